What follows belongs to an exercise in optimizing a design on an open flow for small area, a short achievable clock period and few clock cycles per item; a production flow would make more cautious choices.
RTL that was checked went through simulation tests only; none was proved equivalent to the original.
The runs stand in the order in which they began. Some may have run side by side, so a run need not build on the results above it, and the first need not be the original design.
Some runs may be left out. An edit can pass the tests and still lose a function that they never use.
The RTL of runs 3 to 5 and 15 to 19 was laid out without a check of its function.

**constraint.sdc**
```tcl
create_clock -name core_clock -period 6.0 [get_ports {clk_i}]
set_input_delay 1.2000 -clock core_clock [delete_from_list [all_inputs] [get_ports {clk_i}]]
set_output_delay 1.2000 -clock core_clock [all_outputs]
set_load 0.01 [all_outputs]
```
**design.v**
```verilog
   module ctrl_regs(	clk_i,
						rstn_i,
						cmd_i,
						cmd_addr_i,
						cmd_data_i,
						cmd_data_o,
			      slv0_pkglen_o,
						slv1_pkglen_o,
						slv2_pkglen_o,
			      slv0_prio_o,
						slv1_prio_o,
						slv2_prio_o,		
						slv0_margin_i,
						slv1_margin_i,
						slv2_margin_i,
					 	slv0_en_o,
						slv1_en_o,
						slv2_en_o);
input clk_i;
input rstn_i;
input [1:0] cmd_i;
input [8-1:0]  cmd_addr_i; 
input [32-1:0]  cmd_data_i;
input [8-1:0] slv0_margin_i;
input [8-1:0] slv1_margin_i;
input [8-1:0] slv2_margin_i;
reg [32-1:0] mem [5:0];
reg [32-1:0] cmd_data_reg;
output  [32-1:0] cmd_data_o;
output  [3-1:0]  slv0_pkglen_o;
output  [3-1:0]  slv1_pkglen_o;
output  [3-1:0]  slv2_pkglen_o;
output  [2-1:0]  slv0_prio_o;
output  [2-1:0]  slv1_prio_o;
output  [2-1:0]  slv2_prio_o;
output   slv0_en_o;
output   slv1_en_o;
output   slv2_en_o;
always @ (posedge clk_i or negedge rstn_i)  
begin 
  if (!rstn_i)
    begin
      mem [3] <= 32'h00000020;    
      mem [4] <= 32'h00000020;
      mem [5] <= 32'h00000020;
    end
    else 
    begin
      mem [3] <= {24'b0,slv0_margin_i};
      mem [4] <= {24'b0,slv1_margin_i};
      mem [5] <= {24'b0,slv2_margin_i};
    end
end
always @ (posedge clk_i or negedge rstn_i)  
begin
	if (!rstn_i)
  begin 
    mem [0] <= 32'h00000007;
    mem [1] <= 32'h00000007;
    mem [2] <= 32'h00000007;
  end
 else if (cmd_i== 2'b10) begin
				case(cmd_addr_i)
				8'h00: mem[0]<= {26'b0,cmd_data_i[5:0]};				
				8'h04: mem[1]<= {26'b0,cmd_data_i[5:0]};			
				8'h08: mem[2]<= {26'b0,cmd_data_i[5:0]};   
				endcase 
			end	
end 
always@ (posedge clk_i or negedge rstn_i)  
  if(!rstn_i)
  	  cmd_data_reg <= 32'b0;
		else if(cmd_i == 2'b01)
      begin       
				case(cmd_addr_i)
				8'h00:		cmd_data_reg  <= mem[0];
				8'h04:		cmd_data_reg  <= mem[1];
				8'h08:	  cmd_data_reg  <= mem[2];					
				8'h10: 		cmd_data_reg  <= mem[3];
				8'h14: 		cmd_data_reg  <= mem[4];
				8'h18: 		cmd_data_reg  <= mem[5];
				endcase
     end
assign  cmd_data_o  = cmd_data_reg;
assign  slv0_pkglen_o  = mem[0][5:3];
assign  slv1_pkglen_o  = mem[1][5:3];
assign  slv2_pkglen_o  = mem[2][5:3];
assign  slv0_prio_o  = mem[0][2:1];
assign  slv1_prio_o  = mem[1][2:1];
assign  slv2_prio_o  = mem[2][2:1];
assign  slv0_en_o = mem[0][0];
assign  slv1_en_o = mem[1][0];
assign  slv2_en_o = mem[2][0];
endmodule
module slave_fifo (
input                       clk_i,                   
input                       rstn_i,                  
input                       chx_valid_i,             
input [31:0]                chx_data_i,              
input                       a2sx_ack_i,              
input                       slvx_en_i,               
output reg                  chx_ready_o,             
output reg [31:0]           slvx_data_o,             
output [5:0]                margin_o,                
output reg                  slvx_val_o,              
output reg                  slvx_req_o 
);
reg [5:0] w_pointer_r;   
reg [5:0] r_pointer_r;   
reg [31:0] mem [0:31];   
wire full_s, empty_s, r_en_s;
wire [5:0] data_cnt_s;
assign full_s = ({~w_pointer_r[5],w_pointer_r[4:0]} == r_pointer_r);
assign empty_s = (w_pointer_r == r_pointer_r);
assign data_cnt_s = (6'd32 - (w_pointer_r - r_pointer_r));
assign margin_o = data_cnt_s;
assign r_en_s = a2sx_ack_i;
always @ (*)  
begin
  if (!full_s && slvx_en_i) chx_ready_o = 1'b1; 
  else chx_ready_o = 1'b0;
end
always @ (*)  
begin
  if (!rstn_i) slvx_req_o = 1'b0;
  else if (!empty_s) slvx_req_o = 1'b1;
  else slvx_req_o = 1'b0;
end
always @ (posedge clk_i or negedge rstn_i)
begin : WRITE_POINTER
  if (!rstn_i) begin
    w_pointer_r <= 6'b0000;
  end else
  if (chx_valid_i && chx_ready_o) begin
    w_pointer_r <= w_pointer_r + 6'b0001;
  end
end
always @ (posedge clk_i or negedge rstn_i)
begin : READ_POINTER
  if (!rstn_i) begin
    r_pointer_r <= 6'b0000;
  end else 
  if (r_en_s && (!empty_s)) begin
    r_pointer_r <= r_pointer_r + 6'b0001;
  end
end
always @ (posedge clk_i or negedge rstn_i)
begin
  if (!rstn_i) slvx_val_o <= 1'b0;
  else if (r_en_s && (!empty_s))
    slvx_val_o <= 1'b1;
  else slvx_val_o <= 1'b0;
end
always  @ (posedge clk_i )
begin : READ_DATA 
  if (rstn_i && r_en_s && (!empty_s)) begin
    slvx_data_o <= mem[r_pointer_r[4:0]];
  end
end
always @ (posedge clk_i)
begin : MEM_WRITE
	if (rstn_i && chx_valid_i && chx_ready_o && slvx_en_i) 
  begin
	  mem[w_pointer_r[4:0]] <= chx_data_i;
	end
end
endmodule 
module arbiter(
input                    clk_i,
input                    rstn_i,
input  [1:0]             slv0_prio_i,
input  [1:0]             slv1_prio_i,
input  [1:0]             slv2_prio_i,
input [2:0] 				 slv0_pkglen_i,
input [2:0]					 slv1_pkglen_i,
input [2:0]					 slv2_pkglen_i,
input  [31:0]            slv0_data_i,
input  [31:0]            slv1_data_i,
input  [31:0]            slv2_data_i,
input                    slv0_req_i,
input                    slv1_req_i,
input                    slv2_req_i,
input                    slv0_val_i,
input                    slv1_val_i,
input                    slv2_val_i,
output                   a2s0_ack_o,
output                   a2s1_ack_o,
output                   a2s2_ack_o,
input                    f2a_id_req_i,
input                    f2a_ack_i,
output                   a2f_val_o,
output [1:0]             a2f_id_o,
output [31:0]            a2f_data_o,
output [2:0] 				 a2f_pkglen_sel_o
);
reg                   a2f_val_r;
reg [1:0]             a2f_id_r;
reg [31:0]            a2f_data_r;
reg [1:0]             id_sel_r;
reg [2:0] 				 a2f_pkglen_sel_r;
always @ (posedge clk_i or negedge rstn_i)
begin : CHANEL_SELECT
  if (!rstn_i) begin
    id_sel_r  <= 2'b11;
    a2f_pkglen_sel_r <= 3'b111;
  end
  else if (f2a_id_req_i)
         case ({slv2_req_i,slv1_req_i,slv0_req_i})  
				3'b001: 	begin 
							id_sel_r <= 2'b00;
							a2f_pkglen_sel_r <= slv0_pkglen_i;
							end 
				3'b010: 	begin
							id_sel_r <= 2'b01;
							a2f_pkglen_sel_r <= slv1_pkglen_i;
							end 
				3'b011: 	begin
							if(slv1_prio_i >= slv0_prio_i) 
								begin
									id_sel_r <= 2'b00;
									a2f_pkglen_sel_r <= slv0_pkglen_i;
								end 
							else 
								begin
									id_sel_r <= 2'b01;
									a2f_pkglen_sel_r <= slv1_pkglen_i;
								end 
							end 
				3'b100: 	begin
								id_sel_r <= 2'b10;
								a2f_pkglen_sel_r <= slv2_pkglen_i;
							end 
				3'b101: 	begin
							if(slv2_prio_i >= slv0_prio_i) 
								begin
									id_sel_r <= 2'b00;
									a2f_pkglen_sel_r <= slv0_pkglen_i;
								end 
							else 
								begin
									id_sel_r <= 2'b10;
									a2f_pkglen_sel_r <= slv2_pkglen_i;
								end 
							end
		     3'b110: 	begin
							if(slv2_prio_i >= slv1_prio_i) 
								begin
									id_sel_r <= 2'b01;
									a2f_pkglen_sel_r <= slv1_pkglen_i;
								end 
							else 
								begin
									id_sel_r <= 2'b10;
									a2f_pkglen_sel_r <= slv2_pkglen_i;
								end 
							end
		     3'b111: 	begin
							      if(slv2_prio_i >= slv0_prio_i && slv1_prio_i >= slv0_prio_i)  
										begin 
											id_sel_r <= 2'b00;
											a2f_pkglen_sel_r <= slv0_pkglen_i;
										end  																														 
							      if(slv2_prio_i >= slv0_prio_i && slv1_prio_i < slv0_prio_i)   
										begin
											id_sel_r <= 2'b01;              																				 
											a2f_pkglen_sel_r <= slv1_pkglen_i;
										end 
							      if(slv2_prio_i < slv0_prio_i && slv2_prio_i >= slv1_prio_i)   
										begin
											id_sel_r <= 2'b01; 																								 
											a2f_pkglen_sel_r <= slv1_pkglen_i;
										end 	
							      if(slv2_prio_i < slv0_prio_i && slv2_prio_i < slv1_prio_i)    
										begin 
											id_sel_r <= 2'b10; 																								 
											a2f_pkglen_sel_r <= slv2_pkglen_i;
										end 
							    end
		     default: 	begin 
								id_sel_r <= 2'b11;
								a2f_pkglen_sel_r <= 3'b111;
							end 
		     endcase 
       else 
			begin
				id_sel_r <= id_sel_r;
				a2f_pkglen_sel_r <= a2f_pkglen_sel_r;
			end 
end 
always@( id_sel_r or slv0_data_i or slv1_data_i or slv2_data_i or
        slv0_val_i or slv1_val_i or slv2_val_i) begin
  case ( id_sel_r)
    2'b00: begin
      a2f_id_r = 2'b00;
      a2f_data_r = slv0_data_i;
      a2f_val_r = slv0_val_i;
    end
    2'b01: begin
      a2f_id_r = 2'b01;
      a2f_data_r = slv1_data_i;
      a2f_val_r = slv1_val_i;
    end
    2'b10: begin
      a2f_id_r = 2'b10;
      a2f_data_r = slv2_data_i;
      a2f_val_r = slv2_val_i;
    end
    default :begin
      a2f_id_r = 2'b11;               
      a2f_data_r = 32'hffff_ffff; 
      a2f_val_r = 1'b0;
    end
  endcase
end
assign a2s0_ack_o = ( id_sel_r == 2'b00)?f2a_ack_i:1'b0;
assign a2s1_ack_o = ( id_sel_r == 2'b01)?f2a_ack_i:1'b0;
assign a2s2_ack_o = ( id_sel_r == 2'b10)?f2a_ack_i:1'b0;
assign  a2f_val_o = a2f_val_r;
assign  a2f_id_o = a2f_id_r;
assign  a2f_data_o = a2f_data_r;
assign  a2f_pkglen_sel_o = a2f_pkglen_sel_r;
endmodule
module formater(
                 input                      clk_i,
                 input                      rstn_i,
				         output                     f2a_ack_o,
                 output                     fmt_id_req_o,
                 input                      a2f_val_i,
                 input    [1:0]             a2f_id_i,
                 input    [31:0]            a2f_data_i,
					       input 	  [2:0] 				  pkglen_sel_i,
				        input                      fmt_grant_i,
                output   [1:0]             fmt_chid_o,                  
                output   [5:0]             fmt_length_o,                  
                output                     fmt_req_o,
                output   [31:0]            fmt_data_o,
                output                     fmt_start_o,
                output                     fmt_end_o
               );
reg [5:0]     length_r;
reg [31:0]    fmt_fifo [0:31];
reg [5:0]     cnt_rec_r;
reg [5:0]     cnt_sen_r;
reg [31:0]    slv0_buffer_r;
reg [31:0]    slv1_buffer_r;
reg [31:0]    slv2_buffer_r;
reg [31:0]    fmt_data_r;
reg [2:0]     c_state, n_state;
reg buffer0_val_r;
reg buffer1_val_r;
reg buffer2_val_r;
reg fmt_end_r;
reg fmt_start_r;
reg fmt_req_r;
reg fmt_ack_r;
reg fmt_send_r;
reg fmt_id_req_r;
always @ (*)   						
begin
  if (!rstn_i) length_r = 6'd32;
  else 
  case (pkglen_sel_i) 
    3'd0 : length_r = 6'd4;
    3'd1 : length_r = 6'd8;
    3'd2 : length_r = 6'd16;
    3'd3 : length_r = 6'd32;
    default : length_r = 6'd32;
  endcase
end 
always @ (posedge clk_i or negedge rstn_i)
begin
  if (!rstn_i) cnt_rec_r <= 1'b0;
  else if (fmt_id_req_r) cnt_rec_r <= 1'b0;
  else 
  case (a2f_id_i)
    2'b00 : if ((a2f_val_i | buffer0_val_r) && fmt_ack_r) cnt_rec_r <= cnt_rec_r + 1'b1;
    2'b01 : if ((a2f_val_i | buffer1_val_r) && fmt_ack_r) cnt_rec_r <= cnt_rec_r + 1'b1;
    2'b10 : if ((a2f_val_i | buffer2_val_r) && fmt_ack_r) cnt_rec_r <= cnt_rec_r + 1'b1;
    default : cnt_rec_r <= cnt_rec_r;
  endcase 
end 
always @ (posedge clk_i or negedge rstn_i)
begin
  if (!rstn_i) begin
                      slv0_buffer_r <= 32'hffff_ffff; 
					            buffer0_val_r <= 1'b0;
                      slv1_buffer_r <= 32'hffff_ffff;
					            buffer1_val_r <= 1'b0;
                      slv2_buffer_r <= 32'hffff_ffff;
					            buffer2_val_r <= 1'b0;
                end 
  else if (fmt_ack_r) 
        case (a2f_id_i)
              2'b00 : if (buffer0_val_r && fmt_ack_r) buffer0_val_r <= 1'b0;
              2'b01 : if (buffer1_val_r && fmt_ack_r) buffer1_val_r <= 1'b0;
              2'b10 : if (buffer2_val_r && fmt_ack_r) buffer2_val_r <= 1'b0;
        endcase
    else 
      case (a2f_id_i)
            2'b00 : if (a2f_val_i && !fmt_ack_r) begin slv0_buffer_r <= a2f_data_i; buffer0_val_r <= 1'b1; end
            2'b01 : if (a2f_val_i && !fmt_ack_r) begin slv1_buffer_r <= a2f_data_i; buffer1_val_r <= 1'b1; end
            2'b10 : if (a2f_val_i && !fmt_ack_r) begin slv2_buffer_r <= a2f_data_i; buffer2_val_r <= 1'b1; end 
      endcase 
end 
always @ (posedge clk_i)
begin
  if (rstn_i && fmt_ack_r)
        case (a2f_id_i)
              2'b00 : if (buffer0_val_r) fmt_fifo[cnt_rec_r[4:0]] <= slv0_buffer_r;
              else if (a2f_val_i) fmt_fifo[cnt_rec_r[4:0]] <= a2f_data_i;
              2'b01 : if (buffer1_val_r) fmt_fifo[cnt_rec_r[4:0]] <= slv1_buffer_r;
              else if (a2f_val_i) fmt_fifo[cnt_rec_r[4:0]] <= a2f_data_i;
              2'b10 : if (buffer2_val_r) fmt_fifo[cnt_rec_r[4:0]] <= slv2_buffer_r;
              else if (a2f_val_i) fmt_fifo[cnt_rec_r[4:0]] <= a2f_data_i;
        endcase
end
always @ (posedge clk_i or negedge rstn_i)
begin 
  if (!rstn_i) cnt_sen_r <= 1'b0;
  else if (fmt_id_req_r) cnt_sen_r <= 1'b0;
  else if (fmt_send_r) cnt_sen_r <= cnt_sen_r + 1'b1;
end 
always @ (*)
begin
	if (!rstn_i) fmt_data_r <= 32'hffff_ffff;
	else if (fmt_send_r) fmt_data_r <= fmt_fifo[cnt_sen_r[4:0]];
	else fmt_data_r <= 32'hffff_ffff;
end 
parameter FMT_REQ = 3'b000;
parameter FMT_WAIT_GRANT = 3'b001;
parameter FMT_START = 3'b011;
parameter FMT_SEND = 3'b010;
parameter FMT_END = 3'b110;
parameter FMT_IDLE = 3'b111;
always @ (posedge clk_i or negedge rstn_i)
if (!rstn_i) c_state <= FMT_IDLE;
else c_state <= n_state;
always @ (*)                       
begin
	if (!rstn_i) 
	n_state = FMT_IDLE;
	else case (c_state)
	FMT_IDLE : 	begin
						if (cnt_rec_r == length_r - 2'd1)  
							n_state = FMT_REQ;       
						else 
							n_state = FMT_IDLE;
					end 
	FMT_REQ : if(cnt_rec_r >= length_r)	n_state = FMT_WAIT_GRANT;
            else n_state = FMT_REQ;
	FMT_WAIT_GRANT : 	begin
								if(fmt_grant_i) n_state = FMT_START;
								else n_state = FMT_WAIT_GRANT;
							end 
	FMT_START :  n_state = FMT_SEND ;
	FMT_SEND  : 	begin
							if (cnt_sen_r == length_r - 2'd2) n_state = FMT_END;
							else n_state = FMT_SEND;
						end 
	FMT_END : n_state = FMT_IDLE;	
	default : n_state = FMT_IDLE;
	endcase 
end 
always @ (*)
begin
  if (!rstn_i)begin
                fmt_end_r = 1'b0;
                fmt_start_r = 1'b0;
                fmt_req_r = 1'b0;
                fmt_ack_r = 1'b0;
                fmt_send_r = 1'b0;
                fmt_id_req_r = 1'b1;
              end
  else case (c_state)
    FMT_IDLE : begin
      if (a2f_id_i != 2'b11) fmt_ack_r = 1'b1;
      else fmt_ack_r = 1'b0;
      if (a2f_id_i == 2'b11) fmt_id_req_r = 1'b1;
      else fmt_id_req_r = 1'b0;
      fmt_end_r = 1'b0;
      fmt_start_r = 1'b0;
      fmt_req_r = 1'b0;
      fmt_send_r = 1'b0;
    end 
    FMT_REQ : begin
      if (cnt_rec_r >= length_r)  fmt_ack_r = 1'b0;
      else fmt_ack_r = 1'b1;
      fmt_req_r = 1'b1;
      fmt_end_r = 1'b0;
      fmt_start_r = 1'b0;
      fmt_send_r = 1'b0;
      fmt_id_req_r = 1'b0;
    end
    FMT_WAIT_GRANT : begin
      fmt_req_r = 1'b1;
      fmt_ack_r = 1'b0;
      fmt_start_r = 1'b0;
      fmt_end_r = 1'b0;
      fmt_send_r = 1'b0;
      fmt_id_req_r = 1'b0;
    end
    FMT_START : begin
      fmt_req_r = 1'b0;
      fmt_ack_r = 1'b0;
      fmt_start_r = 1'b1;
      fmt_end_r = 1'b0;
      fmt_send_r = 1'b1;
      fmt_id_req_r = 1'b0;
    end
    FMT_SEND : begin
      fmt_req_r = 1'b0;
      fmt_ack_r = 1'b0;
      fmt_start_r = 1'b0;
      fmt_end_r = 1'b0;
      fmt_send_r = 1'b1;
      fmt_id_req_r = 1'b0;
    end
    FMT_END : begin 
      fmt_req_r = 1'b0;
      fmt_ack_r = 1'b0;
      fmt_start_r = 1'b0;
      fmt_end_r = 1'b1;
      fmt_send_r = 1'b1;
      fmt_id_req_r = 1'b1;
    end
    default : begin
      fmt_req_r = 1'b0;
      fmt_ack_r = 1'b0;
      fmt_start_r = 1'b0;
      fmt_end_r = 1'b0;
      fmt_send_r = 1'b0;
      fmt_id_req_r = 1'b0;
    end
  endcase 
end  
assign fmt_id_req_o = fmt_id_req_r;
assign fmt_chid_o = a2f_id_i;
assign fmt_length_o = length_r;
assign fmt_req_o = fmt_req_r;
assign fmt_start_o = fmt_start_r;
assign fmt_end_o = fmt_end_r; 
assign f2a_ack_o = fmt_ack_r;
assign fmt_data_o = fmt_data_r;
endmodule 
module mcdf(
  input clk_i,
  input rstn_i,
  input [1:0]  cmd_i,
  input [8-1:0] cmd_addr_i,
  input [32-1:0] cmd_data_i,
  output[32-1:0] cmd_data_o,
  input [31:0] ch0_data_i,
  input  ch0_vld_i,
  input [31:0] ch1_data_i,
  input  ch1_vld_i,
  input [31:0] ch2_data_i,
  input  ch2_vld_i,
  output  ch0_ready_o,
  output  ch1_ready_o,
  output  ch2_ready_o,
  input  fmt_grant_i,
  output [1:0] fmt_chid_o,
  output fmt_req_o,
  output [5:0]  fmt_length_o,
  output [31:0] fmt_data_o,
  output fmt_start_o,
  output fmt_end_o );
wire  slv0_en_s;
wire  slv1_en_s;
wire  slv2_en_s;
wire [5:0] slv0_margin_s;
wire [5:0] slv1_margin_s;
wire [5:0] slv2_margin_s;
wire [2-1:0] slv0_prio_s;
wire [2-1:0] slv1_prio_s;
wire [2-1:0] slv2_prio_s;
wire  [3-1:0]  slv0_pkglen_s;
wire  [3-1:0]  slv1_pkglen_s;
wire  [3-1:0]  slv2_pkglen_s;
wire [31:0]  slv0_data_s;
wire [31:0]  slv1_data_s;
wire [31:0]  slv2_data_s;
wire slv0_req_s;
wire slv1_req_s;
wire slv2_req_s;
wire slv0_val_s;
wire slv1_val_s;
wire slv2_val_s;
wire a2s0_ack_s;
wire a2s1_ack_s;
wire a2s2_ack_s;
wire   			f2a_ack_s;
wire    			a2f_val_s;
wire    			f2a_id_req_s;
wire[31:0] 		a2f_data_s;
wire[1:0]   	a2f_id_s;
wire[2:0] 		pkglen_sel_s;
ctrl_regs ctrl_regs_inst(
	.clk_i(clk_i),   
	.rstn_i(rstn_i),
	.cmd_i(cmd_i),
	.cmd_addr_i(cmd_addr_i),
	.cmd_data_i(cmd_data_i),
	.cmd_data_o(cmd_data_o),
	.slv0_pkglen_o(slv0_pkglen_s),
	.slv1_pkglen_o(slv1_pkglen_s),
	.slv2_pkglen_o(slv2_pkglen_s),
	.slv0_prio_o(slv0_prio_s),
	.slv1_prio_o(slv1_prio_s),
	.slv2_prio_o(slv2_prio_s),		
	.slv0_margin_i({2'b0, slv0_margin_s}),
	.slv1_margin_i({2'b0, slv1_margin_s}),
	.slv2_margin_i({2'b0, slv2_margin_s}),
	.slv0_en_o(slv0_en_s),
	.slv1_en_o(slv1_en_s),
	.slv2_en_o(slv2_en_s));
 slave_fifo slv0_inst(
         .clk_i(clk_i),
         .rstn_i(rstn_i),
         .chx_data_i(ch0_data_i),
         .chx_valid_i(ch0_vld_i),
         .chx_ready_o(ch0_ready_o),
         .slvx_en_i(slv0_en_s),
         .margin_o(slv0_margin_s),
         .a2sx_ack_i(a2s0_ack_s),
         .slvx_req_o(slv0_req_s),
         .slvx_val_o(slv0_val_s),
         .slvx_data_o(slv0_data_s)
          );
 slave_fifo slv1_inst(
         .clk_i(clk_i),
         .rstn_i(rstn_i),
         .chx_data_i(ch1_data_i),
         .chx_valid_i(ch1_vld_i),
         .chx_ready_o(ch1_ready_o),
         .slvx_en_i(slv1_en_s),
         .margin_o(slv1_margin_s),
         .slvx_req_o(slv1_req_s),
         .a2sx_ack_i(a2s1_ack_s),
         .slvx_val_o(slv1_val_s),
         .slvx_data_o(slv1_data_s)
          );
 slave_fifo slv2_inst(
         .clk_i(clk_i),
         .rstn_i(rstn_i),
         .chx_data_i(ch2_data_i),
         .chx_valid_i(ch2_vld_i),
         .chx_ready_o(ch2_ready_o),
         .slvx_en_i(slv2_en_s),
         .margin_o(slv2_margin_s),
         .slvx_req_o(slv2_req_s),
         .a2sx_ack_i(a2s2_ack_s),
         .slvx_val_o(slv2_val_s),
         .slvx_data_o(slv2_data_s)
          );
arbiter arbiter_inst(
  .clk_i(clk_i),
  .rstn_i(rstn_i),
  .slv0_prio_i(slv0_prio_s),
  .slv1_prio_i(slv1_prio_s),
  .slv2_prio_i(slv2_prio_s),
  .slv0_data_i(slv0_data_s),
  .slv1_data_i(slv1_data_s),
  .slv2_data_i(slv2_data_s),
  .slv0_req_i(slv0_req_s),
  .slv1_req_i(slv1_req_s),
  .slv2_req_i(slv2_req_s),
  .slv0_val_i(slv0_val_s),
  .slv1_val_i(slv1_val_s),
  .slv2_val_i(slv2_val_s),
  .slv0_pkglen_i(slv0_pkglen_s),
  .slv1_pkglen_i(slv1_pkglen_s),
  .slv2_pkglen_i(slv2_pkglen_s),  
  .a2s0_ack_o(a2s0_ack_s),
  .a2s1_ack_o(a2s1_ack_s),
  .a2s2_ack_o(a2s2_ack_s),
  .a2f_pkglen_sel_o(pkglen_sel_s),
  .f2a_ack_i(f2a_ack_s),
  .f2a_id_req_i(f2a_id_req_s),
  .a2f_val_o(a2f_val_s),
  .a2f_id_o(a2f_id_s),
  .a2f_data_o(a2f_data_s)
);
formater formater_inst(
                 .clk_i(clk_i),
                 .rstn_i(rstn_i),
                 .a2f_val_i(a2f_val_s),
					       .pkglen_sel_i(pkglen_sel_s),
                 .a2f_id_i(a2f_id_s),
                 .a2f_data_i(a2f_data_s),                          
                 .f2a_ack_o(f2a_ack_s),
                 .fmt_id_req_o(f2a_id_req_s),
                 .fmt_chid_o(fmt_chid_o),                  
                 .fmt_length_o(fmt_length_o),                  
                 .fmt_req_o(fmt_req_o),
                 .fmt_grant_i(fmt_grant_i),
                 .fmt_data_o(fmt_data_o),
                 .fmt_start_o(fmt_start_o),
                 .fmt_end_o(fmt_end_o)
                  );
endmodule
```
**config.mk**
```make
export PLATFORM = sky130hd
export DESIGN_NAME = mcdf
export DESIGN_NICKNAME = mcdf
export VERILOG_FILES = /design/flow/design.v
export SDC_FILE = /design/flow/constraint.sdc
export NUM_CORES = 4
export LEC_CHECK = 0
export CAP_MARGIN = 20
export CORE_MARGIN = 2
export CORE_UTILIZATION = 45
export PLACE_DENSITY = 0.6
export SLEW_MARGIN = 20
```
**run.sh**
```bash
#!/bin/bash
# synth_recipe.tcl (not shown) runs the flow's synth.tcl, then flattens the netlist and writes it again
# the make line also repeats each setting of config.mk as NAME=value (left out here)
make -C /OpenROAD-flow-scripts/flow DESIGN_CONFIG=/design/flow/config.mk WORK_HOME=/design/flow/orfs CLKGATE_MAP_FILE= SYNTH_SCRIPT=/design/flow/synth_recipe.tcl finish
```
==> results of run 1 <==
==> critical path: stages (launching register included) <==
cell	delay [ps]
dfrtp_4	720
buf_4	590
mux4_2	570
mux4_2	520
mux2i_1	490
nand2_1	120
clkdlybuf4s50_1	530
==> metrics by stage <==
| stage | worst slack (ps) | std cells | util | area [sq um] | hold WS (ps) |
|---|---|---|---|---|---|
| 2_1_floorplan | 803 | 7317 | - | 170000 | 458 |
| 3_3_place_gp | 624 | 12300 | 0.479 | 180000 | 465 |
| 3_5_place_dp | 504 | 12300 | 0.479 | 180000 | 474 |
| 4_1_cts | 142 | 13100 | 0.517 | 194000 | 483 |
| 5_1_grt | 19.0 | 13200 | 0.517 | 194000 | 489 |
| 6_report | 251 | 13200 | 0.517 | 194000 | 480 |
==> synthesized netlist by cell type, types with 42 or more instances <==
master | count | area (sq um)
a211oi_1 | 42 | 315
dfstp_2 | 116 | 3050
dfrtp_1 | 84 | 2100
o21ai_0 | 136 | 681
xnor2_1 | 49 | 429
nand2_1 | 204 | 766
clkbuf_1 | 227 | 852
edfxtp_1 | 4192 | 126000
buf_4 | 55 | 413
nor2_1 | 135 | 507
buf_2 | 89 | 445
ha_1 | 65 | 813
and3_1 | 49 | 307
mux2_2 | 117 | 1320
mux4_2 | 1280 | 28800
inv_1 | 50 | 188
==> cells by family after synthesis <==
logic type      count (synthesis)
flops                        4392
fa+ha+maj                      68
simple gates                  514
buf+inv                       469
xor+xnor                       60
other cells                     1
mux                          1431
compound gates                355
==> cell usage in the layout, fill, tap and decap left out, types with 35 or more instances in the layout <==
cell type        instances
edfxtp_1              4192
mux4_2                1280
clkbuf_16              453
nand2_1                204
buf_4                  173
o21ai_0                136
clkdlybuf4s50_1        127
mux2_2                 117
dfstp_2                116
clkinv_1               111
clkbuf_1               108
nor2_4                  96
buf_12                  91
clkinv_2                64
dfrtp_1                 64
ha_1                    62
inv_1                   50
xnor2_1                 49
nor2_1                  39
buf_2                   39
a211oi_1                36
bufinv_16               35
==> area by class of cell <==
type                    instances  area, sq um  share of cell area
flip-flops and latches       4392       131000               0.675
multi-input cells            2456        37800               0.195
clock buffers                 568        11800              0.0610
well taps                    4994         6250              0.0322
repair buffers                441         4800              0.0247
clock inverters               246         2140              0.0110
inverters                      50          188            0.000967
diodes                         13         32.5            0.000168
==> repair_timing <==
item	in CTS	in global routing
setup buffers	0	0
hold buffers	1	0
endpoints found under the hold margin	10	0
setup endpoints to repair	0	0
resized for setup	0	0
==> path summary, 6_finish.rpt <==
path	from	end	slack [ps]	cells past startpoint
hold / removal	formater_inst.slv1_buffer_r[31]	formater_inst.slv1_buffer_r[31]	480	2
setup reg to reg	arbiter_inst.a2f_pkglen_sel_r[2]	formater_inst.fmt_fifo[13][30]	1640	12
max in group asynchronous	rstn_i	ctrl_regs_inst.mem[5][4]	2990	5
min in group asynchronous	rstn_i	formater_inst.cnt_sen_r[2]	730	2
setup / recovery	formater_inst.cnt_sen_r[0]	fmt_data_o[27]	250	6
hold reg to reg	formater_inst.slv1_buffer_r[31]	formater_inst.slv1_buffer_r[31]	480	2
==> layer usage <==
metal  global-route usage  vias to the layer above  share of wire
met5                    0                        -        0.00025
met2                0.356                     2666           0.50
met1                0.300                    42800           0.41
met3               0.0335                      608          0.063
met4               0.0624                       18          0.032
li1                     -                    32000              -
==> qor.yml, run 1 <==
place:
  gp_congestion: 0.842
  place.detailed.hpwl_mm: 236
  port_buffers: 167
die:
  fp-row-count: 225
  die-height_um: 618
  initial_core_util: 0.452
  dieArea_sq_um: 382000
  ios: 222
  placeableCoreArea_sq_um: 376000
  die_width_um: 618
timing:
  max_freq_ghz: 0.174
  slew_violations: 0
  rsz0062_at_grt: "no"
  fin_skew_ps: 72.9
  fin_tns_setup_ps: 0
  maxSlewHeadroom: 0.239
  min_period_ps: 5750
  worst-slew-pin-transition_ps: 1140
  finalHoldViolCount: 0
  period_share: 0.958
  setup_viol: 0
logic_synthesis:
  synth_mux_area_frac: 0.180
  yosysSeqAreaShare: 0.772
  yosys_warnings: 5
  synth-simple-area-share: 0.0138
  synth_edf_count: 4192
  synth.distinct_cells: 64
  synth_xor_area_frac: 0.00309
  synthArstFlopShare: 0.0455
  synth_compound_area_frac: 0.0137
  syn_area_sq_um: 170000
  synth_top_flop_cell: "edfxtp_1"
  synth_adder_area_share: 0.00514
  avgSynthCellArea_sq_um: 23.3
  synthCells: 7290
  synth_top_family_by_area: "multiplexers"
  ys_ff_latch: 4392
critical_path:
  critPathArrivalTime_ps: 4550
  critPathKind: "register to primary output"
  cp_max_fo: 31
  worstSetupStartpointType: "register"
  worstSetupEndpointType: "primary output"
  crit_required_ps: 4800
route:
  firstDrtPassIters: 5
  via_count: 78100
  wl_per_cell_um: 31.4
  ant_nets: 0
  drc: 0
  drt_iter0_drc: 8270
  wl_mm: 414
  via_per_inst: 5.93
global_routing:
  grt_overflow: 0
  track_usage: 0.216
  grt_pass1_vias: 80000
  grt_pass1_wl_mm: 591
  grt_start_max_net_pins: 154
  antenna_found_initial: 51
status:
  status: "timing/DRC/antenna clean"
final_layout:
  areaGrowthSynthToFinish_pct: 14.3
  nets: 7993
  n_fill_cell: 29000
  drive_gt1_frac: 0.321
job:
  max_cap_viol_count: 0
clock_tree:
  clk-insertion-delay-late_ps: 1010
  cts_tree: "built"
  cts_htree_levels: 5
  clk_pin_slew_worst_paths_ps: 60
  clockBufferDepth: 4
  cts_buffers: 440
  cts-root-buf: "clkbuf_16"
  clock-sinks: 4392
worst_hold_path:
  min_path_type: "register to register"
Testbench counts, summed over its fixed seeds: cycles 6,876, items 3,072.
Power of run 1 is not shown: the default activity estimate is doubtful for this run.
==> run 2: changes to the inputs <==
==> design.v (replaced) <==
module mcdf(
  input clk_i,
  input rstn_i,
  input [1:0]  cmd_i,
  input [8-1:0] cmd_addr_i,
  input [32-1:0] cmd_data_i,
  output[32-1:0] cmd_data_o,
  input [31:0] ch0_data_i,
  input  ch0_vld_i,
  input [31:0] ch1_data_i,
  input  ch1_vld_i,
  input [31:0] ch2_data_i,
  input  ch2_vld_i,
  output  ch0_ready_o,
  output  ch1_ready_o,
  output  ch2_ready_o,
  input  fmt_grant_i,
  output [1:0] fmt_chid_o,
  output fmt_req_o,
  output [5:0]  fmt_length_o,
  output [31:0] fmt_data_o,
  output fmt_start_o,
  output fmt_end_o );
reg [5:0] creg0, creg1, creg2;           
wire cmd_wr = (cmd_i == 2'b10);
wire cmd_rd = (cmd_i == 2'b01);
wire wr0 = cmd_wr & (cmd_addr_i == 8'h00);
wire wr1 = cmd_wr & (cmd_addr_i == 8'h04);
wire wr2 = cmd_wr & (cmd_addr_i == 8'h08);
always @(posedge clk_i or negedge rstn_i)
  if (!rstn_i) begin
    creg0 <= 6'h07; creg1 <= 6'h07; creg2 <= 6'h07;
  end else begin
    if (wr0) creg0 <= cmd_data_i[5:0];
    if (wr1) creg1 <= cmd_data_i[5:0];
    if (wr2) creg2 <= cmd_data_i[5:0];
  end
wire [2:0] en = {creg2[0], creg1[0], creg0[0]};
wire [2:0] en_n = {wr2 ? cmd_data_i[0] : creg2[0],
                   wr1 ? cmd_data_i[0] : creg1[0],
                   wr0 ? cmd_data_i[0] : creg0[0]};
function [4:0] lmask;
  input [2:0] code;
  case (code)
    3'd0: lmask = 5'd3;
    3'd1: lmask = 5'd7;
    3'd2: lmask = 5'd15;
    default: lmask = 5'd31;
  endcase
endfunction
function [2:0] code_of;
  input [1:0] ch;
  case (ch)
    2'd0: code_of = creg0[5:3];
    2'd1: code_of = creg1[5:3];
    default: code_of = creg2[5:3];
  endcase
endfunction
reg  [1023:0] ring;           
reg  [2:0]    sel_r;          
reg  [1:0]    ich;            
reg           in_busy;        
reg  [4:0]    in_cnt;         
reg  [4:0]    nw;             
reg           aligned;        
reg  [5:0]    free;           
reg           f0, f31, f32;   
reg  [4:0]    k;              
reg  [3:0]    count;          
reg  [1:0]    pq [0:7];       
reg           gnt_ok;
reg           req_r;
reg           start_r, end_r, sending;
reg  [4:0]    out_idx;
reg  [1:0]    chid_r;
reg  [5:0]    len_r;
reg  [5:0]    cmd_data_r;
wire emp   = f32 | (f31 & sending);                  
wire wr_ok = (aligned & (~f0 | sending)) | emp;      
wire [2:0] rdy = sel_r & {3{wr_ok}};
wire [2:0] vld = {ch2_vld_i, ch1_vld_i, ch0_vld_i};
wire [2:0] acc_v = rdy & vld;
wire acc = |acc_v;
wire [1:0] acc_ch = {acc_v[2], acc_v[1]};
assign ch0_ready_o = rdy[0];
assign ch1_ready_o = rdy[1];
assign ch2_ready_o = rdy[2];
wire [4:0] in_mask = lmask(code_of(ich));
wire in_last = (in_cnt == in_mask);
wire push = acc & ~in_busy;
wire [31:0] r31 = ring[1023:992];
wire [31:0] r0_n = ({32{rdy[0]}} & ch0_data_i) |
                   ({32{rdy[1]}} & ch1_data_i) |
                   ({32{rdy[2]}} & ch2_data_i) |
                   ({32{~(|rdy)}} & r31);
always @(posedge clk_i)
  ring <= {ring[991:0], r0_n};
assign fmt_data_o = r31;
wire has_head = (count != 4'd0);
wire head_inprog = (count == 4'd1) & in_busy;
wire at_tap = (~sending & (k == 5'd30)) | end_r;
wire start_d = has_head & gnt_ok & at_tap & (~head_inprog | (acc & in_last));
wire [3:0] cnt_a = count - {3'd0, start_r};       
wire busy_n = in_busy ? ~(acc & in_last) : acc;
wire [2:0] cand = vld & en_n & ~rdy;
reg  [2:0] pick;
always @(*) begin
  pick = 3'b000;
  case (ich)
    2'd0: if (cand[1]) pick = 3'b010; else if (cand[2]) pick = 3'b100; else if (cand[0]) pick = 3'b001;
          else if (en_n[0]) pick = 3'b001; else if (en_n[1]) pick = 3'b010; else if (en_n[2]) pick = 3'b100;
    2'd1: if (cand[2]) pick = 3'b100; else if (cand[0]) pick = 3'b001; else if (cand[1]) pick = 3'b010;
          else if (en_n[1]) pick = 3'b010; else if (en_n[2]) pick = 3'b100; else if (en_n[0]) pick = 3'b001;
    default:
          if (cand[0]) pick = 3'b001; else if (cand[1]) pick = 3'b010; else if (cand[2]) pick = 3'b100;
          else if (en_n[2]) pick = 3'b100; else if (en_n[0]) pick = 3'b001; else if (en_n[1]) pick = 3'b010;
  endcase
end
wire [2:0] ich_oh = {ich == 2'd2, ich == 2'd1, ich == 2'd0};
wire [2:0] sel_n = busy_n ? ((in_busy ? ich_oh : acc_v) & en_n) : pick;
integer i;
reg [2:0] busy;
always @(*) begin
  busy = 3'b000;
  if (in_busy) busy = busy | ich_oh;
  if (sending) busy = busy | {chid_r == 2'd2, chid_r == 2'd1, chid_r == 2'd0};
  for (i = 0; i < 8; i = i + 1)
    if (i < count)
      busy = busy | {pq[i] == 2'd2, pq[i] == 2'd1, pq[i] == 2'd0};
end
always @(posedge clk_i or negedge rstn_i)
  if (!rstn_i) begin
    sel_r <= 3'b000;
    ich <= 2'd0;
    in_busy <= 1'b0;
    in_cnt <= 5'd0;
    nw <= 5'd0;
    aligned <= 1'b0;
    free <= 6'd32;
    f0 <= 1'b0; f31 <= 1'b0; f32 <= 1'b1;
    k <= 5'd0;
    count <= 4'd0;
    gnt_ok <= 1'b0;
    req_r <= 1'b0;
    start_r <= 1'b0;
    end_r <= 1'b0;
    sending <= 1'b0;
    out_idx <= 5'd0;
    chid_r <= 2'd0;
    len_r <= 6'd32;
    cmd_data_r <= 6'd0;
  end else begin
    sel_r <= sel_n;
    if (push) ich <= acc_ch;
    in_busy <= busy_n;
    if (acc) in_cnt <= in_busy ? in_cnt + 5'd1 : 5'd1;
    nw <= acc ? 5'd0 : nw + 5'd1;
    aligned <= acc | (nw == 5'd31);
    free <= acc ? (free + {5'd0, sending} - 6'd1) : (free + {5'd0, sending});
    f0  <= acc ? ((free == 6'd1 & ~sending) | (f0 & sending))
               : (f0 & ~sending);
    f32 <= acc ? (f32 & sending)
               : (f32 | (f31 & sending));
    f31 <= acc ? ((f32 & ~sending) | (f31 & sending))
               : ((f31 & ~sending) | ((free == 6'd30) & sending));
    k <= (acc & emp) ? 5'd0 : (sending ? 5'd31 : k + 5'd1);
    count <= push ? cnt_a + 4'd1 : cnt_a;
    gnt_ok <= ~start_r & (gnt_ok | (req_r & fmt_grant_i));
    req_r <= (cnt_a > 4'd1) | ((cnt_a == 4'd1) & (push | ~start_d)) | ((cnt_a == 4'd0) & push);
    start_r <= start_d;
    sending <= start_d | (sending & ~end_r);
    end_r <= sending & ~end_r & ({1'b0, out_idx} == len_r - 6'd2);
    out_idx <= (sending & ~end_r) ? out_idx + 5'd1 : 5'd0;
    if (~(sending & ~end_r)) begin
      chid_r <= pq[0];
      len_r <= {1'b0, lmask(code_of(pq[0]))} + 6'd1;
    end
    if (cmd_rd)
      case (cmd_addr_i)
        8'h00: cmd_data_r <= creg0;
        8'h04: cmd_data_r <= creg1;
        8'h08: cmd_data_r <= creg2;
        8'h10:  cmd_data_r <= busy[0] ? free : 6'd32;
        8'h14:  cmd_data_r <= busy[1] ? free : 6'd32;
        8'h18:  cmd_data_r <= busy[2] ? free : 6'd32;
        default: ;
      endcase
  end
always @(posedge clk_i)
  for (i = 0; i < 8; i = i + 1)
    if (push && cnt_a == i)
      pq[i] <= acc_ch;
    else if (start_r)
      pq[i] <= (i < 7) ? pq[(i + 1) % 8] : pq[7];
assign fmt_req_o = req_r;
assign fmt_start_o = start_r;
assign fmt_end_o = end_r;
assign fmt_chid_o = chid_r;
assign fmt_length_o = len_r;
assign cmd_data_o = {26'd0, cmd_data_r};
endmodule
==> run 2 against run 1 <==
Still clean on timing, DRC and antenna. Clock skew fell by 54 ps. Register-to-register slack improved by 1200 ps. Routed wire length fell by 90%. Via count is 84% lower.
==> qor.yml, run 2 <==
timing:
  fin_skew_ps: 18.9  # -54.0 ps
  slew_violations: 0  # unchanged
  fin_tns_setup_ps: 0  # unchanged
  finalHoldViolCount: 0  # unchanged
  max_freq_ghz: 0.249  # +43%
  worst-slew-pin-transition_ps: 1030  # -111 ps
  rsz0062_at_grt: "no"
  maxSlewHeadroom: 0.305  # +0.0663
  min_period_ps: 4010  # -1740 ps
  setup_viol: 0  # unchanged
  period_share: 0.668  # -0.290
clock_tree:
  cts_htree_levels: 3  # -2
  cts_resized: 0  # unchanged
  clock-sinks: 1115  # -75%
  cts_tree: "built"
  cts-root-buf: "clkbuf_16"
  clk_pin_slew_worst_paths_ps: 60  # about the same
  clk-insertion-delay-late_ps: 630  # -380 ps
  cts_buffers: 99  # -78%
  clockBufferDepth: 3  # -1
  hold_buffers: 0  # -1
  cts_setup_buffers: 0  # unchanged
die:
  ios: 222  # unchanged
  dieArea_sq_um: 62200  # -84%
  initial_core_util: 0.458  # +0.00559
  fp-row-count: 89  # -60%
  placeableCoreArea_sq_um: 59200  # -84%
  die-height_um: 249  # -60%
  die_width_um: 249  # -60%
global_routing:
  grt_start_max_net_pins: 70  # -55%
  antenna_found_initial: 0  # -100%
  grt_overflow: 0  # unchanged
  track_usage: 0.128  # -0.0876
  grt_pass1_wl_mm: 64.2  # -89%
  grt_pass1_vias: 12300  # -85%
logic_synthesis:
  synth.distinct_cells: 77  # +20%
  synth.most_common_cell: "dfxtp_1"
  synth_top_flop_cell: "dfxtp_1"
  synth_area_leaders: "dfxtp_1 (76%), dfrtp_1 (5.8%), edfxtp_1 (1.8%), buf_4 (1.7%), nand2_1 (1.5%)"
  avgSynthCellArea_sq_um: 15.6  # -33%
  synth.largest_area_cell: "dfxtp_1"
  yosys_warnings: 2  # -3
  synth_common_cells: "dfxtp_1 (1,024), nand2_1 (109), dfrtp_1 (63)"
  syn_area_sq_um: 27100  # -84%
  synthArstFlopShare: 0.0673  # +0.0217
  ys_ff_latch: 1115  # -75%
  synth_edf_count: 16  # -99.6%
  synth_top_area_share: 0.756  # +0.0146
  synthCells: 1743  # -76%
  yosysSeqAreaShare: 0.843  # +0.0718
route:
  via_per_inst: 4.42  # -25%
  drc: 0  # unchanged
  wl_per_cell_um: 14.1  # -55%
  drt_iter0_drc: 814  # -90%
  via_count: 12400  # -84%
  firstDrtPassIters: 5  # unchanged
  ant_nets: 0  # unchanged
  wl_mm: 39.7  # -90%
critical_path:
  cp_cell_sequence: "nor2_1 -> a211oi_4 -> buf_4 -> clkdlybuf4s50_1"
  crit_family: "buffers and inverters"
  crit_required_ps: 4800  # about the same
  critPathArrivalTime_ps: 2810  # -1740 ps
  worstSetupEndpointType: "primary output"
  cpPeakStageDelay_ps: 620  # -100 ps
  critPathKind: "register to primary output"
  slowest_stage: "clkdlybuf4s50_1"
  reg2reg_to: "ring[3]"
  rrSetupSlack_ps: 2810  # +1170 ps
  cp_max_fo: 22  # -29%
  worstSetupStartpointType: "register"
  reg2reg_depth: 7  # -5
  crit_buf_inv: 2  # unchanged
worst_hold_path:
  hold_end: "ring[939]"
  hold_depth: 0  # -2
  worstHoldStart: "ring[907]"
  min_path_type: "register to register"
final_layout:
  largest_reg_flops: 1024
  largest-register: "ring"
  final_cell_mix: "dfxtp_1 (1,024), clkdlybuf4s50_1 (166), nand2_1 (109), clkbuf_16 (101), dfrtp_1 (63)"
  top_regs: "ring x1024, pq x16"
  multi_input_area_sq_um: 3620  # -90%
  nets: 2113  # -74%
  layout_commonest_cell: "dfxtp_1"
  finish.utilization: 0.550  # +0.0335
  instances_no_fill: 2806  # -79%
  n_fill_cell: 4735  # -84%
  areaGrowthSynthToFinish_pct: 20.3
  seq_area_sq_um: 22900  # -83%
  drive_gt1_frac: 0.116  # -0.206
status:
  status: "timing/DRC/antenna clean"
place:
  gp_congestion: 0.809  # -4.0%
  port_buffers: 167  # unchanged
  place.detailed.hpwl_mm: 24.5  # -90%
  place_inst: 2621  # -79%
job:
  max_cap_viol_count: 0  # unchanged
## run 2: cell types whose count changed in the layout (fill, tap and decap cells not counted), sizes merged, moves of 44 or more
cell    before   now
o21ai      139    18
edfxtp    4192    16
and3        49     5
ha          65    20
clkinv     185    21
nor2       135    42
mux4      1280     0
buf        313     9
dfxtp        0  1024
mux2       117    30
nand2      204   109
dfstp      116    12
clkbuf     568   142
## run 2: final cells by class
type | count | share of cell area
Sequential cell | 1115 | 0.701
Multi-Input combinational cell | 529 | 0.111
Clock buffer | 142 | 0.0877
Timing Repair Buffer | 175 | 0.0529
Tap cell | 773 | 0.0297
Clock inverter | 41 | 0.0138
Inverter | 29 | 0.00334
Antenna cell | 2 | 0.000153
## run 2: stage by stage
| step | setup WS, ps | hold WS (ps) | instance area, sq um |
|---|---|---|---|
| finish | 1990 | 316 | 32600 |
| global route | 1820 | 324 | 32600 |
| global placement | 1950 | 310 | 29300 |
| floorplan | 2980 | 310 | 27200 |
| CTS | 1940 | 308 | 32600 |
| detailed placement | 1890 | 312 | 29300 |
## run 2: layer usage
metal / wire (um) / part of all wire / track usage
met1: 20300 / 0.51 / 0.187
met2: 16400 / 0.41 / 0.181
met3: 2040 / 0.051 / 0.0351
met4: 1040 / 0.026 / 0.0515
met5: 0 / 0 / 0
## run 2: cell families (layout without fill, tap and decap cells)
family                     count (synthesis)  count (layout)  synth area share
DFF                                     1115            1115             0.843
and+or+nand+nor                          262             262            0.0497
AOI/OAI and AO/OA                        154             154            0.0454
buffers and inverters                    126             387            0.0277
muxes                                     38              38            0.0155
xor gates and xnor gates                  27              27           0.00872
adders and majority gates                 20              20           0.00923
other                                      1              30          0.000138
## run 2: worst max path at each step
stage / startpoint / end / slack [ps] / depth (start not counted)
6_report: sending / ch2_ready_o / 1990 / 4
2_1_floorplan: ch1_vld_i / register / 2980 / 10
4_1_cts: sending / ch2_ready_o / 1940 / 4
5_1_grt: register / ch2_ready_o / 1820 / 4
3_5_place_dp: cmd_addr_i[3] / sel_r[0] / 1890 / 8
3_3_place_gp: cmd_addr_i[3] / sel_r[0] / 1950 / 8
Testbench counts for the RTL of run 2, summed over its fixed seeds: cycles 3,336, items 3,072.
Power of run 2 is not shown: the default activity estimate is doubtful for this run.
==> run 3: changes to the inputs <==
--- a/design.v
+++ b/design.v
@@ -59,3 +59,3 @@
 reg  [1023:0] ring;           
-reg  [2:0]    sel_r;          
+reg  [2:0]    rdy_r;          
 reg  [1:0]    ich;            
@@ -63,4 +63,4 @@
 reg  [4:0]    in_cnt;         
+reg           in_last;        
 reg  [4:0]    nw;             
-reg           aligned;        
 reg  [5:0]    free;           
@@ -68,2 +68,3 @@
 reg  [4:0]    k;              
+reg           k30;            
 reg  [3:0]    count;          
@@ -77,20 +78,15 @@
 reg  [5:0]    cmd_data_r;
-wire emp   = f32 | (f31 & sending);                  
-wire wr_ok = (aligned & (~f0 | sending)) | emp;      
-wire [2:0] rdy = sel_r & {3{wr_ok}};
 wire [2:0] vld = {ch2_vld_i, ch1_vld_i, ch0_vld_i};
-wire [2:0] acc_v = rdy & vld;
-wire acc = |acc_v;
-wire [1:0] acc_ch = {acc_v[2], acc_v[1]};
-assign ch0_ready_o = rdy[0];
-assign ch1_ready_o = rdy[1];
-assign ch2_ready_o = rdy[2];
+wire acc = |(rdy_r & vld);                   
+wire [1:0] rdy_ch = {rdy_r[2], rdy_r[1]};
+assign ch0_ready_o = rdy_r[0];
+assign ch1_ready_o = rdy_r[1];
+assign ch2_ready_o = rdy_r[2];
+wire [2:0] ich_oh = {ich == 2'd2, ich == 2'd1, ich == 2'd0};
 wire [4:0] in_mask = lmask(code_of(ich));
-wire in_last = (in_cnt == in_mask);
-wire push = acc & ~in_busy;
 wire [31:0] r31 = ring[1023:992];
-wire [31:0] r0_n = ({32{rdy[0]}} & ch0_data_i) |
-                   ({32{rdy[1]}} & ch1_data_i) |
-                   ({32{rdy[2]}} & ch2_data_i) |
-                   ({32{~(|rdy)}} & r31);
+wire [31:0] r0_n = ({32{rdy_r[0]}} & ch0_data_i) |
+                   ({32{rdy_r[1]}} & ch1_data_i) |
+                   ({32{rdy_r[2]}} & ch2_data_i) |
+                   ({32{~(|rdy_r)}} & r31);
 always @(posedge clk_i)
@@ -100,7 +96,7 @@
 wire head_inprog = (count == 4'd1) & in_busy;
-wire at_tap = (~sending & (k == 5'd30)) | end_r;
-wire start_d = has_head & gnt_ok & at_tap & (~head_inprog | (acc & in_last));
-wire [3:0] cnt_a = count - {3'd0, start_r};       
-wire busy_n = in_busy ? ~(acc & in_last) : acc;
-wire [2:0] cand = vld & en_n & ~rdy;
+wire at_tap = (~sending & k30) | end_r;
+wire st_base = has_head & gnt_ok & at_tap;
+wire emp = f32 | (f31 & sending);            
+wire [3:0] cnt_a = count - {3'd0, start_r};  
+wire [2:0] cand = vld & en_n & ~rdy_r;
 reg  [2:0] pick;
@@ -118,4 +114,20 @@
 end
-wire [2:0] ich_oh = {ich == 2'd2, ich == 2'd1, ich == 2'd0};
-wire [2:0] sel_n = busy_n ? ((in_busy ? ich_oh : acc_v) & en_n) : pick;
+wire start0 = st_base & ~head_inprog;
+wire start1 = st_base & (~head_inprog | in_last);
+wire snd_keep = sending & ~end_r;
+wire snd0 = start0 | snd_keep;
+wire snd1 = start1 | snd_keep;
+wire al0 = (nw == 5'd31);
+wire f0_0  = f0 & ~sending;
+wire f0_1  = ((free == 6'd1) & ~sending) | (f0 & sending);
+wire f32_0 = f32 | (f31 & sending);
+wire f32_1 = f32 & sending;
+wire f31_0 = (f31 & ~sending) | ((free == 6'd30) & sending);
+wire f31_1 = (f32 & ~sending) | (f31 & sending);
+wire wok0 = (al0 & (~f0_0 | snd0)) | f32_0 | (f31_0 & snd0);
+wire wok1 = (~f0_1 | snd1) | f32_1 | (f31_1 & snd1);
+wire [2:0] sel0 = in_busy ? (ich_oh & en_n) : pick;
+wire [2:0] sel1 = in_busy ? (in_last ? pick : (ich_oh & en_n)) : (rdy_r & en_n);
+wire busy1 = ~in_busy | ~in_last;
+wire start_d = acc ? start1 : start0;
 integer i;
@@ -130,5 +142,6 @@
 end
+wire push = acc & ~in_busy;
 always @(posedge clk_i or negedge rstn_i)
   if (!rstn_i) begin
-    sel_r <= 3'b000;
+    rdy_r <= 3'b000;
     ich <= 2'd0;
@@ -136,4 +149,4 @@
     in_cnt <= 5'd0;
+    in_last <= 1'b0;
     nw <= 5'd0;
-    aligned <= 1'b0;
     free <= 6'd32;
@@ -141,2 +154,3 @@
     k <= 5'd0;
+    k30 <= 1'b0;
     count <= 4'd0;
@@ -152,16 +166,14 @@
   end else begin
-    sel_r <= sel_n;
-    if (push) ich <= acc_ch;
-    in_busy <= busy_n;
+    rdy_r <= acc ? (sel1 & {3{wok1}}) : (sel0 & {3{wok0}});
+    if (push) ich <= rdy_ch;
+    in_busy <= acc ? busy1 : in_busy;
     if (acc) in_cnt <= in_busy ? in_cnt + 5'd1 : 5'd1;
+    if (acc) in_last <= in_busy & ((in_cnt + 5'd1) == in_mask);
     nw <= acc ? 5'd0 : nw + 5'd1;
-    aligned <= acc | (nw == 5'd31);
     free <= acc ? (free + {5'd0, sending} - 6'd1) : (free + {5'd0, sending});
-    f0  <= acc ? ((free == 6'd1 & ~sending) | (f0 & sending))
-               : (f0 & ~sending);
-    f32 <= acc ? (f32 & sending)
-               : (f32 | (f31 & sending));
-    f31 <= acc ? ((f32 & ~sending) | (f31 & sending))
-               : ((f31 & ~sending) | ((free == 6'd30) & sending));
+    f0  <= acc ? f0_1  : f0_0;
+    f32 <= acc ? f32_1 : f32_0;
+    f31 <= acc ? f31_1 : f31_0;
     k <= (acc & emp) ? 5'd0 : (sending ? 5'd31 : k + 5'd1);
+    k30 <= ~(acc & emp) & ~sending & (k == 5'd29);
     count <= push ? cnt_a + 4'd1 : cnt_a;
@@ -170,6 +182,6 @@
     start_r <= start_d;
-    sending <= start_d | (sending & ~end_r);
-    end_r <= sending & ~end_r & ({1'b0, out_idx} == len_r - 6'd2);
-    out_idx <= (sending & ~end_r) ? out_idx + 5'd1 : 5'd0;
-    if (~(sending & ~end_r)) begin
+    sending <= acc ? snd1 : snd0;
+    end_r <= snd_keep & ({1'b0, out_idx} == len_r - 6'd2);
+    out_idx <= snd_keep ? out_idx + 5'd1 : 5'd0;
+    if (~snd_keep) begin
       chid_r <= pq[0];
@@ -191,3 +203,3 @@
     if (push && cnt_a == i)
-      pq[i] <= acc_ch;
+      pq[i] <= rdy_ch;
     else if (start_r)
==> run 3 against run 2 <==
Still clean. Setup slack better by 700 ps. Non-clock buffer count shrank 1. Hold slack worse by 15 ps. Critical path type is now input pin to register.
==> qor.yml, run 3 <==
route:
  via_count: 12600  # +1.9%
  wl_per_cell_um: 14.6  # +3.5%
  ant_nets: 0  # unchanged
  wl_mm: 41.2  # +3.8%
  firstDrtPassIters: 6  # +1
  drc: 0  # unchanged
  via_per_inst: 4.49  # +1.6%
  drt_iter0_drc: 922  # +13%
die:
  die-height_um: 249  # -0.20%
  placeableCoreArea_sq_um: 59100  # -0.19%
  ios: 222  # unchanged
  initial_core_util: 0.457  # -0.00104
  die_width_um: 249  # -0.20%
  fp-row-count: 89  # unchanged
  dieArea_sq_um: 62000  # -0.41%
clock_tree:
  cts-root-buf: "clkbuf_16"
  clk_pin_slew_worst_paths_ps: 60  # about the same
  cts_tree: "built"
  cts_setup_buffers: 0  # unchanged
  cts_buffers: 102  # +3.0%
  hold_buffers: 0  # unchanged
  clock-sinks: 1116  # +0.090%
  cts_htree_levels: 3  # unchanged
  clk-insertion-delay-late_ps: 640  # about the same
  clockBufferDepth: 3  # unchanged
  cts_resized: 0  # unchanged
final_layout:
  layout_commonest_cell: "dfxtp_1"
  diodes: 0  # -2
  finish.utilization: 0.553  # +0.00220
  top_regs: "ring x1024, pq x16"
  final_cell_mix: "dfxtp_1 (1,024), clkdlybuf4s50_1 (166), nand2_1 (112), clkbuf_16 (108), dfrtp_1 (61)"
  nets: 2120  # +0.33%
  n_fill_cell: 4715  # -0.42%
  areaGrowthSynthToFinish_pct: 21.0
  largest_reg_flops: 1024  # unchanged
  largest-register: "ring"
  drive_gt1_frac: 0.114  # -0.00149
logic_synthesis:
  syn_area_sq_um: 27000  # -0.42%
  synth_mux_area_frac: 0.0155  # -0.0000278
  synth_top_area_share: 0.759  # +0.00315
  synth.largest_area_cell: "dfxtp_1"
  yosys_warnings: 2  # unchanged
  synth_common_cells: "dfxtp_1 (1,024), nand2_1 (112), dfrtp_1 (64)"
  synth-simple-area-share: 0.0483  # -0.00141
  synth_adder_area_share: 0.00880  # -0.000425
  synth_area_leaders: "dfxtp_1 (76%), dfrtp_1 (5.9%), edfxtp_1 (1.8%), buf_4 (1.7%), nand2_1 (1.6%)"
  synthCells: 1751  # +0.46%
  synth_edf_count: 16  # unchanged
  synth_xor_area_frac: 0.00876  # +0.0000364
  avgSynthCellArea_sq_um: 15.4  # -0.87%
  ys_ff_latch: 1116  # +0.090%
  synth_top_family_by_area: "simple AND/OR/NAND/NOR gates"
  yosysSeqAreaShare: 0.848  # +0.00444
  synth_compound_area_frac: 0.0445  # -0.000923
  synth.distinct_cells: 72  # -6.5%
  synth_top_flop_cell: "dfxtp_1"
  synth.most_common_cell: "dfxtp_1"
  synthArstFlopShare: 0.0681  # +0.000836
place:
  place.detailed.hpwl_mm: 24.4  # about the same
  port_buffers: 167  # unchanged
  gp_congestion: 0.841  # +3.9%
global_routing:
  antenna_found_initial: 2  # +2
  grt_pass1_vias: 12600  # +2.9%
  grt_start_max_net_pins: 77  # +10%
  grt_overflow: 0  # unchanged
  grt_pass1_wl_mm: 67.0  # +4.2%
  track_usage: 0.135  # +0.00664
critical_path:
  worstSetupStartpointType: "input pin"
  reg2reg_depth: 6  # -1
  cp_max_fo: 7  # -68%
  critPathArrivalTime_ps: 3840  # +1030 ps
  critPathKind: "input pin to register"
  worstSetupEndpointType: "register"
  rrSetupSlack_ps: 3240  # +430 ps
  crit_required_ps: 6520  # +1720 ps
job:
  max_cap_viol_count: 0  # unchanged
timing:
  min_period_ps: 3310  # -695 ps
  max_freq_ghz: 0.302  # +21%
  finalHoldViolCount: 0  # unchanged
  period_share: 0.552  # -0.116
  setup_viol: 0  # unchanged
  slew_violations: 0  # unchanged
  worst-slew-pin-transition_ps: 966  # -62.4 ps
  fin_tns_setup_ps: 0  # unchanged
  fin_skew_ps: 29.9  # +11.0 ps
  rsz0062_at_grt: "no"
  maxSlewHeadroom: 0.356  # +0.0512
worst_hold_path:
  min_path_type: "register to register"
  hold_depth: 0  # unchanged
status:
  status: "timing/DRC/antenna clean"
==> run 3: cell count changes after synthesis, sizes merged, moves of 6 or more <==
cell / previous run / this run
nor2b: 4 / 10
buf: 75 / 67
clkbuf: 22 / 32
a22oi: 9 / 3
nand2b: 13 / 20
nor2: 42 / 31
nand3: 15 / 24
==> run 3: cell families (layout without fill, tap and decap cells) <==
group | count (synthesis) | after routing
buf+inv | 123 | 385
xor+xnor | 27 | 27
fa+ha+maj | 19 | 19
simple gates | 267 | 267
mux | 38 | 38
other cells | 1 | 28
flops | 1116 | 1116
compound gates | 160 | 160
==> run 3: cell type report <==
cell class | instances | area (sq um) | area share
multi-input cells | 539 | 3510 | 0.107
flip-flops and latches | 1116 | 22900 | 0.701
repair buffers | 174 | 1720 | 0.0526
inverters | 24 | 90.1 | 0.00276
clock inverters | 45 | 502 | 0.0154
clock buffers | 142 | 2990 | 0.0915
well taps | 773 | 967 | 0.0296
==> run 3: layer usage <==
layer	vias to the layer above	global-route usage	share of wire
met5	-	0	0
met4	0	0.0513	0.024
met3	70	0.0346	0.051
met2	322	0.195	0.42
met1	6054	0.195	0.50
li1	6195	-	-
==> run 3: worst max-delay path, stage by stage <==
cell	delay [ps]
clkdlybuf4s50_1	600
or4b_2	640
nor3_1	690
nand2_1	340
mux2_2	360
==> run 3: per-stage QoR <==
step	hold WS, ps	instance area (sq um)	cells	worst slack, ps
after floorplan	310	27100	1778	2890
after global placement	310	29200	2626	2180
after detailed placement	312	29200	2626	2080
after CTS	300	32700	2813	2750
after global routing	311	32700	2813	2620
final	302	32700	2813	2690
==> run 3: final timing paths <==
| path | startpoint | to |
|---|---|---|
| setup / recovery | cmd_addr_i[2] | creg1[4] |
| hold / removal | ring[654] | ring[686] |
| setup reg to reg | sending | rdy_r[1] |
| hold reg to reg | ring[654] | ring[686] |
| max in group asynchronous | rstn_i | rdy_r[0] |
| min in group asynchronous | rstn_i | nw[2] |
Power of run 3 is not shown: the default activity estimate is doubtful for this run.
==> run 4: changes to the inputs <==
--- a/config.mk
+++ b/config.mk
@@ -7,2 +7,3 @@
 export LEC_CHECK = 0
+export ABC_CLOCK_PERIOD_IN_PS = 2400
 export CAP_MARGIN = 20
@@ -11,2 +12,3 @@
 export PLACE_DENSITY = 0.6
+export SETUP_SLACK_MARGIN = 3.6
 export SLEW_MARGIN = 20
==> run 4 against run 3 <==
Setup slack gained 670 ps. Die area is the same. First-iteration DRC count shrank 26%. Register-to-register slack gained 220 ps. Synthesized area is the same. Synthesized cell count is the same. Count of clock-buffer cells in the layout is the same. Routed wire length grew 5.4%. Largest cell class unchanged.
==> qor.yml, run 4 <==
final_layout:
  drive_gt1_frac: 0.212  # +0.0979
  n_fill_cell: 4644  # -1.5%
  multi_input_area_sq_um: 4110  # +17%
  areaGrowthSynthToFinish_pct: 24.8
  diodes: 0  # unchanged
  final_cell_mix: "dfxtp_1 (1,006), nand2_1 (108), clkbuf_16 (105), clkdlybuf4s50_1 (102), buf_4 (64)"
  layout_commonest_cell: "dfxtp_1"
  nets: 2190  # +3.3%
  largest_reg_flops: 1024  # unchanged
  top_regs: "ring x1024, pq x16"
  seq_area_sq_um: 23000  # +0.30%
  largest-register: "ring"
critical_path:
  reg2reg_to: "rdy_r[1]"
  reg2reg_depth: 6  # unchanged
  worstSetupStartpointType: "input pin"
  worstSetupEndpointType: "register"
  cp_cell_sequence: "buf_8 -> or4_4 -> o31a_1 -> or2_4 -> a2111o_1 -> a32o_1 -> o311ai_1"
  rrSetupSlack_ps: 3460  # +220 ps
  crit_required_ps: 6520  # about the same
  critPathKind: "input pin to register"
  worstReg2RegStart: "sending"
  crit_family: "compound AO/OA/AOI/OAI gates"
  cpPeakStageDelay_ps: 540  # -150 ps
  cp_max_fo: 4  # -3
  slowest_stage: "or4_4"
  crit_buf_inv: 1  # unchanged
  critPathArrivalTime_ps: 3160  # -680 ps
status:
  status: "timing/DRC/antenna clean"
clock_tree:
  cts-root-buf: "clkbuf_16"
  clock-sinks: 1116  # unchanged
  clockBufferDepth: 3  # unchanged
  clk-insertion-delay-late_ps: 640  # about the same
  cts_buffers: 99  # -2.9%
  clk_pin_slew_worst_paths_ps: 60  # about the same
  cts_htree_levels: 3  # unchanged
  cts_tree: "built"
die:
  die-height_um: 249  # unchanged
  initial_core_util: 0.457  # unchanged
  dieArea_sq_um: 62000  # unchanged
  fp-row-count: 89  # unchanged
  die_width_um: 249  # unchanged
  ios: 222  # unchanged
  placeableCoreArea_sq_um: 59100  # unchanged
logic_synthesis:
  synth_adder_area_share: 0.00880  # unchanged
  synth-simple-area-share: 0.0483  # unchanged
  synth_top_area_share: 0.759  # unchanged
  ys_ff_latch: 1116  # unchanged
  synth.distinct_cells: 72  # unchanged
  synth_edf_count: 16  # unchanged
  synth_top_family_by_area: "simple AND/OR/NAND/NOR gates"
  synthCells: 1751  # unchanged
  yosys_warnings: 2  # unchanged
  synth_area_leaders: "dfxtp_1 (76%), dfrtp_1 (5.9%), edfxtp_1 (1.8%), buf_4 (1.7%), nand2_1 (1.6%)"
  yosysSeqAreaShare: 0.848  # unchanged
  synth_common_cells: "dfxtp_1 (1,024), nand2_1 (112), dfrtp_1 (64)"
  synth.largest_area_cell: "dfxtp_1"
  synth_mux_area_frac: 0.0155  # unchanged
  avgSynthCellArea_sq_um: 15.4  # unchanged
  synth.most_common_cell: "dfxtp_1"
  syn_area_sq_um: 27000  # unchanged
  synth_top_flop_cell: "dfxtp_1"
  synth_compound_area_frac: 0.0445  # unchanged
  synth_xor_area_frac: 0.00876  # unchanged
  synthArstFlopShare: 0.0681  # unchanged
timing:
  worst-slew-pin-transition_ps: 1010  # +40.9 ps
  max_freq_ghz: 0.379  # +25%
  period_share: 0.440  # -0.112
  setup_viol: 0  # unchanged
  slew_violations: 0  # unchanged
  rsz0062_at_grt: "yes"
  min_period_ps: 2640  # -673 ps
  fin_skew_ps: 31.2  # +1.31 ps
  maxSlewHeadroom: 0.329  # -0.0273
  fin_tns_setup_ps: 0  # unchanged
  finalHoldViolCount: 0  # unchanged
place:
  port_buffers: 167  # unchanged
  gp_congestion: 0.833  # -0.86%
  place.detailed.hpwl_mm: 25.4  # +4.0%
global_routing:
  track_usage: 0.141  # +0.00599
  grt_pass1_vias: 13000  # +2.9%
  grt_start_max_net_pins: 77  # unchanged
  grt_overflow: 0  # unchanged
  grt_pass1_wl_mm: 69.3  # +3.4%
  antenna_found_initial: 0  # -2
job:
  max_cap_viol_count: 0  # unchanged
route:
  drt_iter0_drc: 680  # -26%
  wl_mm: 43.4  # +5.4%
  drc: 0  # unchanged
  via_count: 13000  # +2.5%
  via_per_inst: 4.51  # +0.27%
  ant_nets: 0  # unchanged
  firstDrtPassIters: 6  # unchanged
  wl_per_cell_um: 15.1  # +3.1%
worst_hold_path:
  worstHoldStart: "ring[770]"
  hold_depth: 0  # unchanged
  hold_end: "ring[802]"
  min_path_type: "register to register"
## run 4: cell count changes in the layout (fill, tap and decap cells not counted), moves of 8 or more
cell | previous run | this run
mux2_4 | 0 | 14
buf_4 | 7 | 64
dfxtp_1 | 1024 | 1006
clkdlybuf4s50_1 | 166 | 102
dfrtp_2 | 3 | 11
dfxtp_4 | 0 | 11
mux2_2 | 31 | 17
buf_6 | 0 | 30
buf_2 | 1 | 39
dfrtp_1 | 61 | 51
## run 4: worst max-delay path by stage
stage / endpoint / startpoint / cells past startpoint / slack [ps]
after floorplan: rdy_r[1] / cmd_addr_i[1] / 7 / 2910
after global placement: rdy_r[2] / cmd_addr_i[1] / 8 / 2090
after detailed placement: rdy_r[2] / cmd_addr_i[4] / 7 / 2130
after CTS: ch0_ready_o / rdy_r[0] / 2 / 3350
after global routing: ch0_ready_o / rdy_r[0] / 2 / 3350
final: rdy_r[1] / cmd_addr_i[2] / 7 / 3360
## run 4: logic make-up (layout without fill, tap and decap cells)
family / after synthesis / after routing
DFF: 1116 / 1116
adders and majority gates: 19 / 19
buffers and inverters: 123 / 447
AOI/OAI and AO/OA: 160 / 160
and+or+nand+nor: 267 / 268
xor gates and xnor gates: 27 / 27
muxes: 38 / 38
other: 1 / 28
## run 4: layer usage
metal	vias up	wire length (um)	part of all wire	GRT usage
li1	6316	-	-	-
met1	6243	21100	0.48	0.195
met2	301	18600	0.43	0.206
met3	99	2290	0.053	0.0395
met4	0	1480	0.034	0.0648
met5	-	0	0	0
## run 4: area by class of cell
class                   count  area share
repair buffers            246      0.0654
flip-flops and latches   1116       0.682
inverters                  24     0.00275
clock inverters            35      0.0125
well taps                 773      0.0287
clock buffers             142      0.0869
multi-input cells         540       0.122
## run 4: timing repair
action | 4_1_cts | 5_1_grt
cloned | 1 | 0
pin swaps | 29 | 22
hold buffers | 0 | 0
setup buffers | 53 | 19
resized for setup | 367 | 51
endpoints found under the setup margin | 117 | 56
## run 4: through the flow
stage / area (sq um) / hold slack [ps] / setup WS (ps) / instances / util
finish: 33700 / 297 / 3360 / 2876 / 0.570
floorplan: 27300 / 310 / 2910 / 1778 / -
global route: 33700 / 301 / 3350 / 2876 / 0.570
CTS: 33300 / 303 / 3350 / 2857 / 0.563
global placement: 29300 / 311 / 2090 / 2626 / 0.496
detailed placement: 29300 / 312 / 2130 / 2626 / 0.496
Power of run 4 is not shown: the default activity estimate is doubtful for this run.
==> run 5: changes to the inputs <==
--- a/config.mk
+++ b/config.mk
@@ -11,2 +11,4 @@
 export CORE_UTILIZATION = 45
+export CTS_BUF_LIST = sky130_fd_sc_hd__clkbuf_8
+export CTS_CLUSTER_SIZE = 30
 export PLACE_DENSITY = 0.6
==> run 5 against run 4 <==
Cell area is 0.22% higher. Routed wire length is 1.9% higher. Still clean. Critical path depth is 5 lower. Synthesized cell count stayed put. Global-route usage is 0.44 points higher. Hold slack worse by 2.0 ps. Critical endpoint is now ch0_ready_o. Largest cell class unchanged. Count of clock-buffer cells in the layout is 61 higher. Synthesized area stayed put.
==> qor.yml, run 5 <==
clock_tree:
  clock-sinks: 1116  # unchanged
  cts-root-buf: "clkbuf_8"
  clk-insertion-delay-late_ps: 780  # +140 ps
  clockBufferDepth: 3  # unchanged
  cts_htree_levels: 4  # +1
  cts_buffers: 162  # +64%
  cts_tree: "built"
  clk_pin_slew_worst_paths_ps: 60  # about the same
critical_path:
  worstSetupStartpointType: "register"
  worstSetupEndpointType: "primary output"
  reg2reg_depth: 7  # +1
  cp_max_fo: 2  # -2
  crit_required_ps: 4800  # -1720 ps
  critPathKind: "register to primary output"
  slowest_stage: "dfrtp_4"
  critPathArrivalTime_ps: 1540  # -1620 ps
  rrSetupSlack_ps: 3550  # +90 ps
  worstReg2RegStart: "count[0]"
  reg2reg_to: "pq[4][0]"
  crit_buf_inv: 2  # +1
  crit_family: "flip-flops"
  cpPeakStageDelay_ps: 510  # -30 ps
  worst-path-stages: 2  # -5
  cp_cell_sequence: "buf_12 -> buf_6"
logic_synthesis:
  synth_common_cells: "dfxtp_1 (1,024), nand2_1 (112), dfrtp_1 (64)"
  synth_top_flop_cell: "dfxtp_1"
  synth.most_common_cell: "dfxtp_1"
  synthArstFlopShare: 0.0681  # unchanged
  synth.largest_area_cell: "dfxtp_1"
  synthCells: 1751  # unchanged
  avgSynthCellArea_sq_um: 15.4  # unchanged
  synth_area_leaders: "dfxtp_1 (76%), dfrtp_1 (5.9%), edfxtp_1 (1.8%), buf_4 (1.7%), nand2_1 (1.6%)"
  yosys_warnings: 2  # unchanged
  synth_edf_count: 16  # unchanged
  synth.distinct_cells: 72  # unchanged
  syn_area_sq_um: 27000  # unchanged
  synth_top_area_share: 0.759  # unchanged
  yosysSeqAreaShare: 0.848  # unchanged
  ys_ff_latch: 1116  # unchanged
timing:
  finalHoldViolCount: 0  # unchanged
  maxSlewHeadroom: 0.338  # +0.00901
  fin_tns_setup_ps: 0  # unchanged
  slew_violations: 0  # unchanged
  period_share: 0.457  # +0.0175
  fin_skew_ps: 38.9  # +7.64 ps
  worst-slew-pin-transition_ps: 993  # -13.5 ps
  rsz0062_at_grt: "yes"
  setup_viol: 0  # unchanged
  hold_slack_ps: 295  # -2.00 ps
  max_freq_ghz: 0.364  # -3.8%
  min_period_ps: 2740  # +105 ps
final_layout:
  layout_commonest_cell: "dfxtp_1"
  seq_area_sq_um: 23000  # about the same
  areaGrowthSynthToFinish_pct: 25.0
  final_cell_mix: "dfxtp_1 (992), clkbuf_8 (203), nand2_1 (109), clkdlybuf4s50_1 (103), inv_1 (77)"
  design_area_sq_um: 33800  # +0.22%
  nets: 2250  # +2.7%
  multi_input_area_sq_um: 4080  # -0.91%
  n_fill_cell: 4652  # +0.17%
  largest_reg_flops: 1024  # unchanged
  drive_gt1_frac: 0.240  # +0.0277
  largest-register: "ring"
  finish.utilization: 0.571  # +0.00127
  top_regs: "ring x1024, pq x16"
route:
  drt_iter0_drc: 699  # +2.8%
  met1_length_mm: 21.3  # +1.0%
  via_per_inst: 4.45  # -1.3%
  drc: 0  # unchanged
  ant_nets: 0  # unchanged
  firstDrtPassIters: 7  # +1
  wl_met3_mm: 2.54  # +11%
  wl_per_cell_um: 14.8  # -2.0%
  wl_mm: 44.2  # +1.9%
  via_count: 13300  # +2.6%
  dr_wl_met2_mm: 19.1  # +2.9%
  routed.top_layer: "met4"
place:
  postPlaceCellArea_sq_um: 29300  # unchanged
  gp_congestion: 0.833  # unchanged
  port_buffers: 167  # unchanged
  place.detailed.hpwl_mm: 25.4  # unchanged
die:
  fp-row-count: 89  # unchanged
  initial_core_util: 0.457  # unchanged
  die_width_um: 249  # unchanged
  placeableCoreArea_sq_um: 59100  # unchanged
  dieArea_sq_um: 62000  # unchanged
  ios: 222  # unchanged
  die-height_um: 249  # unchanged
job:
  max_cap_viol_count: 0  # unchanged
global_routing:
  track_usage: 0.146  # +0.00440
  grt_overflow: 0  # unchanged
  grt_pass1_wl_mm: 70.7  # +2.0%
  antenna_found_initial: 1  # +1
  grt_pass1_vias: 13700  # +4.9%
  grt_start_max_net_pins: 77  # unchanged
worst_hold_path:
  min_path_type: "register to register"
  hold_depth: 0  # unchanged
  worstHoldStart: "ring[871]"
  hold_end: "ring[903]"
status:
  status: "timing/DRC/antenna clean"
==> run 5: cell counts after synthesis <==
No cell type changed its count.
==> run 5: cell type report <==
type | instances | share of cell area
well taps | 773 | 0.0286
clock inverters | 89 | 0.0165
inverters | 24 | 0.00267
clock buffers | 203 | 0.0827
diodes | 2 | 0.000148
flip-flops and latches | 1116 | 0.681
multi-input cells | 540 | 0.121
repair buffers | 243 | 0.0678
==> run 5: cells by family after synthesis <==
| logic type | synth area share |
|---|---|
| simple gates | 0.0483 |
| other cells | 0.000139 |
| flops | 0.848 |
| fa+ha+maj | 0.00880 |
| xor+xnor | 0.00876 |
| compound gates | 0.0445 |
| buf+inv | 0.0260 |
| mux | 0.0155 |
==> run 5: worst max-delay path by stage <==
| stage | start | to |
|---|---|---|
| final | rdy_r[0] | ch0_ready_o |
| after global routing | rdy_r[0] | ch0_ready_o |
| after CTS | rdy_r[0] | ch0_ready_o |
| after detailed placement | cmd_addr_i[4] | rdy_r[2] |
| after global placement | cmd_addr_i[1] | rdy_r[2] |
| after floorplan | cmd_addr_i[1] | rdy_r[1] |
==> run 5: what timing repair did <==
item                       4_1_cts  5_1_grt
gates cloned                     1        0
pin swaps                       19       27
hold buffers                     0        0
gates resized for setup        382       51
setup buffers                   46       23
setup endpoints to repair      113       87
==> run 5: worst register-to-register path, delay by kind of cell (launching register included) <==
| family | cells | cell delay (ps) |
|---|---|---|
| fa+ha+maj | 2 | 410 |
| simple gates | 2 | 610 |
| buf+inv | 1 | 80 |
| xor+xnor | 1 | 190 |
| mux | 1 | 330 |
| flops | 1 | 540 |
==> run 5: layer usage <==
layer  track usage  up-vias
li1              -     6471
met1         0.196     6370
met2         0.209      363
met3        0.0445       97
met4        0.0805        0
met5             0        -
==> run 5: stage by stage <==
step | setup WS, ps | cells
after floorplan | 2910 | 1778
after global placement | 2090 | 2626
after detailed placement | 2130 | 2626
after CTS | 3160 | 2965
after global routing | 3180 | 2990
final | 3260 | 2990
Power of run 5 is not shown: the default activity estimate is doubtful for this run.
==> run 6: changes to the inputs <==
--- a/design.v
+++ b/design.v
@@ -60,2 +60,3 @@
 reg  [2:0]    rdy_r;          
+reg  [2:0]    wsel_r;         
 reg  [1:0]    ich;            
@@ -87,6 +88,6 @@
 wire [31:0] r31 = ring[1023:992];
-wire [31:0] r0_n = ({32{rdy_r[0]}} & ch0_data_i) |
-                   ({32{rdy_r[1]}} & ch1_data_i) |
-                   ({32{rdy_r[2]}} & ch2_data_i) |
-                   ({32{~(|rdy_r)}} & r31);
+wire [31:0] r0_n = ({32{wsel_r[0]}} & ch0_data_i) |
+                   ({32{wsel_r[1]}} & ch1_data_i) |
+                   ({32{wsel_r[2]}} & ch2_data_i) |
+                   ({32{~(|wsel_r)}} & r31);
 always @(posedge clk_i)
@@ -100,3 +101,3 @@
 wire [3:0] cnt_a = count - {3'd0, start_r};  
-wire [2:0] cand = vld & en_n & ~rdy_r;
+wire [2:0] cand = vld & en & ~rdy_r;
 reg  [2:0] pick;
@@ -106,8 +107,8 @@
     2'd0: if (cand[1]) pick = 3'b010; else if (cand[2]) pick = 3'b100; else if (cand[0]) pick = 3'b001;
-          else if (en_n[0]) pick = 3'b001; else if (en_n[1]) pick = 3'b010; else if (en_n[2]) pick = 3'b100;
+          else if (en[0]) pick = 3'b001; else if (en[1]) pick = 3'b010; else if (en[2]) pick = 3'b100;
     2'd1: if (cand[2]) pick = 3'b100; else if (cand[0]) pick = 3'b001; else if (cand[1]) pick = 3'b010;
-          else if (en_n[1]) pick = 3'b010; else if (en_n[2]) pick = 3'b100; else if (en_n[0]) pick = 3'b001;
+          else if (en[1]) pick = 3'b010; else if (en[2]) pick = 3'b100; else if (en[0]) pick = 3'b001;
     default:
           if (cand[0]) pick = 3'b001; else if (cand[1]) pick = 3'b010; else if (cand[2]) pick = 3'b100;
-          else if (en_n[2]) pick = 3'b100; else if (en_n[0]) pick = 3'b001; else if (en_n[1]) pick = 3'b010;
+          else if (en[2]) pick = 3'b100; else if (en[0]) pick = 3'b001; else if (en[1]) pick = 3'b010;
   endcase
@@ -128,4 +129,6 @@
 wire wok1 = (~f0_1 | snd1) | f32_1 | (f31_1 & snd1);
-wire [2:0] sel0 = in_busy ? (ich_oh & en_n) : pick;
-wire [2:0] sel1 = in_busy ? (in_last ? pick : (ich_oh & en_n)) : (rdy_r & en_n);
+wire [2:0] sel0 = in_busy ? (ich_oh & en) : pick;
+wire [2:0] sel1 = in_busy ? (in_last ? pick : (ich_oh & en)) : (rdy_r & en);
+wire [2:0] kill = {wr2 & ~cmd_data_i[0], wr1 & ~cmd_data_i[0], wr0 & ~cmd_data_i[0]};
+wire [2:0] wsel_n = acc ? (sel1 & {3{wok1}}) : (sel0 & {3{wok0}});
 wire busy1 = ~in_busy | ~in_last;
@@ -146,2 +149,3 @@
     rdy_r <= 3'b000;
+    wsel_r <= 3'b000;
     ich <= 2'd0;
@@ -166,3 +170,4 @@
   end else begin
-    rdy_r <= acc ? (sel1 & {3{wok1}}) : (sel0 & {3{wok0}});
+    wsel_r <= wsel_n;
+    rdy_r <= wsel_n & ~kill;
     if (push) ich <= rdy_ch;
@@ -202,3 +207,3 @@
   for (i = 0; i < 8; i = i + 1)
-    if (push && cnt_a == i)
+    if (~in_busy && cnt_a == i)      
       pq[i] <= rdy_ch;
--- a/config.mk
+++ b/config.mk
@@ -11,4 +11,2 @@
 export CORE_UTILIZATION = 45
-export CTS_BUF_LIST = sky130_fd_sc_hd__clkbuf_8
-export CTS_CLUSTER_SIZE = 30
 export PLACE_DENSITY = 0.6
==> run 6 against run 5 <==
First-iteration DRC count increased by 4.6%. Critical endpoint is now fmt_length_o[5]. Setup slack improved by 260 ps. Flip-flop and latch count increased by 3. Still clean on timing, DRC and antenna.
==> qor.yml, run 6 <==
final_layout:
  nets: 2152  # -4.4%
  top_regs: "ring x1024, pq x16"
  drive_gt1_frac: 0.182  # -0.0580
  areaGrowthSynthToFinish_pct: 22.6
  final_cell_mix: "dfxtp_1 (1,003), clkdlybuf4s50_1 (107), nand2_1 (104), clkbuf_16 (103), dfrtp_1 (54)"
  design_area_sq_um: 33300  # -1.3%
  largest-register: "ring"
  seq_area_sq_um: 23000  # +0.15%
  largest_reg_flops: 1024  # unchanged
  n_fill_cell: 4756  # +2.2%
  multi_input_area_sq_um: 3730  # -8.4%
  layout_commonest_cell: "dfxtp_1"
place:
  postPlaceCellArea_sq_um: 29400  # +0.18%
  place.detailed.hpwl_mm: 24.6  # -3.3%
  gp_congestion: 0.811  # -2.7%
  port_buffers: 167  # unchanged
global_routing:
  antenna_found_initial: 1  # unchanged
  grt_overflow: 0  # unchanged
  met2_usage: 0.193  # -0.0163
  top_usage_layer: "met2"
  grt_util_met3: 0.0356  # -0.00895
  grt_pass1_wl_mm: 67.7  # -4.2%
  track_usage: 0.136  # -0.00952
  grt_pass1_vias: 12900  # -5.3%
  use_met1: 0.192  # -0.00382
  grt_start_max_net_pins: 80  # +3.9%
critical_path:
  reg2reg_depth: 6  # -1
  reg2reg_to: "cmd_data_r[0]"
  crit_required_ps: 4800  # about the same
  crit_family: "flip-flops"
  rrSetupSlack_ps: 3720  # +170 ps
  critPathKind: "register to primary output"
  crit_start: "len_r[5]"
  slowest_stage: "dfstp_2"
  worstSetupStartpointType: "register"
  worst-path-stages: 1  # -1
  cp-endpoint: "fmt_length_o[5]"
  cp_max_fo: 2  # unchanged
  cp_cell_sequence: "buf_6"
  crit_buf_inv: 1  # -1
  cpPeakStageDelay_ps: 540  # +30 ps
  worstReg2RegStart: "count[1]"
  critPathArrivalTime_ps: 1280  # -260 ps
  worstSetupEndpointType: "primary output"
logic_synthesis:
  synth_edf_count: 16  # unchanged
  synth.most_common_cell: "dfxtp_1"
  avgSynthCellArea_sq_um: 15.4  # about the same
  synth.distinct_cells: 71  # -1.4%
  yosys_warnings: 2  # unchanged
  synthCells: 1763  # +0.69%
  ys_ff_latch: 1119  # +0.27%
  synth_top_area_share: 0.754  # -0.00475
  synth_common_cells: "dfxtp_1 (1,024), nand2_1 (106), dfrtp_1 (67)"
  synth_top_flop_cell: "dfxtp_1"
  synthArstFlopShare: 0.0706  # +0.00250
  synth.largest_area_cell: "dfxtp_1"
  syn_area_sq_um: 27200  # +0.63%
  yosysSeqAreaShare: 0.845  # -0.00255
  synth_area_leaders: "dfxtp_1 (75%), dfrtp_1 (6.2%), edfxtp_1 (1.8%), buf_4 (1.7%), nand2_1 (1.5%)"
timing:
  period_share: 0.414  # -0.0436
  maxSlewHeadroom: 0.385  # +0.0469
  rsz0062_at_grt: "yes"
  setup_viol: 0  # unchanged
  fin_tns_setup_ps: 0  # unchanged
  slew_violations: 0  # unchanged
  worst-slew-pin-transition_ps: 923  # -70.3 ps
  max_freq_ghz: 0.403  # +11%
  fin_skew_ps: 39.6  # +0.768 ps
  finalHoldViolCount: 0  # unchanged
  min_period_ps: 2480  # -262 ps
die:
  die-height_um: 250  # +0.31%
  ios: 222  # unchanged
  placeableCoreArea_sq_um: 60000  # +1.5%
  die_width_um: 250  # +0.31%
  initial_core_util: 0.453  # -0.00393
  dieArea_sq_um: 62400  # +0.62%
  fp-row-count: 90  # +1.1%
route:
  drt_iter0_drc: 731  # +4.6%
  via_per_inst: 4.45  # about the same
  drc: 0  # unchanged
  firstDrtPassIters: 6  # -1
  wl_mm: 42.4  # -4.3%
  wl_per_cell_um: 14.8  # +0.15%
  ant_nets: 0  # unchanged
  via_count: 12700  # -4.4%
clock_tree:
  clockBufferDepth: 3  # unchanged
  hold_buffers: 0  # unchanged
  cts-root-buf: "clkbuf_16"
  cts_tree: "built"
  clk-insertion-delay-late_ps: 640  # -140 ps
  cts_buffers: 100  # -38%
  clock-sinks: 1119  # +0.27%
  clk_pin_slew_worst_paths_ps: 60  # about the same
  cts_htree_levels: 3  # -1
job:
  max_cap_viol_count: 0  # unchanged
worst_hold_path:
  min_path_type: "register to register"
  hold_depth: 0  # unchanged
status:
  status: "timing/DRC/antenna clean"
[run 6: cell types whose count changed after synthesis, sizes merged, moves of 5 or more]
cell | before | now
nand3 | 24 | 17
o221ai | 1 | 6
nor2 | 31 | 41
nand2 | 112 | 106
o21ai | 21 | 28
o31ai | 8 | 3
a21boi | 1 | 8
o21bai | 1 | 6
nand2b | 20 | 27
[run 6: cells by family (layout without fill, tap and decap cells)]
kind of cell | count (synthesis) | count (layout) | synth area share
muxes | 42 | 42 | 0.0169
and+or+nand+nor | 266 | 266 | 0.0482
adders and majority gates | 19 | 19 | 0.00875
other | 1 | 29 | 0.000138
AOI/OAI and AO/OA | 155 | 155 | 0.0437
buffers and inverters | 132 | 417 | 0.0275
DFF | 1119 | 1119 | 0.845
xor gates and xnor gates | 29 | 29 | 0.00935
[run 6: worst min path at each step]
| stage | to | slack [ps] | startpoint |
|---|---|---|---|
| 2_1_floorplan | ring[1000] | 310 | ring[968] |
| 3_3_place_gp | ring[607] | 310 | ring[575] |
| 3_5_place_dp | ring[1022] | 310 | ring[990] |
| 4_1_cts | ring[594] | 300 | ring[562] |
| 5_1_grt | ring[594] | 300 | ring[562] |
| 6_report | ring[594] | 300 | ring[562] |
[run 6: through the flow]
step	instances	hold WS, ps	util	worst slack, ps
finish	2858	296	0.555	3520
detailed placement	2640	312	0.490	2530
CTS	2851	304	0.552	3460
global placement	2640	311	0.490	2580
global route	2857	303	0.555	3460
floorplan	1790	310	-	3370
[run 6: what timing repair did]
| item | 4_1_cts | 5_1_grt |
|---|---|---|
| pin swaps | 6 | 7 |
| endpoints found under the setup margin | 85 | 83 |
| resized for setup | 250 | 36 |
| cloned | 1 | 0 |
| buffers inserted | 22 | 6 |
| hold endpoints to repair | 0 | 0 |
[run 6: cell type report]
| class | instances | share of cell area |
|---|---|---|
| inverter | 29 | 0.00345 |
| sequential | 1119 | 0.691 |
| multi-input combinational | 539 | 0.112 |
| clock inverter | 61 | 0.0270 |
| antenna | 1 | 0.0000751 |
| clock buffer | 127 | 0.0845 |
| tap | 782 | 0.0294 |
| timing repair buffer | 200 | 0.0527 |
[run 6: per-layer routing]
| metal | part of all wire | routed length [um] |
|---|---|---|
| met2 | 0.42 | 17700 |
| met1 | 0.49 | 20900 |
| met3 | 0.048 | 2050 |
| met4 | 0.040 | 1700 |
| met5 | 0 | 0 |
Testbench counts for the RTL of run 6, summed over its fixed seeds: cycles 3,336, items 3,072.
Power of run 6 is not shown: the default activity estimate is doubtful for this run.
==> run 7: changes to the inputs <==
--- a/config.mk
+++ b/config.mk
@@ -11,2 +11,5 @@
 export CORE_UTILIZATION = 45
+export CTS_BUF_LIST = sky130_fd_sc_hd__clkbuf_16
+export CTS_CLUSTER_DIAMETER = 50
+export CTS_CLUSTER_SIZE = 40
 export PLACE_DENSITY = 0.6
==> run 7 against run 6 <==
Utilization decreased by 1.4 points. Setup slack gained 45 ps. Register-to-register slack about the same. Clock skew about the same. Maximum frequency is 1.9% higher. Non-clock buffer count is 2 higher. Synthesized cell count stayed put. Synthesized area stayed put.
==> qor.yml, run 7 <==
die:
  die-height_um: 250  # unchanged
  die_width_um: 250  # unchanged
  initial_core_util: 0.453  # unchanged
  fp-row-count: 90  # unchanged
  placeableCoreArea_sq_um: 60000  # unchanged
  ios: 222  # unchanged
  dieArea_sq_um: 62400  # unchanged
critical_path:
  crit_buf_inv: 1  # unchanged
  cpPeakStageDelay_ps: 500  # -40 ps
  crit_family: "flip-flops"
  worstSetupEndpointType: "primary output"
  crit_required_ps: 4800  # about the same
  cp_max_fo: 2  # unchanged
  worstSetupStartpointType: "register"
  critPathArrivalTime_ps: 1240  # -40 ps
  critPathKind: "register to primary output"
  cp_cell_sequence: "buf_6"
  slowest_stage: "dfrtp_4"
logic_synthesis:
  synth.most_common_cell: "dfxtp_1"
  synth_common_cells: "dfxtp_1 (1,024), nand2_1 (106), dfrtp_1 (67)"
  avgSynthCellArea_sq_um: 15.4  # unchanged
  synth_area_leaders: "dfxtp_1 (75%), dfrtp_1 (6.2%), edfxtp_1 (1.8%), buf_4 (1.7%), nand2_1 (1.5%)"
  synth.distinct_cells: 71  # unchanged
  synth_top_area_share: 0.754  # unchanged
  synthArstFlopShare: 0.0706  # unchanged
  yosys_warnings: 2  # unchanged
  synth.largest_area_cell: "dfxtp_1"
  syn_area_sq_um: 27200  # unchanged
  synth_edf_count: 16  # unchanged
  yosysSeqAreaShare: 0.845  # unchanged
  synthCells: 1763  # unchanged
  ys_ff_latch: 1119  # unchanged
  synth_top_flop_cell: "dfxtp_1"
final_layout:
  top_regs: "ring x1024, pq x16"
  layout_commonest_cell: "dfxtp_1"
  drive_gt1_frac: 0.171  # -0.0110
  final_cell_mix: "dfxtp_1 (998), clkdlybuf4s50_1 (106), nand2_1 (104), clkbuf_16 (83), dfrtp_1 (54)"
  nets: 2135  # -0.79%
  areaGrowthSynthToFinish_pct: 19.6
  diodes: 0  # -1
  largest_reg_flops: 1024  # unchanged
  largest-register: "ring"
timing:
  slew_violations: 0  # unchanged
  min_period_ps: 2440  # -45.4 ps
  fin_tns_setup_ps: 0  # unchanged
  rsz0062_at_grt: "yes"
  period_share: 0.406  # -0.00756
  fin_skew_ps: 39.2  # -0.443 ps
  max_freq_ghz: 0.410  # +1.9%
  finalHoldViolCount: 0  # unchanged
  worst-slew-pin-transition_ps: 901  # -22.0 ps
  maxSlewHeadroom: 0.400  # +0.0147
  setup_viol: 0  # unchanged
global_routing:
  grt_start_max_net_pins: 80  # unchanged
  antenna_found_initial: 1  # unchanged
  grt_pass1_vias: 12600  # -2.2%
  track_usage: 0.134  # -0.00240
  grt_pass1_wl_mm: 66.6  # -1.6%
  grt_overflow: 0  # unchanged
status:
  status: "timing/DRC/antenna clean"
clock_tree:
  clockBufferDepth: 3  # unchanged
  clk_pin_slew_worst_paths_ps: 100  # +40 ps
  cts_htree_levels: 3  # unchanged
  cts-root-buf: "clkbuf_16"
  cts_buffers: 81  # -19%
  hold_buffers: 0  # unchanged
  clk-insertion-delay-late_ps: 620  # -20 ps
  cts_tree: "built"
  clock-sinks: 1119  # unchanged
route:
  wl_per_cell_um: 14.7  # -0.78%
  wl_mm: 41.5  # -2.1%
  ant_nets: 0  # unchanged
  via_count: 12500  # -1.4%
  drc: 0  # unchanged
  firstDrtPassIters: 7  # +1
  drt_iter0_drc: 703  # -3.8%
  via_per_inst: 4.45  # -0.11%
place:
  place.detailed.hpwl_mm: 24.6  # unchanged
  port_buffers: 167  # unchanged
  gp_congestion: 0.811  # unchanged
worst_hold_path:
  min_path_type: "register to register"
job:
  max_cap_viol_count: 0  # unchanged
## run 7: cell counts after synthesis
Identical to the previous run, type by type.
## run 7: final cells by class
type	instances	area [sq um]
clock buffer	83	2080
clock inverter	67	827
fill	4865	27500
inverter	29	114
multi-input combinational	539	3740
sequential	1119	23000
tap	782	978
timing repair buffer	202	1740
## run 7: timing repair
action,4_1_cts,5_1_grt
resized for setup,261,29
endpoints found under the setup margin,87,72
gates cloned,1,0
hold endpoints to repair,0,0
pin swaps,6,8
setup buffers,25,5
## run 7: final timing paths
path	end	cells past startpoint	slack (ps)	startpoint
worst max-delay path	ch1_ready_o	1	3560	rdy_r[1]
worst min-delay path	ring[813]	0	290	ring[781]
worst max register to register	pq[1][0]	7	3720	start_r
worst min register to register	ring[813]	0	290	ring[781]
max in group asynchronous	ich[1]	1	4800	rstn_i
min in group asynchronous	out_idx[4]	1	620	rstn_i
## run 7: logic make-up after synthesis
family	after synthesis	share of synthesized area
DFF	1119	0.845
AOI/OAI and AO/OA	155	0.0437
xor gates and xnor gates	29	0.00935
other	1	0.000138
and+or+nand+nor	266	0.0482
adders and majority gates	19	0.00875
muxes	42	0.0169
buffers and inverters	132	0.0275
## run 7: per-layer routing
layer | routed length [um] | GRT usage | vias up
met3 | 1920 | 0.0330 | 105
met1 | 20700 | 0.190 | 5999
met5 | 0 | 0 | -
met2 | 17400 | 0.193 | 278
li1 | - | - | 6160
met4 | 1420 | 0.0592 | 0
## run 7: per-stage QoR
| step | util | area (sq um) | hold WS, ps | std cells | setup slack [ps] |
|---|---|---|---|---|---|
| after CTS | 0.539 | 32400 | 289 | 2816 | 3510 |
| after global routing | 0.542 | 32500 | 293 | 2821 | 3520 |
| final | 0.542 | 32500 | 290 | 2821 | 3560 |
| after global placement | 0.490 | 29400 | 311 | 2640 | 2580 |
| after floorplan | - | 27400 | 310 | 1790 | 3370 |
| after detailed placement | 0.490 | 29400 | 312 | 2640 | 2530 |
Power of run 7 is not shown: the default activity estimate is doubtful for this run.
==> run 8: changes to the inputs <==
--- a/config.mk
+++ b/config.mk
@@ -7,3 +7,3 @@
 export LEC_CHECK = 0
-export ABC_CLOCK_PERIOD_IN_PS = 2400
+export ABC_CLOCK_PERIOD_IN_PS = 2000
 export CAP_MARGIN = 20
@@ -15,3 +15,3 @@
 export PLACE_DENSITY = 0.6
-export SETUP_SLACK_MARGIN = 3.6
+export SETUP_SLACK_MARGIN = 4.0
 export SLEW_MARGIN = 20
==> run 8 against run 7 <==
Critical path depth stayed put. Setup slack worse by 6.1 ps. Critical path type unchanged. Utilization is 2.7 points higher. Maximum frequency is 0.25% lower. Register-to-register slack worse by 20 ps. Routed wire length is 5.0% higher. Non-clock buffer count is 64 higher. Synthesized area stayed put. Synthesized cell count stayed put. Hold slack worse by 6.7 ps. Die area stayed put.
==> qor.yml, run 8 <==
status:
  status: "timing/DRC/antenna clean"
critical_path:
  crit_required_ps: 4800  # about the same
  cpPeakStageDelay_ps: 540  # +40 ps
  worstReg2RegStart: "rdy_r[2]"
  worstSetupStartpointType: "register"
  worstSetupEndpointType: "primary output"
  critPathArrivalTime_ps: 1240  # about the same
  crit_family: "flip-flops"
  critPathKind: "register to primary output"
  reg2reg_depth: 15  # +8
  crit_buf_inv: 1  # unchanged
  rrSetupSlack_ps: 3700  # -20 ps
  cp_cell_sequence: "buf_6"
  slowest_stage: "dfstp_2"
  reg2reg_to: "in_cnt[1]"
  cp_max_fo: 2  # unchanged
clock_tree:
  hold_buffers: 0  # unchanged
  clockBufferDepth: 3  # unchanged
  cts-root-buf: "clkbuf_16"
  clk_pin_slew_worst_paths_ps: 100  # about the same
  cts_buffers: 82  # +1.2%
  clock-sinks: 1119  # unchanged
  clk-insertion-delay-late_ps: 640  # +20 ps
  cts_htree_levels: 3  # unchanged
  cts_tree: "built"
route:
  drc: 0  # unchanged
  via_per_inst: 4.47  # +0.61%
  wl_per_cell_um: 15.1  # +2.5%
  firstDrtPassIters: 5  # -2
  wl_mm: 43.6  # +5.0%
  drt_iter0_drc: 624  # -11%
  via_count: 12900  # +3.0%
  ant_nets: 0  # unchanged
logic_synthesis:
  synthCells: 1763  # unchanged
  synth_top_flop_cell: "dfxtp_1"
  yosysSeqAreaShare: 0.845  # unchanged
  synth_area_leaders: "dfxtp_1 (75%), dfrtp_1 (6.2%), edfxtp_1 (1.8%), buf_4 (1.7%), nand2_1 (1.5%)"
  synth_top_area_share: 0.754  # unchanged
  synth_common_cells: "dfxtp_1 (1,024), nand2_1 (106), dfrtp_1 (67)"
  syn_area_sq_um: 27200  # unchanged
  synth_edf_count: 16  # unchanged
  synthArstFlopShare: 0.0706  # unchanged
  ys_ff_latch: 1119  # unchanged
  synth.distinct_cells: 71  # unchanged
  synth.most_common_cell: "dfxtp_1"
  yosys_warnings: 2  # unchanged
  synth.largest_area_cell: "dfxtp_1"
  avgSynthCellArea_sq_um: 15.4  # unchanged
final_layout:
  finish.utilization: 0.568  # +0.0267
  layout_commonest_cell: "dfxtp_1"
  final_cell_mix: "dfxtp_1 (992), clkdlybuf4s50_1 (103), nand2_1 (92), clkbuf_16 (84), buf_4 (67)"
  nets: 2201  # +3.1%
  drive_gt1_frac: 0.238  # +0.0676
  largest_reg_flops: 1024  # unchanged
  diodes: 0  # unchanged
  top_regs: "ring x1024, pq x16"
  instances_no_fill: 2889  # +2.4%
  areaGrowthSynthToFinish_pct: 25.5
  n_fill_cell: 4706  # -3.3%
  largest-register: "ring"
place:
  place.detailed.hpwl_mm: 24.6  # about the same
  port_buffers: 167  # unchanged
  place_inst: 2641  # +0.038%
  gp_congestion: 0.836  # +3.0%
timing:
  setup_viol: 0  # unchanged
  slew_violations: 0  # unchanged
  maxSlewHeadroom: 0.511  # +0.112
  fin_skew_ps: 49.2  # +10.0 ps
  finalHoldViolCount: 0  # unchanged
  hold_slack_ps: 283  # -6.67 ps
  rsz0062_at_grt: "yes"
  min_period_ps: 2440  # +6.09 ps
  fin_tns_setup_ps: 0  # unchanged
  worst-slew-pin-transition_ps: 733  # -167 ps
  max_freq_ghz: 0.409  # -0.25%
  period_share: 0.407  # +0.00101
worst_hold_path:
  min_path_type: "register to register"
  worstHoldStart: "ring[252]"
  hold_end: "ring[284]"
  hold_depth: 0  # unchanged
global_routing:
  grt_overflow: 0  # unchanged
  grt_pass1_vias: 12900  # +2.4%
  grt_start_max_net_pins: 80  # unchanged
  grt_pass1_wl_mm: 69.3  # +3.9%
  track_usage: 0.139  # +0.00572
  antenna_found_initial: 2  # +1
die:
  placeableCoreArea_sq_um: 60000  # unchanged
  dieArea_sq_um: 62400  # unchanged
  ios: 222  # unchanged
  initial_core_util: 0.453  # unchanged
  die-height_um: 250  # unchanged
  fp-row-count: 90  # unchanged
  die_width_um: 250  # unchanged
job:
  max_cap_viol_count: 0  # unchanged
==> run 8: what timing repair did <==
action	4_1_cts	5_1_grt
setup endpoints to repair	141	125
pin swaps	28	29
resized for setup	417	76
setup buffers	60	32
cloned	3	0
==> run 8: metrics by stage <==
| stage | cell area (sq um) | setup slack [ps] |
|---|---|---|
| after floorplan | 27500 | 3370 |
| after global placement | 29500 | 2560 |
| after detailed placement | 29500 | 2520 |
| after CTS | 33500 | 3500 |
| after global routing | 34100 | 3490 |
| final | 34100 | 3560 |
==> run 8: routing by layer <==
layer	vias to the layer above	global-route usage	routed length (um)
met5	-	0	0
met4	0	0.0535	1340
met3	116	0.0336	1980
met2	296	0.208	18900
met1	6207	0.197	21400
li1	6304	-	-
==> run 8: kinds of logic (layout without fill, tap and decap cells) <==
logic type,Yosys count,in the layout,share of synthesized area
AO/OA/AOI/OAI,155,155,0.0437
XOR/XNOR,29,29,0.00935
adder cells (fa/ha/maj),19,19,0.00875
buffers and inverters,132,448,0.0275
flip-flops,1119,1119,0.845
multiplexers,42,42,0.0169
other,1,28,0.000138
AND/OR/NAND/NOR,266,267,0.0482
==> run 8: how the worst max path moves through the flow <==
| stage | startpoint | end | slack (ps) | cells past startpoint |
|---|---|---|---|---|
| global placement | cmd_addr_i[0] | creg0[3] | 2560 | 6 |
| CTS | len_r[5] | fmt_length_o[5] | 3500 | 1 |
| floorplan | cmd_addr_i[0] | creg1[3] | 3370 | 6 |
| global route | len_r[5] | fmt_length_o[5] | 3490 | 1 |
| detailed placement | cmd_addr_i[0] | creg2[2] | 2520 | 6 |
| finish | len_r[5] | fmt_length_o[5] | 3560 | 1 |
==> run 8: final cells by class <==
cell class / instances / area [sq um] / area share
Clock buffer: 84 / 2100 / 0.0616
Clock inverter: 69 / 968 / 0.0284
Inverter: 29 / 120 / 0.00352
Multi-Input combinational cell: 540 / 4300 / 0.126
Sequential cell: 1119 / 23000 / 0.676
Tap cell: 782 / 978 / 0.0287
Timing Repair Buffer: 266 / 2590 / 0.0759
Power of run 8 is not shown: the default activity estimate is doubtful for this run.
==> run 9: changes to the inputs <==
--- a/config.mk
+++ b/config.mk
@@ -7,3 +7,3 @@
 export LEC_CHECK = 0
-export ABC_CLOCK_PERIOD_IN_PS = 2000
+export ABC_CLOCK_PERIOD_IN_PS = 2400
 export CAP_MARGIN = 20
@@ -13,5 +13,5 @@
 export CTS_CLUSTER_DIAMETER = 50
-export CTS_CLUSTER_SIZE = 40
+export CTS_CLUSTER_SIZE = 50
 export PLACE_DENSITY = 0.6
-export SETUP_SLACK_MARGIN = 4.0
+export SETUP_SLACK_MARGIN = 3.6
 export SLEW_MARGIN = 20
==> run 9 against run 8 <==
Critical path depth unchanged. Via count decreased by 2.9%. Clock skew decreased by 10 ps. Utilization decreased by 2.7 points.
==> qor.yml, run 9 <==
route:
  firstDrtPassIters: 7  # +2
  drt_iter0_drc: 703  # +13%
  drc: 0  # unchanged
  ant_nets: 0  # unchanged
  wl_mm: 41.5  # -4.8%
  wl_per_cell_um: 14.7  # -2.5%
  via_count: 12500  # -2.9%
  via_per_inst: 4.45  # -0.61%
critical_path:
  critPathArrivalTime_ps: 1240  # about the same
  crit_required_ps: 4800  # about the same
  critPathKind: "register to primary output"
  cp_cell_sequence: "buf_6"
  cpPeakStageDelay_ps: 500  # -40 ps
  worstSetupStartpointType: "register"
  rrSetupSlack_ps: 3720  # +20 ps
  crit_family: "flip-flops"
  crit_buf_inv: 1  # unchanged
  worstSetupEndpointType: "primary output"
  cp_max_fo: 2  # unchanged
  slowest_stage: "dfrtp_4"
clock_tree:
  clk-insertion-delay-late_ps: 620  # -20 ps
  cts_tree: "built"
  cts_htree_levels: 3  # unchanged
  cts-root-buf: "clkbuf_16"
  cts_buffers: 81  # -1.2%
  clock-sinks: 1119  # unchanged
  clockBufferDepth: 3  # unchanged
  clk_pin_slew_worst_paths_ps: 100  # about the same
final_layout:
  instances_no_fill: 2821  # -2.4%
  largest_reg_flops: 1024  # unchanged
  areaGrowthSynthToFinish_pct: 19.6
  diodes: 0  # unchanged
  n_fill_cell: 4865  # +3.4%
  nets: 2135  # -3.0%
  drive_gt1_frac: 0.171  # -0.0676
  design_area_sq_um: 32500  # -4.7%
  largest-register: "ring"
  top_regs: "ring x1024, pq x16"
  final_cell_mix: "dfxtp_1 (998), clkdlybuf4s50_1 (106), nand2_1 (104), clkbuf_16 (83), dfrtp_1 (54)"
  layout_commonest_cell: "dfxtp_1"
place:
  place_inst: 2640  # -0.038%
  postPlaceCellArea_sq_um: 29400  # -0.31%
  place.detailed.hpwl_mm: 24.6  # about the same
  gp_congestion: 0.811  # -2.9%
  port_buffers: 167  # unchanged
global_routing:
  track_usage: 0.134  # -0.00572
  grt_overflow: 0  # unchanged
  grt_pass1_vias: 12600  # -2.3%
  grt_pass1_wl_mm: 66.6  # -3.8%
  grt_start_max_net_pins: 80  # unchanged
  antenna_found_initial: 1  # -1
job:
  max_cap_viol_count: 0  # unchanged
timing:
  fin_tns_setup_ps: 0  # unchanged
  max_freq_ghz: 0.410  # +0.25%
  fin_skew_ps: 39.2  # -10.0 ps
  rsz0062_at_grt: "yes"
  min_period_ps: 2440  # -6.09 ps
  finalHoldViolCount: 0  # unchanged
  maxSlewHeadroom: 0.400  # -0.112
  worst-slew-pin-transition_ps: 901  # +167 ps
  slew_violations: 0  # unchanged
  period_share: 0.406  # -0.00101
  setup_viol: 0  # unchanged
logic_synthesis:
  yosysSeqAreaShare: 0.845  # unchanged
  yosys_warnings: 2  # unchanged
  synthArstFlopShare: 0.0706  # unchanged
  ys_ff_latch: 1119  # unchanged
  synth_area_leaders: "dfxtp_1 (75%), dfrtp_1 (6.2%), edfxtp_1 (1.8%), buf_4 (1.7%), nand2_1 (1.5%)"
  synth_top_flop_cell: "dfxtp_1"
  synth.largest_area_cell: "dfxtp_1"
  syn_area_sq_um: 27200  # unchanged
  synth.distinct_cells: 71  # unchanged
  synthCells: 1763  # unchanged
  synth_edf_count: 16  # unchanged
  synth_top_area_share: 0.754  # unchanged
  synth.most_common_cell: "dfxtp_1"
  avgSynthCellArea_sq_um: 15.4  # unchanged
  synth_common_cells: "dfxtp_1 (1,024), nand2_1 (106), dfrtp_1 (67)"
die:
  die-height_um: 250  # unchanged
  die_width_um: 250  # unchanged
  placeableCoreArea_sq_um: 60000  # unchanged
  ios: 222  # unchanged
  dieArea_sq_um: 62400  # unchanged
  initial_core_util: 0.453  # unchanged
  fp-row-count: 90  # unchanged
worst_hold_path:
  min_path_type: "register to register"
status:
  status: "timing/DRC/antenna clean"
## run 9: kinds of logic after synthesis
family	synth area share
and+or+nand+nor	0.0482
adders and majority gates	0.00875
other	0.000138
buffers and inverters	0.0275
muxes	0.0169
AOI/OAI and AO/OA	0.0437
xor gates and xnor gates	0.00935
DFF	0.845
## run 9: final timing paths
kind,start,to,cells past startpoint
min reg2reg,ring[781],ring[813],0
max,rdy_r[1],ch1_ready_o,1
min,ring[781],ring[813],0
max reg2reg,start_r,pq[1][0],7
min in group asynchronous,rstn_i,out_idx[4],1
max in group asynchronous,rstn_i,ich[1],1
## run 9: what timing repair did
action / in CTS / in global routing
endpoints found under the setup margin: 87 / 72
hold buffers: 0 / 0
gates resized for setup: 261 / 29
setup buffers: 25 / 5
pin swaps: 6 / 8
cloned: 1 / 0
## run 9: final cells by class
type                            instances  area (sq um)  share of cell area
Tap cell                              782           978              0.0301
Clock inverter                         67           827              0.0254
Inverter                               29           114             0.00350
Timing Repair Buffer                  202          1740              0.0535
Clock buffer                           83          2080              0.0639
Multi-Input combinational cell        539          3740               0.115
Sequential cell                      1119         23000               0.709
## run 9: routing by layer
metal / up-vias / routed length [um] / GRT usage
li1: 6160 / - / -
met1: 5999 / 20700 / 0.190
met2: 278 / 17400 / 0.193
met3: 105 / 1920 / 0.0330
met4: 0 / 1420 / 0.0592
met5: - / 0 / 0
## run 9: per-stage QoR
step / hold WS, ps / utilization / setup slack (ps)
final: 290 / 0.542 / 3560
after global routing: 293 / 0.542 / 3520
after CTS: 289 / 0.539 / 3510
after detailed placement: 312 / 0.490 / 2530
after global placement: 311 / 0.490 / 2580
after floorplan: 310 / - / 3370
Power of run 9 is not shown: the default activity estimate is doubtful for this run.
==> run 10: changes to the inputs <==
--- a/config.mk
+++ b/config.mk
@@ -12,4 +12,4 @@
 export CTS_BUF_LIST = sky130_fd_sc_hd__clkbuf_16
-export CTS_CLUSTER_DIAMETER = 50
-export CTS_CLUSTER_SIZE = 50
+export CTS_CLUSTER_DIAMETER = 55
+export CTS_CLUSTER_SIZE = 45
 export PLACE_DENSITY = 0.6
==> run 10 against run 9 <==
Highest routed layer unchanged. Hold slack gained 17 ps. Non-clock buffer count is the same. Critical path type unchanged. Synthesized cell count is the same.
==> qor.yml, run 10 <==
status:
  status: "timing/DRC/antenna clean"
final_layout:
  n_fill_cell: 4928  # +1.3%
  seq_area_sq_um: 23000  # about the same
  final_cell_mix: "dfxtp_1 (996), clkdlybuf4s50_1 (106), nand2_1 (104), clkbuf_16 (70), dfrtp_1 (54)"
  top_regs: "ring x1024, pq x16"
  diodes: 0  # unchanged
  largest-register: "ring"
  drive_gt1_frac: 0.161  # -0.00924
  multi_input_area_sq_um: 3740  # unchanged
  nets: 2120  # -0.70%
  areaGrowthSynthToFinish_pct: 17.5
  largest_reg_flops: 1024  # unchanged
  layout_commonest_cell: "dfxtp_1"
timing:
  fin_tns_setup_ps: 0  # unchanged
  maxSlewHeadroom: 0.396  # -0.00366
  rsz0062_at_grt: "yes"
  period_share: 0.403  # -0.00281
  finalHoldViolCount: 0  # unchanged
  setup_viol: 0  # unchanged
  fin_skew_ps: 39.3  # +0.121 ps
  min_period_ps: 2420  # -16.8 ps
  max_freq_ghz: 0.413  # +0.70%
  worst-slew-pin-transition_ps: 906  # +5.50 ps
  slew_violations: 0  # unchanged
global_routing:
  antenna_found_initial: 1  # unchanged
  grt_pass1_wl_mm: 66.1  # -0.78%
  track_usage: 0.133  # -0.000524
  grt_start_max_net_pins: 80  # unchanged
  grt_pass1_vias: 12500  # -1.2%
  grt_overflow: 0  # unchanged
clock_tree:
  cts_htree_levels: 3  # unchanged
  hold_buffers: 0  # unchanged
  cts-root-buf: "clkbuf_16"
  cts_buffers: 66  # -19%
  clock-sinks: 1119  # unchanged
  clockBufferDepth: 3  # unchanged
  clk_pin_slew_worst_paths_ps: 90  # about the same
  clk-insertion-delay-late_ps: 610  # about the same
  cts_tree: "built"
route:
  wl_mm: 41.2  # -0.68%
  wl_per_cell_um: 14.8  # +0.46%
  ant_nets: 0  # unchanged
  firstDrtPassIters: 6  # -1
  drc: 0  # unchanged
  via_count: 12500  # -0.33%
  drt_iter0_drc: 710  # +1.0%
  via_per_inst: 4.48  # +0.82%
critical_path:
  slowest_stage: "dfstp_2"
  crit_start: "len_r[5]"
  crit_required_ps: 4800  # about the same
  worst-path-stages: 1  # unchanged
  cp-endpoint: "fmt_length_o[5]"
  worstReg2RegStart: "count[1]"
  worstSetupEndpointType: "primary output"
  worstSetupStartpointType: "register"
  critPathKind: "register to primary output"
  crit_family: "flip-flops"
  critPathArrivalTime_ps: 1220  # -20 ps
  reg2reg_to: "cmd_data_r[4]"
  cp_cell_sequence: "buf_6"
  cpPeakStageDelay_ps: 540  # +40 ps
  cp_max_fo: 2  # unchanged
  reg2reg_depth: 6  # -1
  rrSetupSlack_ps: 3700  # -20 ps
  crit_buf_inv: 1  # unchanged
logic_synthesis:
  synth-simple-area-share: 0.0482  # unchanged
  synth_adder_area_share: 0.00875  # unchanged
  synth_area_leaders: "dfxtp_1 (75%), dfrtp_1 (6.2%), edfxtp_1 (1.8%), buf_4 (1.7%), nand2_1 (1.5%)"
  ys_ff_latch: 1119  # unchanged
  synth_common_cells: "dfxtp_1 (1,024), nand2_1 (106), dfrtp_1 (67)"
  synthArstFlopShare: 0.0706  # unchanged
  synth_top_family_by_area: "simple AND/OR/NAND/NOR gates"
  yosys_warnings: 2  # unchanged
  synth.distinct_cells: 71  # unchanged
  synth.largest_area_cell: "dfxtp_1"
  synth_top_area_share: 0.754  # unchanged
  synthCells: 1763  # unchanged
  synth_top_flop_cell: "dfxtp_1"
  synth_mux_area_frac: 0.0169  # unchanged
  syn_area_sq_um: 27200  # unchanged
  synth.most_common_cell: "dfxtp_1"
  synth_edf_count: 16  # unchanged
  synth_xor_area_frac: 0.00935  # unchanged
  synth_compound_area_frac: 0.0437  # unchanged
  yosysSeqAreaShare: 0.845  # unchanged
  avgSynthCellArea_sq_um: 15.4  # unchanged
job:
  max_cap_viol_count: 0  # unchanged
die:
  ios: 222  # unchanged
  fp-row-count: 90  # unchanged
  placeableCoreArea_sq_um: 60000  # unchanged
  dieArea_sq_um: 62400  # unchanged
  die_width_um: 250  # unchanged
  die-height_um: 250  # unchanged
  initial_core_util: 0.453  # unchanged
place:
  port_buffers: 167  # unchanged
  place.detailed.hpwl_mm: 24.6  # unchanged
  gp_congestion: 0.811  # unchanged
worst_hold_path:
  min_path_type: "register to register"
  hold_depth: 0  # unchanged
## run 10: cell counts after synthesis
Identical to the previous run, type by type.
## run 10: final cells by class
cell class                 count  share of cell area
sequential                  1119               0.721
multi-input combinational    539               0.117
clock buffer                  70              0.0549
timing repair buffer         202              0.0541
tap                          782              0.0307
clock inverter                48              0.0183
inverter                      29             0.00357
## run 10: stage by stage
step	area (sq um)	instances	setup WS [ps]	hold WS (ps)	util
finish	31900	2789	3580	307	0.532
floorplan	27400	1790	3370	310	-
global placement	29400	2640	2580	311	0.490
CTS	31800	2785	3520	305	0.530
detailed placement	29400	2640	2530	312	0.490
global route	31900	2789	3520	303	0.532
## run 10: how the worst min path moves through the flow
| stage | from | end | slack [ps] |
|---|---|---|---|
| finish | ring[429] | ring[461] | 310 |
| global route | ring[429] | ring[461] | 300 |
| CTS | ring[433] | ring[465] | 310 |
| detailed placement | ring[990] | ring[1022] | 310 |
| global placement | ring[575] | ring[607] | 310 |
| floorplan | ring[968] | ring[1000] | 310 |
## run 10: routing by layer
layer,routed length [um],global-route usage
met1,20400,0.189
met4,1560,0.0608
met3,2100,0.0323
met5,0,0
met2,17200,0.192
## run 10: cell families (layout without fill, tap and decap cells)
logic type | count (synthesis) | count (layout)
flip-flops | 1119 | 1119
AND/OR/NAND/NOR | 266 | 266
AO/OA/AOI/OAI | 155 | 155
buffers and inverters | 132 | 349
multiplexers | 42 | 42
XOR/XNOR | 29 | 29
adder cells (fa/ha/maj) | 19 | 19
other | 1 | 28
## run 10: timing repair
item / 4_1_cts / 5_1_grt
buffers inserted: 26 / 4
setup endpoints to repair: 85 / 71
resized for setup: 261 / 32
gates cloned: 1 / 0
pin swaps: 6 / 7
Power of run 10 is not shown: the default activity estimate is doubtful for this run.
==> run 11: changes to the inputs <==
--- a/config.mk
+++ b/config.mk
@@ -10,3 +10,3 @@
 export CORE_MARGIN = 2
-export CORE_UTILIZATION = 45
+export CORE_UTILIZATION = 80
 export CTS_BUF_LIST = sky130_fd_sc_hd__clkbuf_16
@@ -14,3 +14,3 @@
 export CTS_CLUSTER_SIZE = 45
-export PLACE_DENSITY = 0.6
+export PLACE_DENSITY = 0.88
 export SETUP_SLACK_MARGIN = 3.6
==> run 11 against run 10 <==
The run now fails in clock tree synthesis. Synthesized cell count unchanged. Synthesized area unchanged.
==> qor.yml, run 11 <==
logic_synthesis:
  synth_top_area_share: 0.754  # unchanged
  synth.largest_area_cell: "dfxtp_1"
  ys_ff_latch: 1119  # unchanged
  synth_top_flop_cell: "dfxtp_1"
  synthCells: 1763  # unchanged
  yosysSeqAreaShare: 0.845  # unchanged
  yosys_warnings: 2  # unchanged
  syn_area_sq_um: 27200  # unchanged
  synth.distinct_cells: 71  # unchanged
  synth.most_common_cell: "dfxtp_1"
  synth_common_cells: "dfxtp_1 (1,024), nand2_1 (106), dfrtp_1 (67)"
  synth_area_leaders: "dfxtp_1 (75%), dfrtp_1 (6.2%), edfxtp_1 (1.8%), buf_4 (1.7%), nand2_1 (1.5%)"
  synthArstFlopShare: 0.0706  # unchanged
  avgSynthCellArea_sq_um: 15.4  # unchanged
  synth_edf_count: 16  # unchanged
clock_tree:
  cts_resized: 302  # +16%
  cts_buffers: 40  # -39%
  hold_buffers: 0  # unchanged
  cts_setup_buffers: 43  # +65%
  cts-root-buf: "clkbuf_16"
  clockBufferDepth: 3  # unchanged
  clock-sinks: 1119  # unchanged
  cts_htree_levels: 2  # -1
die:
  initial_core_util: 0.810  # +0.358
  ios: 222  # unchanged
  fp-row-count: 67  # -26%
  die_width_um: 188  # -25%
  die-height_um: 188  # -25%
place:
  gp_congestion: 0.839  # +3.4%
  place.detailed.hpwl_mm: 37.7  # +53%
  port_buffers: 167  # unchanged
status:
  error: "[ERROR DPL-0033] detailed placement checks failed during check placement."
  lastStage: "clock tree synthesis"
  status: "stopped before the end"
==> run 11: cell counts after synthesis <==
No cell type changed its count.
==> run 11: how the worst max path moves through the flow <==
| stage | startpoint | endpoint | cells after the start |
|---|---|---|---|
| detailed placement | cmd_addr_i[0] | creg2[2] | 6 |
| global placement | cmd_addr_i[0] | cmd_data_r[5] | 7 |
| floorplan | cmd_addr_i[0] | creg1[3] | 6 |
==> run 11: kinds of logic after synthesis <==
kind of cell | count (synthesis) | synth area share
flops | 1119 | 0.845
simple gates | 266 | 0.0482
compound gates | 155 | 0.0437
buf+inv | 132 | 0.0275
mux | 42 | 0.0169
xor+xnor | 29 | 0.00935
fa+ha+maj | 19 | 0.00875
other cells | 1 | 0.000138
==> run 11: through the flow <==
step	area (sq um)	setup slack, ps	instances	hold WS (ps)
detailed placement	29000	2420	2306	312
global placement	29000	2590	2306	310
floorplan	27400	3370	1790	310
==> run 12: changes to the inputs <==
==> flow/run.sh (new file) <==
#!/bin/bash
set -e
export BUFFER_PORTS_ARGS="-buffer_cell sky130_fd_sc_hd__buf_1"
export CTS_ARGS="-sink_clustering_enable -repair_clock_nets -sink_clustering_size 45 -sink_clustering_max_diameter 55 -buf_list sky130_fd_sc_hd__clkbuf_16 -dont_use_dummy_load"
bash standard.sh > standard.log 2>&1
==> standard.sh (new file) <==
#!/bin/bash
# synth_recipe.tcl (not shown) runs the flow's synth.tcl, then flattens the netlist and writes it again
# the make line also repeats each setting of config.mk as NAME=value (left out here)
make -C /OpenROAD-flow-scripts/flow DESIGN_CONFIG=/design/flow/config.mk WORK_HOME=/design/flow/orfs CLKGATE_MAP_FILE= SYNTH_SCRIPT=/design/flow/synth_recipe.tcl "${@:-finish}"
--- a/config.mk
+++ b/config.mk
@@ -10,3 +10,3 @@
 export CORE_MARGIN = 2
-export CORE_UTILIZATION = 80
+export CORE_UTILIZATION = 45
 export CTS_BUF_LIST = sky130_fd_sc_hd__clkbuf_16
@@ -14,3 +14,3 @@
 export CTS_CLUSTER_SIZE = 45
-export PLACE_DENSITY = 0.88
+export PLACE_DENSITY = 0.6
 export SETUP_SLACK_MARGIN = 3.6
removed: run.sh
==> run 12 against run 11 <==
Now clean on timing, DRC and antenna. Synthesized cell count unchanged. Synthesized area unchanged.
==> qor.yml, run 12 <==
status:
  status: "timing/DRC/antenna clean"
timing:
  fin_skew_ps: 75.8
  setup_viol: 0
  min_period_ps: 2430
  maxSlewHeadroom: 0.387
  hold_slack_ps: 248
  fin_tns_setup_ps: 0
  slew_violations: 0
  period_share: 0.406
  worst-slew-pin-transition_ps: 920
  max_freq_ghz: 0.411
  rsz0062_at_grt: "yes"
  finalHoldViolCount: 0
critical_path:
  worstSetupStartpointType: "register"
  critPathArrivalTime_ps: 1230
  cp_max_fo: 2
  slowest_stage: "dfrtp_4"
  crit_family: "flip-flops"
  cpPeakStageDelay_ps: 520
  cp_cell_sequence: "buf_6"
  critPathKind: "register to primary output"
  crit_required_ps: 4800
  crit_buf_inv: 1
  worstSetupEndpointType: "primary output"
logic_synthesis:
  syn_area_sq_um: 27200  # unchanged
  synth.largest_area_cell: "dfxtp_1"
  ys_ff_latch: 1119  # unchanged
  synthArstFlopShare: 0.0706  # unchanged
  synth_common_cells: "dfxtp_1 (1,024), nand2_1 (106), dfrtp_1 (67)"
  synth.distinct_cells: 71  # unchanged
  synth_area_leaders: "dfxtp_1 (75%), dfrtp_1 (6.2%), edfxtp_1 (1.8%), buf_4 (1.7%), nand2_1 (1.5%)"
  yosysSeqAreaShare: 0.845  # unchanged
  yosys_warnings: 2  # unchanged
  synth_top_area_share: 0.754  # unchanged
  synth_edf_count: 16  # unchanged
  synth_top_flop_cell: "dfxtp_1"
  avgSynthCellArea_sq_um: 15.4  # unchanged
  synthCells: 1763  # unchanged
  synth.most_common_cell: "dfxtp_1"
final_layout:
  nets: 2092
  drive_gt1_frac: 0.103
  top_regs: "ring x1024, pq x16"
  areaGrowthSynthToFinish_pct: 10.5
  layout_commonest_cell: "dfxtp_1"
  final_cell_mix: "dfxtp_1 (1,011), buf_1 (143), nand2_1 (105), clkbuf_16 (57), dfrtp_1 (53)"
  diodes: 0
  largest_reg_flops: 1024
  largest-register: "ring"
clock_tree:
  clk_pin_slew_worst_paths_ps: 120
  clk-insertion-delay-late_ps: 650
  cts_tree: "built"
  cts_buffers: 57  # +43%
  cts_htree_levels: 2  # unchanged
  clockBufferDepth: 3  # unchanged
  clock-sinks: 1119  # unchanged
  cts-root-buf: "clkbuf_16"
job:
  max_cap_viol_count: 0
die:
  fp-row-count: 90  # +34%
  die-height_um: 250  # +33%
  initial_core_util: 0.453  # -0.358
  dieArea_sq_um: 62400
  ios: 222  # unchanged
  die_width_um: 250  # +33%
  placeableCoreArea_sq_um: 60000
worst_hold_path:
  min_path_type: "register to register"
route:
  wl_per_cell_um: 14.6
  firstDrtPassIters: 7
  drc: 0
  via_count: 12200
  wl_mm: 39.5
  ant_nets: 0
  drt_iter0_drc: 637
  via_per_inst: 4.51
global_routing:
  grt_start_max_net_pins: 80
  grt_pass1_vias: 11800
  track_usage: 0.126
  grt_pass1_wl_mm: 63.0
  antenna_found_initial: 0
  grt_overflow: 0
place:
  gp_congestion: 0.799  # -4.7%
  port_buffers: 167  # unchanged
  place.detailed.hpwl_mm: 23.9  # -37%
## run 12: cell counts after synthesis
No cell type changed its count.
## run 12: path summary, 6_finish.rpt
kind	from	end	slack, ps	cells after the start
worst max register to register	ich[0]	cmd_data_r[4]	3690	6
worst min register to register	ring[125]	ring[157]	250	0
max in group asynchronous	rstn_i	in_busy	4770	1
min in group asynchronous	rstn_i	rdy_r[2]	670	1
worst min-delay path	ring[125]	ring[157]	250	0
worst max-delay path	rdy_r[1]	ch1_ready_o	3570	1
## run 12: cell families (layout without fill, tap and decap cells)
logic type | after synthesis | count (layout) | synth area share
adders and majority gates | 19 | 19 | 0.00875
muxes | 42 | 42 | 0.0169
and+or+nand+nor | 266 | 266 | 0.0482
DFF | 1119 | 1119 | 0.845
AOI/OAI and AO/OA | 155 | 155 | 0.0437
buffers and inverters | 132 | 269 | 0.0275
other | 1 | 28 | 0.000138
xor gates and xnor gates | 29 | 29 | 0.00935
## run 12: metal layers
metal	track usage	wire length (um)	up-vias	part of all wire
li1	-	-	5994	-
met1	0.188	20000	5880	0.51
met2	0.180	16300	265	0.41
met3	0.0246	2040	83	0.052
met4	0.0475	1190	0	0.030
met5	0	0	-	0
## run 12: stage by stage
step                      utilization  instances  setup slack (ps)  area [sq um]
after floorplan                     -       1790              3370         27400
after global placement          0.472       2640              2910         28400
after detailed placement        0.472       2640              2880         28400
after CTS                       0.498       2705              3530         29900
after global routing            0.500       2709              3530         30000
final                           0.500       2709              3570         30000
## run 12: timing repair
action / CTS / global route
setup buffers: 8 / 3
hold buffers: 0 / 0
setup endpoints to repair: 53 / 54
gates cloned: 0 / 1
pin swaps: 0 / 3
resized for setup: 42 / 30
## run 12: final cells by class
| cell class | instances | area (sq um) |
|---|---|---|
| fillers | 5063 | 30000 |
| flip-flops and latches | 1119 | 23000 |
| multi-input cells | 539 | 3680 |
| clock buffers | 57 | 1430 |
| well taps | 782 | 978 |
| repair buffers | 183 | 821 |
| inverters | 29 | 113 |
Power of run 12 is not shown: the default activity estimate is doubtful for this run.
==> run 13: changes to the inputs <==
==> flow/run.sh (replaced) <==
#!/bin/bash
set -e
export BUFFER_PORTS_ARGS="-buffer_cell sky130_fd_sc_hd__buf_2"
export CTS_ARGS="-sink_clustering_enable -repair_clock_nets -sink_clustering_size 45 -sink_clustering_max_diameter 55 -buf_list sky130_fd_sc_hd__clkbuf_16 -dont_use_dummy_load"
bash standard.sh > standard.log 2>&1
==> run 13 against run 12 <==
Critical path depth stayed put. Highest routed layer unchanged. Cell area is 0.79% higher. Sequential share of layout area is 0.58 points lower. Global-route usage hardly changed. Register-to-register slack better by 50 ps. Setup slack better by 19 ps. Flip-flop and latch count stayed put. Critical endpoint unchanged. Hold slack better by 23 ps. Clock skew is 1.1 ps higher. Die area stayed put.
==> qor.yml, run 13 <==
critical_path:
  worstSetupStartpointType: "register"
  worstSetupEndpointType: "primary output"
  cp_cell_sequence: "buf_6"
  cp_max_fo: 2  # unchanged
  crit_family: "flip-flops"
  critPathKind: "register to primary output"
  cpPeakStageDelay_ps: 510  # about the same
  crit_required_ps: 4800  # about the same
  critPathArrivalTime_ps: 1220  # about the same
  crit_buf_inv: 1  # unchanged
  slowest_stage: "dfrtp_4"
place:
  place.detailed.hpwl_mm: 24.2  # +1.3%
  port_buffers: 167  # unchanged
  preCtsSetupSlack_ps: 2900  # +19.5 ps
  gp_congestion: 0.800  # +0.10%
final_layout:
  areaGrowthSynthToFinish_pct: 11.4
  largest_reg_flops: 1024  # unchanged
  drive_gt1_frac: 0.181  # +0.0780
  nets: 2096  # +0.19%
  final_cell_mix: "dfxtp_1 (1,009), buf_2 (163), nand2_1 (105), clkbuf_16 (58), dfrtp_1 (52)"
  largest-register: "ring"
  finish.utilization: 0.504  # +0.00396
  top_regs: "ring x1024, pq x16"
  layout_commonest_cell: "dfxtp_1"
job:
  max_cap_viol_count: 0  # unchanged
clock_tree:
  clk-insertion-delay-late_ps: 640  # about the same
  cts_htree_levels: 2  # unchanged
  clockBufferDepth: 3  # unchanged
  cts-root-buf: "clkbuf_16"
  cts_tree: "built"
  cts_buffers: 58  # +1.8%
  clock-sinks: 1119  # unchanged
  clk_pin_slew_worst_paths_ps: 120  # about the same
route:
  wl_per_cell_um: 14.6  # about the same
  via_per_inst: 4.44  # -1.6%
  routed.top_layer: "met4"
  ant_nets: 0  # unchanged
  via_count: 12100  # -1.4%
  firstDrtPassIters: 6  # -1
  dr_wl_met2_mm: 16.6  # +2.0%
  drt_iter0_drc: 778  # +22%
  met1_length_mm: 20.4  # +1.8%
  drc: 0  # unchanged
  wl_met3_mm: 1.62  # -20%
  wl_mm: 39.6  # +0.20%
die:
  initial_core_util: 0.453  # unchanged
  placeableCoreArea_sq_um: 60000  # unchanged
  fp-row-count: 90  # unchanged
  ios: 222  # unchanged
  die_width_um: 250  # unchanged
  dieArea_sq_um: 62400  # unchanged
  die-height_um: 250  # unchanged
timing:
  maxSlewHeadroom: 0.381  # -0.00611
  min_period_ps: 2420  # -18.9 ps
  slew_violations: 0  # unchanged
  fin_skew_ps: 76.9  # +1.08 ps
  setup_viol: 0  # unchanged
  period_share: 0.403  # -0.00315
  rsz0062_at_grt: "yes"
  hold_slack_ps: 271  # +23.0 ps
  worst-slew-pin-transition_ps: 929  # +9.17 ps
  setup_ws_ps: 3580  # +18.9 ps
  fin_tns_setup_ps: 0  # unchanged
  max_freq_ghz: 0.414  # +0.78%
  finalHoldViolCount: 0  # unchanged
logic_synthesis:
  synth_mux_area_frac: 0.0169  # unchanged
  synth.largest_area_cell: "dfxtp_1"
  yosys_warnings: 2  # unchanged
  synthArstFlopShare: 0.0706  # unchanged
  syn_area_sq_um: 27200  # unchanged
  synth.most_common_cell: "dfxtp_1"
  ys_ff_latch: 1119  # unchanged
  synth_area_leaders: "dfxtp_1 (75%), dfrtp_1 (6.2%), edfxtp_1 (1.8%), buf_4 (1.7%), nand2_1 (1.5%)"
  synth_top_area_share: 0.754  # unchanged
  synth_top_flop_cell: "dfxtp_1"
  synth.distinct_cells: 71  # unchanged
  synth_xor_area_frac: 0.00935  # unchanged
  avgSynthCellArea_sq_um: 15.4  # unchanged
  synth-simple-area-share: 0.0482  # unchanged
  synth_compound_area_frac: 0.0437  # unchanged
  yosysSeqAreaShare: 0.845  # unchanged
  synth_edf_count: 16  # unchanged
  synth_common_cells: "dfxtp_1 (1,024), nand2_1 (106), dfrtp_1 (67)"
  synth_top_family_by_area: "simple AND/OR/NAND/NOR gates"
  synthCells: 1763  # unchanged
  synth_adder_area_share: 0.00875  # unchanged
status:
  status: "timing/DRC/antenna clean"
global_routing:
  grt_pass1_vias: 12100  # +2.0%
  track_usage: 0.126  # +0.000425
  grt_pass1_wl_mm: 63.4  # +0.68%
  antenna_found_initial: 2  # +2
  grt_start_max_net_pins: 80  # unchanged
  grt_overflow: 0  # unchanged
worst_hold_path:
  min_path_type: "register to register"
## run 13: what timing repair did
action | CTS | global route
gates cloned | 0 | 1
buffers inserted | 9 | 4
setup endpoints to repair | 50 | 50
hold buffers | 0 | 0
pin swaps | 0 | 5
resized for setup | 31 | 20
## run 13: routing by layer
metal	global-route usage	vias to the layer above
li1	-	6021
met1	0.186	5736
met2	0.184	228
met3	0.0253	71
met4	0.0466	0
met5	0	-
## run 13: cell type report
cell class,count,area (sq um)
fill,5005,29700
sequential,1119,23000
multi-input combinational,539,3690
clock buffer,58,1450
timing repair buffer,186,1010
tap,782,978
inverter,29,113
antenna,4,10.0
## run 13: metrics by stage
step | std cells | instance area (sq um)
floorplan | 1790 | 27400
global placement | 2641 | 28600
CTS | 2708 | 30100
finish | 2717 | 30300
detailed placement | 2641 | 28600
global route | 2713 | 30300
## run 13: logic make-up (layout without fill, tap and decap cells)
group,Yosys count,count (layout)
AOI/OAI and AO/OA,155,155
xor gates and xnor gates,29,29
adders and majority gates,19,19
buffers and inverters,132,273
DFF,1119,1119
muxes,42,42
other,1,32
and+or+nand+nor,266,266
## run 13: final timing paths
check	start	end	slack (ps)	depth (start not counted)
min in group asynchronous	rstn_i	cmd_data_r[1]	740	2
worst min register to register	ring[537]	ring[569]	270	0
worst min-delay path	ring[537]	ring[569]	270	0
max in group asynchronous	rstn_i	in_busy	4660	2
worst max-delay path	rdy_r[1]	ch1_ready_o	3580	1
worst max register to register	count[1]	cmd_data_r[3]	3740	6
Power of run 13 is not shown: the default activity estimate is doubtful for this run.
==> run 14: changes to the inputs <==
==> flow/run.sh (replaced) <==
#!/bin/bash
set -e
export BUFFER_PORTS_ARGS="-buffer_cell sky130_fd_sc_hd__buf_2"
export CTS_ARGS="-sink_clustering_enable -repair_clock_nets -sink_clustering_size 40 -sink_clustering_max_diameter 50 -buf_list sky130_fd_sc_hd__clkbuf_16 -dont_use_dummy_load"
bash standard.sh > standard.log 2>&1
--- a/config.mk
+++ b/config.mk
@@ -10,3 +10,3 @@
 export CORE_MARGIN = 2
-export CORE_UTILIZATION = 45
+export CORE_UTILIZATION = 55
 export CTS_BUF_LIST = sky130_fd_sc_hd__clkbuf_16
@@ -14,3 +14,3 @@
 export CTS_CLUSTER_SIZE = 45
-export PLACE_DENSITY = 0.6
+export PLACE_DENSITY = 0.68
 export SETUP_SLACK_MARGIN = 3.6
==> run 14 against run 13 <==
Register-to-register slack worse by 40 ps. Still clean. Critical path type unchanged. Utilization up 11 points. Via count up 0.97%. Flip-flop and latch count unchanged. Sequential share of layout area up 0.11 points. Hold slack worse by 3.4 ps.
==> qor.yml, run 14 <==
status:
  status: "timing/DRC/antenna clean"
critical_path:
  critPathKind: "register to primary output"
  crit_buf_inv: 1  # unchanged
  cp_max_fo: 2  # unchanged
  cpPeakStageDelay_ps: 510  # about the same
  slowest_stage: "dfrtp_4"
  worstSetupEndpointType: "primary output"
  worstSetupStartpointType: "register"
  crit_required_ps: 4800  # about the same
  critPathArrivalTime_ps: 1220  # about the same
  cp_cell_sequence: "buf_6"
  crit_family: "flip-flops"
global_routing:
  grt_pass1_vias: 12000  # -0.74%
  grt_pass1_wl_mm: 62.4  # -1.6%
  antenna_found_initial: 0  # -2
  grt_start_max_net_pins: 55  # -31%
  grt_overflow: 0  # unchanged
  track_usage: 0.156  # +0.0296
clock_tree:
  cts-root-buf: "clkbuf_16"
  cts_tree: "built"
  clock-sinks: 1119  # unchanged
  cts_buffers: 61  # +5.2%
  clk-insertion-delay-late_ps: 640  # about the same
  hold_buffers: 0  # unchanged
  clk_pin_slew_worst_paths_ps: 70  # -50 ps
  clockBufferDepth: 3  # unchanged
  cts_htree_levels: 2  # unchanged
logic_synthesis:
  synth.distinct_cells: 71  # unchanged
  ys_ff_latch: 1119  # unchanged
  yosys_warnings: 2  # unchanged
  synthCells: 1763  # unchanged
  avgSynthCellArea_sq_um: 15.4  # unchanged
  synthArstFlopShare: 0.0706  # unchanged
  synth.largest_area_cell: "dfxtp_1"
  synth_common_cells: "dfxtp_1 (1,024), nand2_1 (106), dfrtp_1 (67)"
  syn_area_sq_um: 27200  # unchanged
  synth_top_flop_cell: "dfxtp_1"
  yosysSeqAreaShare: 0.845  # unchanged
  synth_edf_count: 16  # unchanged
  synth.most_common_cell: "dfxtp_1"
  synth_top_area_share: 0.754  # unchanged
  synth_area_leaders: "dfxtp_1 (75%), dfrtp_1 (6.2%), edfxtp_1 (1.8%), buf_4 (1.7%), nand2_1 (1.5%)"
route:
  ant_nets: 0  # unchanged
  wl_per_cell_um: 15.3  # +5.2%
  firstDrtPassIters: 6  # unchanged
  drc: 0  # unchanged
  wl_mm: 39.8  # +0.65%
  via_count: 12200  # +0.97%
  drt_iter0_drc: 828  # +6.4%
  via_per_inst: 4.68  # +5.5%
job:
  max_cap_viol_count: 0  # unchanged
timing:
  period_share: 0.404  # +0.00144
  fin_tns_setup_ps: 0  # unchanged
  fin_skew_ps: 58.6  # -18.2 ps
  worst-slew-pin-transition_ps: 698  # -231 ps
  hold_slack_ps: 267  # -3.41 ps
  maxSlewHeadroom: 0.535  # +0.154
  max_freq_ghz: 0.412  # -0.36%
  min_period_ps: 2420  # +8.62 ps
  slew_violations: 0  # unchanged
  finalHoldViolCount: 0  # unchanged
  setup_viol: 0  # unchanged
  rsz0062_at_grt: "yes"
final_layout:
  largest_reg_flops: 1024  # unchanged
  top_regs: "ring x1024, pq x16"
  final_cell_mix: "dfxtp_1 (1,008), buf_2 (160), nand2_1 (104), clkbuf_16 (61), dfrtp_1 (53)"
  n_fill_cell: 3705  # -26%
  largest-register: "ring"
  areaGrowthSynthToFinish_pct: 11.2
  design_area_sq_um: 30200  # -0.15%
  layout_commonest_cell: "dfxtp_1"
  nets: 2100  # +0.19%
  drive_gt1_frac: 0.183  # +0.00273
die:
  die_width_um: 226  # -9.4%
  dieArea_sq_um: 51200  # -18%
  ios: 222  # unchanged
  placeableCoreArea_sq_um: 48800  # -19%
  fp-row-count: 81  # -10%
  die-height_um: 226  # -9.4%
  initial_core_util: 0.556  # +0.104
place:
  port_buffers: 167  # unchanged
  postPlaceCellArea_sq_um: 28400  # -0.49%
  place.detailed.hpwl_mm: 24.4  # +1.1%
  gp_congestion: 0.844  # +5.5%
worst_hold_path:
  min_path_type: "register to register"
run 14: cell types whose count changed in the layout (fill, tap and decap cells not counted), moves of 2 or more:
cell | before | now
buf_2 | 163 | 160
buf_4 | 18 | 21
buf_6 | 4 | 6
clkbuf_16 | 58 | 61
diode_2 | 4 | 1
run 14: routing by layer:
layer	share of wire	wire length, um	GRT usage
met5	0	0	0
met4	0.026	1030	0.0539
met3	0.049	1940	0.0320
met2	0.43	17200	0.234
met1	0.49	19600	0.225
run 14: timing repair:
action | CTS | global route
cloned | 0 | 0
buffers inserted | 11 | 3
pin swaps | 0 | 3
resized for setup | 34 | 22
endpoints found under the setup margin | 52 | 45
run 14: cells by family after synthesis:
| logic type | count (synthesis) | share of synthesized area |
|---|---|---|
| flip-flops | 1119 | 0.845 |
| AO/OA/AOI/OAI | 155 | 0.0437 |
| other | 1 | 0.000138 |
| AND/OR/NAND/NOR | 266 | 0.0482 |
| adder cells (fa/ha/maj) | 19 | 0.00875 |
| buffers and inverters | 132 | 0.0275 |
| XOR/XNOR | 29 | 0.00935 |
| multiplexers | 42 | 0.0169 |
run 14: layout make-up:
class                      instances  area [sq um]  area share
clock buffer                      61          1530      0.0505
tap                              664           831      0.0275
inverter                          29           113     0.00373
antenna                            1          2.50   0.0000828
sequential                      1119         23000       0.761
timing repair buffer             187          1030      0.0339
multi-input combinational        539          3710       0.123
run 14: worst paths after layout:
| kind | startpoint | end | slack (ps) | depth (start not counted) |
|---|---|---|---|---|
| max reg2reg | start_r | pq[6][1] | 3700 | 8 |
| min reg2reg | ring[6] | ring[38] | 270 | 0 |
| min in group asynchronous | rstn_i | out_idx[0] | 620 | 1 |
| max in group asynchronous | rstn_i | cmd_data_r[5] | 4190 | 2 |
| max | rdy_r[1] | ch1_ready_o | 3580 | 1 |
| min | ring[6] | ring[38] | 270 | 0 |
run 14: metrics by stage:
| stage | worst slack, ps | util | cells |
|---|---|---|---|
| finish | 3580 | 0.619 | 2600 |
| global route | 3530 | 0.619 | 2599 |
| CTS | 3510 | 0.617 | 2596 |
| detailed placement | 2940 | 0.582 | 2524 |
| global placement | 2970 | 0.582 | 2524 |
| floorplan | 3370 | - | 1790 |
Power of run 14 is not shown: the default activity estimate is doubtful for this run.
==> run 15: changes to the inputs <==
--- a/design.v
+++ b/design.v
@@ -60,2 +60,3 @@
 reg  [2:0]    rdy_r;          
+reg  [2:0]    kill_q;         
 reg  [2:0]    wsel_r;         
@@ -77,7 +78,9 @@
 reg  [1:0]    chid_r;
-reg  [5:0]    len_r;
+reg  [5:0]    len_r;          
+reg  [4:0]    lm_r;           
 reg  [5:0]    cmd_data_r;
 wire [2:0] vld = {ch2_vld_i, ch1_vld_i, ch0_vld_i};
-wire acc = |(rdy_r & vld);                   
-wire [1:0] rdy_ch = {rdy_r[2], rdy_r[1]};
+wire [2:0] rdy_i = wsel_r & ~kill_q;         
+wire acc = |(rdy_i & vld);                   
+wire [1:0] rdy_ch = {wsel_r[2], wsel_r[1]};
 assign ch0_ready_o = rdy_r[0];
@@ -101,3 +104,3 @@
 wire [3:0] cnt_a = count - {3'd0, start_r};  
-wire [2:0] cand = vld & en & ~rdy_r;
+wire [2:0] cand = vld & en & ~rdy_i;
 reg  [2:0] pick;
@@ -130,3 +133,3 @@
 wire [2:0] sel0 = in_busy ? (ich_oh & en) : pick;
-wire [2:0] sel1 = in_busy ? (in_last ? pick : (ich_oh & en)) : (rdy_r & en);
+wire [2:0] sel1 = in_busy ? (in_last ? pick : (ich_oh & en)) : (wsel_r & en);
 wire [2:0] kill = {wr2 & ~cmd_data_i[0], wr1 & ~cmd_data_i[0], wr0 & ~cmd_data_i[0]};
@@ -149,2 +152,3 @@
     rdy_r <= 3'b000;
+    kill_q <= 3'b000;
     wsel_r <= 3'b000;
@@ -168,2 +172,3 @@
     len_r <= 6'd32;
+    lm_r <= 5'd31;
     cmd_data_r <= 6'd0;
@@ -172,2 +177,3 @@
     rdy_r <= wsel_n & ~kill;
+    kill_q <= kill;
     if (push) ich <= rdy_ch;
@@ -188,3 +194,3 @@
     sending <= acc ? snd1 : snd0;
-    end_r <= snd_keep & ({1'b0, out_idx} == len_r - 6'd2);
+    end_r <= snd_keep & (out_idx == {lm_r[4:1], 1'b0});
     out_idx <= snd_keep ? out_idx + 5'd1 : 5'd0;
@@ -193,2 +199,3 @@
       len_r <= {1'b0, lmask(code_of(pq[0]))} + 6'd1;
+      lm_r <= lmask(code_of(pq[0]));
     end
==> flow/run.sh (replaced) <==
#!/bin/bash
set -e
export BUFFER_PORTS_ARGS="-buffer_cell sky130_fd_sc_hd__buf_2"
export CTS_ARGS="-sink_clustering_enable -repair_clock_nets -sink_clustering_size 45 -sink_clustering_max_diameter 55 -buf_list sky130_fd_sc_hd__clkbuf_16 -dont_use_dummy_load"
bash standard.sh > standard.log 2>&1
--- a/config.mk
+++ b/config.mk
@@ -10,3 +10,3 @@
 export CORE_MARGIN = 2
-export CORE_UTILIZATION = 55
+export CORE_UTILIZATION = 45
 export CTS_BUF_LIST = sky130_fd_sc_hd__clkbuf_16
@@ -14,3 +14,3 @@
 export CTS_CLUSTER_SIZE = 45
-export PLACE_DENSITY = 0.68
+export PLACE_DENSITY = 0.6
 export SETUP_SLACK_MARGIN = 3.6
==> run 15 against run 14 <==
Still clean. Hold slack got worse by 30 ps. Non-clock buffer count rose by 2. Flip-flop and latch count rose by 5. Global-route usage fell by 2.7 points. Critical path depth did not move. Count of clock-buffer cells in the layout fell by 2. Critical path type unchanged.
==> qor.yml, run 15 <==
route:
  wl_per_cell_um: 14.7  # -3.9%
  via_per_inst: 4.52  # -3.4%
  drc: 0  # unchanged
  via_count: 12500  # +2.4%
  ant_nets: 0  # unchanged
  firstDrtPassIters: 7  # +1
  drt_iter0_drc: 776  # -6.3%
  wl_mm: 40.6  # +1.8%
logic_synthesis:
  yosys_warnings: 2  # unchanged
  synth_area_leaders: "dfxtp_1 (75%), dfrtp_1 (6.4%), edfxtp_1 (1.8%), buf_4 (1.7%), nand2_1 (1.5%)"
  avgSynthCellArea_sq_um: 15.2  # -1.2%
  synth_common_cells: "dfxtp_1 (1,024), nand2_1 (110), dfrtp_1 (70)"
  synth.most_common_cell: "dfxtp_1"
  synth_top_area_share: 0.748  # -0.00665
  syn_area_sq_um: 27400  # +0.89%
  synth.distinct_cells: 72  # +1.4%
  synth.largest_area_cell: "dfxtp_1"
  synth_top_flop_cell: "dfxtp_1"
  synthArstFlopShare: 0.0747  # +0.00413
  ys_ff_latch: 1124  # +0.45%
  synthCells: 1801  # +2.2%
  synth_edf_count: 16  # unchanged
  yosysSeqAreaShare: 0.843  # -0.00279
critical_path:
  crit_buf_inv: 1  # unchanged
  cp_max_fo: 2  # unchanged
  critPathArrivalTime_ps: 1190  # -30 ps
  cpPeakStageDelay_ps: 540  # +30 ps
  critPathKind: "register to primary output"
  slowest_stage: "dfstp_2"
  worstSetupEndpointType: "primary output"
  reg2reg_depth: 7  # -1
  worstSetupStartpointType: "register"
  crit_family: "flip-flops"
  cp_cell_sequence: "buf_6"
  worst-path-stages: 1  # unchanged
  crit_required_ps: 4800  # about the same
clock_tree:
  clk_pin_slew_worst_paths_ps: 100  # +30 ps
  cts_tree: "built"
  cts_htree_levels: 2  # unchanged
  cts-root-buf: "clkbuf_16"
  clock-sinks: 1124  # +0.45%
  clockBufferDepth: 3  # unchanged
  cts_buffers: 59  # -3.3%
  clk-insertion-delay-late_ps: 650  # about the same
final_layout:
  areaGrowthSynthToFinish_pct: 11.5
  finish.utilization: 0.507  # -0.111
  final_cell_mix: "dfxtp_1 (1,013), buf_2 (162), nand2_1 (109), dfrtp_1 (61), clkbuf_16 (59)"
  layout_commonest_cell: "dfxtp_1"
  drive_gt1_frac: 0.177  # -0.00648
  nets: 2136  # +1.7%
  design_area_sq_um: 30600  # +1.1%
  largest-register: "ring"
  largest_reg_flops: 1024  # unchanged
  top_regs: "ring x1024, pq x16"
worst_hold_path:
  hold_depth: 0  # unchanged
  min_path_type: "register to register"
global_routing:
  grt_overflow: 0  # unchanged
  grt_start_max_net_pins: 85  # +55%
  grt_pass1_vias: 12400  # +3.3%
  track_usage: 0.129  # -0.0271
  grt_pass1_wl_mm: 64.4  # +3.2%
  antenna_found_initial: 0  # unchanged
timing:
  fin_skew_ps: 105  # +46.3 ps
  fin_tns_setup_ps: 0  # unchanged
  rsz0062_at_grt: "yes"
  maxSlewHeadroom: 0.473  # -0.0614
  slew_violations: 0  # unchanged
  setup_viol: 0  # unchanged
  max_freq_ghz: 0.418  # +1.4%
  period_share: 0.399  # -0.00555
  finalHoldViolCount: 0  # unchanged
  worst-slew-pin-transition_ps: 790  # +92.1 ps
  min_period_ps: 2390  # -33.3 ps
place:
  gp_congestion: 0.789  # -6.5%
  place.detailed.hpwl_mm: 24.9  # +1.9%
  port_buffers: 167  # unchanged
  postPlaceCellArea_sq_um: 28700  # +1.1%
status:
  status: "timing/DRC/antenna clean"
die:
  ios: 222  # unchanged
  die_width_um: 251  # +11%
  initial_core_util: 0.455  # -0.101
  die-height_um: 251  # +11%
  fp-row-count: 90  # +11%
  dieArea_sq_um: 62900  # +23%
  placeableCoreArea_sq_um: 60200  # +23%
job:
  max_cap_viol_count: 0  # unchanged
==> run 15: per-stage QoR <==
stage	setup slack, ps	hold WS [ps]	cells
after floorplan	3080	310	1828
after global placement	2530	310	2678
after detailed placement	2510	312	2678
after CTS	3510	223	2749
after global routing	3540	233	2754
final	3610	237	2756
==> run 15: logic make-up (layout without fill, tap and decap cells) <==
| logic type | count (synthesis) | after routing | synth area share |
|---|---|---|---|
| other cells | 1 | 30 | 0.000137 |
| fa+ha+maj | 18 | 18 | 0.00822 |
| mux | 42 | 42 | 0.0168 |
| flops | 1124 | 1124 | 0.843 |
| xor+xnor | 28 | 28 | 0.00895 |
| buf+inv | 131 | 275 | 0.0278 |
| compound gates | 172 | 172 | 0.0443 |
| simple gates | 285 | 285 | 0.0512 |
==> run 15: path summary, 6_finish.rpt <==
check | start | slack, ps | end
worst max-delay path | len_r[5] | 3610 | fmt_length_o[5]
worst min-delay path | ring[327] | 240 | ring[359]
worst max register to register | wsel_r[2] | 3690 | rdy_r[1]
worst min register to register | ring[327] | 240 | ring[359]
max in group asynchronous | rstn_i | 4660 | wsel_r[2]
min in group asynchronous | rstn_i | 680 | gnt_ok
==> run 15: cell type report <==
| cell class | count | area (sq um) |
|---|---|---|
| multi-input cells | 573 | 3820 |
| flip-flops and latches | 1124 | 23100 |
| inverters | 27 | 101 |
| clock buffers | 59 | 1480 |
| well taps | 782 | 978 |
| repair buffers | 189 | 1060 |
| diodes | 2 | 5.00 |
| fillers | 4980 | 29700 |
==> run 15: repair_timing <==
item | in CTS | in global routing
resized for setup | 35 | 25
hold buffers | 0 | 0
pin swaps | 0 | 1
setup buffers | 12 | 5
setup endpoints to repair | 62 | 41
==> run 15: per-layer routing <==
| metal | vias to the layer above | wire length (um) | part of all wire | track usage |
|---|---|---|---|---|
| li1 | 6160 | - | - | - |
| met2 | 233 | 17600 | 0.43 | 0.195 |
| met4 | 0 | 1080 | 0.027 | 0.0457 |
| met5 | - | 0 | 0 | 0 |
| met3 | 77 | 1850 | 0.045 | 0.0284 |
| met1 | 5993 | 20000 | 0.49 | 0.182 |
Power of run 15 is not shown: the default activity estimate is doubtful for this run.
==> run 16: changes to the inputs <==
--- a/config.mk
+++ b/config.mk
@@ -15,3 +15,3 @@
 export PLACE_DENSITY = 0.6
-export SETUP_SLACK_MARGIN = 3.6
+export SETUP_SLACK_MARGIN = 3.8
 export SLEW_MARGIN = 20
==> run 16 against run 15 <==
Still clean on timing, DRC and antenna. Setup slack lost 38 ps. First-iteration DRC count grew 2.8%. Cell area grew 3.2%. Count of clock-buffer cells in the layout grew 7. Routed wire length grew 5.1%. Utilization grew 1.6 points. Synthesized area is the same. Die area is the same. Global-route usage grew 0.78 points. Cell count grew 1.7%. Critical path depth is the same. Critical path type unchanged.
==> qor.yml, run 16 <==
logic_synthesis:
  synth.largest_area_cell: "dfxtp_1"
  synth_top_flop_cell: "dfxtp_1"
  yosys_warnings: 2  # unchanged
  synth_top_area_share: 0.748  # unchanged
  synth_edf_count: 16  # unchanged
  synthArstFlopShare: 0.0747  # unchanged
  avgSynthCellArea_sq_um: 15.2  # unchanged
  synth.distinct_cells: 72  # unchanged
  yosysSeqAreaShare: 0.843  # unchanged
  synth_area_leaders: "dfxtp_1 (75%), dfrtp_1 (6.4%), edfxtp_1 (1.8%), buf_4 (1.7%), nand2_1 (1.5%)"
  synth.most_common_cell: "dfxtp_1"
  synthCells: 1801  # unchanged
  ys_ff_latch: 1124  # unchanged
  syn_area_sq_um: 27400  # unchanged
  synth_common_cells: "dfxtp_1 (1,024), nand2_1 (110), dfrtp_1 (70)"
critical_path:
  crit_buf_inv: 1  # unchanged
  cpPeakStageDelay_ps: 550  # about the same
  cp_cell_sequence: "buf_6"
  worstSetupEndpointType: "primary output"
  worstSetupStartpointType: "register"
  critPathArrivalTime_ps: 1230  # +40 ps
  worst-path-stages: 1  # unchanged
  critPathKind: "register to primary output"
  cp_max_fo: 2  # unchanged
  crit_required_ps: 4800  # about the same
  crit_family: "flip-flops"
  slowest_stage: "dfstp_2"
  reg2reg_depth: 6  # -1
clock_tree:
  cts-root-buf: "clkbuf_16"
  cts_htree_levels: 3  # +1
  cts_tree: "built"
  clk_pin_slew_worst_paths_ps: 100  # about the same
  clockBufferDepth: 3  # unchanged
  hold_buffers: 0  # unchanged
  clock-sinks: 1124  # unchanged
  cts_buffers: 66  # +12%
  clk-insertion-delay-late_ps: 630  # -20 ps
timing:
  maxSlewHeadroom: 0.517  # +0.0438
  setup_viol: 0  # unchanged
  setup_ws_ps: 3570  # -37.7 ps
  finalHoldViolCount: 0  # unchanged
  max_freq_ghz: 0.412  # -1.6%
  min_period_ps: 2430  # +37.7 ps
  rsz0062_at_grt: "yes"
  slew_violations: 0  # unchanged
  period_share: 0.405  # +0.00628
  fin_skew_ps: 110  # +5.14 ps
  fin_tns_setup_ps: 0  # unchanged
  worst-slew-pin-transition_ps: 724  # -65.7 ps
final_layout:
  largest_reg_flops: 1024  # unchanged
  layout_commonest_cell: "dfxtp_1"
  drive_gt1_frac: 0.223  # +0.0459
  top_regs: "ring x1024, pq x16"
  largest-register: "ring"
  nets: 2183  # +2.2%
  final_cell_mix: "dfxtp_1 (992), buf_2 (129), nand2_1 (104), clkbuf_16 (66), dfrtp_1 (57)"
  areaGrowthSynthToFinish_pct: 15.1
route:
  via_count: 12700  # +1.5%
  via_per_inst: 4.52  # -0.13%
  wl_mm: 42.6  # +5.1%
  firstDrtPassIters: 7  # unchanged
  drt_iter0_drc: 798  # +2.8%
  drc: 0  # unchanged
  wl_per_cell_um: 15.2  # +3.4%
  ant_nets: 0  # unchanged
place:
  port_buffers: 167  # unchanged
  place.detailed.hpwl_mm: 24.3  # -2.2%
  preCtsSetupSlack_ps: 2520  # +12.1 ps
  gp_congestion: 0.795  # +0.70%
die:
  initial_core_util: 0.455  # unchanged
  ios: 222  # unchanged
  dieArea_sq_um: 62900  # unchanged
  die-height_um: 251  # unchanged
  die_width_um: 251  # unchanged
  fp-row-count: 90  # unchanged
  placeableCoreArea_sq_um: 60200  # unchanged
global_routing:
  grt_pass1_wl_mm: 67.3  # +4.5%
  grt_overflow: 0  # unchanged
  grt_start_max_net_pins: 46  # -46%
  grt_pass1_vias: 12500  # +1.3%
  antenna_found_initial: 1  # +1
  track_usage: 0.136  # +0.00775
status:
  status: "timing/DRC/antenna clean"
worst_hold_path:
  min_path_type: "register to register"
  hold_depth: 0  # unchanged
job:
  max_cap_viol_count: 0  # unchanged
[run 16: cell counts after synthesis]
Identical to the previous run, type by type.
[run 16: layout make-up]
type | instances | area, sq um
Clock buffer | 66 | 1650
Sequential cell | 1124 | 23200
Inverter | 27 | 101
Tap cell | 782 | 978
Antenna cell | 1 | 2.50
Timing Repair Buffer | 229 | 1630
Fill cell | 4927 | 28700
Multi-Input combinational cell | 573 | 4030
[run 16: metrics by stage]
stage | instances | hold slack [ps] | util | instance area [sq um]
global route | 2801 | 271 | 0.524 | 31600
CTS | 2790 | 265 | 0.520 | 31300
floorplan | 1828 | 310 | - | 27600
detailed placement | 2678 | 312 | 0.478 | 28800
global placement | 2678 | 311 | 0.478 | 28800
finish | 2802 | 266 | 0.524 | 31600
[run 16: what timing repair did]
item                       CTS  global route
buffers inserted            46            11
resized for setup          123            30
setup endpoints to repair  137            80
gates cloned                 0             0
pin swaps                    8            11
[run 16: cells by family after synthesis]
kind of cell    Yosys count  synth area share
simple gates            285            0.0512
buf+inv                 131            0.0278
compound gates          172            0.0443
fa+ha+maj                18           0.00822
mux                      42            0.0168
xor+xnor                 28           0.00895
other cells               1          0.000137
flops                  1124             0.843
[run 16: final timing paths]
check	startpoint	end	slack, ps
setup / recovery	len_r[5]	fmt_length_o[5]	3570
hold / removal	ring[67]	ring[99]	270
setup reg to reg	ich[1]	cmd_data_r[2]	3800
hold reg to reg	ring[67]	ring[99]	270
max in group asynchronous	rstn_i	wsel_r[2]	4320
min in group asynchronous	rstn_i	out_idx[0]	620
[run 16: routing by layer]
metal	share of wire	vias to the layer above	track usage	wire (um)
li1	-	6267	-	-
met5	0	-	0	0
met4	0.031	0	0.0541	1340
met3	0.053	94	0.0340	2270
met1	0.49	6031	0.193	20800
met2	0.43	262	0.202	18300
Power of run 16 is not shown: the default activity estimate is doubtful for this run.
==> run 17: changes to the inputs <==
--- a/config.mk
+++ b/config.mk
@@ -15,3 +15,3 @@
 export PLACE_DENSITY = 0.6
-export SETUP_SLACK_MARGIN = 3.8
+export SETUP_SLACK_MARGIN = 3.7
 export SLEW_MARGIN = 20
==> run 17 against run 16 <==
Cell area is 0.79% lower. First-iteration DRC count is 0.88% lower. Register-to-register slack worse by 30 ps. Hold slack worse by 7.5 ps. Sequential share of layout area is 0.56 points higher. Largest cell class unchanged. Critical path type unchanged. Synthesized area stayed put. Still clean. Maximum frequency is 0.21% higher. Non-clock buffer count is 16 lower. Count of clock-buffer cells in the layout stayed put.
==> qor.yml, run 17 <==
timing:
  setup_viol: 0  # unchanged
  fin_tns_setup_ps: 0  # unchanged
  fin_skew_ps: 96.5  # -13.6 ps
  worst-slew-pin-transition_ps: 801  # +77.0 ps
  max_freq_ghz: 0.413  # +0.21%
  period_share: 0.404  # -0.000838
  rsz0062_at_grt: "yes"
  min_period_ps: 2420  # -5.03 ps
  maxSlewHeadroom: 0.466  # -0.0514
  finalHoldViolCount: 0  # unchanged
  slew_violations: 0  # unchanged
critical_path:
  critPathArrivalTime_ps: 1220  # about the same
  slowest_stage: "dfstp_2"
  reg2reg_depth: 6  # unchanged
  worst-path-stages: 1  # unchanged
  worstSetupEndpointType: "primary output"
  crit_buf_inv: 1  # unchanged
  crit_required_ps: 4800  # about the same
  cpPeakStageDelay_ps: 550  # about the same
  worstSetupStartpointType: "register"
  cp_max_fo: 2  # unchanged
  critPathKind: "register to primary output"
  crit_family: "flip-flops"
  worstReg2RegStart: "count[1]"
  reg2reg_to: "rdy_r[0]"
  cp-endpoint: "fmt_length_o[5]"
  crit_start: "len_r[5]"
  rrSetupSlack_ps: 3770  # -30 ps
  cp_cell_sequence: "buf_6"
final_layout:
  diodes: 0  # -1
  nets: 2167  # -0.73%
  drive_gt1_frac: 0.210  # -0.0127
  layout_commonest_cell: "dfxtp_1"
  top_regs: "ring x1024, pq x16"
  areaGrowthSynthToFinish_pct: 14.2
  final_cell_mix: "dfxtp_1 (992), buf_2 (130), nand2_1 (106), clkbuf_16 (66), dfrtp_1 (57)"
  largest-register: "ring"
  largest_reg_flops: 1024  # unchanged
  n_fill_cell: 4947  # +0.41%
route:
  ant_nets: 0  # unchanged
  wl_mm: 42.1  # -1.3%
  via_count: 12600  # -0.055%
  firstDrtPassIters: 8  # +1
  via_per_inst: 4.54  # +0.55%
  wl_per_cell_um: 15.1  # -0.66%
  drt_iter0_drc: 791  # -0.88%
  drc: 0  # unchanged
logic_synthesis:
  synthCells: 1801  # unchanged
  synth.distinct_cells: 72  # unchanged
  synth.largest_area_cell: "dfxtp_1"
  synth_top_area_share: 0.748  # unchanged
  syn_area_sq_um: 27400  # unchanged
  synth_area_leaders: "dfxtp_1 (75%), dfrtp_1 (6.4%), edfxtp_1 (1.8%), buf_4 (1.7%), nand2_1 (1.5%)"
  synth_top_flop_cell: "dfxtp_1"
  synth.most_common_cell: "dfxtp_1"
  synth_common_cells: "dfxtp_1 (1,024), nand2_1 (110), dfrtp_1 (70)"
  synth_edf_count: 16  # unchanged
  avgSynthCellArea_sq_um: 15.2  # unchanged
  ys_ff_latch: 1124  # unchanged
  yosys_warnings: 2  # unchanged
  yosysSeqAreaShare: 0.843  # unchanged
  synthArstFlopShare: 0.0747  # unchanged
clock_tree:
  hold_buffers: 0  # unchanged
  cts-root-buf: "clkbuf_16"
  clockBufferDepth: 3  # unchanged
  cts_buffers: 66  # unchanged
  cts_htree_levels: 3  # unchanged
  clk_pin_slew_worst_paths_ps: 90  # about the same
  cts_tree: "built"
  clk-insertion-delay-late_ps: 620  # about the same
  clock-sinks: 1124  # unchanged
global_routing:
  grt_overflow: 0  # unchanged
  grt_start_max_net_pins: 85  # +85%
  track_usage: 0.133  # -0.00352
  grt_pass1_wl_mm: 65.9  # -2.1%
  top_usage_layer: "met2"
  grt_util_met3: 0.0298  # -0.00414
  grt_pass1_vias: 12500  # -0.27%
  antenna_found_initial: 3  # +2
  use_met1: 0.184  # -0.00850
  met2_usage: 0.203  # +0.00159
job:
  max_cap_viol_count: 0  # unchanged
worst_hold_path:
  min_path_type: "register to register"
place:
  place.detailed.hpwl_mm: 25.0  # +2.6%
  gp_congestion: 0.788  # -0.89%
  port_buffers: 167  # unchanged
status:
  status: "timing/DRC/antenna clean"
die:
  fp-row-count: 90  # unchanged
  ios: 222  # unchanged
  die_width_um: 251  # unchanged
  initial_core_util: 0.455  # unchanged
  dieArea_sq_um: 62900  # unchanged
  placeableCoreArea_sq_um: 60200  # unchanged
  die-height_um: 251  # unchanged
[run 17: cell counts after synthesis]
Identical to the previous run, type by type.
[run 17: worst min-delay path by stage]
| stage | start | endpoint | cells past startpoint |
|---|---|---|---|
| after global placement | ring[991] | ring[1023] | 0 |
| final | ring[134] | ring[166] | 0 |
| after CTS | ring[134] | ring[166] | 0 |
| after detailed placement | ring[978] | ring[1010] | 0 |
| after global routing | ring[326] | ring[358] | 0 |
| after floorplan | ring[968] | ring[1000] | 0 |
[run 17: timing repair]
| action | in CTS | in global routing |
|---|---|---|
| endpoints found under the setup margin | 120 | 85 |
| gates resized for setup | 101 | 41 |
| buffers inserted | 26 | 14 |
| pin swaps | 3 | 10 |
| cloned | 1 | 0 |
[run 17: area by class of cell]
type | count | area (sq um) | share of cell area
inverters | 27 | 101 | 0.00324
repair buffers | 213 | 1470 | 0.0471
multi-input cells | 573 | 3950 | 0.126
well taps | 782 | 978 | 0.0312
clock buffers | 66 | 1650 | 0.0527
flip-flops and latches | 1124 | 23200 | 0.740
[run 17: logic make-up (layout without fill, tap and decap cells)]
group,after synthesis,count (layout),share of synthesized area
AO/OA/AOI/OAI,172,172,0.0443
XOR/XNOR,28,28,0.00895
adder cells (fa/ha/maj),18,18,0.00822
buffers and inverters,131,306,0.0278
flip-flops,1124,1124,0.843
multiplexers,42,42,0.0168
other,1,28,0.000137
AND/OR/NAND/NOR,285,285,0.0512
[run 17: per-layer routing]
metal | wire, um | vias to the layer above | share of wire
li1 | - | 6235 | -
met1 | 20600 | 6039 | 0.49
met4 | 1260 | 0 | 0.030
met5 | 0 | - | 0
met3 | 1850 | 91 | 0.044
met2 | 18300 | 282 | 0.44
[run 17: per-stage QoR]
stage | cells | hold slack [ps] | worst slack [ps] | cell area, sq um | util
2_1_floorplan | 1828 | 310 | 3080 | 27600 | -
3_3_place_gp | 2678 | 311 | 2580 | 28700 | 0.477
3_5_place_dp | 2678 | 312 | 2480 | 28700 | 0.477
4_1_cts | 2771 | 247 | 3540 | 31000 | 0.515
5_1_grt | 2785 | 245 | 3520 | 31300 | 0.520
6_report | 2785 | 258 | 3580 | 31300 | 0.520
Power of run 17 is not shown: the default activity estimate is doubtful for this run.
==> run 18: changes to the inputs <==
--- a/design.v
+++ b/design.v
@@ -170,5 +170,2 @@
     out_idx <= 5'd0;
-    chid_r <= 2'd0;
-    len_r <= 6'd32;
-    lm_r <= 5'd31;
     cmd_data_r <= 6'd0;
@@ -196,7 +193,2 @@
     out_idx <= snd_keep ? out_idx + 5'd1 : 5'd0;
-    if (~snd_keep) begin
-      chid_r <= pq[0];
-      len_r <= {1'b0, lmask(code_of(pq[0]))} + 6'd1;
-      lm_r <= lmask(code_of(pq[0]));
-    end
     if (cmd_rd)
@@ -211,2 +203,8 @@
       endcase
+  end
+always @(posedge clk_i)
+  if (~snd_keep) begin
+    chid_r <= pq[0];
+    len_r <= {1'b0, lmask(code_of(pq[0]))} + 6'd1;
+    lm_r <= lmask(code_of(pq[0]));
   end
--- a/config.mk
+++ b/config.mk
@@ -15,3 +15,3 @@
 export PLACE_DENSITY = 0.6
-export SETUP_SLACK_MARGIN = 3.7
+export SETUP_SLACK_MARGIN = 3.8
 export SLEW_MARGIN = 20
==> run 18 against run 17 <==
Critical path depth did not move. Maximum frequency increased by 1.5%. Still clean on timing, DRC and antenna. First-iteration DRC count up 1.5%. Global-route usage barely moved. Critical endpoint is now fmt_chid_o[1]. Synthesized area about the same. Clock skew shrank 47 ps. Routed wire length up 1.3%. Register-to-register slack better by 40 ps.
==> qor.yml, run 18 <==
status:
  status: "timing/DRC/antenna clean"
die:
  ios: 222  # unchanged
  die_width_um: 251  # about the same
  die-height_um: 251  # about the same
  placeableCoreArea_sq_um: 60200  # unchanged
  fp-row-count: 90  # unchanged
  initial_core_util: 0.455  # about the same
  dieArea_sq_um: 62900  # about the same
clock_tree:
  clk-insertion-delay-late_ps: 640  # +20 ps
  cts-root-buf: "clkbuf_16"
  clk_pin_slew_worst_paths_ps: 90  # about the same
  clockBufferDepth: 3  # unchanged
  cts_tree: "built"
  clock-sinks: 1124  # unchanged
  cts_htree_levels: 2  # -1
  hold_buffers: 0  # unchanged
  cts_buffers: 60  # -9.1%
timing:
  period_share: 0.398  # -0.00601
  rsz0062_at_grt: "yes"
  setup_viol: 0  # unchanged
  fin_skew_ps: 49.6  # -46.9 ps
  max_freq_ghz: 0.419  # +1.5%
  slew_violations: 0  # unchanged
  min_period_ps: 2390  # -36.1 ps
  fin_tns_setup_ps: 0  # unchanged
  maxSlewHeadroom: 0.507  # +0.0416
  finalHoldViolCount: 0  # unchanged
  worst-slew-pin-transition_ps: 739  # -62.5 ps
  setup_ws_ps: 3610  # +36.1 ps
logic_synthesis:
  synth_top_area_share: 0.748  # about the same
  synth.largest_area_cell: "dfxtp_1"
  synthCells: 1819  # +1.0%
  synthArstFlopShare: 0.0676  # -0.00712
  syn_area_sq_um: 27400  # about the same
  synth_common_cells: "dfxtp_1 (1,024), nand2_1 (122), dfrtp_1 (65)"
  yosysSeqAreaShare: 0.844  # +0.00136
  synth_edf_count: 24  # +8
  synth_top_flop_cell: "dfxtp_1"
  synth_area_leaders: "dfxtp_1 (75%), dfrtp_1 (5.9%), edfxtp_1 (2.6%), buf_4 (1.7%), nand2_1 (1.7%)"
  synth.most_common_cell: "dfxtp_1"
  synth.distinct_cells: 68  # -5.6%
  ys_ff_latch: 1124  # unchanged
  yosys_warnings: 2  # unchanged
  avgSynthCellArea_sq_um: 15.1  # -0.99%
final_layout:
  diodes: 0  # unchanged
  top_regs: "ring x1024, pq x16"
  areaGrowthSynthToFinish_pct: 14.4
  layout_commonest_cell: "dfxtp_1"
  finish.utilization: 0.520  # +0.000623
  final_cell_mix: "dfxtp_1 (992), buf_2 (129), nand2_1 (120), clkbuf_16 (61), buf_4 (54)"
  nets: 2194  # +1.2%
  design_area_sq_um: 31400  # +0.12%
  drive_gt1_frac: 0.209  # -0.000825
  largest-register: "ring"
  largest_reg_flops: 1024  # unchanged
critical_path:
  worstSetupStartpointType: "register"
  crit_required_ps: 4800  # about the same
  rrSetupSlack_ps: 3810  # +40 ps
  crit_buf_inv: 1  # unchanged
  worst-path-stages: 1  # unchanged
  cp_max_fo: 2  # unchanged
  critPathArrivalTime_ps: 1190  # -30 ps
  worstReg2RegStart: "count[3]"
  critPathKind: "register to primary output"
  reg2reg_depth: 6  # unchanged
  cp_cell_sequence: "buf_6"
  slowest_stage: "edfxtp_1"
  worstSetupEndpointType: "primary output"
  cpPeakStageDelay_ps: 440  # -110 ps
  crit_family: "flip-flops"
  reg2reg_to: "rdy_r[0]"
route:
  wl_mm: 42.6  # +1.3%
  drt_iter0_drc: 803  # +1.5%
  firstDrtPassIters: 6  # -2
  wl_per_cell_um: 15.2  # +0.32%
  met1_length_mm: 20.5  # -0.83%
  ant_nets: 0  # unchanged
  wl_met3_mm: 1.96  # +5.9%
  drc: 0  # unchanged
  routed.top_layer: "met5"
  via_per_inst: 4.58  # +0.89%
  via_count: 12900  # +1.9%
  dr_wl_met2_mm: 18.9  # +2.8%
global_routing:
  grt_overflow: 0  # unchanged
  antenna_found_initial: 1  # -2
  track_usage: 0.133  # -0.000139
  grt_start_max_net_pins: 77  # -9.4%
  grt_pass1_wl_mm: 66.9  # +1.6%
  grt_pass1_vias: 12700  # +1.9%
worst_hold_path:
  worstHoldStart: "ring[625]"
  hold_end: "ring[657]"
  min_path_type: "register to register"
  hold_depth: 0  # unchanged
place:
  preCtsSetupSlack_ps: 2810  # +329 ps
  place.detailed.hpwl_mm: 24.5  # -1.8%
  postPlaceCellArea_sq_um: 28800  # +0.12%
  gp_congestion: 0.854  # +8.4%
  port_buffers: 167  # unchanged
job:
  max_cap_viol_count: 0  # unchanged
## run 18: cell count changes in the layout (fill, tap and decap cells not counted), sizes merged, moves of 9 or more
cell    previous run  this run
buf              212       230
nand2            110       122
nand2b            24        13
mux2              33        23
a21oi             41        50
inv               25        37
## run 18: cell type report
type	count	area (sq um)
repair buffers	232	1670
multi-input cells	576	3850
inverters	38	144
fillers	4993	28900
flip-flops and latches	1124	23200
well taps	782	978
clock buffers	60	1500
## run 18: per-stage QoR
stage	hold WS [ps]	std cells
after floorplan	310	1846
after global placement	311	2689
after detailed placement	312	2689
after CTS	276	2795
after global routing	284	2812
final	286	2812
## run 18: kinds of logic (layout without fill, tap and decap cells)
family | after synthesis | in the layout | synth area share
AO/OA/AOI/OAI | 182 | 182 | 0.0462
XOR/XNOR | 27 | 27 | 0.00863
adder cells (fa/ha/maj) | 18 | 18 | 0.00822
buffers and inverters | 148 | 330 | 0.0294
flip-flops | 1124 | 1124 | 0.844
multiplexers | 31 | 31 | 0.0124
other | 1 | 28 | 0.000137
AND/OR/NAND/NOR | 288 | 290 | 0.0511
## run 18: worst max path at each step
stage                        startpoint             to  slack [ps]
final                         chid_r[1]  fmt_chid_o[1]        3610
after global routing          chid_r[1]  fmt_chid_o[1]        3560
after global placement    cmd_addr_i[0]       creg2[5]        2850
after detailed placement  cmd_addr_i[0]       creg2[5]        2810
after floorplan           cmd_addr_i[0]       creg0[3]        3320
after CTS                     chid_r[1]  fmt_chid_o[1]        3560
## run 18: timing repair
action	4_1_cts	5_1_grt
endpoints found under the setup margin	118	88
cloned	1	1
setup buffers	45	16
gates resized for setup	123	18
hold endpoints to repair	0	0
pin swaps	22	10
## run 18: routing by layer
metal,GRT usage,vias up
met3,0.0262,112
met5,0,-
met4,0.0518,2
li1,-,6274
met2,0.203,316
met1,0.186,6179
Power of run 18 is not shown: the default activity estimate is doubtful for this run.
==> run 19: changes to the inputs <==
--- a/config.mk
+++ b/config.mk
@@ -15,3 +15,3 @@
 export PLACE_DENSITY = 0.6
-export SETUP_SLACK_MARGIN = 3.8
+export SETUP_SLACK_MARGIN = 4.0
 export SLEW_MARGIN = 20
==> run 19 against run 18 <==
Still clean. Clock skew grew 49 ps. Global-route usage grew 0.20 points. Die area is the same. Utilization grew 0.93 points. Cell area grew 1.8%. Via count grew 1.3%. Critical path type unchanged. Largest cell class unchanged.
==> qor.yml, run 19 <==
final_layout:
  diodes: 0  # unchanged
  n_fill_cell: 4897  # -1.9%
  nets: 2221  # +1.2%
  largest-register: "ring"
  areaGrowthSynthToFinish_pct: 16.4
  final_cell_mix: "dfxtp_1 (992), buf_2 (132), nand2_1 (103), buf_4 (71), clkbuf_16 (60)"
  top_regs: "ring x1024, pq x16"
  drive_gt1_frac: 0.245  # +0.0352
  largest_reg_flops: 1024  # unchanged
  layout_commonest_cell: "dfxtp_1"
logic_synthesis:
  syn_area_sq_um: 27400  # unchanged
  synth_mux_area_frac: 0.0124  # unchanged
  synth_common_cells: "dfxtp_1 (1,024), nand2_1 (122), dfrtp_1 (65)"
  synth_compound_area_frac: 0.0462  # unchanged
  synth_top_family_by_area: "simple AND/OR/NAND/NOR gates"
  synthCells: 1819  # unchanged
  synth_xor_area_frac: 0.00863  # unchanged
  ys_ff_latch: 1124  # unchanged
  synth_area_leaders: "dfxtp_1 (75%), dfrtp_1 (5.9%), edfxtp_1 (2.6%), buf_4 (1.7%), nand2_1 (1.7%)"
  yosys_warnings: 2  # unchanged
  synth_top_area_share: 0.748  # unchanged
  synth.largest_area_cell: "dfxtp_1"
  synth_top_flop_cell: "dfxtp_1"
  synth_edf_count: 24  # unchanged
  synthArstFlopShare: 0.0676  # unchanged
  synth-simple-area-share: 0.0511  # unchanged
  yosysSeqAreaShare: 0.844  # unchanged
  avgSynthCellArea_sq_um: 15.1  # unchanged
  synth_adder_area_share: 0.00822  # unchanged
  synth.most_common_cell: "dfxtp_1"
  synth.distinct_cells: 68  # unchanged
clock_tree:
  clockBufferDepth: 3  # unchanged
  cts_htree_levels: 2  # unchanged
  clock-sinks: 1124  # unchanged
  cts_buffers: 60  # unchanged
  clk-insertion-delay-late_ps: 670  # +30 ps
  clk_pin_slew_worst_paths_ps: 110  # +20 ps
  cts_tree: "built"
  cts-root-buf: "clkbuf_16"
timing:
  fin_skew_ps: 98.8  # +49.2 ps
  rsz0062_at_grt: "yes"
  maxSlewHeadroom: 0.495  # -0.0120
  setup_viol: 0  # unchanged
  slew_violations: 0  # unchanged
  finalHoldViolCount: 0  # unchanged
  period_share: 0.392  # -0.00631
  min_period_ps: 2350  # -37.9 ps
  fin_tns_setup_ps: 0  # unchanged
  max_freq_ghz: 0.426  # +1.6%
  worst-slew-pin-transition_ps: 751  # +12.3 ps
critical_path:
  cpPeakStageDelay_ps: 440  # about the same
  worstSetupEndpointType: "primary output"
  slowest_stage: "dfrtp_2"
  critPathArrivalTime_ps: 1150  # -40 ps
  critPathKind: "register to primary output"
  worstSetupStartpointType: "register"
  crit_buf_inv: 1  # unchanged
  crit_family: "flip-flops"
  cp_cell_sequence: "buf_6"
  cp_max_fo: 2  # unchanged
  crit_required_ps: 4800  # about the same
route:
  wl_per_cell_um: 15.2  # +0.38%
  via_count: 13100  # +1.3%
  drt_iter0_drc: 873  # +8.7%
  ant_nets: 0  # unchanged
  via_per_inst: 4.60  # +0.34%
  wl_mm: 43.2  # +1.3%
  firstDrtPassIters: 8  # +2
  drc: 0  # unchanged
die:
  placeableCoreArea_sq_um: 60200  # unchanged
  dieArea_sq_um: 62900  # unchanged
  ios: 222  # unchanged
  die_width_um: 251  # unchanged
  die-height_um: 251  # unchanged
  initial_core_util: 0.455  # unchanged
  fp-row-count: 90  # unchanged
global_routing:
  grt_start_max_net_pins: 77  # unchanged
  grt_pass1_wl_mm: 67.6  # +1.1%
  antenna_found_initial: 1  # unchanged
  grt_pass1_vias: 12700  # -0.11%
  grt_overflow: 0  # unchanged
  track_usage: 0.135  # +0.00202
worst_hold_path:
  min_path_type: "register to register"
place:
  gp_congestion: 0.826  # -3.3%
  port_buffers: 167  # unchanged
  place.detailed.hpwl_mm: 24.1  # -1.7%
status:
  status: "timing/DRC/antenna clean"
job:
  max_cap_viol_count: 0  # unchanged
[run 19: metal layers]
metal  track usage  vias up  routed length (um)
li1              -     6342                   -
met1         0.194     6261               21100
met2         0.203      354               18700
met3        0.0239       94                2170
met4        0.0532        0                1260
met5             0        -                   0
[run 19: cells by family (layout without fill, tap and decap cells)]
group           after synthesis  count (layout)
compound gates              182             182
xor+xnor                     27              27
fa+ha+maj                    18              18
buf+inv                     148             357
flops                      1124            1124
mux                          31              31
other cells                   1              28
simple gates                288             290
[run 19: final timing paths]
check | start | end | slack [ps] | cells after the start
max | start_r | fmt_start_o | 3650 | 1
min | ring[503] | ring[535] | 270 | 0
max reg2reg | start_r | pq[2][1] | 3700 | 10
min reg2reg | ring[503] | ring[535] | 270 | 0
max in group asynchronous | rstn_i | count[3] | 4730 | 1
min in group asynchronous | rstn_i | req_r | 650 | 1
[run 19: area by class of cell]
class	count	area (sq um)	share of cell area
Timing Repair Buffer	259	1870	0.0585
Inverter	38	144	0.00451
Sequential cell	1124	23200	0.727
Tap cell	782	978	0.0307
Clock buffer	60	1500	0.0470
Multi-Input combinational cell	576	4220	0.132
[run 19: per-stage QoR]
stage               cells  instance area, sq um  hold slack, ps  setup slack (ps)  utilization
finish               2839                 31900             270              3650        0.530
floorplan            1846                 27700             310              3320            -
CTS                  2820                 31500             267              3600        0.523
global placement     2688                 28800             310              2850        0.479
global route         2839                 31900             272              3600        0.530
detailed placement   2688                 28800             312              2830        0.479
[run 19: what timing repair did]
action,in CTS,in global routing
endpoints found under the setup margin,147,123
pin swaps,34,23
buffers inserted,70,19
gates cloned,2,0
gates resized for setup,174,62
hold buffers,0,0
Power of run 19 is not shown: the default activity estimate is doubtful for this run.
==> run 20: changes to the inputs <==
--- a/design.v
+++ b/design.v
@@ -60,3 +60,2 @@
 reg  [2:0]    rdy_r;          
-reg  [2:0]    kill_q;         
 reg  [2:0]    wsel_r;         
@@ -78,9 +77,7 @@
 reg  [1:0]    chid_r;
-reg  [5:0]    len_r;          
-reg  [4:0]    lm_r;           
+reg  [5:0]    len_r;
 reg  [5:0]    cmd_data_r;
 wire [2:0] vld = {ch2_vld_i, ch1_vld_i, ch0_vld_i};
-wire [2:0] rdy_i = wsel_r & ~kill_q;         
-wire acc = |(rdy_i & vld);                   
-wire [1:0] rdy_ch = {wsel_r[2], wsel_r[1]};
+wire acc = |(rdy_r & vld);                   
+wire [1:0] rdy_ch = {rdy_r[2], rdy_r[1]};
 assign ch0_ready_o = rdy_r[0];
@@ -104,3 +101,3 @@
 wire [3:0] cnt_a = count - {3'd0, start_r};  
-wire [2:0] cand = vld & en & ~rdy_i;
+wire [2:0] cand = vld & en & ~rdy_r;
 reg  [2:0] pick;
@@ -133,3 +130,3 @@
 wire [2:0] sel0 = in_busy ? (ich_oh & en) : pick;
-wire [2:0] sel1 = in_busy ? (in_last ? pick : (ich_oh & en)) : (wsel_r & en);
+wire [2:0] sel1 = in_busy ? (in_last ? pick : (ich_oh & en)) : (rdy_r & en);
 wire [2:0] kill = {wr2 & ~cmd_data_i[0], wr1 & ~cmd_data_i[0], wr0 & ~cmd_data_i[0]};
@@ -152,3 +149,2 @@
     rdy_r <= 3'b000;
-    kill_q <= 3'b000;
     wsel_r <= 3'b000;
@@ -170,2 +166,4 @@
     out_idx <= 5'd0;
+    chid_r <= 2'd0;
+    len_r <= 6'd32;
     cmd_data_r <= 6'd0;
@@ -174,3 +172,2 @@
     rdy_r <= wsel_n & ~kill;
-    kill_q <= kill;
     if (push) ich <= rdy_ch;
@@ -191,4 +188,8 @@
     sending <= acc ? snd1 : snd0;
-    end_r <= snd_keep & (out_idx == {lm_r[4:1], 1'b0});
+    end_r <= snd_keep & ({1'b0, out_idx} == len_r - 6'd2);
     out_idx <= snd_keep ? out_idx + 5'd1 : 5'd0;
+    if (~snd_keep) begin
+      chid_r <= pq[0];
+      len_r <= {1'b0, lmask(code_of(pq[0]))} + 6'd1;
+    end
     if (cmd_rd)
@@ -203,8 +204,2 @@
       endcase
-  end
-always @(posedge clk_i)
-  if (~snd_keep) begin
-    chid_r <= pq[0];
-    len_r <= {1'b0, lmask(code_of(pq[0]))} + 6'd1;
-    lm_r <= lmask(code_of(pq[0]));
   end
--- a/config.mk
+++ b/config.mk
@@ -15,3 +15,3 @@
 export PLACE_DENSITY = 0.6
-export SETUP_SLACK_MARGIN = 4.0
+export SETUP_SLACK_MARGIN = 3.4
 export SLEW_MARGIN = 20
==> run 20 against run 19 <==
Sequential share of layout area is 3.6 points higher. Clock skew is 23 ps lower. Cell count is 4.7% lower. Non-clock buffer count is 83 lower. Die area is 0.86% lower.
==> qor.yml, run 20 <==
timing:
  min_period_ps: 2550  # +200 ps
  max_freq_ghz: 0.392  # -7.8%
  fin_tns_setup_ps: 0  # unchanged
  worst-slew-pin-transition_ps: 733  # -18.4 ps
  setup_viol: 0  # unchanged
  period_share: 0.425  # +0.0333
  rsz0062_at_grt: "no"
  maxSlewHeadroom: 0.509  # +0.0135
  fin_skew_ps: 75.3  # -23.5 ps
  finalHoldViolCount: 0  # unchanged
  slew_violations: 0  # unchanged
global_routing:
  grt_pass1_wl_mm: 64.3  # -4.8%
  grt_overflow: 0  # unchanged
  track_usage: 0.130  # -0.00501
  antenna_found_initial: 3  # +2
  grt_pass1_vias: 12000  # -5.7%
  grt_start_max_net_pins: 42  # -45%
route:
  firstDrtPassIters: 6  # -2
  drc: 0  # unchanged
  ant_nets: 0  # unchanged
  wl_mm: 40.4  # -6.5%
  via_per_inst: 4.54  # -1.1%
  wl_per_cell_um: 14.9  # -2.0%
  drt_iter0_drc: 611  # -30%
  via_count: 12300  # -5.8%
logic_synthesis:
  synth-simple-area-share: 0.0482  # -0.00286
  synth_xor_area_frac: 0.00935  # +0.000721
  synth_edf_count: 16  # -33%
  synth_top_area_share: 0.754  # +0.00661
  synth_adder_area_share: 0.00875  # +0.000533
  synth_compound_area_frac: 0.0437  # -0.00249
  synth_top_family_by_area: "simple AND/OR/NAND/NOR gates"
  synth_top_flop_cell: "dfxtp_1"
  synth.distinct_cells: 71  # +4.4%
  synth.largest_area_cell: "dfxtp_1"
  ys_ff_latch: 1119  # -0.44%
  syn_area_sq_um: 27200  # -0.88%
  synth_mux_area_frac: 0.0169  # +0.00458
  yosysSeqAreaShare: 0.845  # +0.00143
  synthArstFlopShare: 0.0706  # +0.00298
  synthCells: 1763  # -3.1%
  synth_common_cells: "dfxtp_1 (1,024), nand2_1 (106), dfrtp_1 (67)"
  synth.most_common_cell: "dfxtp_1"
  synth_area_leaders: "dfxtp_1 (75%), dfrtp_1 (6.2%), edfxtp_1 (1.8%), buf_4 (1.7%), nand2_1 (1.5%)"
  yosys_warnings: 2  # unchanged
  avgSynthCellArea_sq_um: 15.4  # +2.3%
critical_path:
  crit_buf_inv: 1  # unchanged
  worstSetupEndpointType: "primary output"
  slowest_stage: "dfrtp_4"
  rrSetupSlack_ps: 3560  # -140 ps
  crit_required_ps: 4800  # about the same
  worst-path-stages: 1  # unchanged
  crit_family: "flip-flops"
  cpPeakStageDelay_ps: 590  # +150 ps
  reg2reg_to: "rdy_r[1]"
  critPathArrivalTime_ps: 1350  # +200 ps
  cp_cell_sequence: "buf_2"
  critPathKind: "register to primary output"
  worstReg2RegStart: "in_busy"
  reg2reg_depth: 6  # -4
  worstSetupStartpointType: "register"
  cp_max_fo: 15  # +13
clock_tree:
  clock-sinks: 1119  # -0.44%
  cts_htree_levels: 2  # unchanged
  clockBufferDepth: 3  # unchanged
  clk-insertion-delay-late_ps: 650  # -20 ps
  cts_tree: "built"
  clk_pin_slew_worst_paths_ps: 100  # about the same
  cts-root-buf: "clkbuf_16"
  cts_buffers: 61  # +1.7%
final_layout:
  drive_gt1_frac: 0.156  # -0.0881
  areaGrowthSynthToFinish_pct: 10.8
  largest-register: "ring"
  largest_reg_flops: 1024  # unchanged
  top_regs: "ring x1024, pq x16"
  layout_commonest_cell: "dfxtp_1"
  n_fill_cell: 5052  # +3.2%
  seq_area_sq_um: 23000  # -0.98%
  diodes: 0  # unchanged
  multi_input_area_sq_um: 3590  # -15%
  nets: 2089  # -5.9%
  final_cell_mix: "dfxtp_1 (1,024), buf_2 (167), nand2_1 (106), clkbuf_16 (61), dfrtp_1 (60)"
die:
  initial_core_util: 0.453  # -0.00230
  dieArea_sq_um: 62400  # -0.86%
  die_width_um: 250  # -0.43%
  ios: 222  # unchanged
  die-height_um: 250  # -0.43%
  fp-row-count: 90  # unchanged
  placeableCoreArea_sq_um: 60000  # -0.37%
status:
  status: "timing/DRC/antenna clean"
worst_hold_path:
  hold_depth: 0  # unchanged
  hold_end: "ring[95]"
  worstHoldStart: "ring[63]"
  min_path_type: "register to register"
place:
  port_buffers: 167  # unchanged
  gp_congestion: 0.823  # -0.36%
  place.detailed.hpwl_mm: 24.7  # +2.5%
job:
  max_cap_viol_count: 0  # unchanged
-- run 20: worst max-delay path by stage --
| stage | endpoint | startpoint | slack, ps |
|---|---|---|---|
| 6_report | ch1_ready_o | rdy_r[1] | 3450 |
| 5_1_grt | rdy_r[1] | in_busy | 3400 |
| 4_1_cts | ch1_ready_o | rdy_r[1] | 3380 |
| 3_5_place_dp | creg1[2] | cmd_addr_i[0] | 2880 |
| 3_3_place_gp | creg1[1] | cmd_addr_i[0] | 2950 |
| 2_1_floorplan | creg1[3] | cmd_addr_i[0] | 3370 |
-- run 20: cell type report --
cell class | count | area share
sequential | 1119 | 0.763
multi-input combinational | 539 | 0.119
clock buffer | 61 | 0.0507
tap | 782 | 0.0325
timing repair buffer | 176 | 0.0304
inverter | 29 | 0.00374
-- run 20: metal layers --
metal,share of wire,wire length (um),vias to the layer above,GRT usage
met5,0,0,-,0
met4,0.026,1030,0,0.0458
met3,0.049,1990,89,0.0248
met2,0.42,16800,253,0.190
met1,0.51,20500,5971,0.192
li1,-,-,5985,-
-- run 20: timing repair --
| item | in CTS | in global routing |
|---|---|---|
| endpoints found under the hold margin | 0 | 0 |
| setup endpoints to repair | 3 | 9 |
| setup buffers | 0 | 2 |
| gates resized for setup | 3 | 3 |
| hold buffers | 0 | 0 |
-- run 20: cells by family after synthesis --
group | after synthesis
AND/OR/NAND/NOR | 266
XOR/XNOR | 29
flip-flops | 1119
AO/OA/AOI/OAI | 155
other | 1
adder cells (fa/ha/maj) | 19
multiplexers | 42
buffers and inverters | 132
-- run 20: per-stage QoR --
step	setup slack, ps	instances	utilization	instance area (sq um)	hold WS [ps]
after detailed placement	2880	2643	0.476	28600	312
after CTS	3380	2704	0.501	30100	238
after floorplan	3370	1790	-	27300	310
final	3450	2706	0.502	30100	251
after global placement	2950	2642	0.475	28500	310
after global routing	3400	2706	0.502	30100	226
Testbench counts for the RTL of run 20, summed over its fixed seeds: cycles 3,336, items 3,072.
Power of run 20 is not shown: the default activity estimate is doubtful for this run.
==> run 21: changes to the inputs <==
--- a/config.mk
+++ b/config.mk
@@ -14,4 +14,5 @@
 export CTS_CLUSTER_SIZE = 45
+export GPL_TIMING_DRIVEN = 0
 export PLACE_DENSITY = 0.6
-export SETUP_SLACK_MARGIN = 3.4
+export SETUP_SLACK_MARGIN = 3.6
 export SLEW_MARGIN = 20
==> run 21 against run 20 <==
First-iteration DRC count grew 14%. Utilization grew 2.0 points. Global-route usage grew 0.63 points.
==> qor.yml, run 21 <==
worst_hold_path:
  min_path_type: "register to register"
  worstHoldStart: "ring[624]"
  hold_depth: 0  # unchanged
logic_synthesis:
  synth.most_common_cell: "dfxtp_1"
  avgSynthCellArea_sq_um: 15.4  # unchanged
  synth_edf_count: 16  # unchanged
  yosysSeqAreaShare: 0.845  # unchanged
  synth_top_area_share: 0.754  # unchanged
  synth.distinct_cells: 71  # unchanged
  syn_area_sq_um: 27200  # unchanged
  ys_ff_latch: 1119  # unchanged
  synth_top_flop_cell: "dfxtp_1"
  synth.largest_area_cell: "dfxtp_1"
  synthArstFlopShare: 0.0706  # unchanged
  synth_area_leaders: "dfxtp_1 (75%), dfrtp_1 (6.2%), edfxtp_1 (1.8%), buf_4 (1.7%), nand2_1 (1.5%)"
  synthCells: 1763  # unchanged
  synth_common_cells: "dfxtp_1 (1,024), nand2_1 (106), dfrtp_1 (67)"
  yosys_warnings: 2  # unchanged
clock_tree:
  hold_buffers: 0  # unchanged
  clk_pin_slew_worst_paths_ps: 120  # +20 ps
  cts_tree: "built"
  cts_buffers: 59  # -3.3%
  cts_htree_levels: 2  # unchanged
  clock-sinks: 1119  # unchanged
  clk-insertion-delay-late_ps: 660  # about the same
  clockBufferDepth: 3  # unchanged
  cts-root-buf: "clkbuf_16"
critical_path:
  critPathArrivalTime_ps: 1210  # -140 ps
  crit_top_cell: "buf_6"
  crit_family: "flip-flops"
  crit_start: "ring[1015]"
  critPathKind: "register to primary output"
  rrSetupSlack_ps: 3630  # +70 ps
  reg2reg_depth: 6  # unchanged
  cp_cell_sequence: "buf_6 -> buf_6"
  crit_required_ps: 4800  # about the same
  cp_max_fo: 2  # -13
  worstSetupEndpointType: "primary output"
  cpPeakStageDelay_ps: 350  # -240 ps
  slowest_stage: "dfxtp_2"
  worst-path-stages: 2  # +1
  worstReg2RegStart: "count[1]"
  crit_buf_inv: 2  # +1
  worstSetupStartpointType: "register"
final_layout:
  top_regs: "ring x1024, pq x16"
  finish.utilization: 0.522  # +0.0204
  areaGrowthSynthToFinish_pct: 15.3
  layout_commonest_cell: "dfxtp_1"
  drive_gt1_frac: 0.212  # +0.0558
  largest_reg_flops: 1024  # unchanged
  largest-register: "ring"
  nets: 2200  # +5.3%
  final_cell_mix: "dfxtp_1 (992), buf_2 (135), nand2_1 (106), buf_6 (70), dfrtp_1 (62)"
route:
  wl_mm: 42.0  # +4.1%
  ant_nets: 0  # unchanged
  wl_per_cell_um: 14.9  # about the same
  drc: 0  # unchanged
  firstDrtPassIters: 6  # unchanged
  drt_iter0_drc: 696  # +14%
  via_per_inst: 4.46  # -1.8%
  via_count: 12600  # +2.3%
timing:
  setup_ws_ps: 3590  # +137 ps
  fin_skew_ps: 116  # +40.4 ps
  setup_viol: 0  # unchanged
  slew_violations: 0  # unchanged
  rsz0062_at_grt: "yes"
  finalHoldViolCount: 0  # unchanged
  max_freq_ghz: 0.414  # +5.7%
  min_period_ps: 2410  # -137 ps
  period_share: 0.402  # -0.0228
  worst-slew-pin-transition_ps: 970  # +237 ps
  fin_tns_setup_ps: 0  # unchanged
  maxSlewHeadroom: 0.354  # -0.155
place:
  gp_congestion: 0.844  # +2.6%
  port_buffers: 166  # -0.60%
  place.detailed.hpwl_mm: 26.7  # +7.9%
  preCtsSetupSlack_ps: 2800  # -78.6 ps
die:
  die_width_um: 250  # unchanged
  placeableCoreArea_sq_um: 60000  # unchanged
  die-height_um: 250  # unchanged
  ios: 222  # unchanged
  initial_core_util: 0.453  # unchanged
  dieArea_sq_um: 62400  # unchanged
  fp-row-count: 90  # unchanged
global_routing:
  grt_pass1_wl_mm: 67.4  # +4.8%
  antenna_found_initial: 4  # +1
  grt_start_max_net_pins: 49  # +17%
  grt_pass1_vias: 12600  # +5.1%
  grt_overflow: 0  # unchanged
  track_usage: 0.136  # +0.00628
status:
  status: "timing/DRC/antenna clean"
job:
  max_cap_viol_count: 0  # unchanged
==> run 21: metrics by stage <==
step	hold WS, ps	area [sq um]	std cells
after floorplan	310	27400	1790
after global placement	311	29200	2738
after detailed placement	312	29200	2739
after CTS	275	31200	2812
after global routing	274	31300	2817
final	274	31300	2819
==> run 21: cells by family after synthesis <==
family                     Yosys count  synth area share
DFF                               1119             0.845
and+or+nand+nor                    266            0.0482
AOI/OAI and AO/OA                  155            0.0437
buffers and inverters              132            0.0275
muxes                               42            0.0169
xor gates and xnor gates            29           0.00935
adders and majority gates           19           0.00875
other                                1          0.000138
==> run 21: worst paths after layout <==
path / to
max in group asynchronous: creg0[0]
hold reg to reg: ring[656]
setup / recovery: fmt_data_o[23]
hold / removal: ring[656]
min in group asynchronous: out_idx[3]
setup reg to reg: cmd_data_r[5]
==> run 21: per-layer routing <==
| metal | part of all wire | wire length, um | global-route usage |
|---|---|---|---|
| met5 | 0 | 0 | 0 |
| met4 | 0.028 | 1160 | 0.0475 |
| met3 | 0.050 | 2090 | 0.0278 |
| met2 | 0.43 | 17900 | 0.204 |
| met1 | 0.50 | 20800 | 0.196 |
==> run 21: layout make-up <==
| type | count | area, sq um |
|---|---|---|
| multi-input cells | 539 | 3710 |
| fillers | 5010 | 28700 |
| plain buffers | 103 | 812 |
| flip-flops and latches | 1119 | 23000 |
| diodes | 2 | 5.00 |
| clock buffers | 59 | 1480 |
| inverters | 29 | 109 |
| well taps | 782 | 978 |
| repair buffers | 186 | 1220 |
==> run 21: what timing repair did <==
| action | 4_1_cts | 5_1_grt |
|---|---|---|
| pin swaps | 1 | 4 |
| gates resized for setup | 112 | 20 |
| endpoints found under the setup margin | 62 | 86 |
| buffers inserted | 14 | 5 |
Power of run 21 is not shown: the default activity estimate is doubtful for this run.
==> run 22: changes to the inputs <==
--- a/config.mk
+++ b/config.mk
@@ -14,4 +14,3 @@
 export CTS_CLUSTER_SIZE = 45
-export GPL_TIMING_DRIVEN = 0
-export PLACE_DENSITY = 0.6
+export PLACE_DENSITY = 0.5
 export SETUP_SLACK_MARGIN = 3.6
==> run 22 against run 21 <==
Synthesized cell count unchanged. Register-to-register slack better by 60 ps. Highest routed layer unchanged. Utilization down 1.6 points. Clock skew down 52 ps. Synthesized area unchanged. Critical path type unchanged. Hold slack worse by 5.1 ps. Flip-flop and latch count unchanged. Cell count down 3.5%. Global-route usage down 0.51 points. Via count down 3.9%. Cell area down 3.2%. First-iteration DRC count down 5.0%.
==> qor.yml, run 22 <==
logic_synthesis:
  synth_area_leaders: "dfxtp_1 (75%), dfrtp_1 (6.2%), edfxtp_1 (1.8%), buf_4 (1.7%), nand2_1 (1.5%)"
  yosysSeqAreaShare: 0.845  # unchanged
  synth.distinct_cells: 71  # unchanged
  yosys_warnings: 2  # unchanged
  synth_top_area_share: 0.754  # unchanged
  synth.most_common_cell: "dfxtp_1"
  synth_edf_count: 16  # unchanged
  ys_ff_latch: 1119  # unchanged
  synthArstFlopShare: 0.0706  # unchanged
  synth_common_cells: "dfxtp_1 (1,024), nand2_1 (106), dfrtp_1 (67)"
  avgSynthCellArea_sq_um: 15.4  # unchanged
  synthCells: 1763  # unchanged
  synth.largest_area_cell: "dfxtp_1"
  synth_top_flop_cell: "dfxtp_1"
  syn_area_sq_um: 27200  # unchanged
timing:
  min_period_ps: 2440  # +24.3 ps
  max_freq_ghz: 0.410  # -1.0%
  finalHoldViolCount: 0  # unchanged
  period_share: 0.406  # +0.00405
  worst-slew-pin-transition_ps: 1020  # +55.4 ps
  slew_violations: 0  # unchanged
  maxSlewHeadroom: 0.317  # -0.0369
  hold_slack_ps: 269  # -5.06 ps
  fin_skew_ps: 63.6  # -52.2 ps
  setup_ws_ps: 3560  # -24.3 ps
  rsz0062_at_grt: "yes"
  setup_viol: 0  # unchanged
  fin_tns_setup_ps: 0  # unchanged
final_layout:
  areaGrowthSynthToFinish_pct: 11.7
  n_fill_cell: 5048  # +0.76%
  final_cell_mix: "dfxtp_1 (1,013), buf_2 (157), nand2_1 (105), clkbuf_16 (61), dfrtp_1 (52)"
  largest_reg_flops: 1024  # unchanged
  layout_commonest_cell: "dfxtp_1"
  top_regs: "ring x1024, pq x16"
  nets: 2101  # -4.5%
  largest-register: "ring"
  drive_gt1_frac: 0.179  # -0.0330
global_routing:
  grt_overflow: 0  # unchanged
  grt_pass1_wl_mm: 65.1  # -3.5%
  antenna_found_initial: 2  # -2
  grt_pass1_vias: 12000  # -4.9%
  grt_start_max_net_pins: 80  # +63%
  track_usage: 0.131  # -0.00507
clock_tree:
  cts_htree_levels: 2  # unchanged
  cts_buffers: 61  # +3.4%
  clk-insertion-delay-late_ps: 650  # about the same
  cts_tree: "built"
  clk_pin_slew_worst_paths_ps: 90  # -30 ps
  hold_buffers: 0  # unchanged
  cts-root-buf: "clkbuf_16"
  clock-sinks: 1119  # unchanged
  clockBufferDepth: 3  # unchanged
route:
  wl_per_cell_um: 14.8  # -0.43%
  firstDrtPassIters: 9  # +3
  drt_iter0_drc: 661  # -5.0%
  ant_nets: 0  # unchanged
  wl_mm: 40.4  # -4.0%
  drc: 0  # unchanged
  via_count: 12100  # -3.9%
  via_per_inst: 4.45  # -0.37%
critical_path:
  crit_required_ps: 4800  # about the same
  cpPeakStageDelay_ps: 510  # +160 ps
  slowest_stage: "dfrtp_4"
  crit_buf_inv: 1  # -1
  cp_cell_sequence: "buf_6"
  crit_family: "flip-flops"
  worstSetupStartpointType: "register"
  critPathArrivalTime_ps: 1240  # +30 ps
  cp_max_fo: 2  # unchanged
  reg2reg_depth: 6  # unchanged
  worst-path-stages: 1  # -1
  critPathKind: "register to primary output"
  worstSetupEndpointType: "primary output"
die:
  initial_core_util: 0.453  # unchanged
  dieArea_sq_um: 62400  # unchanged
  placeableCoreArea_sq_um: 60000  # unchanged
  die-height_um: 250  # unchanged
  fp-row-count: 90  # unchanged
  ios: 222  # unchanged
  die_width_um: 250  # unchanged
place:
  gp_congestion: 0.766  # -9.2%
  place.detailed.hpwl_mm: 24.2  # -9.2%
  preCtsSetupSlack_ps: 2900  # +97.4 ps
  port_buffers: 167  # +0.60%
worst_hold_path:
  hold_depth: 0  # unchanged
  min_path_type: "register to register"
job:
  max_cap_viol_count: 0  # unchanged
status:
  status: "timing/DRC/antenna clean"
-- run 22: cell counts after synthesis --
No cell type changed its count.
-- run 22: repair_timing --
action | in CTS | in global routing
pin swaps | 1 | 6
endpoints found under the setup margin | 47 | 37
buffers inserted | 8 | 8
resized for setup | 30 | 17
-- run 22: cells by family (layout without fill, tap and decap cells) --
kind of cell	Yosys count	in the layout	share of synthesized area
flip-flops	1119	1119	0.845
AND/OR/NAND/NOR	266	266	0.0482
AO/OA/AOI/OAI	155	155	0.0437
buffers and inverters	132	278	0.0275
multiplexers	42	42	0.0169
XOR/XNOR	29	29	0.00935
adder cells (fa/ha/maj)	19	19	0.00875
other	1	29	0.000138
-- run 22: final cells by class --
type | count | area, sq um | share of cell area
tap | 782 | 978 | 0.0322
sequential | 1119 | 23000 | 0.758
clock buffer | 61 | 1530 | 0.0503
inverter | 29 | 113 | 0.00371
timing repair buffer | 188 | 1040 | 0.0344
antenna | 1 | 2.50 | 0.0000825
multi-input combinational | 539 | 3680 | 0.121
-- run 22: layer usage --
layer | wire (um) | global-route usage
met2 | 16500 | 0.189
met1 | 20200 | 0.192
met3 | 2300 | 0.0276
met5 | 0 | 0
met4 | 1320 | 0.0515
-- run 22: final timing paths --
path | from | end | slack [ps]
min reg2reg | ring[850] | ring[882] | 270
min in group asynchronous | rstn_i | out_idx[1] | 650
min | ring[850] | ring[882] | 270
max | rdy_r[1] | ch1_ready_o | 3560
max in group asynchronous | rstn_i | rdy_r[1] | 4770
max reg2reg | count[0] | cmd_data_r[0] | 3690
-- run 22: through the flow --
step / util / cells / area (sq um)
finish: 0.506 / 2719 / 30300
detailed placement: 0.476 / 2641 / 28600
global route: 0.506 / 2719 / 30300
global placement: 0.476 / 2641 / 28600
CTS: 0.504 / 2710 / 30200
floorplan: - / 1790 / 27400
Power of run 22 is not shown: the default activity estimate is doubtful for this run.

## port drivers added, routing unchanged
How much do the figures lean on ideal ports? The routed layouts below were timed once more, with nothing changed but the port constraints.
Step 1 sets driving cells, clkbuf_16 on the clock port and buf_2 on the other inputs (assumed; they add their load-dependent delay and slew).
Step 2 adds t to the input delays and takes it off the output delays; t is the mean of the earliest and latest rising clock arrival at the registers after step 1. Input paths then give back, and output paths get back, about the clock's delay inside the block.
Three values: no drivers, after step 1, after step 2; two values: the first two.
run | t (ns) | slack for setup (ns) | hold WS [ns] | worst register clock-pin slew, ns | pins driven straight from the clock port
run 1 | 1.077 | 0.251 / 0.142 / -0.094 | 0.480 / 0.480 / 0.480 | 0.07 / 0.07 | 1
run 2 | 0.680 | 1.992 / 1.933 / 1.885 | 0.316 / 0.316 / 0.316 | 0.07 / 0.07 | 1
run 3 | 0.685 | 2.687 / 2.705 / 2.020 | 0.302 / 0.302 / 0.302 | 0.06 / 0.06 | 1
run 4 | 0.679 | 3.360 / 3.349 / 2.700 | 0.297 / 0.297 / 0.297 | 0.07 / 0.07 | 1
run 5 | 0.818 | 3.255 / 3.197 / 2.694 | 0.295 / 0.295 / 0.295 | 0.07 / 0.07 | 1
run 6 | 0.682 | 3.517 / 3.460 / 2.956 | 0.296 / 0.296 / 0.296 | 0.07 / 0.07 | 1
run 7 | 0.663 | 3.563 / 3.505 / 3.037 | 0.290 / 0.290 / 0.290 | 0.10 / 0.10 | 1
run 8 | 0.670 | 3.557 / 3.499 / 3.126 | 0.283 / 0.283 / 0.283 | 0.12 / 0.12 | 1
run 9 | 0.663 | 3.563 / 3.505 / 3.037 | 0.290 / 0.290 / 0.290 | 0.10 / 0.10 | 1
run 10 | 0.654 | 3.579 / 3.522 / 2.982 | 0.307 / 0.307 / 0.307 | 0.12 / 0.12 | 1
run 12 | 0.654 | 3.565 / 3.507 / 3.014 | 0.248 / 0.248 / 0.248 | 0.12 / 0.12 | 1
run 13 | 0.655 | 3.584 / 3.528 / 3.029 | 0.271 / 0.271 / 0.271 | 0.12 / 0.12 | 1
run 14 | 0.651 | 3.576 / 3.519 / 3.047 | 0.267 / 0.267 / 0.267 | 0.11 / 0.11 | 1
run 15 | 0.660 | 3.609 / 3.550 / 3.004 | 0.237 / 0.237 / 0.237 | 0.12 / 0.12 | 1
run 16 | 0.633 | 3.571 / 3.514 / 3.060 | 0.266 / 0.266 / 0.266 | 0.12 / 0.12 | 1
run 17 | 0.631 | 3.576 / 3.514 / 3.054 | 0.258 / 0.258 / 0.258 | 0.12 / 0.12 | 1
run 18 | 0.666 | 3.612 / 3.553 / 3.040 | 0.286 / 0.286 / 0.286 | 0.12 / 0.12 | 1
run 19 | 0.667 | 3.650 / 3.594 / 3.011 | 0.270 / 0.270 / 0.270 | 0.12 / 0.12 | 1
run 20 | 0.663 | 3.450 / 3.393 / 2.856 | 0.251 / 0.251 / 0.251 | 0.13 / 0.13 | 1
run 21 | 0.656 | 3.587 / 3.531 / 2.974 | 0.274 / 0.274 / 0.274 | 0.12 / 0.12 | 1
run 22 | 0.666 | 3.563 / 3.507 / 3.022 | 0.269 / 0.269 / 0.269 | 0.12 / 0.12 | 1
Met with ideal ports but missed after step 2: setup timing in run 1. The setup slack of run 3, which loses most, moves by +0.018 ns with the drivers and by -0.667 ns with both steps.
